Source: an optimization exercise on an open RTL-to-GDS flow (aim: small area, a short achievable clock period and few clock cycles). Production flows keep margins and buffers that such runs may drop. In this exercise RTL edits were held to simulation tests only and were not proved equivalent to the original. Order is by start time. A run may have started before the one above it ended, and the first run may already hold edits. Some runs may be left out. An edit can pass the tests and still lose a function that they never use. No activity file was given, so power comes from the tool's default toggle rates.

===== config.mk =====
export PLATFORM = sky130hd
export DESIGN_NAME = rv32i_pipe
export DESIGN_NICKNAME = rv32i_pipe
export VERILOG_FILES = /design/flow/design.v
export SDC_FILE = /design/flow/constraint.sdc
export NUM_CORES = 4
export LEC_CHECK = 0
export CAP_MARGIN = 20
export CORE_MARGIN = 2
export CORE_UTILIZATION = 40
export SLEW_MARGIN = 20

===== constraint.sdc =====
create_clock -name core_clock -period 10.0 [get_ports {clk}]
set_input_delay 2.0000 -clock core_clock [delete_from_list [all_inputs] [get_ports {clk}]]
set_output_delay 2.0000 -clock core_clock [all_outputs]
set_load 0.01 [all_outputs]

===== design.v =====
typedef enum logic [4-1:0] { 
    ALU_ADD       = 4'b0000,  
    ALU_SUB       = 4'b0001,  
    ALU_AND       = 4'b0010,  
    ALU_OR        = 4'b0011,  
    ALU_XOR       = 4'b0100,  
    ALU_SLL       = 4'b0101,  
    ALU_SRL       = 4'b0110,  
    ALU_SRA       = 4'b0111,  
    ALU_SLT       = 4'b1000,  
    ALU_SLTU      = 4'b1001,   
    ALU_UNDEFINED = 4'bx
} alu_t;
typedef enum logic [1:0] {
    ALUOP_ADD   = 2'b00,   
    ALUOP_SUB   = 2'b01,   
    ALUOP_RTYPE = 2'b10,   
    ALUOP_ITYPE = 2'b11    
} aluop_t;
module mux4 #(
    parameter WIDTH = 32
) (
    input logic [WIDTH-1:0] d0,
    input logic [WIDTH-1:0] d1,
    input logic [WIDTH-1:0] d2,
    input logic [WIDTH-1:0] d3,
    input logic [1:0] signal,
    output logic [WIDTH-1:0] out
);
  always_comb begin
    case (signal)
      2'd0:    out = d0;
      2'd1:    out = d1;
      2'd2:    out = d2;
      default: out = 'x;
    endcase
  end
endmodule
module mux8 #(
    parameter WIDTH = 32
) (
    input logic [WIDTH-1:0] d0,
    input logic [WIDTH-1:0] d1,
    input logic [WIDTH-1:0] d2,
    input logic [WIDTH-1:0] d3,
    input logic [WIDTH-1:0] d4,
    input logic [WIDTH-1:0] d5,
    input logic [WIDTH-1:0] d6,
    input logic [WIDTH-1:0] d7,
    input logic [2:0] signal,
    output logic [WIDTH-1:0] out
);
  always_comb begin
    case (signal)
      3'b000:  out = d0;
      3'b001:  out = d1;
      3'b010:  out = d2;
      3'b011:  out = d3;
      3'b100:  out = d4;
      3'b101:  out = d5;
      3'b110:  out = d6;
      3'b111:  out = d7;
      default: out = {WIDTH{1'bx}};
    endcase
  end
endmodule
module alu #(
    parameter WIDTH = 32
) (
    input alu_t op,
    input logic [WIDTH-1:0] opA,
    input logic [WIDTH-1:0] opB,
    output logic [WIDTH-1:0] out,
    output logic out_is_zero
);
  always_comb begin
    if (out == 0) out_is_zero = 1'b1;
    else out_is_zero = 1'b0;
  end
  always_comb begin
    case (op)
      ALU_ADD:  out = opA + opB;
      ALU_SUB:  out = opA - opB;
      ALU_AND:  out = opA & opB;
      ALU_OR:   out = opA | opB;
      ALU_XOR:  out = opA ^ opB;
      ALU_SLL:  out = opA << opB[4:0];
      ALU_SRL:  out = opA >> opB[4:0];
      ALU_SRA:  out = $signed(opA) >>> opB[4:0];
      ALU_SLT:  out = {{WIDTH - 1{1'b0}}, $signed(opA) < $signed(opB)};
      ALU_SLTU: out = {{WIDTH - 1{1'b0}}, opA < opB};
      default:  out = {WIDTH{1'b0}};
    endcase
  end
endmodule
module alu_control (
    input logic [2:0] func3,   
    input logic [6:0] func7,   
    input aluop_t aluop,
    output alu_t aluctr
);
  alu_t func_rtype;
  alu_t func_itype;
  alu_t default_func;
  alu_t alt_func;
  always_comb begin
    case (aluop)
      ALUOP_ADD:   aluctr = ALU_ADD;      
      ALUOP_SUB:   aluctr = ALU_SUB;      
      ALUOP_RTYPE: aluctr = func_rtype;   
      ALUOP_ITYPE: aluctr = func_itype;   
      default: aluctr = ALU_UNDEFINED;
    endcase
  end
  always_comb begin
    if (func7[5]) func_rtype = alt_func;
    else func_rtype = default_func;
  end
  always_comb begin
    if (func7[5] && func3 == 3'b101) func_itype = alt_func;
    else func_itype = default_func;
  end
  always_comb begin
    case (func3)
      3'b000: default_func = ALU_ADD;
      3'b101: default_func = ALU_SRL;
      3'b001:     default_func = ALU_SLL;
      3'b010:     default_func = ALU_SLT;
      3'b011:    default_func = ALU_SLTU;
      3'b100:     default_func = ALU_XOR;
      3'b110:      default_func = ALU_OR;
      3'b111:     default_func = ALU_AND;
      default:              default_func = ALU_UNDEFINED;
    endcase
  end
  always_comb begin
    case (func3)
      3'b000: alt_func = ALU_SUB;
      3'b101: alt_func = ALU_SRA;
      default:              alt_func = ALU_UNDEFINED;
    endcase
  end
endmodule
module immgen #(
    parameter WIDTH = 32
) (
    input  logic [WIDTH-1:0] instruction,
    output logic [WIDTH-1:0] imm_out
);
  logic [6:0] opc;
  logic sign_bit;
  logic [2:0] imm_sgnl;
  logic [4:0] shamt;
  assign opc = instruction[6:0];
  assign shamt = instruction[24:20];
  assign sign_bit = instruction[31];
  always_comb begin
    imm_sgnl = 3'b110;
    case (opc)
      7'b0110011: imm_sgnl = 3'b111;
      7'b0010011: begin
        imm_sgnl = 3'b000;   
        if (instruction[14:12] == 3'b101 || instruction[14:12] == 3'b001)
          imm_sgnl = 3'b101;
      end
      7'b1110011, 7'b1100111, 7'b0000011: imm_sgnl = 3'b000;
      7'b1100011: imm_sgnl = 3'b010;
      7'b0100011: imm_sgnl = 3'b001;
      7'b1101111: imm_sgnl = 3'b100;
      7'b0010111, 7'b0110111: imm_sgnl = 3'b011;
      default: imm_sgnl = 3'b110;
    endcase
  end
  mux8 #(
      .WIDTH(32)
  ) mux (
      .signal(imm_sgnl),
      .d0({{21{sign_bit}}, instruction[30:20]}),   
      .d1({{21{sign_bit}}, instruction[30:25], instruction[11:7]}),   
      .d2({{20{sign_bit}}, instruction[7], instruction[30:25], instruction[11:8], 1'b0}),   
      .d3({instruction[31:12], 12'b0}),   
      .d4({{12{sign_bit}}, instruction[19:12], instruction[20], instruction[30:21], 1'b0}),   
      .d5({27'b0, shamt}),   
      .d6({WIDTH{1'bx}}),      
      .d7({WIDTH{1'b0}}),   
      .out(imm_out)
  );
endmodule
module branch_unit (
    input logic [31:0] i_r1,   
    input logic [31:0] i_r2,   
    input logic [2:0] i_func3,
    input logic i_bren,
    output logic o_taken
);
  always_comb begin
    if (!i_bren) begin
      o_taken = 1'b0;
    end else begin
      case (i_func3)
        3'b000:  o_taken = (i_r1 == i_r2);   
        3'b001:  o_taken = (i_r1 != i_r2);   
        3'b100:  o_taken = ($signed(i_r1) < $signed(i_r2));   
        3'b101:  o_taken = ($signed(i_r1) >= $signed(i_r2));   
        3'b110: o_taken = (i_r1 < i_r2);   
        3'b111: o_taken = (i_r1 >= i_r2);   
        default:           o_taken = 1'b0;
      endcase
    end
  end
endmodule
module regfile #(
    parameter WIDTH = 32
) (
    input logic clk,
    input logic write_enable,
    input logic [4:0] r_reg1,
    input logic [4:0] r_reg2,
    input logic [4:0] w_reg,
    input logic [WIDTH-1:0] w_data,
    output logic [WIDTH-1:0] r_data1,
    output logic [WIDTH-1:0] r_data2
);
  logic [WIDTH-1:0] regs[0:31];
  assign r_data1 = (r_reg1 == 0) ? {WIDTH{1'b0}} :
                   (write_enable && (w_reg == r_reg1)) ? w_data : regs[r_reg1];
  assign r_data2 = (r_reg2 == 0) ? {WIDTH{1'b0}} :
                   (write_enable && (w_reg == r_reg2)) ? w_data : regs[r_reg2];
  always_ff @(posedge clk) begin
    if (write_enable && (w_reg != 0)) begin
      regs[w_reg] <= w_data;
    end
  end
endmodule
module dmem_interface #(
    parameter WIDTH = 32
) (
    input logic clk,
    input logic mem_read,
    input logic mem_write,
    input logic [2:0] func3,   
    input logic [WIDTH-1:0] address_in,
    input logic [WIDTH-1:0] data_in,
    input logic [WIDTH-1:0] bus_data_out,   
    output logic [WIDTH-1:0] data_out,
    output logic [WIDTH-1:0] bus_addr,   
    output logic [WIDTH-1:0] bus_data_in,   
    output logic [3:0] bus_byteen,   
    output logic bus_we,
    output logic bus_re
);
  assign bus_addr = address_in;
  assign bus_we = mem_write;
  assign bus_re = mem_read;
  assign bus_data_in = data_in << (8 * address_in[1:0]);
  logic [WIDTH-1:0] sz_ext;
  logic [WIDTH-1:0] ld_align_fix;
  assign data_out = sz_ext;
  always_comb begin
    bus_byteen = 4'b0000;
    case (func3[1:0])
      2'b00:   bus_byteen = 4'b0001 << address_in[1:0];   
      2'b01:   bus_byteen = 4'b0011 << address_in[1:0];   
      2'b10:   bus_byteen = 4'b1111;   
      default: bus_byteen = 4'b0000;
    endcase
  end
  always_comb begin
    ld_align_fix = bus_data_out >> (8 * address_in[1:0]);
  end
  always_comb begin
    case (func3[1:0])
      2'b00:   sz_ext = {{24{~func3[2] & ld_align_fix[7]}}, ld_align_fix[7:0]};   
      2'b01:   sz_ext = {{16{~func3[2] & ld_align_fix[15]}}, ld_align_fix[15:0]};   
      2'b10:   sz_ext = ld_align_fix[31:0];   
      default: sz_ext = {WIDTH{1'bx}};
    endcase
  end
endmodule
module hazard_detection_unit (
    input logic [4:0] i_id_rs1, 
    input logic [4:0] i_id_rs2,
    input logic [4:0] i_ex_rd,
    input logic i_ex_is_load,
    input logic i_branch_taken,
    input logic i_jump_taken,
    output logic o_stall,
    output logic o_flush
);    
    always_comb begin
        o_stall = 1'b0;
        o_flush = 1'b0;
        if (i_branch_taken || i_jump_taken) begin
            o_flush = 1'b1;
        end
        else if (i_ex_is_load && 
            ((i_ex_rd == i_id_rs1) || (i_ex_rd == i_id_rs2)) &&
            (i_ex_rd != 5'b0)) begin
            o_stall = 1'b1;
        end
    end
endmodule
module forwarding_unit (
    input logic [4:0] i_ex_rs1,
    input logic [4:0] i_ex_rs2,
    input logic [4:0] i_mem_rd,
    input logic i_mem_reg_write,
    input logic [4:0] i_wb_rd,
    input logic i_wb_reg_write,
    output logic [1:0] o_forward_a,
    output logic [1:0] o_forward_b
);
    always_comb begin
        o_forward_a = 2'b00;
        o_forward_b = 2'b00;
        if (i_mem_reg_write &&
            (i_mem_rd != 5'b0) &&
            (i_mem_rd == i_ex_rs1)) begin
            o_forward_a = 2'b01;
        end
        else if (i_wb_reg_write &&
                 (i_wb_rd != 5'b0) &&
                 (i_wb_rd == i_ex_rs1)) begin
            o_forward_a = 2'b10;
        end
        if (i_mem_reg_write &&
            (i_mem_rd != 5'b0) &&
            (i_mem_rd == i_ex_rs2)) begin
            o_forward_b = 2'b01;
        end
        else if (i_wb_reg_write &&
                 (i_wb_rd != 5'b0) &&
                 (i_wb_rd == i_ex_rs2)) begin
            o_forward_b = 2'b10;
        end
    end
endmodule
module pipelined_datapath #(
    parameter WIDTH = 32
)(
    input logic i_clk,
    input logic i_reset,
    input logic i_hazard_flush,
    input logic i_hazard_stall,
    input logic [1:0] i_CTL_if_pc_sel,
    input logic i_CTL_if_pc_write,
    input logic i_CTL_id_reg_write,
    input logic [1:0] i_CTL_id_reg_write_src,
    input logic [1:0] i_CTL_ex_alu_src_a,
    input logic [2:0] i_CTL_ex_alu_src_b,
    input aluop_t i_CTL_ex_alu_op,
    input logic i_CTL_ex_branch_enable,
    input logic i_CTL_mem_read,
    input logic i_CTL_mem_write,
    input logic i_CTL_wb_reg_write,
    input logic [2:0] i_CTL_wb_reg_write_src,
    input logic [1:0] i_ex_fwd_a,  
    input logic [1:0] i_ex_fwd_b,  
    input logic [WIDTH-1:0] i_instruction,
    output logic [WIDTH-1:0] o_pc_if,
    output logic [WIDTH-1:0] o_dmem_addr,
    output logic [WIDTH-1:0] o_dmem_write_data,
    output logic [3:0] o_dmem_byteen,
    output logic o_dmem_write_enable,
    output logic o_dmem_read_enable,
    input logic [WIDTH-1:0] i_dmem_read_data,
    output logic [6:0] o_id_opcode,
    output logic o_branch_taken,
    output logic o_jump_taken,
    output logic [WIDTH-1:0] o_pc_id,
    output logic [WIDTH-1:0] o_pc_ex,
    output logic [WIDTH-1:0] o_pc_mem,
    output logic [WIDTH-1:0] o_pc_wb,
    output logic [WIDTH-1:0] o_instruction_if,
    output logic [WIDTH-1:0] o_instruction_id,
    output logic [WIDTH-1:0] o_instruction_ex,
    output logic [WIDTH-1:0] o_instruction_mem,
    output logic [WIDTH-1:0] o_instruction_wb
);
    logic [WIDTH-1:0] ifid_pc, ifid_instruction;
    logic [WIDTH-1:0] idex_pc, idex_instruction;
    logic [WIDTH-1:0] idex_reg_data1, idex_reg_data2;
    logic [WIDTH-1:0] idex_immediate;
    logic [4:0] idex_rs1, idex_rs2, idex_rd;
    logic [2:0] idex_funct3;
    logic [6:0] idex_funct7;
    logic [WIDTH-1:0] exmem_pc, exmem_instruction;
    logic [WIDTH-1:0] exmem_alu_result;
    logic [WIDTH-1:0] exmem_reg_data2;
    logic [4:0] exmem_rd;
    logic exmem_zero_flag;
    logic [2:0] exmem_funct3;
    logic [WIDTH-1:0] memwb_pc, memwb_instruction;
    logic [WIDTH-1:0] memwb_alu_result;
    logic [WIDTH-1:0] memwb_mem_data;
    logic [4:0] memwb_rd;
    logic [WIDTH-1:0] pc_current, pc_next, pc_plus4;
    logic [WIDTH-1:0] reg_data1, reg_data2, reg_write_data;
    logic [WIDTH-1:0] immediate;
    logic [WIDTH-1:0] alu_srcA, alu_srcB, alu_result;
    logic alu_zero;
    logic branch_condition_met;
    alu_t alu_control;
    logic [4:0] rs1, rs2, rd;
    logic [2:0] funct3;
    logic [6:0] funct7, opcode;
    assign rs1 = ifid_instruction[19:15];
    assign rs2 = ifid_instruction[24:20];
    assign rd = ifid_instruction[11:7];
    assign funct3 = ifid_instruction[14:12];
    assign funct7 = ifid_instruction[31:25];
    assign opcode = ifid_instruction[6:0];
    assign o_pc_if = pc_current;
    assign o_pc_id = ifid_pc;
    assign o_pc_ex = idex_pc;
    assign o_pc_mem = exmem_pc;
    assign o_pc_wb = memwb_pc;
    assign o_instruction_if = i_instruction;
    assign o_instruction_id = ifid_instruction;
    assign o_instruction_ex = idex_instruction;
    assign o_instruction_mem = exmem_instruction;
    assign o_instruction_wb = memwb_instruction;
    assign o_id_opcode = ifid_instruction[6:0];
    assign o_branch_taken = branch_condition_met;
    assign o_jump_taken = (idex_instruction[6:0] == 7'b1101111) || (idex_instruction[6:0] == 7'b1100111);  
    assign pc_plus4 = pc_current + 32'd4;
    mux4 #(.WIDTH(WIDTH)) MUXPCSrc (
        .signal(i_CTL_if_pc_sel), 
        .d0(pc_plus4),
        .d1((idex_instruction[6:0] == 7'b1100111) ? {alu_result[31:1], 1'b0} : alu_result),
        .d2({alu_result[31:1], 1'b0}), 
        .d3(32'b0),
        .out(pc_next)
    );
    always_ff @(posedge i_clk) begin
        if (i_reset) begin
            pc_current <= 32'h00000000;
        end else if (i_CTL_if_pc_write) begin
            pc_current <= pc_next;
        end
    end
    always_ff @(posedge i_clk) begin
        if (i_reset || i_hazard_flush) begin
            ifid_pc <= 32'b0;
            ifid_instruction <= 32'h00000013;  
        end else if (!i_hazard_stall) begin
            ifid_pc <= pc_current;
            ifid_instruction <= i_instruction;  
        end
    end
    regfile #(
        .WIDTH(WIDTH)
    ) rf (
        .clk(i_clk),
        .write_enable(i_CTL_wb_reg_write),
        .r_reg1(rs1),
        .r_reg2(rs2),
        .w_reg(memwb_rd),
        .w_data(reg_write_data),
        .r_data1(reg_data1),
        .r_data2(reg_data2)
    );
    immgen #(
        .WIDTH(WIDTH)
    ) ig (
        .instruction(ifid_instruction),
        .imm_out(immediate)
    );
    always_ff @(posedge i_clk) begin
        if (i_reset || i_hazard_flush || i_hazard_stall) begin
            idex_pc <= 32'b0;
            idex_instruction <= 32'h00000013;  
            idex_reg_data1 <= 32'b0;
            idex_reg_data2 <= 32'b0;
            idex_immediate <= 32'b0;
            idex_rs1 <= 5'b0;
            idex_rs2 <= 5'b0;
            idex_rd <= 5'b0;
            idex_funct3 <= 3'b0;
            idex_funct7 <= 7'b0;
        end else begin
            idex_pc <= ifid_pc;
            idex_instruction <= ifid_instruction;
            idex_reg_data1 <= reg_data1;
            idex_reg_data2 <= reg_data2;
            idex_immediate <= immediate;
            idex_rs1 <= rs1;
            idex_rs2 <= rs2;
            idex_rd <= rd;
            idex_funct3 <= funct3;
            idex_funct7 <= funct7;
        end
    end
    logic [WIDTH-1:0] forward_srcA, forward_srcB;
    mux4 #(.WIDTH(WIDTH)) MUXForwardA (
        .signal(i_ex_fwd_a),
        .d0(idex_reg_data1),
        .d1(exmem_alu_result),  
        .d2(reg_write_data),    
        .d3(idex_reg_data1),
        .out(forward_srcA)
    );
    mux4 #(.WIDTH(WIDTH)) MUXForwardB (
        .signal(i_ex_fwd_b),
        .d0(idex_reg_data2),
        .d1(exmem_alu_result),  
        .d2(reg_write_data),    
        .d3(idex_reg_data2),
        .out(forward_srcB)
    );
    mux4 #(.WIDTH(WIDTH)) MUXALUSrcA (
        .signal(i_CTL_ex_alu_src_a),
        .d0(idex_pc),
        .d1(forward_srcA),
        .d2(32'b0),
        .d3(forward_srcA),
        .out(alu_srcA)
    );
    mux8 #(.WIDTH(WIDTH)) MUXALUSrcB (
        .signal(i_CTL_ex_alu_src_b),
        .d0(forward_srcB),
        .d1(32'h4),
        .d2(idex_immediate),
        .d3(idex_immediate << 1),
        .d4(32'b0),
        .d5(forward_srcB),
        .d6(forward_srcB),
        .d7(forward_srcB),
        .out(alu_srcB)
    );
    alu_control alu_ctrl (
        .func3(idex_funct3),
        .func7(idex_funct7),
        .aluop(i_CTL_ex_alu_op),
        .aluctr(alu_control)
    );
    alu #(
        .WIDTH(WIDTH)
    ) alu_inst (
        .op(alu_control),
        .opA(alu_srcA),
        .opB(alu_srcB),
        .out(alu_result),
        .out_is_zero(alu_zero)
    );
    branch_unit bu (
        .i_r1(forward_srcA),            
        .i_r2(forward_srcB),            
        .i_func3(idex_funct3),
        .i_bren(i_CTL_ex_branch_enable),
        .o_taken(branch_condition_met)
    );
    always_ff @(posedge i_clk) begin
        if (i_reset) begin
            exmem_pc <= 32'b0;
            exmem_instruction <= 32'h00000013;  
            exmem_alu_result <= 32'b0;
            exmem_reg_data2 <= 32'b0;
            exmem_rd <= 5'b0;
            exmem_zero_flag <= 1'b0;
            exmem_funct3 <= 3'b0;
        end else begin
            exmem_pc <= idex_pc;
            exmem_instruction <= idex_instruction;
            exmem_alu_result <= o_jump_taken ? (idex_pc + 32'd4) : alu_result;  
            exmem_reg_data2 <= forward_srcB;
            exmem_rd <= idex_rd;
            exmem_zero_flag <= alu_zero;
            exmem_funct3 <= idex_funct3;
        end
    end
    logic [WIDTH-1:0] dmem_data_out;
    dmem_interface #(
        .WIDTH(WIDTH)
    ) dmem_int (
        .clk(i_clk),
        .mem_read(i_CTL_mem_read),
        .mem_write(i_CTL_mem_write),
        .func3(exmem_funct3),
        .address_in(exmem_alu_result),
        .data_in(exmem_reg_data2),  
        .bus_data_out(i_dmem_read_data),  
        .data_out(dmem_data_out),  
        .bus_addr(o_dmem_addr),
        .bus_data_in(o_dmem_write_data),  
        .bus_byteen(o_dmem_byteen),
        .bus_we(o_dmem_write_enable),
        .bus_re(o_dmem_read_enable)
    );
    always_ff @(posedge i_clk) begin
        if (i_reset) begin
            memwb_pc <= 32'b0;
            memwb_instruction <= 32'h00000013;  
            memwb_alu_result <= 32'b0;
            memwb_mem_data <= 32'b0;
            memwb_rd <= 5'b0;
        end else begin
            memwb_pc <= exmem_pc;
            memwb_instruction <= exmem_instruction;
            memwb_alu_result <= exmem_alu_result;
            memwb_mem_data <= dmem_data_out;  
            memwb_rd <= exmem_rd;
        end
    end
    logic [WIDTH-1:0] pc_plus4_wb, lui_immediate, auipc_result;
    assign pc_plus4_wb = memwb_pc + 32'd4;
    assign lui_immediate = {memwb_instruction[31:12], 12'b0};
    assign auipc_result = memwb_pc + {memwb_instruction[31:12], 12'b0};
    mux8 #(.WIDTH(WIDTH)) MUXRegWrite (
        .signal(i_CTL_wb_reg_write_src),
        .d0(memwb_alu_result),
        .d1(memwb_mem_data),       
        .d2(pc_plus4_wb),          
        .d3(lui_immediate),        
        .d4(auipc_result),         
        .d5(memwb_alu_result),
        .d6(memwb_alu_result),
        .d7(memwb_alu_result),
        .out(reg_write_data)
    );
endmodule
module pipelined_control (
    input logic i_clk,
    input logic i_reset,
    input logic [6:0] i_id_opcode,
    input logic i_branch_taken,
    input logic i_jump_taken,
    input logic i_hazard_stall,
    input logic i_hazard_flush,
    output logic [1:0] o_CTL_if_pc_sel,
    output logic o_CTL_if_pc_write,
    output logic o_CTL_id_reg_write,
    output logic [1:0] o_CTL_id_reg_write_src,
    output logic [1:0] o_CTL_ex_alu_src_a,
    output logic [2:0] o_CTL_ex_alu_src_b,
    output aluop_t o_CTL_ex_alu_op,
    output logic o_CTL_ex_branch_enable,
    output logic o_CTL_mem_read,
    output logic o_CTL_mem_write,
    output logic o_CTL_wb_reg_write,
    output logic [2:0] o_CTL_wb_reg_write_src,
    output logic o_CTL_ex_is_load,
    output logic o_CTL_mem_reg_write
);
    logic [1:0] if_pc_sel_int;
    logic if_pc_write_int;
    logic id_reg_write_int;
    logic [1:0] id_reg_write_src_int;
    logic [1:0] ex_alu_src_a_int;
    logic [2:0] ex_alu_src_b_int;
    logic ex_branch_enable_int;
    aluop_t ex_alu_op_int;
    logic mem_read_int, mem_write_int;
    logic wb_reg_write_int;
    logic [2:0] wb_reg_write_src_int;
    logic [1:0] id_ex_reg_write_src;
    logic [1:0] id_ex_alu_src_a;
    logic [2:0] id_ex_alu_src_b;
    logic id_ex_branch_enable;
    aluop_t id_ex_alu_op;
    logic id_ex_mem_read, id_ex_mem_write;
    logic id_ex_wb_reg_write;
    logic [2:0] id_ex_wb_reg_write_src;
    logic ex_mem_mem_read, ex_mem_mem_write;
    logic ex_mem_wb_reg_write;
    logic [2:0] ex_mem_wb_reg_write_src;
    logic mem_wb_reg_write;
    logic [2:0] mem_wb_reg_write_src;
    always_comb begin
        if_pc_sel_int = 2'b00;
        if_pc_write_int = 1'b1;
        if (i_branch_taken || i_jump_taken) begin
            if_pc_sel_int = 2'b01;
        end
        if (i_hazard_stall) begin
            if_pc_write_int = 1'b0; 
        end
    end
    always_comb begin
        id_reg_write_int = 1'b0;
        id_reg_write_src_int = 2'b00;
        ex_alu_src_a_int = 2'b01;
        ex_alu_src_b_int = 3'b000;
        ex_alu_op_int = ALUOP_ADD;
        ex_branch_enable_int = 1'b0;
        mem_read_int = 1'b0;
        mem_write_int = 1'b0;
        wb_reg_write_int = 1'b0;
        wb_reg_write_src_int = 3'b000;
        case (i_id_opcode)
            7'b0110011: begin
                ex_alu_src_a_int = 2'b01;      
                ex_alu_src_b_int = 3'b000;     
                ex_alu_op_int = ALUOP_RTYPE;
                wb_reg_write_int = 1'b1;
                wb_reg_write_src_int = 3'b000;  
            end
            7'b0010011: begin
                ex_alu_src_a_int = 2'b01;      
                ex_alu_src_b_int = 3'b010;     
                ex_alu_op_int = ALUOP_ITYPE;
                wb_reg_write_int = 1'b1;
                wb_reg_write_src_int = 3'b000;  
            end
            7'b0000011: begin                
                ex_alu_src_a_int = 2'b01;      
                ex_alu_src_b_int = 3'b010;     
                ex_alu_op_int = ALUOP_ADD;
                mem_read_int = 1'b1;
                wb_reg_write_int = 1'b1;
                wb_reg_write_src_int = 3'b001;  
            end
            7'b0100011: begin                  
                ex_alu_src_a_int = 2'b01;      
                ex_alu_src_b_int = 3'b010;     
                ex_alu_op_int = ALUOP_ADD;
                mem_write_int = 1'b1;
                wb_reg_write_int = 1'b0;        
            end
            7'b1100011: begin                  
                ex_alu_src_a_int = 2'b00;      
                ex_alu_src_b_int = 3'b010;     
                ex_alu_op_int = ALUOP_ADD;     
                ex_branch_enable_int = 1'b1;
                wb_reg_write_int = 1'b0;        
            end
            7'b1101111: begin                  
                ex_alu_src_a_int = 2'b00;      
                ex_alu_src_b_int = 3'b010;     
                ex_alu_op_int = ALUOP_ADD;
                wb_reg_write_int = 1'b1;
                wb_reg_write_src_int = 3'b010;  
            end
            7'b1100111: begin                
                ex_alu_src_a_int = 2'b01;      
                ex_alu_src_b_int = 3'b010;     
                ex_alu_op_int = ALUOP_ADD;
                wb_reg_write_int = 1'b1;
                wb_reg_write_src_int = 3'b010;  
            end
            7'b0110111: begin                
                ex_alu_src_a_int = 2'b10;      
                ex_alu_src_b_int = 3'b010;     
                ex_alu_op_int = ALUOP_ADD;
                wb_reg_write_int = 1'b1;
                wb_reg_write_src_int = 3'b011;  
            end
            7'b0010111: begin                
                ex_alu_src_a_int = 2'b00;      
                ex_alu_src_b_int = 3'b010;     
                ex_alu_op_int = ALUOP_ADD;
                wb_reg_write_int = 1'b1;
                wb_reg_write_src_int = 3'b100;  
            end
            default: begin
                ex_alu_op_int = ALUOP_ADD;
                wb_reg_write_int = 1'b0;
            end
        endcase
    end
    always_ff @(posedge i_clk) begin
        if (i_reset || i_hazard_flush || i_hazard_stall) begin
            id_ex_alu_src_a <= 2'b01;
            id_ex_alu_src_b <= 3'b000;
            id_ex_alu_op <= ALUOP_ADD;
            id_ex_branch_enable <= 1'b0;
            id_ex_mem_read <= 1'b0;
            id_ex_mem_write <= 1'b0;
            id_ex_wb_reg_write <= 1'b0;
            id_ex_wb_reg_write_src <= 3'b000;
        end else begin
            id_ex_alu_src_a <= ex_alu_src_a_int;
            id_ex_alu_src_b <= ex_alu_src_b_int;
            id_ex_alu_op <= ex_alu_op_int;
            id_ex_branch_enable <= ex_branch_enable_int;
            id_ex_mem_read <= mem_read_int;
            id_ex_mem_write <= mem_write_int;
            id_ex_wb_reg_write <= wb_reg_write_int;
            id_ex_wb_reg_write_src <= wb_reg_write_src_int;
        end
    end
    always_ff @(posedge i_clk) begin
        if (i_reset) begin
            ex_mem_mem_read <= 1'b0;
            ex_mem_mem_write <= 1'b0;
            ex_mem_wb_reg_write <= 1'b0;
            ex_mem_wb_reg_write_src <= 3'b000;
        end else begin
            ex_mem_mem_read <= id_ex_mem_read;
            ex_mem_mem_write <= id_ex_mem_write;
            ex_mem_wb_reg_write <= id_ex_wb_reg_write;
            ex_mem_wb_reg_write_src <= id_ex_wb_reg_write_src;
        end
    end
    always_ff @(posedge i_clk) begin
        if (i_reset) begin
            mem_wb_reg_write <= 1'b0;
            mem_wb_reg_write_src <= 3'b000;
        end else begin
            mem_wb_reg_write <= ex_mem_wb_reg_write;
            mem_wb_reg_write_src <= ex_mem_wb_reg_write_src;
        end
    end
    assign o_CTL_if_pc_sel = if_pc_sel_int;
    assign o_CTL_if_pc_write = if_pc_write_int;
    assign o_CTL_id_reg_write = 1'b0;            
    assign o_CTL_id_reg_write_src = 2'b00;
    assign o_CTL_ex_alu_src_a = id_ex_alu_src_a;
    assign o_CTL_ex_alu_src_b = id_ex_alu_src_b;
    assign o_CTL_ex_alu_op = id_ex_alu_op;
    assign o_CTL_ex_branch_enable = id_ex_branch_enable;
    assign o_CTL_mem_read = ex_mem_mem_read;
    assign o_CTL_mem_write = ex_mem_mem_write;
    assign o_CTL_wb_reg_write = mem_wb_reg_write;
    assign o_CTL_wb_reg_write_src = mem_wb_reg_write_src;
    assign o_CTL_ex_is_load = id_ex_mem_read;
    assign o_CTL_mem_reg_write = ex_mem_wb_reg_write;
endmodule
module riscv_pipelined_core #(
    parameter WIDTH = 32
) (
    input logic i_clk,
    input logic i_reset,
    input logic [WIDTH-1:0] i_instruction,
    output logic [WIDTH-1:0] o_pc_if,
    input logic [WIDTH-1:0] i_dmem_read_data,
    output logic [WIDTH-1:0] o_dmem_addr,
    output logic [WIDTH-1:0] o_dmem_write_data,
    output logic [3:0] o_dmem_byteen,
    output logic o_dmem_write_en,
    output logic o_dmem_read_en,
    output logic [WIDTH-1:0] o_pc_id,
    output logic [WIDTH-1:0] o_pc_ex,
    output logic [WIDTH-1:0] o_pc_mem,
    output logic [WIDTH-1:0] o_pc_wb,
    output logic [WIDTH-1:0] o_instruction_if,
    output logic [WIDTH-1:0] o_instruction_id,
    output logic [WIDTH-1:0] o_instruction_ex,
    output logic [WIDTH-1:0] o_instruction_mem,
    output logic [WIDTH-1:0] o_instruction_wb
);
    logic [1:0] CTL_if_pc_sel;
    logic CTL_if_pc_write;
    logic CTL_id_reg_write;
    logic [1:0] CTL_id_reg_write_src;
    logic [1:0] CTL_ex_alu_src_a;
    logic [2:0] CTL_ex_alu_src_b;
    logic CTL_ex_branch_enable;
    aluop_t CTL_ex_alu_op;
    logic CTL_mem_read, CTL_mem_write;
    logic CTL_wb_reg_write;
    logic [2:0] CTL_wb_reg_write_src;
    logic CTL_ex_is_load;
    logic CTL_mem_reg_write;
    logic [6:0] id_opcode;
    logic branch_taken, jump_taken;
    logic hazard_stall, hazard_flush;
    logic [1:0] forwardA, forwardB;
    hazard_detection_unit hdu (
        .i_id_rs1(o_instruction_id[19:15]),
        .i_id_rs2(o_instruction_id[24:20]),
        .i_ex_rd(o_instruction_ex[11:7]),
        .i_ex_is_load(CTL_ex_is_load),
        .i_jump_taken(jump_taken),
        .i_branch_taken(branch_taken),
        .o_stall(hazard_stall),
        .o_flush(hazard_flush)
    );
    forwarding_unit fwdu (
        .i_ex_rs1(o_instruction_ex[19:15]),
        .i_ex_rs2(o_instruction_ex[24:20]),
        .i_mem_rd(o_instruction_mem[11:7]),
        .i_mem_reg_write(CTL_mem_reg_write),
        .i_wb_rd(o_instruction_wb[11:7]),
        .i_wb_reg_write(CTL_wb_reg_write),
        .o_forward_a(forwardA),
        .o_forward_b(forwardB)
    );
    pipelined_datapath #(
        .WIDTH(WIDTH)
    ) datapath (
        .i_clk(i_clk),
        .i_reset(i_reset),
        .i_hazard_flush(hazard_flush),
        .i_hazard_stall(hazard_stall),
        .i_CTL_if_pc_sel(CTL_if_pc_sel),
        .i_CTL_if_pc_write(CTL_if_pc_write),
        .i_CTL_id_reg_write(CTL_id_reg_write),
        .i_CTL_id_reg_write_src(CTL_id_reg_write_src),
        .i_CTL_ex_alu_src_a(CTL_ex_alu_src_a),
        .i_CTL_ex_alu_src_b(CTL_ex_alu_src_b),
        .i_CTL_ex_alu_op(CTL_ex_alu_op),
        .i_CTL_ex_branch_enable(CTL_ex_branch_enable),
        .i_CTL_mem_read(CTL_mem_read),
        .i_CTL_mem_write(CTL_mem_write),
        .i_CTL_wb_reg_write(CTL_wb_reg_write),
        .i_CTL_wb_reg_write_src(CTL_wb_reg_write_src),
        .i_ex_fwd_a(forwardA),
        .i_ex_fwd_b(forwardB),
        .i_instruction(i_instruction),
        .o_pc_if(o_pc_if),
        .o_dmem_addr(o_dmem_addr),
        .o_dmem_write_data(o_dmem_write_data),
        .o_dmem_byteen(o_dmem_byteen),
        .o_dmem_write_enable(o_dmem_write_en),
        .o_dmem_read_enable(o_dmem_read_en),
        .i_dmem_read_data(i_dmem_read_data),
        .o_id_opcode(id_opcode),
        .o_branch_taken(branch_taken),
        .o_jump_taken(jump_taken),
        .o_pc_id(o_pc_id),
        .o_pc_ex(o_pc_ex),
        .o_pc_mem(o_pc_mem),
        .o_pc_wb(o_pc_wb),
        .o_instruction_if(o_instruction_if),
        .o_instruction_id(o_instruction_id),
        .o_instruction_ex(o_instruction_ex),
        .o_instruction_mem(o_instruction_mem),
        .o_instruction_wb(o_instruction_wb)
    );
    pipelined_control control (
        .i_clk(i_clk),
        .i_reset(i_reset),
        .i_id_opcode(id_opcode),
        .i_branch_taken(branch_taken),
        .i_jump_taken(jump_taken),
        .i_hazard_stall(hazard_stall),
        .i_hazard_flush(hazard_flush),
        .o_CTL_if_pc_sel(CTL_if_pc_sel),
        .o_CTL_if_pc_write(CTL_if_pc_write),
        .o_CTL_id_reg_write(CTL_id_reg_write),
        .o_CTL_id_reg_write_src(CTL_id_reg_write_src),
        .o_CTL_ex_alu_src_a(CTL_ex_alu_src_a),
        .o_CTL_ex_alu_src_b(CTL_ex_alu_src_b),
        .o_CTL_ex_alu_op(CTL_ex_alu_op),
        .o_CTL_ex_branch_enable(CTL_ex_branch_enable),
        .o_CTL_mem_read(CTL_mem_read),
        .o_CTL_mem_write(CTL_mem_write),
        .o_CTL_wb_reg_write(CTL_wb_reg_write),
        .o_CTL_wb_reg_write_src(CTL_wb_reg_write_src),
        .o_CTL_ex_is_load(CTL_ex_is_load),
        .o_CTL_mem_reg_write(CTL_mem_reg_write)
    );
endmodule
module rv32i_pipe (
    input  logic        clk,
    input  logic        reset,
    output logic [31:0] imem_addr,
    input  logic [31:0] imem_rdata,
    output logic [31:0] dmem_addr,
    output logic [31:0] dmem_wdata,
    output logic [3:0]  dmem_byteen,
    output logic        dmem_we,
    input  logic [31:0] dmem_rdata
);
    logic        dmem_re_unused;
    logic [31:0] pc_id, pc_ex, pc_mem, pc_wb;
    logic [31:0] instr_if, instr_id, instr_ex, instr_mem, instr_wb;
    riscv_pipelined_core #(.WIDTH(32)) core (
        .i_clk(clk),
        .i_reset(reset),
        .i_instruction(imem_rdata),
        .o_pc_if(imem_addr),
        .i_dmem_read_data(dmem_rdata),
        .o_dmem_addr(dmem_addr),
        .o_dmem_write_data(dmem_wdata),
        .o_dmem_byteen(dmem_byteen),
        .o_dmem_write_en(dmem_we),
        .o_dmem_read_en(dmem_re_unused),
        .o_pc_id(pc_id),
        .o_pc_ex(pc_ex),
        .o_pc_mem(pc_mem),
        .o_pc_wb(pc_wb),
        .o_instruction_if(instr_if),
        .o_instruction_id(instr_id),
        .o_instruction_ex(instr_ex),
        .o_instruction_mem(instr_mem),
        .o_instruction_wb(instr_wb)
    );
endmodule

===== run.sh =====
#!/bin/bash
# synth_recipe.tcl (not shown) runs the flow's synth.tcl, then flattens the netlist and writes it again
# the make line also repeats each setting of config.mk as NAME=value (left out here)
make -C /OpenROAD-flow-scripts/flow DESIGN_CONFIG=/design/flow/config.mk WORK_HOME=/design/flow/orfs CLKGATE_MAP_FILE= SYNTH_SCRIPT=/design/flow/synth_recipe.tcl finish

==> reports/results.env, run 1 <==
FLOORPLAN.INITIALDENSITY=0.4022
AREA_DELTA_SYNTH_FINAL_PCT=13.64
WORST_SLEW_MARGIN_REL=0.1552
POWER.STATIC_LEAKAGE_nW=30.71
COMPOUND_CELL_AREA_SHARE_OF_THE_YOSYS_NETLIST=0.1043
OVERFLOW=0
MOST-COMMON-LAYOUT-CELLS='sky130_fd_sc_hd__edfxtp_1, sky130_fd_sc_hd__mux4_2, sky130_fd_sc_hd__dfxtp_1'
REG2REG_TO='core.datapath.exmem_alu_result[25]'
YOSYSSEQAREASHARE=0.5071
CLOCK_TREE_FROM_TRITONCTS='done'
CTS_MADE_BUFFERS=169
SYNTHADDERAREAFRAC=0.02444
R2R_PATH_START='core.datapath.memwb_pc[12]'
LAYOUT.CELLS.MOST_COMMON='sky130_fd_sc_hd__edfxtp_1'
INITIAL_DRT_PASS_ITERATIONS=5
CP_SLOWEST_CELL='sky130_fd_sc_hd__o21ai_0'
DIE-HEIGHT_UM=454.8
SETUP_TNS_NS=0
SETUP.WORST_PATH.START='core.datapath.memwb_pc[12]'
TIMING.SETUP.CRITICAL_PATH_CLASS='reg2reg'
STD_CELL_ROWS=165
POST_SYNTH_EDFFS=1024
POST-CTS-SETUP-BUFFER-COUNT=0
POWER_DENSITY_OVER_CELL_AREA_nW_PER_UM2=177.7
CLOCK_SINKS=1547
TIMING.CLOCK.SKEW_NS=0.06924
INSERTION_DELAY_TO_THE_LATER_SINK_OF_THE_WORST_SKEW_PAIR_NS=0.85
ROUTED_WIRE_LENGTH_PER_INSTANCE_UM=35.66
PLACE_CONGESTION=1.058
MAX-VDD-IR-DROP_uV=145.0
MINIMUM_PERIOD_IMPLIED_BY_THE_FINAL_WORST_SETUP_SLACK_NS=8.375
MET1_LENGTH_MM=133.9
FINAL_MIN_PERIOD_OVER_CLOCK_PERIOD=0.8375
TIMING.CRITICAL_PATH.FANOUT_MAX=35
RSZ_0062_RAISED_AFTER_GLOBAL_ROUTING='false'
DRIVE_ABOVE_1_SHARE=0.1991
SYNTH_TOP_FAMILY_BY_AREA='multiplexers'
YS_WARN_COUNT=12
PREDOMINANT_POST_SYNTHESIS_FLOP_CELL='sky130_fd_sc_hd__edfxtp_1'
RUN_STATUS='complete, no violations'
HIGHEST-SIGNAL-LAYER='met5'
POST_SYNTH_XOR_AREA_FRACTION=0.01487
CP_CAPTURE_TYPE='flip-flop'
CRIT_PATH_START_KIND='flip-flop'
FLOORPLAN.IO_PINS=167
MET2_WIRELENGTH_MM=147.5
LAYOUT.CELLS.NON_FILLER=9291
LARGEST_NET_DEGREE_AT_THE_START_OF_GLOBAL_ROUTING=96
TOTAL_NUMBER_OF_VIAS=59883
NETLIST_AREA_UM2=81280
FINAL_HOLD_VIOL_COUNT=0
DESIGN_AREA_FINAL_UM2=92370
FINAL_CORE_UTILIZATION=0.4570
GRT_FIRST_PASS_WIRELENGTH_MM=457.6
SETUP_VIOL=0
MAX_CAP_VIOLATIONS=0
DIE_AREA_UM2=206800
RRSETUPSLACK_NS=1.63
CLOCKBUFFERDEPTH=3
WORST_SLEW_PIN_SLEW_NS=1.254
PATH_COMMON_CELL='sky130_fd_sc_hd__buf_4'
TIMING.HOLD.WORST.CLASS='reg2reg'
IO_BUFFERS=166
CTS_RESIZED=0
CRIT_REQUIRED_NS=10.71
SYN_AREA_PER_CELL_UM2=12.80
CLOCK-ROOT-BUFFER='sky130_fd_sc_hd__clkbuf_16'
CELLS_AFTER_SYNTHESIS=6348
MINIMUM_HOLD_SLACK_NS=0.4081
HTREE_LEVELS=4
CRITICAL_PATH_DATA_ARRIVAL_TIME_NS=9.08
MAXCLOCKFREQUENCY_MHz=119.4
GRT_ANTENNA_BEFORE_REPAIR=21
REMAINING_DRC_ERRORS=0
PLACED_CELL_AREA_UM2=86730
SYNTHSIMPLEGATEAREAFRAC=0.1004
AVGVIACOUNTPERCELL=6.445
ROUTE.MET3.WL_MM=30.50
GRT_PASS1_VIAS=57379
SYNTH_CELL_TYPES=113
CTS_HOLD_REPAIR.BUFFERS=0
CP_SLOWEST_STAGE_DELAY_NS=0.96
SUM_OF_NET_HALF_PERIMETERS_AFTER_DETAILED_PLACEMENT_MM=230.5
FF2FF_PATH_DEPTH=31
CLOCK_TRANSITION_AT_THE_REGISTERS_OF_THE_REPORTED_PATHS_NS=0.06
REPORT.FINAL.SLEW_VIOL_COUNT=0
OVERALL_GLOBAL_ROUTING_USAGE=0.3154
SYNTH.MUX.AREA_FRACTION=0.2179
WORST_SETUP_PATH_ENDPOINT='core.datapath.exmem_alu_result[25]'
HOLD_PATH.STARTPOINT='core.datapath.exmem_instruction[29]'
DIE-WIDTH_UM=454.8
ROUTE.ANTENNA.REMAINING_NETS=0
YOSYS_REGISTER_BITS=1547
POSTROUTEWIRELENGTH_MM=331.4
PLACE.DETAILED.INSTANCES=8960
YS_ASYNC_SR_FRACTION=0
FP.COREAREA_UM2=202100
DRT-INITIAL-DRC-COUNT=8722
NETS=6683
## worst max-delay path, delay by kind of cell (launching register included)
kind / cells / cell delay [ns]
AO/OA/AOI/OAI: 13 / 3.56
XOR/XNOR: 1 / 0.15
adder cells (fa/ha/maj): 3 / 0.95
buffers and inverters: 8 / 1.59
flip-flops: 1 / 0.48
AND/OR/NAND/NOR: 6 / 1.46
## sequential cells by signal, summed over array words and instances, names as in the netlist, 4 cells and up
register and cells:
core.datapath.rf.regs 1024, core.datapath.ifid_pc 32, core.datapath.memwb_mem_data 32, core.datapath.exmem_reg_data2 32
core.datapath.idex_instruction 32, core.datapath.memwb_alu_result 32, core.datapath.idex_pc 32, core.datapath.exmem_alu_result 32
core.datapath.alu_ctrl.default_func 4, core.datapath.memwb_pc 32, core.datapath.pc_current 32, core.datapath.idex_reg_data1 32
core.datapath.exmem_pc 32, core.datapath.ifid_instruction 32, core.datapath.idex_reg_data2 32, core.datapath.memwb_instruction 25
core.datapath.idex_immediate 32, core.datapath.exmem_instruction 25
## worst min path at each step
stage | to | slack (ns) | cells after the start
global placement | core.datapath.memwb_pc[27] | 0.42 | 1
global route | core.datapath.memwb_instruction[29] | 0.44 | 1
finish | core.datapath.memwb_instruction[29] | 0.41 | 1
floorplan | core.control.ex_mem_mem_write | 0.41 | 1
CTS | core.datapath.memwb_instruction[29] | 0.43 | 1
detailed placement | core.datapath.exmem_instruction[26] | 0.42 | 1
## per-layer routing
| layer | global-route usage | vias to the layer above |
|---|---|---|
| met2 | 0.4779 | 3462 |
| met5 | 0 | - |
| met3 | 0.06413 | 759 |
| li1 | - | 24989 |
| met4 | 0.1586 | 10 |
| met1 | 0.4312 | 30663 |
## power breakdown
part / leakage [nW] / switching [mW] / total, mW / internal [mW]
Combinational: 14.3 / 1.84 / 2.84 / 1.00
Clock: 2.74 / 2.67 / 6.27 / 3.60
Sequential: 13.7 / 0.294 / 7.30 / 7.01
Total: 30.7 / 4.81 / 16.4 / 11.6
## Yosys cell counts, types with 14 or more instances
library cell,count,area (um^2)
sky130_fd_sc_hd__edfxtp_1,1024,30750
sky130_fd_sc_hd__mux4_2,643,14480
sky130_fd_sc_hd__dfxtp_1,523,10470
sky130_fd_sc_hd__nor2_1,520,1952
sky130_fd_sc_hd__nand2_1,383,1438
sky130_fd_sc_hd__clkbuf_1,354,1329
sky130_fd_sc_hd__a21oi_1,277,1386
sky130_fd_sc_hd__mux2i_1,277,2773
sky130_fd_sc_hd__nor2b_1,184,1151
sky130_fd_sc_hd__a211oi_1,182,1366
sky130_fd_sc_hd__o21ai_0,159,795.8
sky130_fd_sc_hd__ha_1,154,1927
sky130_fd_sc_hd__inv_1,132,495.5
sky130_fd_sc_hd__nor3_1,117,585.6
sky130_fd_sc_hd__nand3_1,108,540.5
sky130_fd_sc_hd__xnor2_1,97,849.6
sky130_fd_sc_hd__and2_1,94,588.1
sky130_fd_sc_hd__buf_1,61,229.0
sky130_fd_sc_hd__buf_2,57,285.3
sky130_fd_sc_hd__nand4_1,54,337.8
sky130_fd_sc_hd__o21a_1,48,360.4
sky130_fd_sc_hd__a31oi_1,46,287.8
sky130_fd_sc_hd__o211ai_1,46,345.3
sky130_fd_sc_hd__o22ai_1,43,269.0
sky130_fd_sc_hd__a22oi_1,41,307.8
sky130_fd_sc_hd__nor4_1,41,256.5
sky130_fd_sc_hd__xor2_1,41,359.1
sky130_fd_sc_hd__o31ai_1,39,292.8
sky130_fd_sc_hd__a21o_1,35,262.8
sky130_fd_sc_hd__and3_1,34,212.7
sky130_fd_sc_hd__mux2_2,33,371.6
sky130_fd_sc_hd__a221oi_1,31,271.5
sky130_fd_sc_hd__nand2b_1,30,187.7
sky130_fd_sc_hd__o21ai_1,30,150.1
sky130_fd_sc_hd__o21bai_1,28,210.2
sky130_fd_sc_hd__or3_1,24,150.1
sky130_fd_sc_hd__a211o_1,17,148.9
sky130_fd_sc_hd__o221ai_1,16,140.1
sky130_fd_sc_hd__or4_1,15,112.6
sky130_fd_sc_hd__nand3b_1,14,105.1
## stage by stage
stage	worst slack (ns)	power [mW]
CTS	1.793	16.42
global placement	2.022	10.19
floorplan	3.316	8.860
global route	1.481	16.85
finish	1.625	16.41
detailed placement	1.867	10.17
## final cells by class
class / count / area, um^2
Multi-Input combinational cell: 4202 / 38130
Clock buffer: 214 / 4619
Clock inverter: 98 / 945.9
Antenna cell: 18 / 45.04
Sequential cell: 1547 / 41270
Tap cell: 2672 / 3343
Inverter: 143 / 539.3
Timing Repair Buffer: 397 / 3481
Fill cell: 18015 / 109700
## logic make-up (layout without fill, tap and decap cells)
logic type / Yosys count / in the layout
flip-flops: 1547 / 1547
multiplexers: 960 / 960
AO/OA/AOI/OAI: 1230 / 1230
buffers and inverters: 630 / 852
other: 1 / 50
adder cells (fa/ha/maj): 157 / 157
XOR/XNOR: 138 / 138
AND/OR/NAND/NOR: 1685 / 1685
Testbench counts, summed over its fixed seeds: cycles 67,165.
==> run 2, diff against run 1 <==
==> design.v (replaced) <==
module rv32i_pipe (
    input  logic        clk,
    input  logic        reset,
    output logic [31:0] imem_addr,
    input  logic [31:0] imem_rdata,
    output logic [31:0] dmem_addr,
    output logic [31:0] dmem_wdata,
    output logic [3:0]  dmem_byteen,
    output logic        dmem_we,
    input  logic [31:0] dmem_rdata
);
    localparam logic [6:0] OP_LUI    = 7'b0110111;
    localparam logic [6:0] OP_AUIPC  = 7'b0010111;
    localparam logic [6:0] OP_JAL    = 7'b1101111;
    localparam logic [6:0] OP_JALR   = 7'b1100111;
    localparam logic [6:0] OP_BRANCH = 7'b1100011;
    localparam logic [6:0] OP_LOAD   = 7'b0000011;
    localparam logic [6:0] OP_STORE  = 7'b0100011;
    localparam logic [6:0] OP_IMM    = 7'b0010011;
    localparam logic [6:0] OP_REG    = 7'b0110011;
    logic [31:0] pc_f;
    logic        id_v;
    logic        id_pred;
    logic [31:0] id_inst, id_pc;
    logic [31:0] ex_a, ex_b, ex_alt;
    logic [4:0]  ex_rd;
    logic        ex_wr, ex_load, ex_store, ex_br, ex_jalr, ex_pred;
    logic        ex_sub, ex_sadd, ex_sslt, ex_ssltu, ex_sxor, ex_sor, ex_sand,
                 ex_ssll, ex_ssr, ex_sra, ex_salt;
    logic [2:0]  ex_f3;
    logic        ex_fa_m, ex_fa_w, ex_fb_m, ex_fb_w, ex_fs_m, ex_fs_w;
    logic [31:0] mem_res, mem_wdata;
    logic [3:0]  mem_be;
    logic        mem_we, mem_load, mem_wr;
    logic [2:0]  mem_f3;
    logic [4:0]  mem_rd;
    logic [31:0] wb_val;
    logic [4:0]  wb_rd;
    logic        wb_we;
    logic [31:1][31:0] rf;
    logic        redirect, stall;
    logic [31:0] redirect_pc;
    assign imem_addr = pc_f;
    logic        f_jal, f_bback, f_pred;
    logic [31:0] f_imm, f_target;
    assign f_jal   = imem_rdata[6:0] == OP_JAL;
    assign f_bback = imem_rdata[6:0] == OP_BRANCH && imem_rdata[31];
    assign f_pred  = f_jal | f_bback;
    assign f_imm   = f_jal ? {{12{imem_rdata[31]}}, imem_rdata[19:12], imem_rdata[20], imem_rdata[30:21], 1'b0}
                           : {{20{imem_rdata[31]}}, imem_rdata[7], imem_rdata[30:25], imem_rdata[11:8], 1'b0};
    assign f_target = pc_f + (f_pred ? f_imm : 32'd4);
    always_ff @(posedge clk) begin
        if (reset)
            pc_f <= 32'd0;
        else if (redirect)
            pc_f <= redirect_pc;
        else if (!stall)
            pc_f <= f_target;
    end
    always_ff @(posedge clk) begin
        if (reset || redirect)
            id_v <= 1'b0;
        else if (!stall)
            id_v <= 1'b1;
    end
    always_ff @(posedge clk) begin
        if (!stall) begin
            id_inst <= imem_rdata;
            id_pc   <= pc_f;
            id_pred <= f_bback;
        end
    end
    logic [6:0]  op;
    logic [4:0]  rs1, rs2, rd;
    logic [2:0]  f3;
    logic        d_lui, d_auipc, d_jal, d_jalr, d_br, d_load, d_store, d_imm, d_reg;
    logic        use1, use2, d_wr;
    logic [31:0] imm, pc_imm, pc_4;
    assign op  = id_inst[6:0];
    assign rd  = id_inst[11:7];
    assign f3  = id_inst[14:12];
    assign rs1 = id_inst[19:15];
    assign rs2 = id_inst[24:20];
    assign d_lui   = op == OP_LUI;
    assign d_auipc = op == OP_AUIPC;
    assign d_jal   = op == OP_JAL;
    assign d_jalr  = op == OP_JALR;
    assign d_br    = op == OP_BRANCH;
    assign d_load  = op == OP_LOAD;
    assign d_store = op == OP_STORE;
    assign d_imm   = op == OP_IMM;
    assign d_reg   = op == OP_REG;
    assign use1 = d_jalr | d_br | d_load | d_store | d_imm | d_reg;
    assign use2 = d_br | d_store | d_reg;
    assign d_wr = (d_lui | d_auipc | d_jal | d_jalr | d_load | d_imm | d_reg) && rd != 5'd0;
    always_comb begin
        if (d_store)
            imm = {{20{id_inst[31]}}, id_inst[31:25], id_inst[11:7]};
        else if (d_br)
            imm = {{20{id_inst[31]}}, id_inst[7], id_inst[30:25], id_inst[11:8], 1'b0};
        else if (d_lui | d_auipc)
            imm = {id_inst[31:12], 12'b0};
        else
            imm = {{20{id_inst[31]}}, id_inst[31:20]};
    end
    assign pc_imm = id_pc + imm;
    assign pc_4   = id_pc + 32'd4;
    logic [31:0] rv1, rv2, r1, r2;
    always_comb begin
        rv1 = 32'd0;
        rv2 = 32'd0;
        for (int i = 1; i < 32; i++) begin
            rv1 = rv1 | ({32{rs1 == 5'(i)}} & rf[i]);
            rv2 = rv2 | ({32{rs2 == 5'(i)}} & rf[i]);
        end
    end
    assign r1 = (wb_we && wb_rd == rs1) ? wb_val : rv1;
    assign r2 = (wb_we && wb_rd == rs2) ? wb_val : rv2;
    assign stall = id_v && ex_load &&
                   ((use1 && rs1 == ex_rd) || (use2 && rs2 == ex_rd));
    logic go;
    assign go = id_v && !stall && !redirect;
    logic f1m, f1w, f2m, f2w;
    assign f1m = ex_wr && ex_rd == rs1;
    assign f1w = mem_wr && mem_rd == rs1;
    assign f2m = ex_wr && ex_rd == rs2;
    assign f2w = mem_wr && mem_rd == rs2;
    always_ff @(posedge clk) begin
        if (reset || !go) begin
            ex_wr    <= 1'b0;
            ex_load  <= 1'b0;
            ex_store <= 1'b0;
            ex_br    <= 1'b0;
            ex_jalr  <= 1'b0;
        end else begin
            ex_wr    <= d_wr;
            ex_load  <= d_load;
            ex_store <= d_store;
            ex_br    <= d_br;
            ex_jalr  <= d_jalr;
        end
    end
    always_ff @(posedge clk) begin
        ex_a    <= r1;
        ex_b    <= (d_br | d_reg) ? r2 : imm;
        ex_alt  <= d_store ? r2 :
                   d_lui ? imm :
                   (d_auipc | (d_br & ~id_pred)) ? pc_imm : pc_4;
        ex_rd   <= rd;
        ex_pred <= id_pred;
        ex_f3   <= f3;
        ex_fa_m <= use1 && f1m;
        ex_fa_w <= use1 && !f1m && f1w;
        ex_fb_m <= (d_br | d_reg) && f2m;
        ex_fb_w <= (d_br | d_reg) && !f2m && f2w;
        ex_fs_m <= d_store && f2m;
        ex_fs_w <= d_store && !f2m && f2w;
        ex_sub   <= d_br | (d_reg & (f3 == 3'd0) & id_inst[30]) |
                    ((d_reg | d_imm) & (f3 == 3'd2 || f3 == 3'd3));
        ex_sadd  <= ~((d_reg | d_imm) & (f3 != 3'd0));
        ex_sslt  <= (d_reg | d_imm) & (f3 == 3'd2);
        ex_ssltu <= (d_reg | d_imm) & (f3 == 3'd3);
        ex_sxor  <= (d_reg | d_imm) & (f3 == 3'd4);
        ex_sor   <= (d_reg | d_imm) & (f3 == 3'd6);
        ex_sand  <= (d_reg | d_imm) & (f3 == 3'd7);
        ex_ssll  <= (d_reg | d_imm) & (f3 == 3'd1);
        ex_ssr   <= (d_reg | d_imm) & (f3 == 3'd5);
        ex_sra   <= id_inst[30];
        ex_salt  <= d_lui | d_auipc | d_jal | d_jalr;
    end
    logic [31:0] a, b, sd;
    assign a  = ex_fa_m ? mem_res : ex_fa_w ? wb_val : ex_a;
    assign b  = ex_fb_m ? mem_res : ex_fb_w ? wb_val : ex_b;
    assign sd = ex_fs_m ? mem_res : ex_fs_w ? wb_val : ex_alt;
    logic [32:0] sum;
    logic        lt_u, lt_s, eq, taken;
    assign sum  = {1'b0, a} + {1'b0, b ^ {32{ex_sub}}} + {32'd0, ex_sub};
    assign lt_u = ~sum[32];
    assign lt_s = (a[31] ^ b[31]) ? a[31] : sum[31];
    assign eq   = a == b;
    logic [31:0] sh_in, sh_out, sh_res;
    logic [32:0] sh_tmp;
    always_comb begin
        for (int i = 0; i < 32; i++) sh_in[i] = ex_ssll ? a[31 - i] : a[i];
        sh_tmp = $signed({ex_ssr & ex_sra & a[31], sh_in}) >>> b[4:0];
        sh_out = sh_tmp[31:0];
        for (int i = 0; i < 32; i++) sh_res[i] = ex_ssll ? sh_out[31 - i] : sh_out[i];
    end
    logic [31:0] res;
    assign res = ({32{ex_sadd}}  & sum[31:0]) |
                 ({32{ex_sslt}}  & {31'd0, lt_s}) |
                 ({32{ex_ssltu}} & {31'd0, lt_u}) |
                 ({32{ex_sxor}}  & (a ^ b)) |
                 ({32{ex_sor}}   & (a | b)) |
                 ({32{ex_sand}}  & (a & b)) |
                 ({32{ex_ssll | ex_ssr}} & sh_res);
    always_comb begin
        case (ex_f3)
            3'd0, 3'd1: taken = eq;
            3'd4, 3'd5: taken = lt_s;
            default:    taken = lt_u;
        endcase
        taken = taken ^ ex_f3[0];
    end
    assign redirect    = (ex_br && (taken != ex_pred)) || ex_jalr;
    assign redirect_pc = ex_jalr ? {sum[31:1], 1'b0} : ex_alt;
    logic [3:0] be;
    always_comb begin
        case (ex_f3[1:0])
            2'd0:    be = 4'b0001 << sum[1:0];
            2'd1:    be = sum[1] ? 4'b1100 : 4'b0011;
            default: be = 4'b1111;
        endcase
    end
    always_ff @(posedge clk) begin
        if (reset) begin
            mem_we   <= 1'b0;
            mem_wr   <= 1'b0;
            mem_load <= 1'b0;
        end else begin
            mem_we   <= ex_store;
            mem_wr   <= ex_wr;
            mem_load <= ex_load;
        end
    end
    always_ff @(posedge clk) begin
        mem_res   <= ex_salt ? ex_alt : res;
        mem_wdata <= (ex_f3[1:0] == 2'd0) ? {4{sd[7:0]}} :
                     (ex_f3[1:0] == 2'd1) ? {2{sd[15:0]}} : sd;
        mem_be    <= be;
        mem_f3    <= ex_f3;
        mem_rd    <= ex_rd;
    end
    assign dmem_addr   = mem_res;
    assign dmem_wdata  = mem_wdata;
    assign dmem_byteen = mem_be;
    assign dmem_we     = mem_we;
    logic [31:0] ld_sh, ld_val;
    assign ld_sh = dmem_rdata >> {mem_res[1:0], 3'b000};
    always_comb begin
        case (mem_f3[1:0])
            2'd0:    ld_val = {{24{~mem_f3[2] & ld_sh[7]}}, ld_sh[7:0]};
            2'd1:    ld_val = {{16{~mem_f3[2] & ld_sh[15]}}, ld_sh[15:0]};
            default: ld_val = ld_sh;
        endcase
    end
    always_ff @(posedge clk) begin
        if (reset)
            wb_we <= 1'b0;
        else
            wb_we <= mem_wr;
    end
    always_ff @(posedge clk) begin
        wb_val <= mem_load ? ld_val : mem_res;
        wb_rd  <= mem_rd;
    end
    always_ff @(posedge clk) begin
        for (int i = 1; i < 32; i++)
            if (wb_we && wb_rd == 5'(i))
                rf[i] <= wb_val;
    end
endmodule
==> reports/results.env, run 2 <==
RUN_STATUS='complete, no violations'
POST_SYNTH_EDFFS=1057
WORST_SLEW_MARGIN_REL=0.1160
FLOORPLAN.IO_PINS=167
CLOCK_SINKS=1334
PREDOMINANT_POST_SYNTHESIS_FLOP_CELL='sky130_fd_sc_hd__edfxtp_1'
SETUP_TNS_NS=0
CLOCK-ROOT-BUFFER='sky130_fd_sc_hd__clkbuf_16'
CLOCKBUFFERDEPTH=3
YS_TOP_CELLS_BY_AREA='sky130_fd_sc_hd__edfxtp_1, sky130_fd_sc_hd__dfxtp_1, sky130_fd_sc_hd__a22oi_1'
FP.COREAREA_UM2=162800
FINAL_MIN_PERIOD_OVER_CLOCK_PERIOD=0.6433
DRT-INITIAL-DRC-COUNT=13712
RSZ_0062_RAISED_AFTER_GLOBAL_ROUTING='false'
ROUTED_WIRE_LENGTH_PER_INSTANCE_UM=40.86
TIMING.CRITICAL_PATH.FANOUT_MAX=44
SYNTH.MOST_COMMON_CELL='sky130_fd_sc_hd__edfxtp_1'
CRIT_PATH_START_KIND='flip-flop'
NETLIST_AREA_UM2=65540
INSERTION_DELAY_TO_THE_LATER_SINK_OF_THE_WORST_SKEW_PAIR_NS=0.86
SUM_OF_NET_HALF_PERIMETERS_AFTER_DETAILED_PLACEMENT_MM=193.8
CLOCK_TRANSITION_AT_THE_REGISTERS_OF_THE_REPORTED_PATHS_NS=0.06
OVERFLOW=0
DIE_AREA_UM2=167100
TOTAL_SWITCHING_POWER_mW=4.828
PLACE_CONGESTION=1.021
HTREE_LEVELS=4
DIE-HEIGHT_UM=408.8
P_INT_mW=10.64
CRITICAL-PATH-TOP-DELAY-FAMILY='compound AO/OA/AOI/OAI gates'
AREA_TAKEN_BY_MULTI_INPUT_LOGIC_GATES_UM2=27010
STD_CELL_ROWS=148
INITIAL_DRT_PASS_ITERATIONS=21
FLOORPLAN.INITIALDENSITY=0.4026
DRIVE_ABOVE_1_SHARE=0.1148
CLOCK_TREE_FROM_TRITONCTS='done'
POSTROUTEWIRELENGTH_MM=326.3
AREA_DELTA_SYNTH_FINAL_PCT=15.33
YS_WARN_COUNT=1
POWER.STATIC_LEAKAGE_nW=25.92
WORST_SLEW_PIN_SLEW_NS=1.316
MAXCLOCKFREQUENCY_MHz=155.4
TIMING.HOLD.WORST.CLASS='reg2reg'
CTS_HOLD_REPAIR.BUFFERS=0
SETUP_VIOL=0
MAX_CAP_VIOLATIONS=0
SYNTH_CELL_TYPES=95
POST-CTS-SETUP-BUFFER-COUNT=0
SYNTH_LARGEST_AREA_CELL='sky130_fd_sc_hd__edfxtp_1'
SWSHARE=0.3121
REPORT.FINAL.SLEW_VIOL_COUNT=0
P_CLK_FRAC=0.358
OVERALL_GLOBAL_ROUTING_USAGE=0.3755
CRITICAL_PATH_DATA_ARRIVAL_TIME_NS=7.11
ROUTE.ANTENNA.REMAINING_NETS=0
WORSTPATHBUFFERINVERTERCOUNT=3
GRT_ANTENNA_BEFORE_REPAIR=38
TOTAL_NUMBER_OF_VIAS=58518
CP_CELL_SEQUENCE='buf_4, clkinv_1, mux2i_1, inv_1, ha_1, o21a_1, o31a_1, o41a_1, o21ai_1, o21ai_1, a41o_1, and2_1, a221o_1, nor4_4, nor2_1, a32o_1'
SHARE_SEQ_OF_TOTAL_POWER=0.469
REGISTER_WITH_THE_MOST_FLIP_FLOPS='rf'
AVGVIACOUNTPERCELL=7.328
YOSYS_REGISTER_BITS=1334
TOTALPOWERFINAL_mW=15.47
RRSETUPSLACK_NS=3.57
MINIMUM_PERIOD_IMPLIED_BY_THE_FINAL_WORST_SETUP_SLACK_NS=6.433
TIMING.CLOCK.SKEW_NS=0.08665
CP_SLOWEST_CELL='sky130_fd_sc_hd__mux2i_1'
CP_SLOWEST_STAGE_DELAY_NS=0.74
MOST-COMMON-LAYOUT-CELLS='sky130_fd_sc_hd__edfxtp_1, sky130_fd_sc_hd__a22oi_1, sky130_fd_sc_hd__a21oi_1'
REMAINING_DRC_ERRORS=0
GRT_FIRST_PASS_WIRELENGTH_MM=437.3
POWER_DENSITY_OVER_CELL_AREA_nW_PER_UM2=204.7
PATH_COMMON_CELL='sky130_fd_sc_hd__o21ai_1'
GRT_PASS1_VIAS=54271
CTS_MADE_BUFFERS=144
SYNTH_COMMONEST_CELLS='sky130_fd_sc_hd__edfxtp_1, sky130_fd_sc_hd__a22oi_1, sky130_fd_sc_hd__nor2_1'
DIE-WIDTH_UM=408.8
CP_CAPTURE_TYPE='flip-flop'
NETS=5893
CTS_RESIZED=0
CRIT_REQUIRED_NS=10.67
TIMING.SETUP.CRITICAL_PATH_CLASS='reg2reg'
LARGEST_REGISTER_FFS=992
SYNTH_LARGEST_TYPE_AREA_FRACTION=0.4843
YS_ASYNC_SR_FRACTION=0
CELLS_AFTER_SYNTHESIS=5548
SEQUENTIAL_CELL_AREA_UM2=37300
IO_BUFFERS=166
MAX-VDD-IR-DROP_uV=203.3
SYN_AREA_PER_CELL_UM2=11.81
FILLER_CELL_COUNT=14577
POWER.COMBINATIONAL.FRACTION=0.173
LAYOUT.CELLS.MOST_COMMON='sky130_fd_sc_hd__edfxtp_1'
FINAL_HOLD_VIOL_COUNT=0
YOSYSSEQAREASHARE=0.5689
LARGEST_NET_DEGREE_AT_THE_START_OF_GLOBAL_ROUTING=65
==> run 2: kinds of logic (layout without fill, tap and decap cells) <==
kind of cell / after synthesis / count (layout) / synth area share
other cells: 0 / 24 / 0
xor+xnor: 166 / 166 / 0.02218
fa+ha+maj: 160 / 160 / 0.03089
buf+inv: 524 / 762 / 0.03127
mux: 266 / 266 / 0.04779
compound gates: 1865 / 1865 / 0.2098
simple gates: 1233 / 1233 / 0.08914
flops: 1334 / 1334 / 0.5689
==> run 2: cell type report <==
class,instances,share of cell area
diodes,24,0.0007946
clock buffers,189,0.05226
clock inverters,76,0.01182
inverters,134,0.006671
multi-input cells,3690,0.3574
flip-flops and latches,1334,0.4935
well taps,2175,0.03600
repair buffers,363,0.04155
==> run 2: through the flow <==
| stage | cells | hold slack, ns | utilization | area, um^2 | worst slack, ns |
|---|---|---|---|---|---|
| 2_1_floorplan | 5548 | 0.3290 | - | 65540 | 4.268 |
| 4_1_cts | 7961 | 0.3947 | 0.4637 | 75480 | 3.734 |
| 3_3_place_gp | 7696 | 0.3835 | 0.4339 | 70630 | 3.039 |
| 6_report | 7985 | 0.3917 | 0.4644 | 75590 | 3.567 |
| 5_1_grt | 7963 | 0.4066 | 0.4640 | 75530 | 3.252 |
| 3_5_place_dp | 7696 | 0.3855 | 0.4340 | 70640 | 3.025 |
==> run 2: final timing paths <==
check,endpoint,depth (start not counted),start
min reg2reg,mem_rd[2],0,ex_rd[2]
max reg2reg,pc_f[13],16,ex_fa_m
min,mem_rd[2],0,ex_rd[2]
max,pc_f[13],16,ex_fa_m
==> run 2: worst reg2reg max path: cells and delay by family (launching register included) <==
family | cells | cell delay [ns]
compound gates | 8 | 2.54
simple gates | 3 | 1.11
buf+inv | 3 | 1.21
mux | 1 | 0.75
fa+ha+maj | 1 | 0.36
flops | 1 | 0.31
==> run 2: power by group through the flow <==
stage	combinational (mW)	sequential [mW]	clock, mW
3_5_place_dp	2.52	7.31	0
4_1_cts	2.52	7.19	5.53
3_3_place_gp	2.49	7.31	0
5_1_grt	2.71	7.22	5.73
2_1_floorplan	1.00	7.27	0
6_report	2.67	7.25	5.55
==> run 2: per-layer routing <==
layer	track usage	up-vias	wire length, um
met2	0.5086	6283	127000
li1	-	22424	-
met3	0.1835	1674	58980
met4	0.2543	43	28420
met5	0.002586	-	449
met1	0.4667	28094	111400
Testbench counts for the RTL of run 2, summed over its fixed seeds: cycles 60,711.
==> run 3, diff against run 2 <==
--- a/design.v
+++ b/design.v
@@ -43,7 +43,7 @@
     assign imem_addr = pc_f;
-    logic        f_jal, f_bback, f_pred;
+    logic        f_jal, f_btaken, f_pred;
     logic [31:0] f_imm, f_target;
     assign f_jal   = imem_rdata[6:0] == OP_JAL;
-    assign f_bback = imem_rdata[6:0] == OP_BRANCH && imem_rdata[31];
-    assign f_pred  = f_jal | f_bback;
+    assign f_btaken = imem_rdata[6:0] == OP_BRANCH && (imem_rdata[31] || imem_rdata[14:12] == 3'b001);
+    assign f_pred  = f_jal | f_btaken;
     assign f_imm   = f_jal ? {{12{imem_rdata[31]}}, imem_rdata[19:12], imem_rdata[20], imem_rdata[30:21], 1'b0}
@@ -69,3 +69,3 @@
             id_pc   <= pc_f;
-            id_pred <= f_bback;
+            id_pred <= f_btaken;
         end
--- a/config.mk
+++ b/config.mk
@@ -9,3 +9,4 @@
 export CORE_MARGIN = 2
-export CORE_UTILIZATION = 40
+export CORE_UTILIZATION = 55
+export SETUP_SLACK_MARGIN = 5
 export SLEW_MARGIN = 20
==> reports/results.env, run 3 <==
AREA_TAKEN_BY_MULTI_INPUT_LOGIC_GATES_UM2=27600
CRIT_REQUIRED_NS=10.69
YS_ASYNC_SR_FRACTION=0
DRT-INITIAL-DRC-COUNT=12587
PREDOMINANT_POST_SYNTHESIS_FLOP_CELL='sky130_fd_sc_hd__edfxtp_1'
GRT_FIRST_PASS_WIRELENGTH_MM=428.7
WORST_SLEW_MARGIN_REL=0.1479
ROUTED_WIRE_LENGTH_PER_INSTANCE_UM=43.78
SYNTHSIMPLEGATEAREAFRAC=0.08817
HTREE_LEVELS=4
NETLIST_AREA_UM2=65390
CRIT_PATH_START_KIND='primary input'
CRITICAL_PATH_DATA_ARRIVAL_TIME_NS=5.66
SYN_AREA_PER_CELL_UM2=11.88
INSERTION_DELAY_TO_THE_LATER_SINK_OF_THE_WORST_SKEW_PAIR_NS=0.83
FINAL_CORE_UTILIZATION=0.6415
PRE_CTS_SLACK_NS=3.367
MINIMUM_PERIOD_IMPLIED_BY_THE_FINAL_WORST_SETUP_SLACK_NS=4.972
WORST_SLEW_PIN_SLEW_NS=1.278
CLOCK-ROOT-BUFFER='sky130_fd_sc_hd__clkbuf_16'
REGISTER_WITH_THE_MOST_FLIP_FLOPS='rf'
MINIMUM_HOLD_SLACK_NS=0.3941
POWER.STATIC_LEAKAGE_nW=26.25
LAYOUT.CELLS.MOST_COMMON='sky130_fd_sc_hd__edfxtp_1'
CLOCK_TREE_FROM_TRITONCTS='done'
MOST-COMMON-LAYOUT-CELLS='sky130_fd_sc_hd__edfxtp_1, sky130_fd_sc_hd__a22oi_1, sky130_fd_sc_hd__a21oi_1'
YOSYSSEQAREASHARE=0.5702
OVERFLOW=0
SYNTH.MUX.AREA_FRACTION=0.05042
FLOORPLAN.IO_PINS=167
LARGEST_NET_DEGREE_AT_THE_START_OF_GLOBAL_ROUTING=66
MAX_CAP_VIOLATIONS=0
FILLER_CELL_COUNT=9167
TIMING.CRITICAL_PATH.FANOUT_MAX=6
DIE-WIDTH_UM=348.8
CTS_MADE_BUFFERS=143
SYNTH_LARGEST_AREA_CELL='sky130_fd_sc_hd__edfxtp_1'
DRIVE_ABOVE_1_SHARE=0.1399
POST-ROUTE-WORST-SETUP-SLACK_NS=5.028
NETS=5891
TIMING.SETUP.CRITICAL_PATH_CLASS='in2reg'
MAXCLOCKFREQUENCY_MHz=201.1
CELLS_AFTER_SYNTHESIS=5506
FLOORPLAN.INITIALDENSITY=0.5545
STD_CELL_ROWS=126
DIE_AREA_UM2=121700
SYNTH.MOST_COMMON_CELL='sky130_fd_sc_hd__edfxtp_1'
SUM_OF_NET_HALF_PERIMETERS_AFTER_DETAILED_PLACEMENT_MM=193.9
MAX-VDD-IR-DROP_uV=177.4
LARGEST_REGISTER_FFS=992
TIMING.CLOCK.SKEW_NS=0.04338
SYNTH_CELL_TYPES=91
ROUTE.ANTENNA.REMAINING_NETS=0
POST_SYNTH_EDFFS=1057
RUN_STATUS='complete, no violations'
SEQUENTIAL_CELL_AREA_UM2=37300
PLACED_CELL_AREA_UM2=69790
AVGVIACOUNTPERCELL=7.937
POST_SYNTH_XOR_AREA_FRACTION=0.02304
YS_WARN_COUNT=1
SETUP_TNS_NS=0
POWER_DENSITY_OVER_CELL_AREA_nW_PER_UM2=201.5
INITIAL_DRT_PASS_ITERATIONS=11
GRT_ANTENNA_BEFORE_REPAIR=21
TIMING.HOLD.WORST.CLASS='reg2reg'
FP.COREAREA_UM2=117900
YS_TOP_CELLS_BY_AREA='sky130_fd_sc_hd__edfxtp_1, sky130_fd_sc_hd__dfxtp_1, sky130_fd_sc_hd__a22oi_1'
TOTAL_NUMBER_OF_VIAS=58136
FINAL_HOLD_VIOL_COUNT=0
SYNTH_LARGEST_TYPE_AREA_FRACTION=0.4854
YOSYS_REGISTER_BITS=1334
GRT_PASS1_VIAS=54203
FINAL_MIN_PERIOD_OVER_CLOCK_PERIOD=0.4972
CLOCK_SINKS=1334
SETUP_VIOL=0
AREA_DELTA_SYNTH_FINAL_PCT=15.69
SYNTHADDERAREAFRAC=0.03096
REMAINING_DRC_ERRORS=0
DIE-HEIGHT_UM=348.8
POSTROUTEWIRELENGTH_MM=320.7
CLOCKBUFFERDEPTH=3
REPORT.FINAL.SLEW_VIOL_COUNT=0
SYNTH_TOP_FAMILY_BY_AREA='compound AO/OA/AOI/OAI gates'
PLACE_CONGESTION=1.014
SYNTH_COMMONEST_CELLS='sky130_fd_sc_hd__edfxtp_1, sky130_fd_sc_hd__a22oi_1, sky130_fd_sc_hd__nor2_1'
CLOCK_TRANSITION_AT_THE_REGISTERS_OF_THE_REPORTED_PATHS_NS=0.06
OVERALL_GLOBAL_ROUTING_USAGE=0.5120
COMPOUND_CELL_AREA_SHARE_OF_THE_YOSYS_NETLIST=0.2062
CP_CAPTURE_TYPE='flip-flop'
DESIGN_AREA_FINAL_UM2=75650
RSZ_0062_RAISED_AFTER_GLOBAL_ROUTING='true'
IO_BUFFERS=166
==> run 3: final timing paths <==
path / start / to / slack, ns / cells after the start
worst max-delay path: imem_rdata[6] / pc_f[31] / 5.03 / 20
worst min-delay path: mem_rd[4] / wb_rd[4] / 0.39 / 0
worst max register to register: ex_fa_w / pc_f[31] / 5.09 / 16
worst min register to register: mem_rd[4] / wb_rd[4] / 0.39 / 0
==> run 3: final cells by class <==
class                           instances  area share
Timing Repair Buffer                  398     0.04662
Clock buffer                          181     0.05054
Multi-Input combinational cell       3649      0.3649
Inverter                              139    0.007261
Sequential cell                      1334      0.4931
Clock inverter                         81     0.01199
Tap cell                             1536     0.02540
Antenna cell                            7   0.0002315
==> run 3: what timing repair did <==
item | CTS | global route
cloned | 3 | 2
gates resized for setup | 119 | 59
hold endpoints to repair | 0 | 0
buffers inserted | 11 | 25
pin swaps | 28 | 28
hold buffers | 0 | 0
endpoints found under the setup margin | 58 | 49
==> run 3: critical path, stage by stage <==
cell and delay, ns:
sky130_fd_sc_hd__buf_6 0.09, sky130_fd_sc_hd__nor2b_4 0.12, sky130_fd_sc_hd__nand4_1 0.10, sky130_fd_sc_hd__buf_6 0.14, sky130_fd_sc_hd__nor4_4 0.05, sky130_fd_sc_hd__buf_6 0.14
sky130_fd_sc_hd__a22o_1 0.21, sky130_fd_sc_hd__ha_2 0.19, sky130_fd_sc_hd__fa_2 0.39, sky130_fd_sc_hd__a211oi_2 0.30, sky130_fd_sc_hd__o21ai_2 0.14, sky130_fd_sc_hd__a31oi_4 0.25
sky130_fd_sc_hd__o31ai_4 0.09, sky130_fd_sc_hd__o31a_1 0.28, sky130_fd_sc_hd__a221o_1 0.36, sky130_fd_sc_hd__a211o_1 0.29, sky130_fd_sc_hd__a21oi_2 0.13, sky130_fd_sc_hd__xnor2_1 0.08
sky130_fd_sc_hd__a211oi_1 0.23, sky130_fd_sc_hd__o22ai_1 0.09
==> run 3: through the flow <==
step | total power [mW] | instances
6_report | 15.25 | 7325
5_1_grt | 15.44 | 7318
3_5_place_dp | 9.667 | 7013
2_1_floorplan | 8.272 | 5506
3_3_place_gp | 9.659 | 7012
4_1_cts | 14.95 | 7289
==> run 3: where the power goes <==
group          internal [mW]  total, mW  switching [mW]
sequential              6.71       7.09           0.372
combinational          0.807       2.76            1.95
clock                   3.07       5.40            2.33
==> run 3: kinds of logic (layout without fill, tap and decap cells) <==
logic type / count (synthesis) / count (layout)
DFF: 1334 / 1334
other: 0 / 7
and+or+nand+nor: 1217 / 1219
buffers and inverters: 526 / 799
muxes: 281 / 281
xor gates and xnor gates: 172 / 172
AOI/OAI and AO/OA: 1816 / 1817
adders and majority gates: 160 / 160
==> run 3: per-layer routing <==
layer | up-vias | share of wire | track usage
li1 | 22342 | - | -
met1 | 27474 | 0.32 | 0.5987
met2 | 6284 | 0.40 | 0.7287
met3 | 2011 | 0.16 | 0.2133
met4 | 25 | 0.11 | 0.4313
met5 | - | 0.0011 | 0.01561
Testbench counts for the RTL of run 3, summed over its fixed seeds: cycles 59,499.
==> run 4, diff against run 3 <==
--- a/design.v
+++ b/design.v
@@ -26,3 +26,3 @@
     logic [4:0]  ex_rd;
-    logic        ex_wr, ex_load, ex_store, ex_br, ex_jalr, ex_pred;
+    logic        ex_wr, ex_load, ex_store, ex_br, ex_jalr, ex_pred, ex_kill;
     logic        ex_sub, ex_sadd, ex_sslt, ex_ssltu, ex_sxor, ex_sor, ex_sand,
@@ -43,10 +43,11 @@
     assign imem_addr = pc_f;
-    logic        f_jal, f_btaken, f_pred;
-    logic [31:0] f_imm, f_target;
-    assign f_jal   = imem_rdata[6:0] == OP_JAL;
+    logic        f_jal, f_btaken;
+    logic [31:0] f_imm, f_target, pc_4f, f_next;
+    assign f_jal    = imem_rdata[6:0] == OP_JAL;
     assign f_btaken = imem_rdata[6:0] == OP_BRANCH && (imem_rdata[31] || imem_rdata[14:12] == 3'b001);
-    assign f_pred  = f_jal | f_btaken;
-    assign f_imm   = f_jal ? {{12{imem_rdata[31]}}, imem_rdata[19:12], imem_rdata[20], imem_rdata[30:21], 1'b0}
-                           : {{20{imem_rdata[31]}}, imem_rdata[7], imem_rdata[30:25], imem_rdata[11:8], 1'b0};
-    assign f_target = pc_f + (f_pred ? f_imm : 32'd4);
+    assign f_imm    = f_jal ? {{12{imem_rdata[31]}}, imem_rdata[19:12], imem_rdata[20], imem_rdata[30:21], 1'b0}
+                            : {{20{imem_rdata[31]}}, imem_rdata[7], imem_rdata[30:25], imem_rdata[11:8], 1'b0};
+    assign f_target = pc_f + f_imm;
+    assign pc_4f    = pc_f + 32'd4;
+    assign f_next   = (f_jal | f_btaken) ? f_target : pc_4f;
     always_ff @(posedge clk) begin
@@ -57,3 +58,3 @@
         else if (!stall)
-            pc_f <= f_target;
+            pc_f <= f_next;
     end
@@ -77,3 +78,3 @@
     logic        use1, use2, d_wr;
-    logic [31:0] imm, pc_imm, pc_4;
+    logic [31:0] imm, pc_sum;
     assign op  = id_inst[6:0];
@@ -105,4 +106,3 @@
     end
-    assign pc_imm = id_pc + imm;
-    assign pc_4   = id_pc + 32'd4;
+    assign pc_sum = id_pc + ((d_auipc | (d_br & ~id_pred)) ? imm : 32'd4);
     logic [31:0] rv1, rv2, r1, r2;
@@ -121,3 +121,3 @@
     logic go;
-    assign go = id_v && !stall && !redirect;
+    assign go = id_v && !stall;
     logic f1m, f1w, f2m, f2w;
@@ -143,7 +143,11 @@
     always_ff @(posedge clk) begin
+        if (reset)
+            ex_kill <= 1'b0;
+        else
+            ex_kill <= redirect;
+    end
+    always_ff @(posedge clk) begin
         ex_a    <= r1;
         ex_b    <= (d_br | d_reg) ? r2 : imm;
-        ex_alt  <= d_store ? r2 :
-                   d_lui ? imm :
-                   (d_auipc | (d_br & ~id_pred)) ? pc_imm : pc_4;
+        ex_alt  <= d_store ? r2 : d_lui ? imm : pc_sum;
         ex_rd   <= rd;
@@ -204,3 +208,3 @@
     end
-    assign redirect    = (ex_br && (taken != ex_pred)) || ex_jalr;
+    assign redirect    = ((ex_br && (taken != ex_pred)) || ex_jalr) && !ex_kill;
     assign redirect_pc = ex_jalr ? {sum[31:1], 1'b0} : ex_alt;
@@ -220,4 +224,4 @@
         end else begin
-            mem_we   <= ex_store;
-            mem_wr   <= ex_wr;
+            mem_we   <= ex_store && !ex_kill;
+            mem_wr   <= ex_wr && !ex_kill;
             mem_load <= ex_load;
==> reports/results.env, run 4 <==
SYNTH_LARGEST_TYPE_AREA_FRACTION=0.4840
DIE-WIDTH_UM=349.3
CRITICAL_PATH_DATA_ARRIVAL_TIME_NS=5.56
SHARE_SEQ_OF_TOTAL_POWER=0.464
FILLER_CELL_COUNT=9157
FP.COREAREA_UM2=118200
FLOORPLAN.INITIALDENSITY=0.5547
CP_SLOWEST_CELL='sky130_fd_sc_hd__or3_4'
GRT_ANTENNA_BEFORE_REPAIR=18
CELLS_AFTER_SYNTHESIS=5608
DRT-INITIAL-DRC-COUNT=15399
ROUTE.ANTENNA.REMAINING_NETS=0
FINAL_HOLD_VIOL_COUNT=0
WORST_SLEW_MARGIN_REL=0.1366
DIE_AREA_UM2=122000
SETUP_TNS_NS=0
SYNTH_LARGEST_AREA_CELL='sky130_fd_sc_hd__edfxtp_1'
CLOCK_TREE_FROM_TRITONCTS='done'
CP_CAPTURE_TYPE='flip-flop'
CP_SLOWEST_STAGE_DELAY_NS=0.52
IO_BUFFERS=166
POSTROUTEWIRELENGTH_MM=321.6
MINIMUM_PERIOD_IMPLIED_BY_THE_FINAL_WORST_SETUP_SLACK_NS=4.927
POWER.STATIC_LEAKAGE_nW=26.06
TOTAL_NUMBER_OF_VIAS=59530
CRIT_PATH_START_KIND='flip-flop'
PLACED_CELL_AREA_UM2=69930
MINIMUM_HOLD_SLACK_NS=0.3916
ROUTED_WIRE_LENGTH_PER_INSTANCE_UM=43.37
FLOORPLAN.IO_PINS=167
TIMING.SETUP.CRITICAL_PATH_CLASS='reg2reg'
POST_SYNTH_EDFFS=1057
YS_WARN_COUNT=1
CRITICAL-PATH-TOP-DELAY-FAMILY='simple AND/OR/NAND/NOR gates'
GRT_PASS1_VIAS=54445
DIE-HEIGHT_UM=349.3
AREA_DELTA_SYNTH_FINAL_PCT=15.15
OVERALL_GLOBAL_ROUTING_USAGE=0.5133
FINAL_CORE_UTILIZATION=0.6387
TIMING.CRITICAL_PATH.FANOUT_MAX=10
MAX-VDD-IR-DROP_uV=221.3
MAXCLOCKFREQUENCY_MHz=202.9
SYN_AREA_PER_CELL_UM2=11.69
YS_TOP_CELLS_BY_AREA='sky130_fd_sc_hd__edfxtp_1, sky130_fd_sc_hd__dfxtp_1, sky130_fd_sc_hd__a22oi_1'
SUM_OF_NET_HALF_PERIMETERS_AFTER_DETAILED_PLACEMENT_MM=191.1
CTS_HOLD_REPAIR.BUFFERS=0
P_CLK_FRAC=0.352
NETS=5984
INSERTION_DELAY_TO_THE_LATER_SINK_OF_THE_WORST_SKEW_PAIR_NS=0.82
CRIT_REQUIRED_NS=10.64
YS_ASYNC_SR_FRACTION=0
MAX_CAP_VIOLATIONS=0
SETUP_VIOL=0
STD_CELL_ROWS=126
RUN_STATUS='complete, no violations'
YOSYS_REGISTER_BITS=1335
YOSYSSEQAREASHARE=0.5688
REGISTER_WITH_THE_MOST_FLIP_FLOPS='rf'
WORST_SLEW_PIN_SLEW_NS=1.292
CLOCK_SINKS=1335
POWER_DENSITY_OVER_CELL_AREA_nW_PER_UM2=199.2
TIMING.HOLD.WORST.CLASS='reg2reg'
P_INT_mW=10.44
SWSHARE=0.3060
TIMING.CLOCK.SKEW_NS=0.05001
WORSTPATHBUFFERINVERTERCOUNT=0
CLOCK-ROOT-BUFFER='sky130_fd_sc_hd__clkbuf_16'
GRT_FIRST_PASS_WIRELENGTH_MM=431.8
REPORT.FINAL.SLEW_VIOL_COUNT=0
RSZ_0062_RAISED_AFTER_GLOBAL_ROUTING='true'
POWER.COMBINATIONAL.FRACTION=0.184
SEQUENTIAL_CELL_AREA_UM2=37320
HTREE_LEVELS=4
LARGEST_NET_DEGREE_AT_THE_START_OF_GLOBAL_ROUTING=68
CLOCK_TRANSITION_AT_THE_REGISTERS_OF_THE_REPORTED_PATHS_NS=0.07
PLACE_CONGESTION=1.084
OVERFLOW=0
SYNTH_CELL_TYPES=92
SYNTH.MOST_COMMON_CELL='sky130_fd_sc_hd__edfxtp_1'
CLOCKBUFFERDEPTH=3
PLACE.DETAILED.INSTANCES=7102
FINAL_MIN_PERIOD_OVER_CLOCK_PERIOD=0.4927
PATH_COMMON_CELL='sky130_fd_sc_hd__a21oi_1'
CP_CELL_SEQUENCE='nand3b_1, or3_4, and2_1, a21oi_1, nor2_1, ha_1, a211o_1, or3_1, or2_2, a31o_2, a21oi_1, xor2_1, nand2_1, o21ai_0, a21oi_1'
CTS_MADE_BUFFERS=140
LAYOUT.CELLS.MOST_COMMON='sky130_fd_sc_hd__edfxtp_1'
SYNTH_COMMONEST_CELLS='sky130_fd_sc_hd__edfxtp_1, sky130_fd_sc_hd__a22oi_1, sky130_fd_sc_hd__nor2_1'
LAYOUT.CELLS.NON_FILLER=7416
INITIAL_DRT_PASS_ITERATIONS=11
NETLIST_AREA_UM2=65580
TOTAL_SWITCHING_POWER_mW=4.604
DESIGN_AREA_FINAL_UM2=75510
REMAINING_DRC_ERRORS=0
AREA_TAKEN_BY_MULTI_INPUT_LOGIC_GATES_UM2=27620
PREDOMINANT_POST_SYNTHESIS_FLOP_CELL='sky130_fd_sc_hd__edfxtp_1'
LARGEST_REGISTER_FFS=992
DRIVE_ABOVE_1_SHARE=0.1274
AVGVIACOUNTPERCELL=8.027
MOST-COMMON-LAYOUT-CELLS='sky130_fd_sc_hd__edfxtp_1, sky130_fd_sc_hd__a22oi_1, sky130_fd_sc_hd__a21oi_1'
==> run 4: changes by cell type after synthesis, moves of 20 or more <==
| cell | before | now |
|---|---|---|
| sky130_fd_sc_hd__nor2_1 | 393 | 436 |
| sky130_fd_sc_hd__nand2_1 | 273 | 314 |
| sky130_fd_sc_hd__a22oi_1 | 420 | 457 |
| sky130_fd_sc_hd__a21oi_1 | 321 | 355 |
| sky130_fd_sc_hd__xnor2_1 | 113 | 84 |
| sky130_fd_sc_hd__o21ai_0 | 150 | 178 |
| sky130_fd_sc_hd__mux2i_1 | 176 | 196 |
==> run 4: area by class of cell <==
class,count,share of cell area
clock inverter,80,0.01099
inverter,131,0.006512
tap,1536,0.02545
timing repair buffer,399,0.04717
clock buffer,174,0.04959
sequential,1335,0.4942
antenna,10,0.0003314
multi-input combinational,3751,0.3657
==> run 4: power by group through the flow <==
stage | Sequential [mW] | Clock [mW] | Combinational, mW
after floorplan | 7.25 | 0 | 0.992
after global placement | 7.07 | 0 | 2.52
after detailed placement | 7.06 | 0 | 2.54
after CTS | 6.95 | 5.25 | 2.56
after global routing | 6.97 | 5.46 | 2.81
final | 6.98 | 5.30 | 2.77
==> run 4: cells by family after synthesis <==
group                      Yosys count  synth area share
AOI/OAI and AO/OA                 1877            0.2090
DFF                               1335            0.5688
and+or+nand+nor                   1294           0.09202
buffers and inverters              523           0.03060
muxes                              287           0.05115
adders and majority gates          160           0.03087
xor gates and xnor gates           131           0.01749
other                                1        0.00005718
==> run 4: final timing paths <==
check / cells after the start / end / startpoint / slack (ns)
worst min register to register: 0 / mem_rd[1] / ex_rd[1] / 0.39
worst max-delay path: 15 / ex_alt[16] / id_inst[3] / 5.07
worst min-delay path: 0 / mem_rd[1] / ex_rd[1] / 0.39
worst max register to register: 15 / ex_alt[16] / id_inst[3] / 5.07
==> run 4: metal layers <==
layer | global-route usage | wire [um] | vias to the layer above
li1 | - | - | 22666
met5 | 0 | 306 | -
met1 | 0.6743 | 111500 | 28296
met3 | 0.2665 | 62770 | 1706
met2 | 0.6669 | 121400 | 6830
met4 | 0.3053 | 25700 | 32
==> run 4: worst reg2reg max path: cells and delay by family, from the launching register on <==
family,cells,cell delay [ns]
AND/OR/NAND/NOR,7,2.01
XOR/XNOR,1,0.16
adder cells (fa/ha/maj),1,0.37
AO/OA/AOI/OAI,6,1.81
flip-flops,1,0.43
==> run 4: repair_timing <==
action,in CTS,in global routing
endpoints found under the hold margin,0,0
resized for setup,49,81
pin swaps,19,25
endpoints found under the setup margin,52,40
cloned,0,4
setup buffers,23,23
==> run 4: through the flow <==
step                total power [mW]  setup WS, ns
floorplan                      8.239         4.831
global placement               9.589         3.622
detailed placement             9.607         3.578
global route                   15.24         4.960
finish                         15.04         5.073
CTS                            14.76         5.008
Testbench counts for the RTL of run 4, summed over its fixed seeds: cycles 59,499.
==> run 5, diff against run 4 <==
==> flow/run.sh (new file) <==
#!/bin/bash
set -euo pipefail
bash standard.sh SETUP_SLACK_MARGIN=5.5 finish > standard.log 2>&1
==> standard.sh (new file) <==
#!/bin/bash
# synth_recipe.tcl (not shown) runs the flow's synth.tcl, then flattens the netlist and writes it again
# the make line also repeats each setting of config.mk as NAME=value (left out here)
make -C /OpenROAD-flow-scripts/flow DESIGN_CONFIG=/design/flow/config.mk WORK_HOME=/design/flow/orfs CLKGATE_MAP_FILE= SYNTH_SCRIPT=/design/flow/synth_recipe.tcl "${@:-finish}"
removed: run.sh
==> reports/results.env, run 5 <==
MOST-COMMON-LAYOUT-CELLS='sky130_fd_sc_hd__edfxtp_1, sky130_fd_sc_hd__a22oi_1, sky130_fd_sc_hd__nor2_1'
R2R_PATH_START='id_inst[22]'
TIMING.HOLD.WORST_PATH_DEPTH=0
REGISTER_WITH_THE_MOST_FLIP_FLOPS='rf'
CLOCK_TREE_FROM_TRITONCTS='done'
STD_CELL_ROWS=126
RRSETUPSLACK_NS=5.33
SYN_AREA_PER_CELL_UM2=11.69
REG2REG_TO='ex_b[15]'
AVGVIACOUNTPERCELL=8.039
CRIT_REQUIRED_NS=10.66
YOSYSSEQAREASHARE=0.5688
SYNTH_COMMONEST_CELLS='sky130_fd_sc_hd__edfxtp_1, sky130_fd_sc_hd__a22oi_1, sky130_fd_sc_hd__nor2_1'
TIMING.HOLD.WORST.CLASS='reg2reg'
CLOCK_SINKS=1335
YOSYS_REGISTER_BITS=1335
DIE-WIDTH_UM=349.3
POST_SYNTH_EDFFS=1057
OVERFLOW=0
POWER.STATIC_LEAKAGE_nW=26.77
TOTALPOWERFINAL_mW=15.28
MINIMUM_PERIOD_IMPLIED_BY_THE_FINAL_WORST_SETUP_SLACK_NS=4.776
CTS_MADE_BUFFERS=140
DRT-INITIAL-DRC-COUNT=14906
SYNTH_LARGEST_AREA_CELL='sky130_fd_sc_hd__edfxtp_1'
MINIMUM_HOLD_SLACK_NS=0.3934
INITIAL_DRT_PASS_ITERATIONS=17
CP_SLOWEST_STAGE_DELAY_NS=0.34
GRT_ANTENNA_BEFORE_REPAIR=15
MAX-VDD-IR-DROP_uV=213.3
SYNTH.MOST_COMMON_CELL='sky130_fd_sc_hd__edfxtp_1'
FP.COREAREA_UM2=118200
TIMING.SETUP.CRITICAL_PATH_CLASS='in2reg'
REPORT.FINAL.SLEW_VIOL_COUNT=0
SYNTH_LARGEST_TYPE_AREA_FRACTION=0.4840
ROUTED_WIRE_LENGTH_PER_INSTANCE_UM=43.65
INSERTION_DELAY_TO_THE_LATER_SINK_OF_THE_WORST_SKEW_PAIR_NS=0.82
POSTROUTEWIRELENGTH_MM=327.4
SETUP_VIOL=0
CELLS_AFTER_SYNTHESIS=5608
CP_CELL_SEQUENCE='buf_6, nor2b_1, nand4_1, nor2_4, buf_6, buf_6, mux2_4, ha_4, fa_2, a21o_1, nand4_1, a21oi_4, o2111ai_2, a21boi_2, buf_4, o2111ai_4, a21boi_4, o41ai_4, nand2_1, o2111ai_2, o221ai_1'
TOTAL_NUMBER_OF_VIAS=60312
LAYOUT.CELLS.MOST_COMMON='sky130_fd_sc_hd__edfxtp_1'
LARGEST_NET_DEGREE_AT_THE_START_OF_GLOBAL_ROUTING=69
YS_TOP_CELLS_BY_AREA='sky130_fd_sc_hd__edfxtp_1, sky130_fd_sc_hd__dfxtp_1, sky130_fd_sc_hd__a22oi_1'
CRITICAL_PATH_DATA_ARRIVAL_TIME_NS=5.44
IO_BUFFERS=166
CRIT_PATH_START_KIND='primary input'
SUM_OF_NET_HALF_PERIMETERS_AFTER_DETAILED_PLACEMENT_MM=195.7
RSZ_0062_RAISED_AFTER_GLOBAL_ROUTING='true'
TIMING.CRITICAL_PATH.FANOUT_MAX=3
DRIVE_ABOVE_1_SHARE=0.1566
HTREE_LEVELS=4
DIE_AREA_UM2=122000
WORST_SLEW_MARGIN_REL=0.07094
YS_ASYNC_SR_FRACTION=0
FF2FF_PATH_DEPTH=11
FINAL_MIN_PERIOD_OVER_CLOCK_PERIOD=0.4776
CP_SLOWEST_CELL='sky130_fd_sc_hd__fa_2'
MAX_CAP_VIOLATIONS=0
GRT_PASS1_VIAS=54978
LARGEST_REGISTER_FFS=992
SETUP_TNS_NS=0
ROUTE.ANTENNA.REMAINING_NETS=0
POST-ROUTE-WORST-SETUP-SLACK_NS=5.224
RUN_STATUS='complete, no violations'
DESIGN_AREA_FINAL_UM2=77240
AREA_DELTA_SYNTH_FINAL_PCT=17.78
SYNTH_CELL_TYPES=92
FLOORPLAN.INITIALDENSITY=0.5547
TIMING.CLOCK.SKEW_NS=0.03905
CLOCK-ROOT-BUFFER='sky130_fd_sc_hd__clkbuf_16'
DIE-HEIGHT_UM=349.3
CP_CAPTURE_TYPE='flip-flop'
MAXCLOCKFREQUENCY_MHz=209.4
PRE_CTS_SLACK_NS=3.671
CLOCKBUFFERDEPTH=3
DESTINATION_OF_THE_WORST_HOLD_PATH='wb_rd[3]'
PLACED_CELL_AREA_UM2=70130
WORST_SLEW_PIN_SLEW_NS=1.383
NETLIST_AREA_UM2=65580
CLOCK_TRANSITION_AT_THE_REGISTERS_OF_THE_REPORTED_PATHS_NS=0.06
PREDOMINANT_POST_SYNTHESIS_FLOP_CELL='sky130_fd_sc_hd__edfxtp_1'
REMAINING_DRC_ERRORS=0
GRT_FIRST_PASS_WIRELENGTH_MM=437.7
FILLER_CELL_COUNT=9110
HOLD_PATH.STARTPOINT='mem_rd[3]'
POWER_DENSITY_OVER_CELL_AREA_nW_PER_UM2=197.8
PATH_COMMON_CELL='sky130_fd_sc_hd__buf_6'
YS_WARN_COUNT=1
FLOORPLAN.IO_PINS=167
NETS=6077
FINAL_HOLD_VIOL_COUNT=0
PLACE_CONGESTION=1.056
OVERALL_GLOBAL_ROUTING_USAGE=0.5213
[run 5: cell counts after synthesis]
Identical to the previous run, type by type.
[run 5: kinds of logic after synthesis]
family	Yosys count	synth area share
compound gates	1877	0.2090
flops	1335	0.5688
simple gates	1294	0.09202
fa+ha+maj	160	0.03087
buf+inv	523	0.03060
mux	287	0.05115
xor+xnor	131	0.01749
other cells	1	0.00005718
[run 5: how the worst max path moves through the flow]
| stage | startpoint | end | slack [ns] |
|---|---|---|---|
| floorplan | imem_rdata[6] | pc_f[28] | 4.83 |
| global placement | imem_rdata[6] | pc_f[30] | 3.62 |
| detailed placement | imem_rdata[6] | pc_f[28] | 3.67 |
| CTS | imem_rdata[4] | pc_f[30] | 5.30 |
| global route | imem_rdata[4] | pc_f[29] | 5.10 |
| finish | imem_rdata[4] | pc_f[29] | 5.22 |
[run 5: worst max-delay path: cells and delay by family]
family | cells | cell delay (ns)
AO/OA/AOI/OAI | 9 | 1.47
adder cells (fa/ha/maj) | 2 | 0.52
buffers and inverters | 4 | 0.45
multiplexers | 1 | 0.30
AND/OR/NAND/NOR | 5 | 0.69
[run 5: through the flow]
stage,instances,util
finish,7502,0.6533
global route,7499,0.6532
CTS,7449,0.6448
detailed placement,7118,0.5931
global placement,7117,0.5929
floorplan,5608,-
[run 5: area by class of cell]
| class | count | area (um^2) | area share |
|---|---|---|---|
| Inverter | 131 | 491.7 | 0.006366 |
| Sequential cell | 1335 | 37340 | 0.4834 |
| Antenna cell | 3 | 7.507 | 0.00009719 |
| Clock inverter | 75 | 833.3 | 0.01079 |
| Tap cell | 1536 | 1922 | 0.02488 |
| Timing Repair Buffer | 492 | 4592 | 0.05945 |
| Clock buffer | 179 | 3836 | 0.04967 |
| Multi-Input combinational cell | 3751 | 28220 | 0.3654 |
[run 5: routing by layer]
layer  vias up  track usage  routed length [um]
li1      22844            -                   -
met1     28712       0.6971              112800
met2      6929       0.6797              123100
met3      1803       0.2542               64940
met4        24       0.3010               26330
met5         -            0                 279
[run 5: what timing repair did]
action                     CTS  global route
pin swaps                   60            62
cloned                       8             3
hold buffers                 0             0
setup endpoints to repair   65            59
setup buffers               69            47
gates resized for setup    160           114
[run 5: report_power, final]
group	switching [mW]	internal (mW)
registers	0.293	6.69
logic	2.02	0.866
clock network	2.33	3.07
total	4.64	10.6
==> run 6, diff against run 5 <==
--- a/design.v
+++ b/design.v
@@ -30,3 +30,2 @@
     logic [2:0]  ex_f3;
-    logic        ex_fa_m, ex_fa_w, ex_fb_m, ex_fb_w, ex_fs_m, ex_fs_w;
     logic [31:0] mem_res, mem_wdata;
@@ -44,10 +43,9 @@
     logic        f_jal, f_btaken;
-    logic [31:0] f_imm, f_target, pc_4f, f_next;
-    assign f_jal    = imem_rdata[6:0] == OP_JAL;
-    assign f_btaken = imem_rdata[6:0] == OP_BRANCH && (imem_rdata[31] || imem_rdata[14:12] == 3'b001);
-    assign f_imm    = f_jal ? {{12{imem_rdata[31]}}, imem_rdata[19:12], imem_rdata[20], imem_rdata[30:21], 1'b0}
-                            : {{20{imem_rdata[31]}}, imem_rdata[7], imem_rdata[30:25], imem_rdata[11:8], 1'b0};
-    assign f_target = pc_f + f_imm;
-    assign pc_4f    = pc_f + 32'd4;
-    assign f_next   = (f_jal | f_btaken) ? f_target : pc_4f;
+    logic [31:0] f_jtarget, f_btarget, pc_4f, f_next;
+    assign f_jal     = imem_rdata[6:0] == OP_JAL;
+    assign f_btaken  = imem_rdata[6:0] == OP_BRANCH && (imem_rdata[31] || imem_rdata[14:12] == 3'b001);
+    assign f_jtarget = pc_f + {{12{imem_rdata[31]}}, imem_rdata[19:12], imem_rdata[20], imem_rdata[30:21], 1'b0};
+    assign f_btarget = pc_f + {{20{imem_rdata[31]}}, imem_rdata[7], imem_rdata[30:25], imem_rdata[11:8], 1'b0};
+    assign pc_4f     = pc_f + 32'd4;
+    assign f_next    = f_jal ? f_jtarget : f_btaken ? f_btarget : pc_4f;
     always_ff @(posedge clk) begin
@@ -122,3 +120,4 @@
     assign go = id_v && !stall;
-    logic f1m, f1w, f2m, f2w;
+    logic        f1m, f1w, f2m, f2w;
+    logic [31:0] ex_out, m_out, r1f, r2f;
     assign f1m = ex_wr && ex_rd == rs1;
@@ -127,2 +126,4 @@
     assign f2w = mem_wr && mem_rd == rs2;
+    assign r1f = f1m ? ex_out : f1w ? m_out : r1;
+    assign r2f = f2m ? ex_out : f2w ? m_out : r2;
     always_ff @(posedge clk) begin
@@ -149,5 +150,5 @@
     always_ff @(posedge clk) begin
-        ex_a    <= r1;
-        ex_b    <= (d_br | d_reg) ? r2 : imm;
-        ex_alt  <= d_store ? r2 : d_lui ? imm : pc_sum;
+        ex_a    <= r1f;
+        ex_b    <= (d_br | d_reg) ? r2f : imm;
+        ex_alt  <= d_store ? r2f : d_lui ? imm : pc_sum;
         ex_rd   <= rd;
@@ -155,8 +156,2 @@
         ex_f3   <= f3;
-        ex_fa_m <= use1 && f1m;
-        ex_fa_w <= use1 && !f1m && f1w;
-        ex_fb_m <= (d_br | d_reg) && f2m;
-        ex_fb_w <= (d_br | d_reg) && !f2m && f2w;
-        ex_fs_m <= d_store && f2m;
-        ex_fs_w <= d_store && !f2m && f2w;
         ex_sub   <= d_br | (d_reg & (f3 == 3'd0) & id_inst[30]) |
@@ -175,5 +170,5 @@
     logic [31:0] a, b, sd;
-    assign a  = ex_fa_m ? mem_res : ex_fa_w ? wb_val : ex_a;
-    assign b  = ex_fb_m ? mem_res : ex_fb_w ? wb_val : ex_b;
-    assign sd = ex_fs_m ? mem_res : ex_fs_w ? wb_val : ex_alt;
+    assign a  = ex_a;
+    assign b  = ex_b;
+    assign sd = ex_alt;
     logic [32:0] sum;
@@ -218,2 +213,3 @@
     end
+    assign ex_out = ex_salt ? ex_alt : res;
     always_ff @(posedge clk) begin
@@ -230,3 +226,3 @@
     always_ff @(posedge clk) begin
-        mem_res   <= ex_salt ? ex_alt : res;
+        mem_res   <= ex_out;
         mem_wdata <= (ex_f3[1:0] == 2'd0) ? {4{sd[7:0]}} :
@@ -250,2 +246,3 @@
     end
+    assign m_out = mem_load ? ld_val : mem_res;
     always_ff @(posedge clk) begin
@@ -257,3 +254,3 @@
     always_ff @(posedge clk) begin
-        wb_val <= mem_load ? ld_val : mem_res;
+        wb_val <= m_out;
         wb_rd  <= mem_rd;
==> flow/run.sh (replaced) <==
#!/bin/bash
set -euo pipefail
bash standard.sh SETUP_SLACK_MARGIN=6 finish > standard.log 2>&1
--- a/config.mk
+++ b/config.mk
@@ -10,2 +10,4 @@
 export CORE_UTILIZATION = 55
+export CTS_CLUSTER_DIAMETER = 100
+export CTS_CLUSTER_SIZE = 20
 export SETUP_SLACK_MARGIN = 5
==> reports/results.env, run 6 <==
TIMING.CLOCK.SKEW_NS=0.06132
RSZ_0062_RAISED_AFTER_GLOBAL_ROUTING='true'
YS_ASYNC_SR_FRACTION=0
GRT_ANTENNA_BEFORE_REPAIR=16
R2R_PATH_START='ex_a[8]'
DRT-INITIAL-DRC-COUNT=16111
REMAINING_DRC_ERRORS=0
MET1_LENGTH_MM=113.5
CP_CAPTURE_TYPE='flip-flop'
INSERTION_DELAY_TO_THE_LATER_SINK_OF_THE_WORST_SKEW_PAIR_NS=0.78
SYNTH_CELL_TYPES=87
DIE-WIDTH_UM=352.6
PLACE_CONGESTION=1.056
FILLER_CELL_COUNT=9498
NETS=6381
SYNTH_COMMONEST_CELLS='sky130_fd_sc_hd__edfxtp_1, sky130_fd_sc_hd__a22oi_1, sky130_fd_sc_hd__nand2_1'
POWER_DENSITY_OVER_CELL_AREA_nW_PER_UM2=173.6
REPORT.FINAL.SLEW_VIOL_COUNT=0
CELLS_AFTER_SYNTHESIS=5970
WORST_SLEW_PIN_SLEW_NS=1.255
CRITICAL_PATH_DATA_ARRIVAL_TIME_NS=4.93
INITIAL_DRT_PASS_ITERATIONS=13
CLOCK-ROOT-BUFFER='sky130_fd_sc_hd__clkbuf_16'
ROUTE.ANTENNA.REMAINING_NETS=0
WORST_SLEW_MARGIN_REL=0.1625
STD_CELL_ROWS=127
MAXCLOCKFREQUENCY_MHz=232.6
CTS_MADE_BUFFERS=79
CLOCKBUFFERDEPTH=3
POST_SYNTH_EDFFS=1057
MAX_CAP_VIOLATIONS=0
DIE-HEIGHT_UM=352.6
LAYOUT.CELLS.MOST_COMMON='sky130_fd_sc_hd__edfxtp_1'
FLOORPLAN.INITIALDENSITY=0.5557
SUM_OF_NET_HALF_PERIMETERS_AFTER_DETAILED_PLACEMENT_MM=196.9
HOLD_PATH.STARTPOINT='ex_rd[0]'
AVGVIACOUNTPERCELL=7.998
OVERFLOW=0
SETUP_VIOL=0
FINAL_CORE_UTILIZATION=0.6430
ROUTE.MET3.WL_MM=66.18
AREA_TAKEN_BY_MULTI_INPUT_LOGIC_GATES_UM2=30400
NETLIST_AREA_UM2=66840
SETUP_TNS_NS=0
FLOORPLAN.IO_PINS=167
SYNTH.MOST_COMMON_CELL='sky130_fd_sc_hd__edfxtp_1'
LAYOUT.CELLS.NON_FILLER=7830
GRT_PASS1_VIAS=57109
TIMING.SETUP.CRITICAL_PATH_CLASS='reg2reg'
MAX-VDD-IR-DROP_uV=172.2
SYNTH_LARGEST_TYPE_AREA_FRACTION=0.4749
HTREE_LEVELS=3
SETUP.WORST_PATH.START='ex_a[8]'
LARGEST_NET_DEGREE_AT_THE_START_OF_GLOBAL_ROUTING=65
TOTAL_NUMBER_OF_VIAS=62625
SYN_AREA_PER_CELL_UM2=11.20
MINIMUM_PERIOD_IMPLIED_BY_THE_FINAL_WORST_SETUP_SLACK_NS=4.300
POSTROUTEWIRELENGTH_MM=338.5
HIGHEST-SIGNAL-LAYER='met5'
CLOCK_TREE_FROM_TRITONCTS='done'
CRIT_PATH_START_KIND='flip-flop'
CP_CELL_SEQUENCE='ha_1, a211o_1, a2111o_1, nor3_4, buf_6, nor3_4, or3_1, o21a_1, o211ai_1, a211oi_4, buf_6, buf_12, a311oi_4, a311oi_1'
DIE_AREA_UM2=124300
CP_SLOWEST_CELL='sky130_fd_sc_hd__dfxtp_1'
YS_TOP_CELLS_BY_AREA='sky130_fd_sc_hd__edfxtp_1, sky130_fd_sc_hd__a22oi_1, sky130_fd_sc_hd__dfxtp_1'
PREDOMINANT_POST_SYNTHESIS_FLOP_CELL='sky130_fd_sc_hd__edfxtp_1'
YOSYS_REGISTER_BITS=1329
YS_WARN_COUNT=1
POWER.STATIC_LEAKAGE_nW=27.04
CLOCK_SINKS=1329
GRT_FIRST_PASS_WIRELENGTH_MM=453.8
TIMING.HOLD.WORST.CLASS='reg2reg'
FP.COREAREA_UM2=120300
MET2_WIRELENGTH_MM=127.9
AREA_DELTA_SYNTH_FINAL_PCT=15.72
IO_BUFFERS=166
LARGEST_REGISTER_FFS=992
MOST-COMMON-LAYOUT-CELLS='sky130_fd_sc_hd__edfxtp_1, sky130_fd_sc_hd__a22oi_1, sky130_fd_sc_hd__nand2_1'
CRIT_REQUIRED_NS=10.63
PLACE.DETAILED.INSTANCES=7508
YOSYSSEQAREASHARE=0.5563
RUN_STATUS='complete, no violations'
DRIVE_ABOVE_1_SHARE=0.1621
FINAL_HOLD_VIOL_COUNT=0
ROUTED_WIRE_LENGTH_PER_INSTANCE_UM=43.23
FINAL_MIN_PERIOD_OVER_CLOCK_PERIOD=0.4300
OVERALL_GLOBAL_ROUTING_USAGE=0.5232
TIMING.CRITICAL_PATH.FANOUT_MAX=7
SYNTH_LARGEST_AREA_CELL='sky130_fd_sc_hd__edfxtp_1'
CTS_HOLD_REPAIR.BUFFERS=0
CLOCK_TRANSITION_AT_THE_REGISTERS_OF_THE_REPORTED_PATHS_NS=0.09
SEQUENTIAL_CELL_AREA_UM2=37240
CP_SLOWEST_STAGE_DELAY_NS=0.71
REGISTER_WITH_THE_MOST_FLIP_FLOPS='rf'
[run 6: metal layers]
metal	GRT usage	vias up
met5	0.006538	-
met4	0.3431	22
met2	0.6845	7167
li1	-	23817
met3	0.2394	1816
met1	0.6906	29803
[run 6: what timing repair did]
item / in CTS / in global routing
hold endpoints to repair: 0 / 0
gates cloned: 10 / 7
pin swaps: 68 / 104
gates resized for setup: 258 / 285
setup endpoints to repair: 182 / 129
setup buffers: 88 / 58
[run 6: critical path, delay by kind of cell, from the launching register on]
| family | cells | cell delay (ns) |
|---|---|---|
| AND/OR/NAND/NOR | 3 | 0.62 |
| AO/OA/AOI/OAI | 7 | 2.04 |
| flip-flops | 1 | 0.71 |
| adder cells (fa/ha/maj) | 1 | 0.35 |
| buffers and inverters | 3 | 0.46 |
[run 6: worst paths after layout]
check,end,slack [ns],cells after the start
max,pc_f[27],5.70,14
min,mem_rd[0],0.40,0
max reg2reg,pc_f[27],5.70,14
min reg2reg,mem_rd[0],0.40,0
[run 6: through the flow]
stage                     power [mW]  hold WS, ns  area [um^2]  worst slack, ns
final                          13.43       0.3971        77350            5.700
after floorplan                8.206       0.3290        67040            5.759
after CTS                      13.04       0.3957        75590            5.944
after detailed placement       9.568       0.3817        71120            4.460
after global placement         9.558       0.3863        71070            4.492
after global routing           13.61       0.4125        77320            5.732
[run 6: final cells by class]
class | count | area share
Antenna cell | 13 | 0.0004206
Clock buffer | 129 | 0.02798
Clock inverter | 16 | 0.003348
Inverter | 144 | 0.007101
Multi-Input combinational cell | 4095 | 0.3930
Sequential cell | 1329 | 0.4814
Tap cell | 1612 | 0.02608
Timing Repair Buffer | 491 | 0.06053
Timing Repair inverter | 1 | 0.00006471
[run 6: kinds of logic after synthesis]
family,after synthesis,synth area share
buffers and inverters,551,0.03156
and+or+nand+nor,1566,0.1095
other,1,0.00005610
adders and majority gates,174,0.03302
DFF,1329,0.5563
xor gates and xnor gates,162,0.02123
AOI/OAI and AO/OA,1988,0.2102
muxes,199,0.03809
[run 6: where the power goes]
group / switching, mW / leakage, nW / internal (mW)
registers: 0.693 / 11.9 / 6.65
clock network: 1.98 / 1.15 / 1.56
logic: 1.68 / 14.0 / 0.863
Testbench counts for the RTL of run 6, summed over its fixed seeds: cycles 59,499.
==> run 7, diff against run 6 <==
--- a/design.v
+++ b/design.v
@@ -35,5 +35,2 @@
     logic [4:0]  mem_rd;
-    logic [31:0] wb_val;
-    logic [4:0]  wb_rd;
-    logic        wb_we;
     logic [31:1][31:0] rf;
@@ -105,13 +102,11 @@
     assign pc_sum = id_pc + ((d_auipc | (d_br & ~id_pred)) ? imm : 32'd4);
-    logic [31:0] rv1, rv2, r1, r2;
-    always_comb begin
-        rv1 = 32'd0;
-        rv2 = 32'd0;
+    logic [31:0] r1, r2;
+    always_comb begin
+        r1 = 32'd0;
+        r2 = 32'd0;
         for (int i = 1; i < 32; i++) begin
-            rv1 = rv1 | ({32{rs1 == 5'(i)}} & rf[i]);
-            rv2 = rv2 | ({32{rs2 == 5'(i)}} & rf[i]);
-        end
-    end
-    assign r1 = (wb_we && wb_rd == rs1) ? wb_val : rv1;
-    assign r2 = (wb_we && wb_rd == rs2) ? wb_val : rv2;
+            r1 = r1 | ({32{rs1 == 5'(i)}} & rf[i]);
+            r2 = r2 | ({32{rs2 == 5'(i)}} & rf[i]);
+        end
+    end
     assign stall = id_v && ex_load &&
@@ -248,15 +243,5 @@
     always_ff @(posedge clk) begin
-        if (reset)
-            wb_we <= 1'b0;
-        else
-            wb_we <= mem_wr;
-    end
-    always_ff @(posedge clk) begin
-        wb_val <= m_out;
-        wb_rd  <= mem_rd;
-    end
-    always_ff @(posedge clk) begin
         for (int i = 1; i < 32; i++)
-            if (wb_we && wb_rd == 5'(i))
-                rf[i] <= wb_val;
+            if (mem_wr && mem_rd == 5'(i))
+                rf[i] <= m_out;
     end
==> reports/results.env, run 7 <==
RUN_STATUS='complete, no violations'
TIMING.CRITICAL_PATH.FANOUT_MAX=8
MINIMUM_PERIOD_IMPLIED_BY_THE_FINAL_WORST_SETUP_SLACK_NS=4.253
MET1_LENGTH_MM=112.1
DRIVE_ABOVE_1_SHARE=0.1845
HIGHEST-SIGNAL-LAYER='met5'
YS_TOP_CELLS_BY_AREA='sky130_fd_sc_hd__edfxtp_1, sky130_fd_sc_hd__a22oi_1, sky130_fd_sc_hd__dfxtp_1'
HOLD_PATH.STARTPOINT='ex_rd[4]'
ROUTE.ANTENNA.REMAINING_NETS=0
HTREE_LEVELS=3
NETS=6114
MAXCLOCKFREQUENCY_MHz=235.1
SYNTH.MOST_COMMON_CELL='sky130_fd_sc_hd__edfxtp_1'
CRIT_PATH_START_KIND='flip-flop'
CRITICAL_PATH_DATA_ARRIVAL_TIME_NS=4.89
REGISTER_WITH_THE_MOST_FLIP_FLOPS='rf'
TOTAL_NUMBER_OF_VIAS=61726
R2R_PATH_START='ex_sub'
CTS_HOLD_REPAIR.BUFFERS=0
PLACE_CONGESTION=1.060
ROUTED_WIRE_LENGTH_PER_INSTANCE_UM=45.31
OVERFLOW=0
DRT-INITIAL-DRC-COUNT=15742
LAYOUT.CELLS.MOST_COMMON='sky130_fd_sc_hd__edfxtp_1'
CP_CAPTURE_TYPE='flip-flop'
SYNTH_CELL_TYPES=91
SEQUENTIAL_CELL_AREA_UM2=36490
CRIT_REQUIRED_NS=10.64
CLOCK-ROOT-BUFFER='sky130_fd_sc_hd__clkbuf_16'
TIMING.HOLD.WORST_PATH_DEPTH=0
LARGEST_REGISTER_FFS=992
CLOCK_TRANSITION_AT_THE_REGISTERS_OF_THE_REPORTED_PATHS_NS=0.10
REMAINING_DRC_ERRORS=0
CLOCK_TREE_FROM_TRITONCTS='done'
SYNTH_COMMONEST_CELLS='sky130_fd_sc_hd__edfxtp_1, sky130_fd_sc_hd__a22oi_1, sky130_fd_sc_hd__nand2_1'
MAX_CAP_VIOLATIONS=0
LARGEST_NET_DEGREE_AT_THE_START_OF_GLOBAL_ROUTING=68
RSZ_0062_RAISED_AFTER_GLOBAL_ROUTING='true'
OVERALL_GLOBAL_ROUTING_USAGE=0.5380
POSTROUTEWIRELENGTH_MM=338.2
FP.COREAREA_UM2=117800
DESTINATION_OF_THE_WORST_HOLD_PATH='mem_rd[4]'
CTS_MADE_BUFFERS=77
TIMING.SETUP.CRITICAL_PATH_CLASS='reg2reg'
REPORT.FINAL.SLEW_VIOL_COUNT=0
SETUP_TNS_NS=0
YS_ASYNC_SR_FRACTION=0
FINAL_HOLD_VIOL_COUNT=0
POWER.STATIC_LEAKAGE_nW=26.70
FILLER_CELL_COUNT=9020
GRT_FIRST_PASS_WIRELENGTH_MM=450.9
SETUP_VIOL=0
YS_WARN_COUNT=1
CLOCKBUFFERDEPTH=3
FINAL_MIN_PERIOD_OVER_CLOCK_PERIOD=0.4253
DIE-WIDTH_UM=348.4
RRSETUPSLACK_NS=5.75
WORST_SLEW_PIN_SLEW_NS=1.230
IO_BUFFERS=166
MOST-COMMON-LAYOUT-CELLS='sky130_fd_sc_hd__edfxtp_1, sky130_fd_sc_hd__a22oi_1, sky130_fd_sc_hd__nand2_1'
ROUTE.MET3.WL_MM=67.65
REG2REG_TO='pc_f[17]'
FF2FF_PATH_DEPTH=17
TIMING.HOLD.WORST.CLASS='reg2reg'
SYNTH_LARGEST_AREA_CELL='sky130_fd_sc_hd__edfxtp_1'
WORST_SLEW_MARGIN_REL=0.1781
YOSYS_REGISTER_BITS=1291
NETLIST_AREA_UM2=65230
DIE-HEIGHT_UM=348.4
CELLS_AFTER_SYNTHESIS=5647
AVGVIACOUNTPERCELL=8.270
YOSYSSEQAREASHARE=0.5584
PREDOMINANT_POST_SYNTHESIS_FLOP_CELL='sky130_fd_sc_hd__edfxtp_1'
AREA_DELTA_SYNTH_FINAL_PCT=17.34
MET2_WIRELENGTH_MM=126.9
FLOORPLAN.INITIALDENSITY=0.5539
TIMING.CLOCK.SKEW_NS=0.05756
GRT_PASS1_VIAS=55902
FINAL_CORE_UTILIZATION=0.6499
AREA_TAKEN_BY_MULTI_INPUT_LOGIC_GATES_UM2=30150
GRT_ANTENNA_BEFORE_REPAIR=21
DIE_AREA_UM2=121400
STD_CELL_ROWS=126
SUM_OF_NET_HALF_PERIMETERS_AFTER_DETAILED_PLACEMENT_MM=197.8
INITIAL_DRT_PASS_ITERATIONS=15
SYN_AREA_PER_CELL_UM2=11.55
MAX-VDD-IR-DROP_uV=190.9
SYNTH_LARGEST_TYPE_AREA_FRACTION=0.4866
FLOORPLAN.IO_PINS=167
CLOCK_SINKS=1291
POWER_DENSITY_OVER_CELL_AREA_nW_PER_UM2=173.2
POST_SYNTH_EDFFS=1057
INSERTION_DELAY_TO_THE_LATER_SINK_OF_THE_WORST_SKEW_PAIR_NS=0.77
==> run 7: cell types whose count changed in the layout (fill, tap and decap cells not counted), moves of 20 or more <==
cell	delta
sky130_fd_sc_hd__nor2_1	-85
sky130_fd_sc_hd__o21ai_0	-53
sky130_fd_sc_hd__mux2i_1	-25
sky130_fd_sc_hd__nor2_4	+21
sky130_fd_sc_hd__nor3_1	-56
sky130_fd_sc_hd__buf_4	+53
sky130_fd_sc_hd__nand2_1	-87
sky130_fd_sc_hd__a22o_1	+84
sky130_fd_sc_hd__dfxtp_1	-41
sky130_fd_sc_hd__o211ai_1	+32
sky130_fd_sc_hd__a22oi_1	-186
sky130_fd_sc_hd__a21oi_1	-38
sky130_fd_sc_hd__a221oi_1	+99
sky130_fd_sc_hd__buf_6	-20
==> run 7: worst max path at each step <==
stage	start	end	slack (ns)	depth (start not counted)
finish	ex_sub	pc_f[17]	5.75	17
CTS	mem_res[21]	dmem_addr[21]	5.85	1
global route	ex_sub	pc_f[31]	5.69	17
floorplan	imem_rdata[28]	pc_f[19]	5.63	12
global placement	imem_rdata[31]	pc_f[23]	3.92	13
detailed placement	imem_rdata[31]	pc_f[23]	3.95	13
==> run 7: repair_timing <==
action                     in CTS  in global routing
setup endpoints to repair     535                110
cloned                         21                  7
gates resized for setup       410                204
setup buffers                 110                 60
pin swaps                     130                 99
==> run 7: cell type report <==
cell class,count,area share
clock buffers,110,0.02679
inverters,146,0.007732
diodes,8,0.0002616
clock inverters,15,0.003351
flip-flops and latches,1291,0.4768
repair inverters,1,0.00006539
well taps,1536,0.02511
multi-input cells,3826,0.3939
repair buffers,531,0.06604
==> run 7: per-layer routing <==
layer / up-vias / global-route usage
met5: - / 0.003601
met4: 30 / 0.3506
met3: 1959 / 0.2615
met2: 7412 / 0.7016
met1: 29332 / 0.7038
li1: 22993 / -
==> run 7: kinds of logic after synthesis <==
family | synth area share
buffers and inverters | 0.03196
XOR/XNOR | 0.02028
adder cells (fa/ha/maj) | 0.03384
other | 0.00005749
multiplexers | 0.04013
AO/OA/AOI/OAI | 0.2181
AND/OR/NAND/NOR | 0.09718
flip-flops | 0.5584
==> run 7: stage by stage <==
step	setup slack, ns	hold WS [ns]	power (mW)	std cells	instance area, um^2
3_3_place_gp	3.920	0.3880	9.350	7132	69720
2_1_floorplan	5.631	0.3290	7.994	5647	65560
6_report	5.747	0.4064	13.26	7464	76540
4_1_cts	5.847	0.3998	12.86	7388	75010
3_5_place_dp	3.945	0.3885	9.365	7132	69720
5_1_grt	5.690	0.4095	13.39	7457	76520
==> run 7: critical path: stages, from the launching register on <==
cell and delay, ns:
sky130_fd_sc_hd__dfxtp_4 0.42, sky130_fd_sc_hd__buf_12 0.17, sky130_fd_sc_hd__xor2_1 0.17, sky130_fd_sc_hd__ha_1 0.36
sky130_fd_sc_hd__o21ai_4 0.08, sky130_fd_sc_hd__or3_4 0.39, sky130_fd_sc_hd__o32ai_4 0.29, sky130_fd_sc_hd__a211oi_4 0.13
sky130_fd_sc_hd__or4_1 0.43, sky130_fd_sc_hd__o211ai_1 0.12, sky130_fd_sc_hd__buf_4 0.19, sky130_fd_sc_hd__o311ai_4 0.12
sky130_fd_sc_hd__o31ai_4 0.52, sky130_fd_sc_hd__buf_6 0.22, sky130_fd_sc_hd__buf_12 0.11, sky130_fd_sc_hd__buf_16 0.13
sky130_fd_sc_hd__nor2_4 0.04, sky130_fd_sc_hd__o21a_1 0.21
==> run 7: where the power goes <==
| group | total, mW | switching [mW] | internal [mW] |
|---|---|---|---|
| clock | 3.42 | 1.92 | 1.50 |
| sequential | 6.75 | 0.310 | 6.44 |
| combinational | 3.09 | 2.12 | 0.969 |
| total | 13.3 | 4.35 | 8.90 |
Testbench counts for the RTL of run 7, summed over its fixed seeds: cycles 59,499.
==> run 8, diff against run 7 <==
--- a/design.v
+++ b/design.v
@@ -169,3 +169,3 @@
     logic [32:0] sum;
-    logic        lt_u, lt_s, eq, taken;
+    logic        lt_u, lt_s, taken;
     assign sum  = {1'b0, a} + {1'b0, b ^ {32{ex_sub}}} + {32'd0, ex_sub};
@@ -173,3 +173,2 @@
     assign lt_s = (a[31] ^ b[31]) ? a[31] : sum[31];
-    assign eq   = a == b;
     logic [31:0] sh_in, sh_out, sh_res;
@@ -190,7 +189,18 @@
                  ({32{ex_ssll | ex_ssr}} & sh_res);
+    logic [31:0] dif;
+    logic [30:0] hi30;
+    logic        lt31, b_ltu, b_lts;
+    assign dif = a ^ b;
+    always_comb begin
+        hi30[30] = 1'b0;
+        for (int i = 29; i >= 0; i--) hi30[i] = hi30[i + 1] | dif[i + 1];
+    end
+    assign lt31  = |(b[30:0] & dif[30:0] & ~hi30);
+    assign b_ltu = dif[31] ? b[31] : lt31;
+    assign b_lts = dif[31] ? a[31] : lt31;
     always_comb begin
         case (ex_f3)
-            3'd0, 3'd1: taken = eq;
-            3'd4, 3'd5: taken = lt_s;
-            default:    taken = lt_u;
+            3'd0, 3'd1: taken = ~|dif;
+            3'd4, 3'd5: taken = b_lts;
+            default:    taken = b_ltu;
         endcase
==> reports/results.env, run 8 <==
RUN_STATUS='complete, no violations'
SYNTH.MUX.AREA_FRACTION=0.03625
CP_SLOWEST_CELL='sky130_fd_sc_hd__edfxtp_1'
ROUTE.ANTENNA.REMAINING_NETS=0
SYNTH.MOST_COMMON_CELL='sky130_fd_sc_hd__edfxtp_1'
IO_BUFFERS=166
CP_CAPTURE_TYPE='flip-flop'
DRIVE_ABOVE_1_SHARE=0.1657
WORST_SLEW_MARGIN_REL=0.1917
WORST_SLEW_PIN_SLEW_NS=1.179
STD_CELL_ROWS=127
YS_WARN_COUNT=1
NETLIST_AREA_UM2=65920
PREDOMINANT_POST_SYNTHESIS_FLOP_CELL='sky130_fd_sc_hd__edfxtp_1'
CLOCK_TREE_FROM_TRITONCTS='done'
CRITICAL_PATH_DATA_ARRIVAL_TIME_NS=4.91
NETS=6283
RSZ_0062_RAISED_AFTER_GLOBAL_ROUTING='true'
AREA_DELTA_SYNTH_FINAL_PCT=15.30
CRIT_PATH_START_KIND='flip-flop'
TIMING.CLOCK.SKEW_NS=0.06019
FINAL_HOLD_VIOL_COUNT=0
DIE-HEIGHT_UM=350.2
POST_SYNTH_XOR_AREA_FRACTION=0.02020
FP.COREAREA_UM2=119300
POWER_DENSITY_OVER_CELL_AREA_nW_PER_UM2=173.4
YOSYSSEQAREASHARE=0.5526
SYNTH_CELL_TYPES=98
YS_TOP_CELLS_BY_AREA='sky130_fd_sc_hd__edfxtp_1, sky130_fd_sc_hd__a22oi_1, sky130_fd_sc_hd__dfxtp_1'
CTS_MADE_BUFFERS=77
OVERFLOW=0
MOST-COMMON-LAYOUT-CELLS='sky130_fd_sc_hd__edfxtp_1, sky130_fd_sc_hd__a22oi_1, sky130_fd_sc_hd__nand2_1'
SYN_AREA_PER_CELL_UM2=11.33
R2R_PATH_START='id_inst[22]'
GRT_ANTENNA_BEFORE_REPAIR=17
MAXCLOCKFREQUENCY_MHz=233.9
GRT_PASS1_VIAS=56063
INSERTION_DELAY_TO_THE_LATER_SINK_OF_THE_WORST_SKEW_PAIR_NS=0.77
CP_SLOWEST_STAGE_DELAY_NS=0.53
YOSYS_REGISTER_BITS=1291
CRITICAL-PATH-TOP-DELAY-FAMILY='simple AND/OR/NAND/NOR gates'
LARGEST_NET_DEGREE_AT_THE_START_OF_GLOBAL_ROUTING=62
POSTROUTEWIRELENGTH_MM=339.8
CLOCKBUFFERDEPTH=3
ROUTED_WIRE_LENGTH_PER_INSTANCE_UM=44.27
SETUP_VIOL=0
GRT_FIRST_PASS_WIRELENGTH_MM=452.8
PRE_CTS_SLACK_NS=4.295
DRT-INITIAL-DRC-COUNT=14859
SYNTHSIMPLEGATEAREAFRAC=0.1048
POWER.STATIC_LEAKAGE_nW=26.58
INITIAL_DRT_PASS_ITERATIONS=14
DIE_AREA_UM2=122600
CLOCK-ROOT-BUFFER='sky130_fd_sc_hd__clkbuf_16'
AVGVIACOUNTPERCELL=8.077
SYNTHADDERAREAFRAC=0.03937
MAX-VDD-IR-DROP_uV=180.5
CLOCK_SINKS=1291
LARGEST_REGISTER_FFS=992
FLOORPLAN.IO_PINS=167
OVERALL_GLOBAL_ROUTING_USAGE=0.5382
SUM_OF_NET_HALF_PERIMETERS_AFTER_DETAILED_PLACEMENT_MM=203.3
REPORT.FINAL.SLEW_VIOL_COUNT=0
YS_ASYNC_SR_FRACTION=0
SETUP_TNS_NS=0
MINIMUM_PERIOD_IMPLIED_BY_THE_FINAL_WORST_SETUP_SLACK_NS=4.275
HTREE_LEVELS=3
SETUP.WORST_PATH.START='id_inst[22]'
CELLS_AFTER_SYNTHESIS=5818
TIMING.SETUP.CRITICAL_PATH_CLASS='reg2reg'
LAYOUT.CELLS.MOST_COMMON='sky130_fd_sc_hd__edfxtp_1'
TIMING.HOLD.WORST.CLASS='reg2reg'
TIMING.CRITICAL_PATH.FANOUT_MAX=14
SYNTH_LARGEST_AREA_CELL='sky130_fd_sc_hd__edfxtp_1'
POST_SYNTH_EDFFS=1057
CRIT_REQUIRED_NS=10.64
CLOCK_TRANSITION_AT_THE_REGISTERS_OF_THE_REPORTED_PATHS_NS=0.09
WORSTPATHBUFFERINVERTERCOUNT=3
MAX_CAP_VIOLATIONS=0
REMAINING_DRC_ERRORS=0
REGISTER_WITH_THE_MOST_FLIP_FLOPS='rf'
TOTAL_NUMBER_OF_VIAS=61990
DIE-WIDTH_UM=350.2
POST-ROUTE-WORST-SETUP-SLACK_NS=5.725
SYNTH_LARGEST_TYPE_AREA_FRACTION=0.4815
HOLD_PATH.STARTPOINT='ex_f3[2]'
FINAL_MIN_PERIOD_OVER_CLOCK_PERIOD=0.4275
COMPOUND_CELL_AREA_SHARE_OF_THE_YOSYS_NETLIST=0.2152
SYNTH_TOP_FAMILY_BY_AREA='compound AO/OA/AOI/OAI gates'
CP_CELL_SEQUENCE='buf_4, or3_1, nor2_4, buf_6, buf_4, a22oi_1, nand2_1, nor3_1, nand3_1, o21ai_0, or3_1, o221ai_1'
SYNTH_COMMONEST_CELLS='sky130_fd_sc_hd__edfxtp_1, sky130_fd_sc_hd__a22oi_1, sky130_fd_sc_hd__nand2_1'
FLOORPLAN.INITIALDENSITY=0.5524
PLACE_CONGESTION=1.055
run 8: cell types whose count changed after synthesis, moves of 21 or more:
cell	previous run	this run
sky130_fd_sc_hd__a221oi_1	117	93
sky130_fd_sc_hd__a22o_1	111	89
sky130_fd_sc_hd__a22oi_1	703	756
sky130_fd_sc_hd__buf_1	54	30
sky130_fd_sc_hd__clkbuf_1	321	342
sky130_fd_sc_hd__ha_1	170	201
sky130_fd_sc_hd__nand2_1	369	448
sky130_fd_sc_hd__nand3_1	166	190
sky130_fd_sc_hd__o21ai_0	192	217
run 8: timing repair:
item,in CTS,in global routing
cloned,11,3
pin swaps,68,102
setup endpoints to repair,461,121
resized for setup,261,255
hold buffers,0,0
buffers inserted,82,56
run 8: metal layers:
layer / global-route usage / vias up / wire [um]
met5: 0.02708 / - / 566
met4: 0.3736 / 35 / 32020
met3: 0.2758 / 1944 / 65250
met2: 0.6975 / 6967 / 128600
met1: 0.6863 / 29711 / 113300
li1: - / 23333 / -
run 8: power breakdown:
| group | internal [mW] | switching [mW] | leakage [nW] | total (mW) |
|---|---|---|---|---|
| combinational | 0.935 | 2.14 | 13.9 | 3.07 |
| sequential | 6.44 | 0.291 | 11.6 | 6.73 |
| clock | 1.47 | 1.91 | 1.08 | 3.37 |
run 8: final cells by class:
type | instances | area [um^2]
Inverter | 144 | 561.8
Timing Repair inverter | 2 | 10.01
Timing Repair Buffer | 501 | 4448
Clock inverter | 17 | 262.8
Clock buffer | 91 | 1979
Antenna cell | 22 | 55.05
Fill cell | 9295 | 43330
Tap cell | 1612 | 2017
Sequential cell | 1291 | 36480
Multi-Input combinational cell | 3995 | 30190
run 8: path summary, 6_finish.rpt:
check | end | slack, ns | depth (start not counted)
worst max-delay path | ex_b[18] | 5.73 | 12
worst min-delay path | mem_f3[2] | 0.36 | 0
worst max register to register | ex_b[18] | 5.73 | 12
worst min register to register | mem_f3[2] | 0.36 | 0
run 8: stage by stage:
step / power (mW) / std cells / cell area (um^2) / hold slack, ns / utilization
after floorplan: 8.068 / 5818 / 66320 / 0.3317 / -
after global placement: 9.419 / 7392 / 70610 / 0.3357 / 0.5917
after detailed placement: 9.439 / 7393 / 70620 / 0.3441 / 0.5918
after CTS: 12.82 / 7594 / 74520 / 0.3574 / 0.6245
after global routing: 13.34 / 7653 / 75950 / 0.3776 / 0.6364
final: 13.18 / 7675 / 76000 / 0.3590 / 0.6369
run 8: cells by family after synthesis:
logic type               count (synthesis)
adder cells (fa/ha/maj)                205
flip-flops                            1291
AND/OR/NAND/NOR                       1477
AO/OA/AOI/OAI                         1972
XOR/XNOR                               152
buffers and inverters                  539
multiplexers                           181
other                                    1
Testbench counts for the RTL of run 8, summed over its fixed seeds: cycles 59,499.
==> run 9, diff against run 8 <==
--- a/design.v
+++ b/design.v
@@ -23,3 +23,3 @@
     logic        id_pred;
-    logic [31:0] id_inst, id_pc;
+    logic [31:0] id_inst, id_alt;
     logic [31:0] ex_a, ex_b, ex_alt;
@@ -40,3 +40,3 @@
     logic        f_jal, f_btaken;
-    logic [31:0] f_jtarget, f_btarget, pc_4f, f_next;
+    logic [31:0] f_jtarget, f_btarget, f_utarget, pc_4f, f_next, f_alt;
     assign f_jal     = imem_rdata[6:0] == OP_JAL;
@@ -47,2 +47,5 @@
     assign f_next    = f_jal ? f_jtarget : f_btaken ? f_btarget : pc_4f;
+    assign f_utarget = {pc_f[31:12] + imem_rdata[31:12], pc_f[11:0]};
+    assign f_alt     = (imem_rdata[6:0] == OP_AUIPC) ? f_utarget :
+                       (imem_rdata[6:0] == OP_BRANCH && !f_btaken) ? f_btarget : pc_4f;
     always_ff @(posedge clk) begin
@@ -64,3 +67,3 @@
             id_inst <= imem_rdata;
-            id_pc   <= pc_f;
+            id_alt  <= f_alt;
             id_pred <= f_btaken;
@@ -73,3 +76,3 @@
     logic        use1, use2, d_wr;
-    logic [31:0] imm, pc_sum;
+    logic [31:0] imm;
     assign op  = id_inst[6:0];
@@ -101,3 +104,2 @@
     end
-    assign pc_sum = id_pc + ((d_auipc | (d_br & ~id_pred)) ? imm : 32'd4);
     logic [31:0] r1, r2;
@@ -147,3 +149,3 @@
         ex_b    <= (d_br | d_reg) ? r2f : imm;
-        ex_alt  <= d_store ? r2f : d_lui ? imm : pc_sum;
+        ex_alt  <= d_store ? r2f : d_lui ? imm : id_alt;
         ex_rd   <= rd;
==> reports/results.env, run 9 <==
PATH_COMMON_CELL='sky130_fd_sc_hd__nand3_1'
COMPOUND_CELL_AREA_SHARE_OF_THE_YOSYS_NETLIST=0.2110
ROUTE.ANTENNA.REMAINING_NETS=0
FINAL_MIN_PERIOD_OVER_CLOCK_PERIOD=0.4261
INSERTION_DELAY_TO_THE_LATER_SINK_OF_THE_WORST_SKEW_PAIR_NS=0.76
DIE_AREA_UM2=124000
REGISTER_WITH_THE_MOST_FLIP_FLOPS='rf'
CRITICAL-PATH-TOP-DELAY-FAMILY='simple AND/OR/NAND/NOR gates'
LARGEST_NET_DEGREE_AT_THE_START_OF_GLOBAL_ROUTING=73
CP_CELL_SEQUENCE='buf_12, or3b_2, nor2_4, buf_4, a222oi_1, nand3_1, nor2_1, nand3_1, o211ai_1, o21a_1, o21ai_0'
NETLIST_AREA_UM2=66680
POWER_DENSITY_OVER_CELL_AREA_nW_PER_UM2=176.4
YS_WARN_COUNT=1
CRIT_PATH_START_KIND='flip-flop'
CP_SLOWEST_CELL='sky130_fd_sc_hd__buf_4'
STD_CELL_ROWS=127
FLOORPLAN.IO_PINS=167
CLOCK_SINKS=1291
DIE-WIDTH_UM=352.2
FP.COREAREA_UM2=120100
YOSYS_REGISTER_BITS=1291
POWER.STATIC_LEAKAGE_nW=26.75
ROUTED_WIRE_LENGTH_PER_INSTANCE_UM=44.12
SYNTH.MOST_COMMON_CELL='sky130_fd_sc_hd__edfxtp_1'
CP_CAPTURE_TYPE='flip-flop'
FLOORPLAN.INITIALDENSITY=0.5550
REPORT.FINAL.SLEW_VIOL_COUNT=0
YS_TOP_CELLS_BY_AREA='sky130_fd_sc_hd__edfxtp_1, sky130_fd_sc_hd__a22oi_1, sky130_fd_sc_hd__dfxtp_1'
YS_ASYNC_SR_FRACTION=0
TOTALPOWERFINAL_mW=13.42
SYNTHADDERAREAFRAC=0.03517
MAXCLOCKFREQUENCY_MHz=234.7
SYN_AREA_PER_CELL_UM2=11.30
GRT_PASS1_VIAS=56145
MAX_CAP_VIOLATIONS=0
CLOCK_TRANSITION_AT_THE_REGISTERS_OF_THE_REPORTED_PATHS_NS=0.10
TOTAL_NUMBER_OF_VIAS=62298
GRT_ANTENNA_BEFORE_REPAIR=14
REMAINING_DRC_ERRORS=0
SEQUENTIAL_CELL_AREA_UM2=36470
FILLER_CELL_COUNT=9532
WORSTPATHBUFFERINVERTERCOUNT=2
PLACE_CONGESTION=1.081
HTREE_LEVELS=3
PREDOMINANT_POST_SYNTHESIS_FLOP_CELL='sky130_fd_sc_hd__edfxtp_1'
CRIT_REQUIRED_NS=10.59
TIMING.SETUP.CRITICAL_PATH_CLASS='reg2reg'
SETUP_VIOL=0
SYNTH_COMMONEST_CELLS='sky130_fd_sc_hd__edfxtp_1, sky130_fd_sc_hd__a22oi_1, sky130_fd_sc_hd__nand2_1'
YOSYSSEQAREASHARE=0.5463
POST_SYNTH_XOR_AREA_FRACTION=0.02128
SYNTH.MUX.AREA_FRACTION=0.04579
AREA_TAKEN_BY_MULTI_INPUT_LOGIC_GATES_UM2=30550
POSTROUTEWIRELENGTH_MM=339.4
MAX-VDD-IR-DROP_uV=178.6
PLACE.DETAILED.INSTANCES=7456
TIMING.CLOCK.SKEW_NS=0.04915
OVERALL_GLOBAL_ROUTING_USAGE=0.5247
DIE-HEIGHT_UM=352.2
DRIVE_ABOVE_1_SHARE=0.1507
SYNTH_LARGEST_TYPE_AREA_FRACTION=0.4760
CTS_MADE_BUFFERS=77
WORST_SLEW_MARGIN_REL=0.1303
SYNTH_CELL_TYPES=91
MINIMUM_PERIOD_IMPLIED_BY_THE_FINAL_WORST_SETUP_SLACK_NS=4.261
TIMING.HOLD.WORST.CLASS='reg2reg'
TIMING.CRITICAL_PATH.FANOUT_MAX=26
NETS=6280
RUN_STATUS='complete, no violations'
SYNTH_TOP_FAMILY_BY_AREA='compound AO/OA/AOI/OAI gates'
CELLS_AFTER_SYNTHESIS=5902
WORST_SLEW_PIN_SLEW_NS=1.291
SETUP_TNS_NS=0
SUM_OF_NET_HALF_PERIMETERS_AFTER_DETAILED_PLACEMENT_MM=202.9
CLOCK-ROOT-BUFFER='sky130_fd_sc_hd__clkbuf_16'
FINAL_HOLD_VIOL_COUNT=0
MOST-COMMON-LAYOUT-CELLS='sky130_fd_sc_hd__edfxtp_1, sky130_fd_sc_hd__a22oi_1, sky130_fd_sc_hd__nand2_1'
CTS_HOLD_REPAIR.BUFFERS=0
CLOCKBUFFERDEPTH=3
LARGEST_REGISTER_FFS=992
DRT-INITIAL-DRC-COUNT=14762
CLOCK_TREE_FROM_TRITONCTS='done'
SYNTH_LARGEST_AREA_CELL='sky130_fd_sc_hd__edfxtp_1'
RSZ_0062_RAISED_AFTER_GLOBAL_ROUTING='true'
INITIAL_DRT_PASS_ITERATIONS=9
AREA_DELTA_SYNTH_FINAL_PCT=14.04
GRT_FIRST_PASS_WIRELENGTH_MM=453.4
IO_BUFFERS=166
OVERFLOW=0
POST_SYNTH_EDFFS=1057
LAYOUT.CELLS.MOST_COMMON='sky130_fd_sc_hd__edfxtp_1'
CP_SLOWEST_STAGE_DELAY_NS=0.65
AVGVIACOUNTPERCELL=8.099
LAYOUT.CELLS.NON_FILLER=7692
SYNTHSIMPLEGATEAREAFRAC=0.1075
CRITICAL_PATH_DATA_ARRIVAL_TIME_NS=4.85
## run 9: worst reg2reg max path, cell delays in order (launching register included)
cell	delay, ns
sky130_fd_sc_hd__edfxtp_1	0.43
sky130_fd_sc_hd__buf_12	0.17
sky130_fd_sc_hd__or3b_2	0.64
sky130_fd_sc_hd__nor2_4	0.42
sky130_fd_sc_hd__buf_4	0.67
sky130_fd_sc_hd__a222oi_1	0.34
sky130_fd_sc_hd__nand3_1	0.13
sky130_fd_sc_hd__nor2_1	0.06
sky130_fd_sc_hd__nand3_1	0.41
sky130_fd_sc_hd__o211ai_1	0.20
sky130_fd_sc_hd__o21a_1	0.22
sky130_fd_sc_hd__o21ai_0	0.41
## run 9: per-layer routing
metal | vias to the layer above | GRT usage | wire, um
li1 | 23561 | - | -
met1 | 29771 | 0.6844 | 114000
met2 | 7170 | 0.6942 | 130000
met3 | 1777 | 0.2549 | 65780
met4 | 19 | 0.3235 | 29100
met5 | - | 0.006538 | 493
## run 9: cells by family after synthesis
family / Yosys count
muxes: 220
buffers and inverters: 561
adders and majority gates: 185
and+or+nand+nor: 1537
DFF: 1291
xor gates and xnor gates: 162
AOI/OAI and AO/OA: 1946
## run 9: power breakdown
group / switching (mW) / total, mW / internal (mW)
registers: 0.306 / 6.75 / 6.44
clock network: 1.92 / 3.40 / 1.48
logic: 2.22 / 3.27 / 1.05
## run 9: area by class of cell
class | instances | area share
flip-flops and latches | 1291 | 0.4796
multi-input cells | 4056 | 0.4017
repair buffers | 458 | 0.05451
well taps | 1612 | 0.02652
clock buffers | 97 | 0.02633
inverters | 144 | 0.007256
clock inverters | 13 | 0.003324
diodes | 20 | 0.0006582
repair inverters | 1 | 0.00009873
## run 9: final timing paths
kind / start / endpoint / slack [ns] / cells after the start
worst max-delay path: id_inst[22] / ex_b[5] / 5.74 / 11
worst min-delay path: id_pred / ex_pred / 0.37 / 0
worst max register to register: id_inst[22] / ex_b[5] / 5.74 / 11
worst min register to register: id_pred / ex_pred / 0.37 / 0
## run 9: metrics by stage
stage | setup slack, ns | hold slack, ns | instance area, um^2 | utilization
finish | 5.739 | 0.3707 | 76040 | 0.6330
detailed placement | 4.137 | 0.3501 | 71310 | 0.5936
CTS | 5.914 | 0.3722 | 74970 | 0.6240
global route | 5.911 | 0.3778 | 75990 | 0.6326
floorplan | 5.595 | 0.3233 | 67150 | -
global placement | 4.225 | 0.3521 | 71290 | 0.5934
## run 9: timing repair
action | in CTS | in global routing
endpoints found under the hold margin | 0 | 0
pin swaps | 46 | 52
cloned | 5 | 5
buffers inserted | 62 | 34
endpoints found under the setup margin | 510 | 125
resized for setup | 226 | 176
Testbench counts for the RTL of run 9, summed over its fixed seeds: cycles 59,499.

==> afterwards: timing with drivers on the ports <==
The results above use ideal ports. As a check the final layouts listed here were re-extracted and re-timed, cells and wires unchanged. Step 1 (the two cells are an assumption about what drives the block):
set clk [get_ports {clk}]
set_driving_cell -lib_cell sky130_fd_sc_hd__clkbuf_16 $clk
set_driving_cell -lib_cell sky130_fd_sc_hd__buf_2 [delete_from_list [all_inputs] $clk]
Step 2 moves the port delays by t, midway between the first and last clock arrival at a register: inputs arrive t later, outputs are due t later. That takes back most of the time a late clock gives input paths. Slacks: ideal ports / drivers / drivers and shift; pairs: ideal ports / drivers.
run | shift t [ns] | slack for setup (ns) | hold WS [ns] | latest minus earliest clock arrival (ns)
run 1 | 0.901 | 1.625 / 1.625 / 1.625 | 0.408 / 0.408 / 0.408 | 0.070 / 0.069
run 2 | 0.901 | 3.567 / 3.567 / 2.960 | 0.392 / 0.392 / 0.392 | 0.092 / 0.092
run 3 | 0.890 | 5.028 / 5.080 / 4.190 | 0.394 / 0.394 / 0.394 | 0.047 / 0.048
run 4 | 0.875 | 5.073 / 5.073 / 4.338 | 0.392 / 0.392 / 0.392 | 0.050 / 0.050
run 5 | 0.881 | 5.224 / 5.266 / 4.385 | 0.393 / 0.393 / 0.393 | 0.040 / 0.040
run 6 | 0.827 | 5.700 / 5.700 / 5.194 | 0.397 / 0.397 / 0.397 | 0.064 / 0.065
run 7 | 0.829 | 5.747 / 5.747 / 5.066 | 0.406 / 0.406 / 0.406 | 0.062 / 0.062
run 8 | 0.819 | 5.725 / 5.725 / 5.095 | 0.359 / 0.359 / 0.359 | 0.060 / 0.060
run 9 | 0.823 | 5.739 / 5.739 / 5.115 | 0.371 / 0.371 / 0.371 | 0.061 / 0.061
After both steps every run listed still meets setup and hold. For run 5, which loses most, drivers alone change the setup slack by +0.042 ns; drivers and shift together by -0.839 ns.
